Context: an optimization exercise on an open-source flow, tuned for small area. The choices shown serve that exercise and are no tape-out recipe. At most, simulation tests tie the RTL to the original design; equivalence was not proved. Order is by start time. A run may have started before the one above it ended, and the first run may already hold edits. Some runs may be left out. An edit can pass the tests and still lose a function that they never use. Function not checked in runs 3 to 5: the RTL went through the layout flow alone. In runs 6 to 19 the design's own scripts or RTL, not TritonCTS, make the clock network. No driver is modelled on the clock port, so clock power and skew are understated where the tree is cut down; a real chip needs a root buffer or a tree. No activity file was given, so power comes from the tool's default toggle rates.

==> constraint.sdc <==
create_clock -name core_clock -period 8.0 [get_ports {clk}]
set_input_delay 1.6000 -clock core_clock [delete_from_list [all_inputs] [get_ports {clk}]]
set_output_delay 1.6000 -clock core_clock [all_outputs]
set_load 0.01 [all_outputs]
==> design.v <==
module jtframe_cencross_strobe(
    input      rst,
    input      clk,
    input      cen,
    input      stin,
    output     stout
);
reg last, pending;
assign stout = pending;
always @(posedge clk) begin
    if( rst ) begin
        last    <= 1'b0;
        pending <= 1'b0;
    end else begin
        last <= stin;
        if( stin && !last )
            pending <= 1'b1;
        else if( cen )
            pending <= 1'b0;
    end
end
endmodule
module jtgng_objcnt #(parameter
    [5:0] OBJMAX_LINE = 6'd24
) (
    input               rst,
    input               clk,
    input               draw_cen  ,
    input               rom_ok,
    input               HINIT,
    output              HINIT_draw,
    output              rom_wait,
    output reg          draw_over,
    output reg [4:0]    objcnt,
    output reg [3:0]    pxlcnt
);
jtframe_cencross_strobe u_hinit(
    .rst    ( rst         ),
    .clk    ( clk         ),
    .cen    ( draw_cen    ),
    .stin   ( HINIT       ),
    .stout  ( HINIT_draw  )
);
reg  over;
reg  wait_latch;
wire wait_cond = !rom_ok  ;  
assign rom_wait = wait_cond | wait_latch;
always @(posedge clk) if( rst ) begin
    { over, objcnt, pxlcnt } <= 10'd0;
    draw_over  <= 1'b1;
    wait_latch <= 1'b0;
end else if(draw_cen) begin
    if( HINIT_draw ) begin
        { over, objcnt, pxlcnt } <= { 6'd32-OBJMAX_LINE,4'd0};
        draw_over  <= 1'b0;
        wait_latch <= 1'b0;
    end else begin
        if( over && pxlcnt[2:0] == 3'd6 ) draw_over <= 1'b1;
        if( draw_over ) { objcnt, pxlcnt } <= { 5'd0, 4'd0 };
        if( !draw_over && !rom_wait )
            { over, objcnt, pxlcnt } <=  { over, objcnt, pxlcnt } + 1'd1;
        wait_latch <= wait_cond;
    end
end
endmodule
module jtgng_objdraw #(parameter
    DW               = 8,    
    ROM_AW           = 16,
    LAYOUT           = 0,    
    PALW             = 2,    
    PALETTE          = 0,    
    PALETTE1_SIMFILE = "",  
    PALETTE0_SIMFILE = "",  
    parameter [8:0] XOUT = 9'h1F0  
) (
    (* direct_enable *) input cen,
    input              rst,
    input              clk,
    input       [7:0]  VF,
    input       [3:0]  pxlcnt,
    output reg  [8:0]  posx,
    input              flip,
    input       [4:0]  objcnt,
    input    [DW-1:0]  objbuf_data,
    output  reg [ROM_AW-1:0] obj_addr,
    input       [15:0] obj_data,
    input              rom_wait,
    input              draw_over,
    input              OBJON,
    input       [7:0]  prog_addr,
    input              prom_hi_we,
    input              prom_lo_we,
    input       [3:0]  prog_din,
    output reg  [PALW-1:0]       pospal,
    output reg  [(PALETTE?7:3):0]  new_pxl   
);
localparam IDW = LAYOUT==3 ? 12 : (ROM_AW-6);
localparam IDWDIRECT = IDW<DW ? IDW : DW;
localparam PW = LAYOUT==11 ? 5 : PALW;  
reg  [ IDW-1:0] id;
reg  [ IDW-1:0] idalt;
reg  [  PW-1:0] objpal, objpal1;
reg  [     8:0] objx;
reg             obj_vflip, obj_hflip, hover;
wire            posvflip;
reg             poshflip;
reg             vinzone;
reg             resize, repeated;
reg             poshflip2;
reg  [     7:0] Vsum;
always @(*) begin
    Vsum = (~VF + { {7{~flip}}, 1'b1})+objbuf_data[7:0];  
end
always @(*) begin
    idalt = resize ? (id+{(~obj_vflip)^Vsum[4],4'd0}) : id;
    if( resize ) begin
        if( !obj_hflip ) begin
            if(repeated) idalt = idalt + 1'd1;
        end else begin
            if(!repeated) idalt = idalt + 1'd1;
        end
    end
    if(idalt[4]!=idalt[3]) begin
        idalt[4:3] = ~idalt[4:3];  
    end
end
reg [3:0] Vobj;
always @(posedge clk) begin
if( rst ) begin
    id        <= {IDW{1'b0}};
    objpal    <= {PW{1'b0}};
    obj_vflip <= 1'b0;
    obj_hflip <= 1'b0;
    hover     <= 1'b0;
    resize    <= 1'b0;
    repeated  <= 1'b0;
    Vobj      <= 4'd0;
    vinzone   <= 1'b0;
    objx      <= 9'd0;
end else if(cen) begin
    if(!rom_wait) case( pxlcnt[3:0] )
        4'd0: id[IDWDIRECT-1:0] <= objbuf_data[ IDWDIRECT-1: 0 ];
        4'd1: case( LAYOUT )
            0,7: begin  
                id[9:8]     <= objbuf_data[7:6];
                objpal[1:0] <= objbuf_data[5:4];
                obj_vflip   <= objbuf_data[3];
                obj_hflip   <= objbuf_data[2];
                hover       <= objbuf_data[0];
            end
            1: begin  
                id[10:8]  <= objbuf_data[7:5];
                objpal    <= objbuf_data[3:0];
                obj_vflip <= 1'b0;
                obj_hflip <= 1'b0;
                hover     <= objbuf_data[4];
            end
            2: begin  
                id[9:8]   <= objbuf_data[7:6];
                objpal    <= objbuf_data[3:0];
                obj_vflip <= objbuf_data[4];
                obj_hflip <= 1'b0;
                hover     <= objbuf_data[5];
            end
            3: begin  
                obj_vflip <= objbuf_data[0];
                obj_hflip <= objbuf_data[1];
                objpal    <= objbuf_data[5:2];
            end
            4: begin  
                id[10:8]  <= objbuf_data[7:5];
                hover     <= objbuf_data[4];
                obj_hflip <= objbuf_data[3];
                obj_vflip <= 1'b0;
                objpal    <= objbuf_data[2:0];
            end
            5: begin  
                id[9:8]   <= objbuf_data[7:6];
                hover     <= objbuf_data[0];
                obj_hflip <= objbuf_data[1];
                obj_vflip <= objbuf_data[2];
                objpal    <= objbuf_data[5:3];
            end
            6: begin  
                id[10:8]  <= { objbuf_data[7], objbuf_data[5], objbuf_data[6] };
                hover     <= objbuf_data[0];
                obj_hflip <= objbuf_data[4];
                obj_vflip <= 1;
                objpal    <= objbuf_data[3:1];
            end
            8: begin  
                id[10:8]  <= objbuf_data[7:5];
                hover     <= objbuf_data[4];
                obj_hflip <= 0;
                obj_vflip <= 0;
                objpal    <= objbuf_data[3:0];
            end
            9: begin  
                obj_vflip <= objbuf_data[9];
                obj_hflip <= objbuf_data[8];
                objpal    <= objbuf_data[3:0];
                resize    <= objbuf_data[10];
                repeated  <= objbuf_data[15];
            end
            10: begin  
                id[10:8]  <= objbuf_data[7:5];
                obj_vflip <= objbuf_data[1];
                obj_hflip <= 0;
                objpal    <= objbuf_data[4:2];
                hover     <= objbuf_data[0];
            end
            11: begin  
                objpal      <= { objbuf_data[6], objbuf_data[3:0] };  
                obj_hflip   <= objbuf_data[4];
                obj_vflip   <= objbuf_data[5];
                hover       <= objbuf_data[7];
            end
        endcase
        4'd2: begin  
            if( LAYOUT == 9 ) begin  
                Vobj    <= Vsum[3:0];
                vinzone <= resize ? &Vsum[7:5] : &Vsum[7:4];
                id      <= idalt;
            end else begin
                Vobj    <=  Vsum[3:0];
                vinzone <= &Vsum[7:4];
            end
        end
        4'd3: begin
            objx <= vinzone ?
                { (LAYOUT==3 || LAYOUT==9) ? objbuf_data[8] : hover, objbuf_data[7:0] }  
                : XOUT;
        end
        default:;
    endcase
end
end
always @(posedge clk) begin
    if( rst ) begin
        obj_addr <= {ROM_AW{1'b0}};
    end else if(cen) begin
        if( pxlcnt[1:0]==2'd3 && !rom_wait ) begin
            obj_addr <= !vinzone ? {ROM_AW{1'b0}} :
                { id, Vobj^{4{~obj_vflip}}, pxlcnt[3:2]^{2{obj_hflip}} };
        end
    end
end
reg [ 3:0] z,y,x,w;
reg [8:0] posx1;
always @(posedge clk) if( rst ) begin
    posx1     <= XOUT;
    {z,y,x,w} <= 16'hFFFF;
    objpal1   <= {PW{1'b0}};
    poshflip2 <= 1'b0;
end else if(cen) begin
    if( draw_over ) begin
        posx1 <= XOUT;
        {z,y,x,w} <= 16'hFFFF;
    end else begin
        if( !rom_wait ) begin
            if( pxlcnt[3:0]==4'h7 ) begin
                objpal1   <= objpal;
                poshflip2 <= obj_hflip;
                posx1     <= objx;
            end else begin
                posx1     <= posx1 + 9'b1;
            end
            case( pxlcnt[1:0] )
                2'd3:  begin  
                        {z,y,x,w} <= obj_data;
                    end
                default:
                    if( poshflip2 ) begin
                        z <= z >> 1;
                        y <= y >> 1;
                        x <= x >> 1;
                        w <= w >> 1;
                    end else begin
                        z <= z << 1;
                        y <= y << 1;
                        x <= x << 1;
                        w <= w << 1;
                    end
            endcase
        end
    end
end
generate
    if( PALETTE == 1 ) begin
        wire [7:0] prom_dout;
        wire [3:0] new_col = poshflip2 ? {w[0],x[0],y[0],z[0]} : {w[3],x[3],y[3],z[3]};
        wire [7:0] pal_addr = { objpal1[3:0], new_col };
        jtframe_prom #(.aw(8),.dw(4), .simfile(PALETTE1_SIMFILE) ) u_prom_msb(
            .clk    ( clk            ),
            .cen    ( cen            ),
            .data   ( prog_din       ),
            .rd_addr( pal_addr       ),
            .wr_addr( prog_addr      ),
            .we     ( prom_hi_we     ),
            .q      ( prom_dout[7:4] )
        );
        jtframe_prom #(.aw(8),.dw(4), .simfile(PALETTE0_SIMFILE) ) u_prom_lsb(
            .clk    ( clk            ),
            .cen    ( cen            ),
            .data   ( prog_din       ),
            .rd_addr( pal_addr       ),
            .wr_addr( prog_addr      ),
            .we     ( prom_lo_we     ),
            .q      ( prom_dout[3:0] )
        );
        reg  [8:0] posx2;
        always @(posedge clk ) if (cen) begin  
            pospal <= objpal1;
            posx2  <= posx1;  
            if( OBJON ) begin
                new_pxl <= prom_dout;
                if( LAYOUT==11 )
                    new_pxl[7] <= objpal1[4];
                posx    <= posx2;
            end else begin
                new_pxl <= 8'hf;
                posx    <= XOUT;
            end
        end
    end else begin
        always @(posedge clk) if( rst ) begin
            new_pxl <= 4'hf;
            posx    <= XOUT;
            pospal  <= {PALW{1'b0}};
        end else if(cen && !rom_wait) begin
            new_pxl <= poshflip2 ? {w[0],x[0],y[0],z[0]} : {w[3],x[3],y[3],z[3]};
            posx    <= posx1;
            pospal  <= objpal1;
        end
    end
endgenerate
endmodule  
module jtsf_objdraw(
    input              rst,
    input              clk,
    input              draw_cen,
    input              HINIT,
    input       [ 7:0] VF,
    input              flip,
    output      [ 4:0] objcnt,
    output      [ 3:0] pxlcnt,
    input       [15:0] objbuf_data,
    output      [16:0] obj_addr,
    input       [15:0] obj_data,
    input              rom_ok,
    output             HINIT_draw,
    output             rom_wait,
    output             draw_over,
    output      [ 8:0] posx,
    output      [ 3:0] pospal,
    output      [ 3:0] new_pxl
);
jtgng_objcnt #(.OBJMAX_LINE(6'd32)) u_cnt(
    .rst        ( rst         ),
    .clk        ( clk         ),
    .draw_cen   ( draw_cen    ),
    .rom_ok     ( rom_ok      ),
    .rom_wait   ( rom_wait    ),
    .draw_over  ( draw_over   ),
    .HINIT      ( HINIT       ),
    .HINIT_draw ( HINIT_draw  ),
    .objcnt     ( objcnt      ),
    .pxlcnt     ( pxlcnt      )
);
jtgng_objdraw #(
    .DW               ( 16            ),
    .ROM_AW           ( 17            ),
    .LAYOUT           ( 9             ),
    .PALW             ( 4             ),
    .PALETTE          ( 0             ))
u_draw(
    .rst            ( rst           ),
    .clk            ( clk           ),
    .cen            ( draw_cen      ),
    .OBJON          ( 1'b1          ),
    .VF             ( VF            ),
    .pxlcnt         ( pxlcnt        ),
    .flip           ( flip          ),
    .objcnt         ( objcnt        ),
    .objbuf_data    ( objbuf_data   ),
    .obj_addr       ( obj_addr      ),
    .obj_data       ( obj_data      ),
    .rom_wait       ( rom_wait      ),
    .draw_over      ( draw_over     ),
    .prog_addr      ( 8'd0          ),
    .prom_hi_we     ( 1'b0          ),
    .prom_lo_we     ( 1'b0          ),
    .prog_din       ( 4'd0          ),
    .posx           ( posx          ),
    .pospal         ( pospal        ),
    .new_pxl        ( new_pxl       )
);
endmodule
==> config.mk <==
export PLATFORM = sky130hd
export DESIGN_NAME = jtsf_objdraw
export DESIGN_NICKNAME = jtsf_objdraw
export VERILOG_FILES = /design/flow/design.v
export SDC_FILE = /design/flow/constraint.sdc
export NUM_CORES = 4
export LEC_CHECK = 0
export CAP_MARGIN = 20
export CORE_MARGIN = 2
export CORE_UTILIZATION = 40
export PLACE_DENSITY = 0.6
export SLEW_MARGIN = 20
==> run.sh <==
#!/bin/bash
# synth_recipe.tcl (not shown) runs the flow's synth.tcl, then flattens the netlist and writes it again
# the make line also repeats each setting of config.mk as NAME=value (left out here)
make -C /OpenROAD-flow-scripts/flow DESIGN_CONFIG=/design/flow/config.mk WORK_HOME=/design/flow/orfs CLKGATE_MAP_FILE= SYNTH_SCRIPT=/design/flow/synth_recipe.tcl finish
==> results of run 1 <==
power groups by stage:
stage / logic, W / clock network (W) / registers, W
2_1_floorplan: 0.0000989 / 0 / 0.000584
3_3_place_gp: 0.000155 / 0 / 0.000587
3_5_place_dp: 0.000157 / 0 / 0.000587
4_1_cts: 0.000158 / 0.000532 / 0.000574
5_1_grt: 0.000175 / 0.000548 / 0.000576
6_report: 0.000156 / 0.000518 / 0.000574
layer usage:
layer | vias up | part of all wire [%]
li1 | 2606 | -
met2 | 117 | 49
met3 | 24 | 4.3
met4 | 0 | 2.3
met5 | - | 0
met1 | 2442 | 45
worst min path at each step:
stage | startpoint | to | cells past startpoint
floorplan | u_draw.objpal1[0] | u_draw.pospal[0] | 2
global placement | u_draw.objpal1[2] | u_draw.pospal[2] | 2
detailed placement | u_draw.obj_addr[9] | u_draw.obj_addr[9] | 2
CTS | u_draw.posx[3] | u_draw.posx[3] | 2
global route | u_draw.pospal[2] | u_draw.pospal[2] | 2
finish | u_draw.obj_addr[15] | u_draw.obj_addr[15] | 2
cell families after synthesis:
logic type / Yosys count / synth area share (%)
buf+inv: 81 / 6.05
simple gates: 272 / 22.9
compound gates: 180 / 19.0
flops: 111 / 37.9
fa+ha+maj: 22 / 5.60
mux: 24 / 4.47
xor+xnor: 27 / 4.04
cell type report:
| class | count | area share (%) |
|---|---|---|
| Clock buffer | 11 | 3.43 |
| Clock inverter | 5 | 1.47 |
| Inverter | 32 | 1.69 |
| Tap cell | 184 | 3.25 |
| Timing Repair Buffer | 90 | 12.5 |
| Sequential cell | 111 | 31.4 |
| Multi-Input combinational cell | 525 | 46.3 |
flip-flops by register name (all words and copies together) (netlist names), 5 cells and up:
register         flops
u_cnt.objcnt         5
u_draw.id           11
u_draw.obj_addr     17
u_draw.objx          9
u_draw.posx          9
u_draw.posx1         9
cell usage after synthesis, types with 13 or more instances:
| library cell | number |
|---|---|
| nand2_1 | 85 |
| dfxtp_1 | 111 |
| inv_1 | 32 |
| clkbuf_1 | 24 |
| xnor2_1 | 15 |
| a211o_1 | 13 |
| nor2_1 | 72 |
| o22ai_1 | 13 |
| nand3_1 | 35 |
| ha_1 | 15 |
| a21oi_1 | 90 |
| buf_2 | 16 |
| mux2_2 | 17 |
| nand2b_1 | 14 |
| o21ai_0 | 19 |
worst max-delay path, stage by stage:
cell and delay (ps):
clkdlybuf4s50_1 670, fa_1 710, inv_1 60, ha_1 280, a211oi_1 280, nor2_1 100
xor2_1 230, xnor2_1 190, ha_1 240, ha_1 300, xor2_1 170, nand4_1 170
or3_1 400, a31oi_1 240, a211oi_1 100
metrics by stage:
step	hold slack (ps)	worst slack (ps)	area, sq um
after floorplan	428	3300	5860
after global placement	444	2090	6740
after detailed placement	448	2100	6740
after CTS	460	2450	7090
after global routing	477	2090	7090
final	454	2460	7090
==> impl_metrics.toml, run 1 <==
[clock_network]
post_cts_buffers = 0
clock-sinks = 111
numCtsBuffers = 9
ctsHtreeMaxLevel = 3
clk-insertion-delay-late_ps = 360
clockBufferDepth = 2
cts_tree = "done"
cts_root_buf = "clkbuf_16"
cts-resized-gates = 0
holdBufCountCts = 0
cts.clk_slew.worst_paths_ps = 70

[placed_design]
place.port_buffers = 87
dp.cells = 942
gp_congestion = 0.882
hpwl_mm = 10.8

[detailed_routing]
drt_wl_total_mm = 15.2
drt_pass1_iterations = 5
vias = 5189
viasPerCell = 5.42
wl_per_cell_um = 15.9
drt_iter0_drc = 322
ant_nets = 0
drc = 0

[yosys]
synth-edff-count = 0
synthTopCellsByArea = "dfxtp_1, a21oi_1, nand2_1"
synth_largest_area_cell = "dfxtp_1"
yosysSeqAreaShare_pct = 37.9
synth_ff_type = "dfxtp_1"
yosys_register_bits = 111
synth.yosys.warnings = 3
synth_nets = 785
ys_types = 64
async_flop_share_pct = 0
syn_inst = 717
avgSynthCellArea_sq_um = 8.17
syn_area_sq_um = 5860
synth_top_area_share_pct = 37.9

[timing]
hold_viol = 0
rsz0062_at_grt = "false"
max_freq_mhz = 180
slew_violations = 0
finalSetupViolations = 0
worst_pin_slew_ps = 1060
fin_skew_ps = 9.55
period_share_pct = 69.3
timing.final.crit_period_ps = 5540
slew_headroom_pct = 29.2
fin_tns_setup_ps = 0

[setup_path]
rrSetupSlack_ps = 5510
path_max_fanout = 7
reg2reg_to = "u_draw.id[7]"
r2r_start = "u_draw.obj_vflip"
cp-end-kind = "register"
critPathRequiredTime_ps = 8220
worstPathArrival_ps = 5760
crit_end = "u_draw.id[7]"
crit_type = "input pin to register"
worstSetupStartpointType = "input pin"
startpoint = "flip"
r2r_cells = 8

[min_path]
hp-class = "register to register"

[layout]
finalNonFillerCells = 958
seq_area_sq_um = 2220
final_common_cell = "dfxtp_1"
syn2layout_area_growth_pct = 21.0
layout-drive-gt1-share_pct = 6.59
mostFrequentLayoutCells = "dfxtp_1, a21oi_1, clkdlybuf4s50_1"
num_antenna_cells = 0
final_util_pct = 49.1
multiInputGateArea_sq_um = 3280
nFillCells = 1418
nNetsFinal = 837

[global_route]
grt_max_degree = 64
use_met2_pct = 33.6
track_usage_pct = 19.9
use_met3_pct = 4.49
grt_use_met1_pct = 25.1
grt_pass1_wl_mm = 25.6
grt_pass1_vias = 5141
grt-busiest-layer = "met2"
overflow = 0
antenna_found_initial = 0

[floorplan]
io_pins = 92
start_util_pct = 40.6
dieWidth_um = 125
core_sq_um = 14400
die_h_um = 125
die-area_sq_um = 15600
rows = 44

[pwr]
p_sw_w = 0.000297
p_leak_nw = 2.56
clockPowerShare_pct = 41.5
p_sw_share_pct = 23.8
seqPwrFrac_pct = 46.0
powerDensity_nw_per_um2 = 176
p_int_w = 0.000951
irDropWorstVdd_uv = 129
combPwrFrac_pct = 12.5
finalPower_w = 0.00125

[outcome]
status = "timing/DRC/antenna clean"

[job]
drv_cap = 0
==> run 2: changes to the inputs <==
==> design.v (replaced) <==
module jtsf_objdraw(
    input              rst,
    input              clk,
    input              draw_cen,
    input              HINIT,
    input       [ 7:0] VF,
    input              flip,
    output reg  [ 4:0] objcnt,
    output reg  [ 3:0] pxlcnt,
    input       [15:0] objbuf_data,
    output reg  [16:0] obj_addr,
    input       [15:0] obj_data,
    input              rom_ok,
    output             HINIT_draw,
    output             rom_wait,
    output reg         draw_over,
    output reg  [ 8:0] posx,
    output reg  [ 3:0] pospal,
    output reg  [ 3:0] new_pxl
);
localparam [8:0] XOUT = 9'h1F0;
reg last, pending, over, wait_latch;
assign HINIT_draw = pending;
assign rom_wait   = !rom_ok | wait_latch;
always @(posedge clk) begin
    if( rst ) begin
        last    <= 1'b0;
        pending <= 1'b0;
    end else begin
        last <= HINIT;
        if( HINIT && !last )
            pending <= 1'b1;
        else if( draw_cen )
            pending <= 1'b0;
    end
end
always @(posedge clk) if( rst ) begin
    { over, objcnt, pxlcnt } <= 10'd0;
    draw_over  <= 1'b1;
    wait_latch <= 1'b0;
end else if(draw_cen) begin
    if( pending ) begin
        { over, objcnt, pxlcnt } <= 10'd0;
        draw_over  <= 1'b0;
        wait_latch <= 1'b0;
    end else begin
        if( over && pxlcnt[2:0] == 3'd6 ) draw_over <= 1'b1;
        if( draw_over ) { objcnt, pxlcnt } <= 9'd0;
        else if( !rom_wait )
            { over, objcnt, pxlcnt } <= { over, objcnt, pxlcnt } + 1'd1;
        wait_latch <= !rom_ok;
    end
end
wire adv = draw_cen & !rom_wait;
reg  [10:0] sr;      
reg  [ 3:0] vr;      
reg         vinzone, hflip, hflip2, jmp, xo;
reg  [ 3:0] objpal;
reg  [15:0] planes;
wire [ 7:0] Vsum = (~VF + { {7{~flip}}, 1'b1}) + objbuf_data[7:0];
wire        addv = vr[2] & (~vr[3] ^ Vsum[4]);
wire [10:0] idsum = sr + { 6'd0, addv, 3'd0, vr[1] };
wire [10:0] idalt = { idsum[10:5], idsum[3], idsum[4], idsum[2:0] };
always @(posedge clk) if( adv ) begin
    case( pxlcnt )
        4'd0: sr <= objbuf_data[10:0];
        4'd1: begin
            vr[3:1] <= { objbuf_data[9], objbuf_data[10],
                         objbuf_data[10] & (objbuf_data[8] ^ objbuf_data[15]) };
            hflip   <= objbuf_data[8];
            objpal  <= objbuf_data[3:0];
        end
        4'd2: begin
            sr      <= idalt;
            vr      <= Vsum[3:0] ^ {4{~vr[3]}};
            vinzone <= vr[2] ? &Vsum[7:5] : &Vsum[7:4];
        end
        4'd3: sr[8:0] <= objbuf_data[8:0];
        default:;
    endcase
end
always @(posedge clk) begin
    if( rst ) begin
        obj_addr <= 17'd0;
    end else if( adv && pxlcnt[1:0]==2'd3 ) begin
        if( pxlcnt[3:2]==2'd0 )
            obj_addr[16:2] <= vinzone ? { sr, vr } : 15'd0;
        obj_addr[1:0] <= vinzone ? pxlcnt[3:2] ^ {2{hflip}} : 2'd0;
    end
end
wire       load7 = pxlcnt==4'd7;
wire       hnew  = load7 ? hflip : hflip2;
wire [8:0] posx1 = xo ? XOUT : jmp ? (vinzone ? sr[8:0] : XOUT) : posx + 9'd1;
always @(posedge clk) if( rst ) begin
    planes  <= 16'hFFFF;
    new_pxl <= 4'hF;
    posx    <= XOUT;
    pospal  <= 4'd0;
    hflip2  <= 1'b0;
    jmp     <= 1'b0;
    xo      <= 1'b1;
end else if( draw_cen ) begin
    if( !rom_wait ) begin
        new_pxl <= { planes[3], planes[7], planes[11], planes[15] };
        posx    <= posx1;
        if( jmp ) pospal <= objpal;
        jmp     <= !draw_over && load7;
    end
    if( draw_over ) begin
        planes <= 16'hFFFF;
        xo     <= 1'b1;
    end else if( !rom_wait ) begin
        xo <= 1'b0;
        if( load7 ) hflip2 <= hflip;
        if( pxlcnt[1:0]==2'd3 )
            planes <= hnew ?
                { obj_data[12], obj_data[13], obj_data[14], obj_data[15],
                  obj_data[ 8], obj_data[ 9], obj_data[10], obj_data[11],
                  obj_data[ 4], obj_data[ 5], obj_data[ 6], obj_data[ 7],
                  obj_data[ 0], obj_data[ 1], obj_data[ 2], obj_data[ 3] }
                : obj_data;
        else
            planes <= { planes[14:12], 1'b0, planes[10:8], 1'b0,
                        planes[ 6: 4], 1'b0, planes[ 2:0], 1'b0 };
    end
end
endmodule
==> impl_metrics.toml, run 2 <==
[layout]
largest_reg_flops = 17
mostFrequentLayoutCells = "clkdlybuf4s50_1, dfxtp_1, nand2_1"
final_util_pct = 50.7
num_antenna_cells = 0
regMostFlops = "obj_addr"
finalNonFillerCells = 752
nFillCells = 1145
syn2layout_area_growth_pct = 25.3
layout-drive-gt1-share_pct = 6.12
reg.largest.list = "obj_addr: 17 flops, planes: 16 flops, sr: 11 flops"
final_common_cell = "clkdlybuf4s50_1"
nNetsFinal = 668

[timing]
slew_headroom_pct = 45.7
rsz0062_at_grt = "false"
timing.final.crit_period_ps = 5210
fin_tns_setup_ps = 0
worst_pin_slew_ps = 797
slew_violations = 0
max_freq_mhz = 192
fin_skew_ps = 4.67
hold_viol = 0
layout_setup_ws_ps = 2790
finalSetupViolations = 0
period_share_pct = 65.1

[setup_path]
startpoint = "flip"
cp-end-kind = "register"
path_max_fanout = 7
crit_type = "input pin to register"
cp_cell_sequence = "clkdlybuf4s50_1, fa_1, inv_1, ha_1, a211oi_1, or2_2, xnor3_1, nor2b_1, ha_1, and3_1, a31oi_1, or3_1, a41oi_1"
worstPathArrival_ps = 5260
crit_end = "sr[9]"
reg2reg_to = "sr[9]"
worstSetupStartpointType = "input pin"
critPathRequiredTime_ps = 8050
cp_slowest_stage_delay_ps = 610
r2r_start = "vr[3]"
r2r_cells = 7
rrSetupSlack_ps = 5420
crit_slowest_cell = "clkdlybuf4s50_1"
crit_top_cell = "ha_1"

[placed_design]
place_ws_ps = 2430
place.port_buffers = 87
dp.cells = 736
hpwl_mm = 8.57
gp_congestion = 0.805

[yosys]
async_flop_share_pct = 0
synth-compound-area-share_pct = 17.1
synth.yosys.warnings = 1
synth_top_area_share_pct = 27.8
yosys_register_bits = 88
synthSimpleGateAreaFrac_pct = 19.3
synth_ff_type = "dfxtp_1"
yosysSeqAreaShare_pct = 40.9
synthXorXnorAreaFrac_pct = 4.83
syn_area_sq_um = 4820
synth_top_family_by_area = "simple AND/OR/NAND/NOR gates"
synth_largest_area_cell = "dfxtp_1"
ys_types = 63
synth_adder_area_share_pct = 6.80
avgSynthCellArea_sq_um = 9.01
synthTopCellsByArea = "dfxtp_1, edfxtp_1, nand2_1"
muxShareOfSynthArea_pct = 4.67
synth-edff-count = 21
synth_nets = 603
synth_commonest_cells = "dfxtp_1, nand2_1, inv_1"
syn_inst = 535
yosysMostFrequentCell = "dfxtp_1"

[detailed_routing]
wl_per_cell_um = 15.9
drt_iter0_drc = 230
drt_pass1_iterations = 5
vias = 4135
drc = 0
drt_wl_total_mm = 11.9
viasPerCell = 5.50
ant_nets = 0

[floorplan]
start_util_pct = 40.5
core_sq_um = 11900
die_h_um = 114
rows = 40
io_pins = 92
dieWidth_um = 114
die-area_sq_um = 12900

[clock_network]
cts_root_buf = "clkbuf_16"
numCtsBuffers = 9
clk-insertion-delay-late_ps = 340
cts_tree = "done"
holdBufCountCts = 0
clockBufferDepth = 2
cts.clk_slew.worst_paths_ps = 60
clock-sinks = 88
post_cts_buffers = 0
cts-resized-gates = 0
ctsHtreeMaxLevel = 3

[pwr]
irDropWorstVdd_uv = 98.4
p_leak_nw = 2.45
powerDensity_nw_per_um2 = 174

[global_route]
grt_pass1_wl_mm = 19.4
grt_pass1_vias = 3853
overflow = 0
track_usage_pct = 18.8
antenna_found_initial = 0
grt_max_degree = 54

[outcome]
status = "timing/DRC/antenna clean"

[job]
drv_cap = 0

[min_path]
hp-class = "register to register"
## run 2: cell families after synthesis
family / count (synthesis)
flops: 88
mux: 21
fa+ha+maj: 22
compound gates: 120
buf+inv: 75
xor+xnor: 25
simple gates: 184
## run 2: power breakdown
group | switching, W | internal (W) | total (W)
sequential | 0.00000822 | 0.000463 | 0.000471
clock | 0.000172 | 0.000259 | 0.000432
combinational | 0.0000773 | 0.0000723 | 0.000150
## run 2: layout make-up
class | count | area, sq um | area share, %
multi-input cells | 372 | 2540 | 42.0
flip-flops and latches | 88 | 1970 | 32.6
repair buffers | 91 | 896 | 14.8
clock buffers | 11 | 254 | 4.20
well taps | 147 | 184 | 3.04
inverters | 38 | 143 | 2.36
clock inverters | 5 | 53.8 | 0.891
## run 2: metrics by stage
step / instance area, sq um / hold WS, ps / total power, W
finish: 6040 / 455 / 0.00105
global route: 6040 / 472 / 0.00110
CTS: 6040 / 457 / 0.00106
detailed placement: 5730 / 448 / 0.000630
global placement: 5730 / 444 / 0.000627
floorplan: 4820 / 442 / 0.000575
## run 2: worst max-delay path, delay by kind of cell
kind / cells / cell delay [ps]
AND/OR/NAND/NOR: 4 / 730
XOR/XNOR: 1 / 240
AO/OA/AOI/OAI: 3 / 860
adder cells (fa/ha/maj): 3 / 1140
buffers and inverters: 2 / 680
## run 2: worst min path at each step
stage                             end  slack, ps  cells past startpoint   startpoint
after detailed placement    pospal[1]        450                      2    pospal[1]
final                     obj_addr[4]        450                      2  obj_addr[4]
after CTS                   pospal[1]        460                      2    pospal[1]
after floorplan            new_pxl[1]        440                      2   planes[11]
after global placement    obj_addr[4]        440                      2  obj_addr[4]
after global routing       planes[14]        470                      2   planes[13]
## run 2: per-layer routing
metal / vias to the layer above / wire length, um / global-route usage [%]
li1: 2044 / - / -
met1: 1986 / 5720 / 25.5
met2: 99 / 5600 / 31.0
met3: 6 / 476 / 3.45
met4: 0 / 117 / 4.88
met5: - / 0 / 0
==> run 3: changes to the inputs <==
--- a/design.v
+++ b/design.v
@@ -55,14 +55,13 @@
 reg  [10:0] sr;      
 reg  [ 3:0] vr;      
-reg         vinzone, hflip, hflip2, jmp, xo;
+reg         vinzone, hflip, hflip2, jmp, xo, add1, add16;
 reg  [ 3:0] objpal;
 reg  [15:0] planes;
 wire [ 7:0] Vsum = (~VF + { {7{~flip}}, 1'b1}) + objbuf_data[7:0];
-wire        addv = vr[2] & (~vr[3] ^ Vsum[4]);
-wire [10:0] idsum = sr + { 6'd0, addv, 3'd0, vr[1] };
+wire [10:0] idsum = sr + { 6'd0, add16, 3'd0, add1 };
 wire [10:0] idalt = { idsum[10:5], idsum[3], idsum[4], idsum[2:0] };
 always @(posedge clk) if( adv ) begin
     case( pxlcnt )
-        4'd0: sr <= objbuf_data[10:0];
+        4'd0, 4'd3: sr <= objbuf_data[10:0];
         4'd1: begin
             vr[3:1] <= { objbuf_data[9], objbuf_data[10],
@@ -72,9 +71,9 @@
         end
         4'd2: begin
-            sr      <= idalt;
             vr      <= Vsum[3:0] ^ {4{~vr[3]}};
             vinzone <= vr[2] ? &Vsum[7:5] : &Vsum[7:4];
+            add16   <= vr[2] & (~vr[3] ^ Vsum[4]);
+            add1    <= vr[1];
         end
-        4'd3: sr[8:0] <= objbuf_data[8:0];
         default:;
     endcase
@@ -85,5 +84,5 @@
     end else if( adv && pxlcnt[1:0]==2'd3 ) begin
         if( pxlcnt[3:2]==2'd0 )
-            obj_addr[16:2] <= vinzone ? { sr, vr } : 15'd0;
+            obj_addr[16:2] <= vinzone ? { idalt, vr } : 15'd0;
         obj_addr[1:0] <= vinzone ? pxlcnt[3:2] ^ {2{hflip}} : 2'd0;
     end
==> flow/run.sh (new file) <==
#!/bin/bash
# The standard layout (standard.sh, standard synthesis unchanged) with:
#  - port buffers made with the smallest buffer cell (buf_1)
#  - clock tree synthesis without dummy load cells and with small clock buffers
export BUFFER_PORTS_ARGS="-buffer_cell sky130_fd_sc_hd__buf_1"
export CTS_ARGS="-sink_clustering_enable -repair_clock_nets -dont_use_dummy_load -buf_list {sky130_fd_sc_hd__clkbuf_4 sky130_fd_sc_hd__clkbuf_8} -root_buf sky130_fd_sc_hd__clkbuf_8"
bash standard.sh > standard.log 2>&1
==> standard.sh (new file) <==
#!/bin/bash
# synth_recipe.tcl (not shown) runs the flow's synth.tcl, then flattens the netlist and writes it again
# the make line also repeats each setting of config.mk as NAME=value (left out here)
make -C /OpenROAD-flow-scripts/flow DESIGN_CONFIG=/design/flow/config.mk WORK_HOME=/design/flow/orfs CLKGATE_MAP_FILE= SYNTH_SCRIPT=/design/flow/synth_recipe.tcl "${@:-finish}"
removed: run.sh
==> impl_metrics.toml, run 3 <==
[layout]
num_antenna_cells = 0
largest_reg_flops = 17
final_util_pct = 45.2
syn2layout_area_growth_pct = 10.6
nNetsFinal = 641
layout-drive-gt1-share_pct = 5.43
mostFrequentLayoutCells = "buf_1, dfxtp_1, nor2_1"
final_common_cell = "buf_1"
reg.largest.list = "obj_addr: 17 flops, planes: 16 flops, sr: 11 flops"
regMostFlops = "obj_addr"

[floorplan]
die-area_sq_um = 12500
rows = 39
die_h_um = 112
start_util_pct = 40.8
core_sq_um = 11400
dieWidth_um = 112
io_pins = 92

[yosys]
synth.yosys.warnings = 1
synth_top_area_share_pct = 28.9
synth_nets = 571
synth_commonest_cells = "dfxtp_1, nor2_1, nand2_1"
synth_top_family_by_area = "simple AND/OR/NAND/NOR gates"
synth-edff-count = 23
syn_inst = 503
synth-compound-area-share_pct = 15.6
synth_ff_type = "dfxtp_1"
syn_area_sq_um = 4640
synthXorXnorAreaFrac_pct = 5.47
avgSynthCellArea_sq_um = 9.23
synth_largest_area_cell = "dfxtp_1"
async_flop_share_pct = 0
synth_adder_area_share_pct = 7.06
muxShareOfSynthArea_pct = 4.04
ys_types = 54
yosys_register_bits = 90
yosysMostFrequentCell = "dfxtp_1"
synthSimpleGateAreaFrac_pct = 17.7
synthTopCellsByArea = "dfxtp_1, edfxtp_1, a21oi_1"
yosysSeqAreaShare_pct = 43.8

[pwr]
p_sw_share_pct = 25.3
seqPwrFrac_pct = 57.9
p_sw_w = 0.000210
irDropWorstVdd_uv = 62.8
combPwrFrac_pct = 13.1
powerDensity_nw_per_um2 = 162
p_int_w = 0.000620
clockPowerShare_pct = 29.0
p_leak_nw = 2.04

[min_path]
hp-class = "register to register"

[placed_design]
hpwl_mm = 7.75
gp_congestion = 0.799
place.port_buffers = 87

[timing]
hold_viol = 0
timing.final.crit_period_ps = 4000
slew_violations = 0
holdWs_ps = 451
max_freq_mhz = 250
finalSetupViolations = 0
period_share_pct = 50.0
rsz0062_at_grt = "false"
slew_headroom_pct = 35.6
fin_skew_ps = 19.2
fin_tns_setup_ps = 0
worst_pin_slew_ps = 966

[setup_path]
crit_type = "input pin to output pin"
cp-end-kind = "output pin"
crit_slowest_cell = "nor2b_1"
worstSetupStartpointType = "input pin"
worstPathArrival_ps = 2400
crit_top_cell = "buf_1"
cp_slowest_stage_delay_ps = 390
path_max_fanout = 5
cp_cell_sequence = "buf_1, nor2b_1, inv_1, buf_1"
critPathRequiredTime_ps = 6400

[detailed_routing]
drt_wl_total_mm = 10.6
drc = 0
drt_pass1_iterations = 4
wl_per_cell_um = 14.9
ant_nets = 0
drt_iter0_drc = 154
viasPerCell = 5.28
vias = 3773

[global_route]
grt_pass1_wl_mm = 17.9
grt_pass1_vias = 3691
overflow = 0
grt_max_degree = 46
antenna_found_initial = 0
track_usage_pct = 17.5

[job]
drv_cap = 0

[outcome]
status = "timing/DRC/antenna clean"

[clock_network]
holdBufCountCts = 0
clockBufferDepth = 2
clock-sinks = 90
ctsHtreeMaxLevel = 3
post_cts_buffers = 0
numCtsBuffers = 9
cts_tree = "done"
cts_root_buf = "clkbuf_8"
cts-resized-gates = 0
clk-insertion-delay-late_ps = 360
cts.clk_slew.worst_paths_ps = 60
## run 3: power groups by stage
stage / Sequential, W / Clock, W / Combinational [W]
final: 0.000480 / 0.000240 / 0.000109
after global routing: 0.000481 / 0.000266 / 0.000126
after CTS: 0.000480 / 0.000249 / 0.000110
after detailed placement: 0.000491 / 0 / 0.000110
after global placement: 0.000491 / 0 / 0.000107
after floorplan: 0.000490 / 0 / 0.0000806
## run 3: path summary, 6_finish.rpt
kind	cells after the start	slack [ps]	startpoint	endpoint
setup / recovery	4	4000	rom_ok	rom_wait
hold reg to reg	2	450	obj_addr[7]	obj_addr[7]
setup reg to reg	6	5240	pxlcnt[0]	planes[12]
hold / removal	2	450	obj_addr[7]	obj_addr[7]
## run 3: cells by family (layout without fill, tap and decap cells)
kind of cell / after synthesis / count (layout)
and+or+nand+nor: 174 / 174
AOI/OAI and AO/OA: 104 / 104
DFF: 90 / 90
buffers and inverters: 67 / 135
xor gates and xnor gates: 29 / 29
adders and majority gates: 22 / 22
muxes: 17 / 17
## run 3: metal layers
metal	share of wire [%]	vias to the layer above	global-route usage, %
met5	0	-	0
met4	1.4	0	5.60
met3	4.9	11	3.43
met2	46	92	27.7
met1	48	1778	24.4
li1	-	1892	-
## run 3: final cells by class
cell class / count / area [sq um]
clock buffer: 9 / 124
inverter: 39 / 146
timing repair buffer: 87 / 328
fill: 1148 / 6240
multi-input combinational: 346 / 2320
tap: 143 / 179
sequential: 90 / 2030
## run 3: worst max-delay path: cells and delay by family
family	cells	cell delay, ps
buffers and inverters	3	420
and+or+nand+nor	1	390
## run 3: through the flow
step                      instances  setup slack [ps]  power (W)  instance area [sq um]
after floorplan                 503              4400   0.000570                   4640
after global placement          705              3570   0.000598                   5000
after detailed placement        705              3430   0.000601                   5000
after CTS                       714              3810   0.000840                   5130
after global routing            714              3840   0.000874                   5130
final                           714              4000   0.000830                   5130
==> run 4: changes to the inputs <==
==> flow/run.sh (replaced) <==
#!/bin/bash
export BUFFER_PORTS_ARGS="-buffer_cell sky130_fd_sc_hd__buf_1"
export CTS_ARGS="-sink_clustering_enable -repair_clock_nets -dont_use_dummy_load -buf_list {sky130_fd_sc_hd__clkbuf_16} -root_buf sky130_fd_sc_hd__clkbuf_16 -sink_clustering_size 100 -sink_clustering_max_diameter 500"
bash standard.sh > standard.log 2>&1
==> impl_metrics.toml, run 4 <==
[layout]
nFillCells = 1132
seq_area_sq_um = 2030
multiInputGateArea_sq_um = 2320
final_common_cell = "buf_1"
final_util_pct = 46.0
regMostFlops = "obj_addr"
largest_reg_flops = 17
num_antenna_cells = 0
nNetsFinal = 641
reg.largest.list = "obj_addr: 17 flops, planes: 16 flops, sr: 11 flops"
layout-drive-gt1-share_pct = 5.43
mostFrequentLayoutCells = "buf_1, dfxtp_1, nor2_1"
syn2layout_area_growth_pct = 12.7

[setup_path]
cp_slowest_stage_delay_ps = 390
crit_family = "buffers and inverters"
path_buf_inv = 3
crit_type = "input pin to output pin"
worstSetupStartpointType = "input pin"
cp-end-kind = "output pin"
critPathRequiredTime_ps = 6400
cp_cell_sequence = "buf_1, nor2b_1, inv_1, buf_1"
crit_top_cell = "buf_1"
crit_slowest_cell = "nor2b_1"
path_max_fanout = 5
worstPathArrival_ps = 2400

[detailed_routing]
vias = 3775
wl_met2_mm = 4.84
drt_wl_total_mm = 10.7
drc = 0
drt_pass1_iterations = 4
met3WireLength_um = 546
wl_per_cell_um = 14.9
drt_iter0_drc = 155
wl_met1_mm = 5.10
ant_nets = 0
viasPerCell = 5.29
highest_layer = "met4"

[placed_design]
hpwl_mm = 7.75
place.port_buffers = 87
place_ws_ps = 3430
gp_congestion = 0.799

[yosys]
synth_top_area_share_pct = 28.9
avgSynthCellArea_sq_um = 9.23
yosysMostFrequentCell = "dfxtp_1"
synth_commonest_cells = "dfxtp_1, nor2_1, nand2_1"
yosys_register_bits = 90
synth.yosys.warnings = 1
syn_inst = 503
syn_area_sq_um = 4640
async_flop_share_pct = 0
synthTopCellsByArea = "dfxtp_1, edfxtp_1, a21oi_1"
yosysSeqAreaShare_pct = 43.8
synth_nets = 571
synth_largest_area_cell = "dfxtp_1"
ys_types = 54
synth-edff-count = 23
synth_ff_type = "dfxtp_1"

[global_route]
track_usage_pct = 17.7
grt_max_degree = 46
grt_pass1_vias = 3679
overflow = 0
grt_pass1_wl_mm = 18.0
antenna_found_initial = 0

[clock_network]
cts_root_buf = "clkbuf_16"
clockBufferDepth = 2
cts.clk_slew.worst_paths_ps = 50
clock-sinks = 90
clk-insertion-delay-late_ps = 340
ctsHtreeMaxLevel = 3
holdBufCountCts = 0
post_cts_buffers = 0
cts-resized-gates = 0
cts_tree = "done"
numCtsBuffers = 9

[timing]
worst_pin_slew_ps = 983
fin_tns_setup_ps = 0
fin_skew_ps = 10.6
slew_violations = 0
max_freq_mhz = 250
layout_setup_ws_ps = 4000
slew_headroom_pct = 34.5
finalSetupViolations = 0
timing.final.crit_period_ps = 4000
hold_viol = 0
period_share_pct = 50.0
rsz0062_at_grt = "false"

[floorplan]
dieWidth_um = 112
start_util_pct = 40.8
die-area_sq_um = 12500
io_pins = 92
core_sq_um = 11400
rows = 39
die_h_um = 112

[job]
drv_cap = 0

[pwr]
p_leak_nw = 2.09
irDropWorstVdd_uv = 82.2
finalPower_w = 0.000942
powerDensity_nw_per_um2 = 180

[outcome]
status = "timing/DRC/antenna clean"

[min_path]
hp-class = "register to register"
## run 4: cell counts after synthesis
Identical to the previous run, type by type.
## run 4: cells by family (layout without fill, tap and decap cells)
kind of cell               after synthesis  in the layout  synth area share (%)
muxes                                   17             17                  4.04
buffers and inverters                   67            135                  6.41
xor gates and xnor gates                29             29                  5.47
DFF                                     90             90                  43.8
AOI/OAI and AO/OA                      104            104                  15.6
and+or+nand+nor                        174            174                  17.7
adders and majority gates               22             22                  7.06
## run 4: routing by layer
layer | up-vias | GRT usage [%]
met4 | 0 | 6.42
met5 | - | 0
li1 | 1899 | -
met2 | 102 | 27.7
met3 | 11 | 3.59
met1 | 1763 | 24.5
## run 4: power by group
group | switching (W) | total [W] | leakage [nW] | internal (W)
sequential | 0.00000692 | 0.000481 | 0.753 | 0.000474
clock | 0.000154 | 0.000351 | 0.111 | 0.000198
combinational | 0.0000636 | 0.000109 | 1.22 | 0.0000452
total | 0.000224 | 0.000942 | 2.09 | 0.000717
## run 4: cell type report
type | count | share of cell area [%]
clock buffer | 9 | 4.30
inverter | 39 | 2.80
tap | 143 | 3.42
sequential | 90 | 38.8
timing repair buffer | 87 | 6.26
multi-input combinational | 346 | 44.4
## run 4: final timing paths
kind | to | startpoint | cells after the start | slack (ps)
worst max-delay path | rom_wait | rom_ok | 4 | 4000
worst min-delay path | obj_addr[7] | obj_addr[7] | 2 | 450
worst max register to register | planes[4] | pxlcnt[0] | 6 | 5240
worst min register to register | obj_addr[7] | obj_addr[7] | 2 | 450
## run 4: worst min-delay path, stage by stage, from the launching register on
cell and delay (ps):
dfxtp_1 300, nand2_1 50, a21oi_1 50
## run 4: per-stage QoR
stage          std cells  area [sq um]  hold slack, ps
5_1_grt              714          5240             458
3_3_place_gp         705          5000             438
3_5_place_dp         705          5000             436
2_1_floorplan        503          4640             427
4_1_cts              714          5230             451
6_report             714          5240             448
==> run 5: changes to the inputs <==
==> flow/run.sh (replaced) <==
#!/bin/bash
# Standard layout (standard.sh: standard synthesis, floorplan, placement,
# routing, finish) with two changes:
#  - port buffers use the smallest buffer cell (buf_1)
#  - the clock tree is a single clock buffer placed at the centre of the
#    registers (cts_hook.tcl replaces the clock_tree_synthesis call of the
#    standard CTS step; the rest of that step, timing repair and legalisation,
#    runs unchanged)
HERE=$(cd "$(dirname "$0")" && pwd)
export BUFFER_PORTS_ARGS="-buffer_cell sky130_fd_sc_hd__buf_1"
export PRE_CTS_TCL="$HERE/cts_hook.tcl"
export CTS_ROOT_BUF="${CTS_ROOT_BUF:-sky130_fd_sc_hd__clkbuf_16}"
bash standard.sh > standard.log 2>&1
==> flow/cts_hook.tcl (new file) <==
# Replaces clock_tree_synthesis for this design: one clock buffer drives every
# register clock pin. It sits at the centre of the registers.
proc clock_tree_synthesis { args } {
  set block [ord::get_db_block]
  set dbu [$block getDbUnitsPerMicron]
  set sx 0.0
  set sy 0.0
  set n 0
  foreach inst [$block getInsts] {
    if { [[$inst getMaster] isSequential] } {
      set bb [$inst getBBox]
      set sx [expr { $sx + ([$bb xMin] + [$bb xMax]) / 2.0 }]
      set sy [expr { $sy + ([$bb yMin] + [$bb yMax]) / 2.0 }]
      incr n
    }
  }
  set cx [expr { $sx / $n / $dbu }]
  set cy [expr { $sy / $n / $dbu }]
  puts "clock buffer $::env(CTS_ROOT_BUF) for $n registers at ($cx, $cy)"
  insert_buffer -buffer_cell $::env(CTS_ROOT_BUF) -net clk \
    -location [list $cx $cy] -buffer_name clkbuf_root -net_name clknet_root
  set net [$block findNet clknet_root]
  $net setSigType CLOCK
  set_propagated_clock [all_clocks]
}
==> impl_metrics.toml, run 5 <==
[outcome]
status = "stopped before the end"
haltStage = "clock tree synthesis (4_1_cts)"
tool.error = "Error: cts.tcl, 36 invalid command name \"NULL\""

[yosys]
synth_largest_area_cell = "dfxtp_1"
synth-edff-count = 23
synthTopCellsByArea = "dfxtp_1, edfxtp_1, a21oi_1"
synth_ff_type = "dfxtp_1"
yosysMostFrequentCell = "dfxtp_1"
synth_top_area_share_pct = 28.9
synth_commonest_cells = "dfxtp_1, nor2_1, nand2_1"
synthSimpleGateAreaFrac_pct = 17.7
synth_top_family_by_area = "simple AND/OR/NAND/NOR gates"
ys_types = 54
synth.yosys.warnings = 1
synth_nets = 571
syn_area_sq_um = 4640
async_flop_share_pct = 0
synthXorXnorAreaFrac_pct = 5.47
syn_inst = 503
avgSynthCellArea_sq_um = 9.23
yosys_register_bits = 90
muxShareOfSynthArea_pct = 4.04
synth-compound-area-share_pct = 15.6
synth_adder_area_share_pct = 7.06
yosysSeqAreaShare_pct = 43.8

[floorplan]
rows = 39
dieWidth_um = 112
io_pins = 92
die_h_um = 112
start_util_pct = 40.8

[placed_design]
hpwl_mm = 7.75
gp_congestion = 0.799
place_ws_ps = 3430
place.port_buffers = 87
## run 5: kinds of logic after synthesis
group / after synthesis
AND/OR/NAND/NOR: 174
AO/OA/AOI/OAI: 104
flip-flops: 90
buffers and inverters: 67
XOR/XNOR: 29
adder cells (fa/ha/maj): 22
multiplexers: 17
## run 5: worst max-delay path by stage
stage / to / depth (start not counted) / slack (ps)
global placement: planes[3] / 5 / 3570
detailed placement: planes[2] / 5 / 3430
floorplan: rom_wait / 2 / 4400
## run 5: power groups by stage
| stage | Sequential [W] | Clock (W) | Combinational (W) |
|---|---|---|---|
| after floorplan | 0.000490 | 0 | 0.0000806 |
| after global placement | 0.000491 | 0 | 0.000107 |
| after detailed placement | 0.000491 | 0 | 0.000110 |
## run 5: metrics by stage
step	hold slack (ps)	util [%]	total power (W)	instances	area, sq um
detailed placement	436	44.0	0.000601	705	5000
global placement	438	44.0	0.000598	705	5000
floorplan	427	-	0.000570	503	4640
==> run 6: changes to the inputs <==
--- a/design.v
+++ b/design.v
@@ -58,5 +58,5 @@
 reg  [ 3:0] objpal;
 reg  [15:0] planes;
-wire [ 7:0] Vsum = (~VF + { {7{~flip}}, 1'b1}) + objbuf_data[7:0];
+wire [ 7:0] Vsum = ~(VF + ~objbuf_data[7:0] + { 6'd0, ~flip, 1'b0 });
 wire [10:0] idsum = sr + { 6'd0, add16, 3'd0, add1 };
 wire [10:0] idalt = { idsum[10:5], idsum[3], idsum[4], idsum[2:0] };
==> flow/run.sh (replaced) <==
#!/bin/bash
# Standard layout (standard.sh: standard synthesis, floorplan, placement,
# routing, finish) with two changes:
#  - port buffers use the smallest buffer cell (buf_1)
#  - the clock tree is built by cts_multi.tcl: the clock port drives four clock
#    buffers, each for one group of nearby registers (balanced k-means on the
#    placed register positions), placed at the centre of its group. It replaces
#    the clock_tree_synthesis call of the standard CTS step; the rest of that
#    step (timing repair, legalisation) runs unchanged.
# All tool output goes to standard.log here and to the ORFS logs under orfs/logs.
HERE=$(cd "$(dirname "$0")" && pwd)
export BUFFER_PORTS_ARGS="-buffer_cell sky130_fd_sc_hd__buf_1"
export PRE_CTS_TCL="$HERE/cts_multi.tcl"
export CTS_LEAVES=4
export CTS_SLACK_N=0
export CTS_LEAF_BUF=sky130_fd_sc_hd__buf_12
export CTS_ROOT_BUF=
bash standard.sh > standard.log 2>&1
==> flow/cts_multi.tcl (new file) <==
proc clock_tree_synthesis { args } {
  set block [ord::get_db_block]
  set dbu [$block getDbUnitsPerMicron]
  set k $::env(CTS_LEAVES)
  set pts {}
  foreach pin [get_pins -hierarchical */CLK] {
    set inst [[sta::sta_to_db_pin $pin] getInst]
    set bb [$inst getBBox]
    lappend pts [list $pin [expr { ([$bb xMin] + [$bb xMax]) / 2.0 / $dbu }] \
                           [expr { ([$bb yMin] + [$bb yMax]) / 2.0 / $dbu }]]
  }
  set n [llength $pts]
  # initial centres: spread along the sorted x+y order
  set sorted [lsort -real -index 1 $pts]
  set cen {}
  for { set c 0 } { $c < $k } { incr c } {
    set p [lindex $sorted [expr { int(($c + 0.5) * $n / $k) }]]
    lappend cen [list [lindex $p 1] [lindex $p 2]]
  }
  set cap [expr { int(ceil(double($n) / $k)) + ($::env(CTS_SLACK_N)) }]
  for { set it 0 } { $it < 50 } { incr it } {
    # balanced assignment: each point to nearest centre with room left
    set cnt {}
    for { set c 0 } { $c < $k } { incr c } { lappend cnt 0 }
    set order {}
    foreach p $pts {
      set best 1e18
      foreach cc $cen {
        set d [expr { abs([lindex $p 1] - [lindex $cc 0]) + abs([lindex $p 2] - [lindex $cc 1]) }]
        if { $d < $best } { set best $d }
      }
      lappend order [list $p $best]
    }
    set asg {}
    foreach e [lsort -real -decreasing -index 1 $order] {
      set p [lindex $e 0]
      set best 1e18
      set bc 0
      for { set c 0 } { $c < $k } { incr c } {
        if { [lindex $cnt $c] >= $cap } { continue }
        set cc [lindex $cen $c]
        set d [expr { abs([lindex $p 1] - [lindex $cc 0]) + abs([lindex $p 2] - [lindex $cc 1]) }]
        if { $d < $best } { set best $d; set bc $c }
      }
      lset cnt $bc [expr { [lindex $cnt $bc] + 1 }]
      lappend asg [list $p $bc]
    }
    set ncen {}
    for { set c 0 } { $c < $k } { incr c } {
      set sx 0.0; set sy 0.0; set m 0
      foreach a $asg {
        if { [lindex $a 1] == $c } {
          set sx [expr { $sx + [lindex $a 0 1] }]
          set sy [expr { $sy + [lindex $a 0 2] }]
          incr m
        }
      }
      if { $m > 0 } { lappend ncen [list [expr { $sx / $m }] [expr { $sy / $m }]] } else { lappend ncen [lindex $cen $c] }
    }
    set cen $ncen
  }
  for { set c 0 } { $c < $k } { incr c } {
    set pins {}
    foreach a $asg { if { [lindex $a 1] == $c } { lappend pins [lindex $a 0 0] } }
    if { [llength $pins] == 0 } { continue }
    set cc [lindex $cen $c]
    puts "clock buffer $c: $::env(CTS_LEAF_BUF), [llength $pins] registers, at ($cc)"
    insert_buffer -buffer_cell $::env(CTS_LEAF_BUF) -net clk -load_pins $pins \
      -location $cc -buffer_name clkleaf_$c
  }
  if { [info exists ::env(CTS_ROOT_BUF)] && $::env(CTS_ROOT_BUF) ne "" } {
    # one root buffer between the clock port and the group buffers
    set sx 0.0; set sy 0.0
    foreach cc $cen { set sx [expr { $sx + [lindex $cc 0] }]; set sy [expr { $sy + [lindex $cc 1] }] }
    set rc [list [expr { $sx / $k }] [expr { $sy / $k }]]
    puts "clock root buffer: $::env(CTS_ROOT_BUF) at ($rc)"
    insert_buffer -buffer_cell $::env(CTS_ROOT_BUF) -net clk -location $rc -buffer_name clkroot
    foreach it [[$block findNet clk] getITerms] {
      foreach ot [[$it getInst] getITerms] {
        if { [$ot isOutputSignal] && [$ot getNet] ne "NULL" } { [$ot getNet] setSigType CLOCK }
      }
    }
  }
  foreach it [[$block findNet clk] getITerms] {
    foreach ot [[$it getInst] getITerms] {
      if { [$ot isOutputSignal] && [$ot getNet] ne "NULL" } { [$ot getNet] setSigType CLOCK }
    }
  }
  set_propagated_clock [all_clocks]
}
--- a/config.mk
+++ b/config.mk
@@ -8,5 +8,5 @@
 export CAP_MARGIN = 20
 export CORE_MARGIN = 2
-export CORE_UTILIZATION = 40
-export PLACE_DENSITY = 0.6
+export CORE_UTILIZATION = 65
+export PLACE_DENSITY = 0.85
 export SLEW_MARGIN = 20
removed: flow/cts_hook.tcl
==> impl_metrics.toml, run 6 <==
[clock_network]
post_cts_buffers = 0
cts-resized-gates = 0
cts.clk_slew.worst_paths_ps = 90
clk-insertion-delay-late_ps = 130
holdBufCountCts = 0

[outcome]
status = "timing/DRC/antenna clean"

[yosys]
synth_nets = 556
synth-edff-count = 23
synth_commonest_cells = "nand2_1, dfxtp_1, nand3_1"
syn_inst = 488
syn_area_sq_um = 4530
async_flop_share_pct = 0
synth_adder_area_share_pct = 6.41
synth_ff_type = "dfxtp_1"
avgSynthCellArea_sq_um = 9.28
synth_top_family_by_area = "simple AND/OR/NAND/NOR gates"
yosysMostFrequentCell = "nand2_1"
synthTopCellsByArea = "dfxtp_1, edfxtp_1, nand2_1"
yosys_register_bits = 90
synth_top_area_share_pct = 29.6
synth.yosys.warnings = 1
yosysSeqAreaShare_pct = 44.9
synthXorXnorAreaFrac_pct = 5.22
synthSimpleGateAreaFrac_pct = 20.3
synth-compound-area-share_pct = 16.6
muxShareOfSynthArea_pct = 2.29
synth_largest_area_cell = "dfxtp_1"
ys_types = 60

[detailed_routing]
drt_wl_total_mm = 10.4
vias = 3941
wl_per_cell_um = 16.4
drc = 0
drt_iter0_drc = 314
viasPerCell = 6.25
ant_nets = 0
drt_pass1_iterations = 5

[global_route]
track_usage_pct = 26.3
grt_pass1_wl_mm = 16.6
grt_pass1_vias = 3498
antenna_found_initial = 0
overflow = 0
grt_max_degree = 49

[floorplan]
rows = 30
io_pins = 92
core_sq_um = 6760
start_util_pct = 67.0
die-area_sq_um = 7650
dieWidth_um = 87.5
die_h_um = 87.5

[setup_path]
crit_slowest_cell = "nor2b_1"
r2r_start = "pxlcnt[1]"
crit_type = "input pin to output pin"
startpoint = "rom_ok"
cp-end-kind = "output pin"
worstPathArrival_ps = 2600
path_max_fanout = 10
crit_top_cell = "buf_1"
cp_cell_sequence = "buf_1, nor2b_1, inv_1, buf_1"
critPathRequiredTime_ps = 6400
cp_slowest_stage_delay_ps = 560
worstSetupStartpointType = "input pin"

[timing]
finalSetupViolations = 0
max_freq_mhz = 238
worst_pin_slew_ps = 1000
fin_tns_setup_ps = 0
hold_viol = 0
timing.final.crit_period_ps = 4200
fin_skew_ps = 4.88
slew_headroom_pct = 33.3
period_share_pct = 52.5
rsz0062_at_grt = "false"
slew_violations = 0

[layout]
multiInputGateArea_sq_um = 2300
nNetsFinal = 621
regMostFlops = "obj_addr"
layout-drive-gt1-share_pct = 2.36
syn2layout_area_growth_pct = 8.45
nFillCells = 527
reg.largest.list = "obj_addr: 17 flops, planes: 16 flops, sr: 11 flops"
finalNonFillerCells = 631
stdcell_area_sq_um = 4910
final_common_cell = "buf_1"
largest_reg_flops = 17
mostFrequentLayoutCells = "buf_1, nand2_1, dfxtp_1"
num_antenna_cells = 0
seq_area_sq_um = 2030

[pwr]
powerDensity_nw_per_um2 = 156
p_leak_nw = 1.79
irDropWorstVdd_uv = 163

[job]
drv_cap = 0

[min_path]
min-delay-start = "obj_addr[5]"
hp-class = "register to register"

[placed_design]
place.port_buffers = 87
hpwl_mm = 7.43
dp.cells = 627
gp_congestion = 0.841
dpl_cell_area_sq_um = 4830
[run 6: report_power, final]
group          leakage, nW  internal, W  switching (W)
sequential           0.754     0.000474     0.00000726
combinational         1.00    0.0000360      0.0000570
clock               0.0376    0.0000814       0.000113
[run 6: worst max-delay path, delay by kind of cell]
| family | cells | cell delay, ps |
|---|---|---|
| buffers and inverters | 3 | 440 |
| AND/OR/NAND/NOR | 1 | 560 |
[run 6: routing by layer]
layer  part of all wire, %  wire length [um]  vias up  track usage, %
li1                      -                 -     1908               -
met1                    43              4480     1865            37.3
met2                    49              5110      153            45.1
met3                   6.2               639       15            2.27
met4                   1.3               134        0            3.50
met5                     0                 0        -               0
[run 6: cell families after synthesis]
logic type,after synthesis
XOR/XNOR,27
buffers and inverters,47
AND/OR/NAND/NOR,183
multiplexers,9
adder cells (fa/ha/maj),22
AO/OA/AOI/OAI,110
flip-flops,90
[run 6: path summary, 6_finish.rpt]
path	slack, ps	cells past startpoint	endpoint
worst min-delay path	460	2	obj_addr[5]
worst max register to register	5590	5	planes[0]
worst min register to register	460	2	obj_addr[5]
worst max-delay path	3800	4	rom_wait
[run 6: through the flow]
| step | worst slack [ps] | hold WS, ps | utilization [%] | power, W |
|---|---|---|---|---|
| final | 3800 | 463 | 72.7 | 0.000768 |
| after global routing | 3670 | 474 | 72.7 | 0.000797 |
| after CTS | 3790 | 463 | 72.7 | 0.000770 |
| after detailed placement | 3700 | 442 | 71.5 | 0.000583 |
| after global placement | 3820 | 438 | 71.5 | 0.000578 |
| after floorplan | 4200 | 427 | - | 0.000556 |
[run 6: final cells by class, clock buffers not listed]
type | count | share of cell area (%)
repair buffers | 87 | 6.67
inverters | 19 | 1.45
multi-input cells | 351 | 46.8
well taps | 80 | 2.04
flip-flops and latches | 90 | 41.4
==> run 7: changes to the inputs <==
==> design.v (replaced) <==
module jtsf_objdraw(
    input              rst,
    input              clk,
    input              draw_cen,
    input              HINIT,
    input       [ 7:0] VF,
    input              flip,
    output reg  [ 4:0] objcnt,
    output reg  [ 3:0] pxlcnt,
    input       [15:0] objbuf_data,
    output reg  [16:0] obj_addr,
    input       [15:0] obj_data,
    input              rom_ok,
    output             HINIT_draw,
    output             rom_wait,
    output reg         draw_over,
    output reg  [ 8:0] posx,
    output reg  [ 3:0] pospal,
    output reg  [ 3:0] new_pxl
);
localparam [8:0] XOUT = 9'h1F0;
reg last, pending, over, wait_latch;
assign HINIT_draw = pending;
assign rom_wait   = !rom_ok | wait_latch;
wire [ 9:0] cnt_cur = { over, objcnt, pxlcnt };
wire [10:0] cnt_cy;
wire [ 9:0] cnt_inc;
assign cnt_cy[0] = 1'b1;
genvar gi;
generate for( gi=0; gi<10; gi=gi+1 ) begin : g_cnt
    assign cnt_inc[gi]  = cnt_cur[gi] ^ cnt_cy[gi];
    assign cnt_cy[gi+1] = cnt_cur[gi] & cnt_cy[gi];
end endgenerate
wire c_run = draw_cen & !pending & !rst;      
wire c_inc = c_run & !draw_over & !rom_wait;  
wire c_hld = (!rst & !draw_cen) | (c_run & !draw_over & rom_wait);
wire o_hld = (!rst & !draw_cen) | (c_run & (draw_over | rom_wait));
always @(posedge clk) begin
    last       <= !rst & HINIT;
    pending    <= !rst & ((HINIT & !last) | (!draw_cen & pending));
    { objcnt, pxlcnt } <= ({9{c_inc}} & cnt_inc[8:0]) | ({9{c_hld}} & { objcnt, pxlcnt });
    over       <= (c_inc & cnt_inc[9]) | (o_hld & over);
    draw_over  <= rst | (c_run & over & (pxlcnt[2:0]==3'd6)) |
                  (!rst & !(draw_cen & pending) & draw_over);
    wait_latch <= (c_run & !rom_ok) | (!rst & !draw_cen & wait_latch);
end
wire adv = draw_cen & !rom_wait;
reg  [10:0] sr;      
reg  [ 3:0] vr;      
reg         vinzone, hflip, hflip2, jmp, xo, add1, add16;
reg  [ 3:0] objpal;
reg  [15:0] planes;
wire [ 7:0] vfm;
wire [ 7:1] vfm_cy;
assign vfm_cy[1] = ~flip;
assign vfm[0]    = VF[0];
generate for( gi=1; gi<8; gi=gi+1 ) begin : g_vfm
    assign vfm[gi] = VF[gi] ^ vfm_cy[gi];
    if( gi<7 ) begin : g_c
        assign vfm_cy[gi+1] = VF[gi] & vfm_cy[gi];
    end
end endgenerate
wire [ 7:0] nvfm = ~vfm;
wire [ 7:0] ydat = objbuf_data[7:0];
wire [ 8:0] vs_cy;
wire [ 7:0] Vsum;
assign vs_cy[0] = 1'b1;
generate for( gi=0; gi<8; gi=gi+1 ) begin : g_vsum
    assign Vsum[gi]    = ydat[gi] ^ nvfm[gi] ^ vs_cy[gi];
    assign vs_cy[gi+1] = (ydat[gi] & nvfm[gi]) | (vs_cy[gi] & (ydat[gi] ^ nvfm[gi]));
end endgenerate
wire [11:0] id_cy;
wire [10:0] idsum;
assign id_cy[0] = add1;
generate for( gi=0; gi<11; gi=gi+1 ) begin : g_id
    if( gi==4 ) begin : g_fa
        assign idsum[gi]   = sr[gi] ^ add16 ^ id_cy[gi];
        assign id_cy[gi+1] = (sr[gi] & add16) | (id_cy[gi] & (sr[gi] ^ add16));
    end else begin : g_ha
        assign idsum[gi]   = sr[gi] ^ id_cy[gi];
        assign id_cy[gi+1] = sr[gi] & id_cy[gi];
    end
end endgenerate
wire [10:0] idalt = { idsum[10:5], idsum[3], idsum[4], idsum[2:0] };
always @(posedge clk) if( adv ) begin
    case( pxlcnt )
        4'd0, 4'd3: sr <= objbuf_data[10:0];
        4'd1: begin
            vr[3:1] <= { objbuf_data[9], objbuf_data[10],
                         objbuf_data[10] & (objbuf_data[8] ^ objbuf_data[15]) };
            hflip   <= objbuf_data[8];
            objpal  <= objbuf_data[3:0];
        end
        4'd2: begin
            vr      <= Vsum[3:0] ^ {4{~vr[3]}};
            vinzone <= vr[2] ? &Vsum[7:5] : &Vsum[7:4];
            add16   <= vr[2] & (~vr[3] ^ Vsum[4]);
            add1    <= vr[1];
        end
        default:;
    endcase
end
wire [ 9:0] px_cy;
wire [ 8:0] posx_inc;
assign px_cy[0] = 1'b1;
generate for( gi=0; gi<9; gi=gi+1 ) begin : g_px
    assign posx_inc[gi] = posx[gi] ^ px_cy[gi];
    assign px_cy[gi+1]  = posx[gi] & px_cy[gi];
end endgenerate
wire       load7 = pxlcnt==4'd7;
wire        oa_ld  = adv & (pxlcnt==4'd3);
wire        oa_new = oa_ld & vinzone & !rst;
wire        oa_hld = !oa_ld & !rst;
wire        ob_ld  = adv & (pxlcnt[1:0]==2'd3);
wire        ob_new = ob_ld & vinzone & !rst;
wire        ob_hld = !ob_ld & !rst;
always @(posedge clk) begin
    obj_addr[16:2] <= ({15{oa_new}} & { idalt, vr }) | ({15{oa_hld}} & obj_addr[16:2]);
    obj_addr[ 1:0] <= ({ 2{ob_new}} & (pxlcnt[3:2] ^ {2{hflip}})) | ({2{ob_hld}} & obj_addr[1:0]);
end
wire        px_out = rst | (adv & (xo | (jmp & !vinzone)));
wire        px_obj = adv & !rst & !xo & jmp & vinzone;
wire        px_inc = adv & !rst & !xo & !jmp;
wire        px_hld = !adv & !rst;
wire [ 8:0] posx_nx = ({9{px_out}} & XOUT) | ({9{px_obj}} & sr[8:0]) |
                      ({9{px_inc}} & posx_inc) | ({9{px_hld}} & posx);
wire        pp_new = adv & jmp & !rst;
wire        pp_hld = !(adv & jmp) & !rst;
wire [ 3:0] pospal_nx = ({4{pp_new}} & objpal) | ({4{pp_hld}} & pospal);
wire        pl_set = rst | (draw_cen & draw_over);
wire        pl_adv = adv & !draw_over;
wire        pl_ld  = pl_adv & (pxlcnt[1:0]==2'd3);
wire        pl_sh  = pl_adv & (pxlcnt[1:0]!=2'd3);
wire        pl_shr = pl_sh & hflip2;
wire        pl_shl = pl_sh & !hflip2;
wire        pl_hld = !pl_adv;
wire [15:0] pl_left  = { planes[14:12], 1'b0, planes[10:8], 1'b0,
                         planes[ 6: 4], 1'b0, planes[ 2:0], 1'b0 };
wire [15:0] pl_right = { 1'b0, planes[15:13], 1'b0, planes[11:9],
                         1'b0, planes[ 7: 5], 1'b0, planes[ 3:1] };
wire [15:0] planes_nx = {16{pl_set}} | ({16{pl_ld}} & obj_data) |
                        ({16{pl_shl}} & pl_left) | ({16{pl_shr}} & pl_right) |
                        ({16{pl_hld}} & planes);
wire [ 3:0] pxl_out = hflip2 ? { planes[0], planes[4], planes[ 8], planes[12] }
                             : { planes[3], planes[7], planes[11], planes[15] };
wire [ 3:0] newpxl_nx = {4{rst}} | ({4{adv}} & pxl_out) | ({4{!adv}} & new_pxl);
always @(posedge clk) begin
    posx    <= posx_nx;
    pospal  <= pospal_nx;
    planes  <= planes_nx;
    new_pxl <= newpxl_nx;
end
always @(posedge clk) if( rst ) begin
    hflip2  <= 1'b0;
    jmp     <= 1'b0;
    xo      <= 1'b1;
end else if( draw_cen ) begin
    if( !rom_wait )
        jmp     <= !draw_over && load7;
    if( draw_over ) begin
        xo     <= 1'b1;
    end else if( !rom_wait ) begin
        xo <= 1'b0;
        if( load7 ) hflip2 <= hflip;
    end
end
endmodule
==> impl_metrics.toml, run 7 <==
[outcome]
status = "timing/DRC/antenna clean"

[yosys]
synth_adder_area_share_pct = 13.4
synthTopCellsByArea = "dfxtp_1, edfxtp_1, ha_1"
syn_inst = 392
synth_top_family_by_area = "simple AND/OR/NAND/NOR gates"
async_flop_share_pct = 0
avgSynthCellArea_sq_um = 10.7
yosysMostFrequentCell = "dfxtp_1"
synth_nets = 479
synth_top_area_share_pct = 31.8
syn_area_sq_um = 4210
muxShareOfSynthArea_pct = 1.69
synthXorXnorAreaFrac_pct = 2.50
synth_commonest_cells = "dfxtp_1, nand2_1, ha_1, nand3_1"
synth-compound-area-share_pct = 14.6
synth-edff-count = 23
synth.yosys.warnings = 1
synth_ff_type = "dfxtp_1"
synthSimpleGateAreaFrac_pct = 14.8
ys_types = 46
yosysSeqAreaShare_pct = 48.2
synth_largest_area_cell = "dfxtp_1"
yosys_register_bits = 90

[setup_path]
crit_top_cell = "fa_1"
cp_slowest_stage_delay_ps = 430
cp-end-kind = "register"
reg2reg_to = "obj_addr[16]"
r2r_start = "sr[0]"
worstPathArrival_ps = 4780
worstSetupStartpointType = "input pin"
cp_cell_sequence = "buf_1, inv_1, ha_1, inv_1, fa_1, inv_1, fa_1, inv_1, fa_1, inv_1, fa_1, fa_1, fa_1, xnor2_1, xnor2_1, a2111oi_0"
crit_type = "input pin to register"
rrSetupSlack_ps = 5000
crit_slowest_cell = "fa_1"
r2r_cells = 12
path_max_fanout = 3
critPathRequiredTime_ps = 7910

[timing]
slew_headroom_pct = 31.0
fin_skew_ps = 8.99
max_freq_mhz = 205
hold_viol = 0
rsz0062_at_grt = "false"
period_share_pct = 60.9
worst_pin_slew_ps = 1030
slew_violations = 0
timing.final.crit_period_ps = 4870
fin_tns_setup_ps = 0
finalSetupViolations = 0

[placed_design]
gp_congestion = 0.818
hpwl_mm = 6.27
dp.cells = 534
place.port_buffers = 87

[global_route]
grt_pass1_vias = 3025
antenna_found_initial = 0
track_usage_pct = 23.7
grt_max_degree = 29
grt_pass1_wl_mm = 14.4
overflow = 0

[pwr]
combPwrFrac_pct = 9.3
p_int_w = 0.000586
irDropWorstVdd_uv = 158
seqPwrFrac_pct = 64.3
p_sw_share_pct = 22.1
clockPowerShare_pct = 26.4
p_leak_nw = 1.80
p_sw_w = 0.000166
powerDensity_nw_per_um2 = 163

[job]
drv_cap = 0

[clock_network]
clk-insertion-delay-late_ps = 130
holdBufCountCts = 0
cts.clk_slew.worst_paths_ps = 100
post_cts_buffers = 0
cts-resized-gates = 0

[detailed_routing]
drc = 0
viasPerCell = 5.92
ant_nets = 0
drt_pass1_iterations = 4
drt_iter0_drc = 199
vias = 3187
drt_wl_total_mm = 8.69
wl_per_cell_um = 16.2

[floorplan]
start_util_pct = 66.7
dieWidth_um = 84.5
die-area_sq_um = 7140
die_h_um = 84.5
rows = 29
io_pins = 92
core_sq_um = 6310

[layout]
syn2layout_area_growth_pct = 9.30
mostFrequentLayoutCells = "buf_1, dfxtp_1, nand2_1"
reg.largest.list = "obj_addr: 17 flops, planes: 16 flops, sr: 11 flops"
largest_reg_flops = 17
finalNonFillerCells = 538
layout-drive-gt1-share_pct = 3.69
final_common_cell = "buf_1"
num_antenna_cells = 0
nNetsFinal = 550
regMostFlops = "obj_addr"

[min_path]
hp-class = "register to register"
hold_path_end = "new_pxl[0]"
whs_path_depth = 1
min-delay-start = "new_pxl[0]"
[run 7: critical path: cells and delay by family]
kind	cells	cell delay, ps
AOI/OAI and AO/OA	1	310
adders and majority gates	7	2130
xor gates and xnor gates	2	270
buffers and inverters	6	460
[run 7: through the flow]
step                power, W  worst slack [ps]  hold slack, ps  instance area (sq um)  utilization, %
CTS                 0.000748              3080             474                   4600            72.8
global route        0.000774              2830             503                   4600            72.9
global placement    0.000560              3060             435                   4520            71.6
finish              0.000752              3130             477                   4600            72.9
detailed placement  0.000564              2940             457                   4520            71.6
floorplan           0.000541              3300             427                   4210               -
[run 7: worst max path at each step]
stage                              start  endpoint  cells after the start
after CTS                 objbuf_data[0]   vinzone                     16
after detailed placement  objbuf_data[0]   vinzone                     16
after floorplan                     flip   vinzone                     15
after global placement    objbuf_data[0]   vinzone                     16
after global routing      objbuf_data[0]   vinzone                     16
final                     objbuf_data[0]   vinzone                     16
[run 7: cell type report, clock buffers not listed]
type,count,area (sq um)
sequential,90,2030
multi-input combinational,259,1980
fill,480,1710
timing repair buffer,89,342
tap,77,96.3
inverter,19,71.3
[run 7: per-layer routing]
layer / wire [um] / up-vias / share of wire (%) / GRT usage (%)
met4: 80 / 0 / 0.92 / 2.60
met3: 457 / 8 / 5.3 / 1.77
met5: 0 / - / 0 / 0
met2: 4170 / 98 / 48 / 39.8
met1: 3980 / 1527 / 46 / 35.1
li1: - / 1554 / - / -
[run 7: logic make-up (layout without fill, tap and decap cells)]
| logic type | Yosys count | count (layout) |
|---|---|---|
| AOI/OAI and AO/OA | 84 | 84 |
| xor gates and xnor gates | 12 | 12 |
| adders and majority gates | 41 | 41 |
| buffers and inverters | 43 | 112 |
| DFF | 90 | 90 |
| muxes | 7 | 7 |
| and+or+nand+nor | 115 | 115 |
[run 7: power by group through the flow]
stage | clock network [W] | logic, W | registers [W]
finish | 0.000199 | 0.0000696 | 0.000484
global route | 0.000210 | 0.0000792 | 0.000485
CTS | 0.000194 | 0.0000700 | 0.000484
detailed placement | 0 | 0.0000698 | 0.000494
global placement | 0 | 0.0000663 | 0.000494
floorplan | 0 | 0.0000479 | 0.000493
==> run 8: changes to the inputs <==
--- a/config.mk
+++ b/config.mk
@@ -8,5 +8,5 @@
 export CAP_MARGIN = 20
 export CORE_MARGIN = 2
-export CORE_UTILIZATION = 65
-export PLACE_DENSITY = 0.85
+export CORE_UTILIZATION = 75
+export PLACE_DENSITY = 0.95
 export SLEW_MARGIN = 20
==> impl_metrics.toml, run 8 <==
[min_path]
hp-class = "register to register"
hold_path_end = "obj_addr[2]"
min-delay-start = "vr[0]"
whs_path_depth = 1

[timing]
layout_setup_ws_ps = 3170
max_freq_mhz = 207
timing.final.crit_period_ps = 4830
slew_violations = 0
fin_tns_setup_ps = 0
fin_skew_ps = 16.5
rsz0062_at_grt = "false"
finalSetupViolations = 0
holdWs_ps = 482
worst_pin_slew_ps = 993
slew_headroom_pct = 33.8
hold_viol = 0
period_share_pct = 60.4

[layout]
finalNonFillerCells = 533
multiInputGateArea_sq_um = 1980
nNetsFinal = 550
seq_area_sq_um = 2030
reg.largest.list = "obj_addr: 17 flops, planes: 16 flops, sr: 11 flops"
layout-drive-gt1-share_pct = 3.69
syn2layout_area_growth_pct = 9.15
num_antenna_cells = 0
mostFrequentLayoutCells = "buf_1, dfxtp_1, nand2_1"
stdcell_area_sq_um = 4600
largest_reg_flops = 17
nFillCells = 321
regMostFlops = "obj_addr"
final_common_cell = "buf_1"

[yosys]
synth_largest_area_cell = "dfxtp_1"
yosysSeqAreaShare_pct = 48.2
synth_nets = 479
syn_inst = 392
synthTopCellsByArea = "dfxtp_1, edfxtp_1, ha_1"
synth-edff-count = 23
synth-compound-area-share_pct = 14.6
synth_top_family_by_area = "simple AND/OR/NAND/NOR gates"
async_flop_share_pct = 0
synthSimpleGateAreaFrac_pct = 14.8
ys_types = 46
synth_ff_type = "dfxtp_1"
avgSynthCellArea_sq_um = 10.7
synthXorXnorAreaFrac_pct = 2.50
yosysMostFrequentCell = "dfxtp_1"
synth_top_area_share_pct = 31.8
syn_area_sq_um = 4210
synth_adder_area_share_pct = 13.4
synth_commonest_cells = "dfxtp_1, nand2_1, ha_1, nand3_1"
synth.yosys.warnings = 1
yosys_register_bits = 90
muxShareOfSynthArea_pct = 1.69

[global_route]
grt_pass1_wl_mm = 15.1
overflow = 0
grt_pass1_vias = 3164
antenna_found_initial = 0
track_usage_pct = 30.2
grt_max_degree = 29

[detailed_routing]
drt_pass1_iterations = 5
vias = 3427
drt_wl_total_mm = 9.62
drt_iter0_drc = 403
drc = 0
viasPerCell = 6.43
wl_per_cell_um = 18.0
ant_nets = 0

[placed_design]
gp_congestion = 0.822
dp.cells = 529
hpwl_mm = 6.93
dpl_cell_area_sq_um = 4510
place_ws_ps = 2990
place.port_buffers = 87

[setup_path]
rrSetupSlack_ps = 4930
reg2reg_to = "obj_addr[16]"
worstPathArrival_ps = 4760
cp-end-kind = "register"
r2r_start = "sr[0]"
path_max_fanout = 3
crit_type = "input pin to register"
r2r_cells = 12
critPathRequiredTime_ps = 7920
worstSetupStartpointType = "input pin"

[pwr]
irDropWorstVdd_uv = 145
p_leak_nw = 1.80
powerDensity_nw_per_um2 = 164
combPwrFrac_pct = 9.8
seqPwrFrac_pct = 64.3
p_sw_w = 0.000167
p_int_w = 0.000587
clockPowerShare_pct = 25.9
p_sw_share_pct = 22.1

[floorplan]
die-area_sq_um = 6230
core_sq_um = 5470
io_pins = 92
rows = 27
die_h_um = 78.9
dieWidth_um = 78.9
start_util_pct = 77.0

[clock_network]
holdBufCountCts = 0
clk-insertion-delay-late_ps = 140
cts-resized-gates = 0
post_cts_buffers = 0
cts.clk_slew.worst_paths_ps = 90

[outcome]
status = "timing/DRC/antenna clean"

[job]
drv_cap = 0
run 8: area by class of cell, clock buffers not listed:
cell class	count	share of cell area [%]
inverters	19	1.55
flip-flops and latches	90	44.2
well taps	72	1.96
multi-input cells	259	43.1
repair buffers	89	7.43
run 8: how the worst max path moves through the flow:
| stage | start | end |
|---|---|---|
| floorplan | flip | vinzone |
| global placement | objbuf_data[0] | vinzone |
| detailed placement | objbuf_data[0] | vinzone |
| CTS | objbuf_data[0] | vinzone |
| global route | objbuf_data[0] | vinzone |
| finish | objbuf_data[0] | vinzone |
run 8: kinds of logic after synthesis:
logic type	after synthesis
and+or+nand+nor	115
DFF	90
AOI/OAI and AO/OA	84
buffers and inverters	43
adders and majority gates	41
xor gates and xnor gates	12
muxes	7
run 8: power by group through the flow:
stage | Combinational, W | Sequential (W) | Clock, W
floorplan | 0.0000479 | 0.000493 | 0
CTS | 0.0000731 | 0.000484 | 0.000192
finish | 0.0000738 | 0.000485 | 0.000195
detailed placement | 0.0000724 | 0.000494 | 0
global route | 0.0000824 | 0.000485 | 0.000207
global placement | 0.0000657 | 0.000494 | 0
run 8: critical path, stage by stage:
cell and delay (ps):
buf_1 140, inv_1 60, ha_1 180, inv_1 70
fa_1 160, inv_1 50, fa_1 380, inv_1 80
fa_1 170, inv_1 50, fa_1 410, fa_1 430
fa_1 410, xnor2_1 180, xnor2_1 110, a2111oi_0 260
run 8: routing by layer:
metal / track usage, % / vias up / share of wire (%)
li1: - / 1556 / -
met5: 0 / - / 0
met4: 10.3 / 0 / 3.4
met2: 53.6 / 181 / 51
met3: 1.48 / 37 / 6.6
met1: 40.0 / 1653 / 39
run 8: per-stage QoR:
step | util, % | total power [W]
after floorplan | - | 0.000541
after global placement | 82.5 | 0.000559
after detailed placement | 82.5 | 0.000567
after CTS | 83.9 | 0.000750
after global routing | 84.0 | 0.000774
final | 84.0 | 0.000754
==> run 9: changes to the inputs <==
--- a/flow/run.sh
+++ b/flow/run.sh
@@ -16,3 +16,4 @@
 export CTS_LEAF_BUF=sky130_fd_sc_hd__buf_12
 export CTS_ROOT_BUF=
+export RECOVER_POWER=100
 bash standard.sh > standard.log 2>&1
--- a/config.mk
+++ b/config.mk
@@ -8,5 +8,5 @@
 export CAP_MARGIN = 20
 export CORE_MARGIN = 2
-export CORE_UTILIZATION = 75
-export PLACE_DENSITY = 0.95
+export CORE_UTILIZATION = 65
+export PLACE_DENSITY = 0.85
 export SLEW_MARGIN = 20
==> impl_metrics.toml, run 9 <==
[layout]
reg.largest.list = "obj_addr: 17 flops, planes: 16 flops, sr: 11 flops"
syn2layout_area_growth_pct = 7.96
multiInputGateArea_sq_um = 1930
layout-drive-gt1-share_pct = 1.95
final_common_cell = "buf_1"
final_util_pct = 72.0
stdcell_area_sq_um = 4550
mostFrequentLayoutCells = "buf_1, dfxtp_1, nand2_1"
seq_area_sq_um = 2030
largest_reg_flops = 17
nNetsFinal = 550
num_antenna_cells = 0
nFillCells = 492
regMostFlops = "obj_addr"

[yosys]
synth_top_family_by_area = "simple AND/OR/NAND/NOR gates"
synth_nets = 479
synth_largest_area_cell = "dfxtp_1"
yosysSeqAreaShare_pct = 48.2
synth-edff-count = 23
synthTopCellsByArea = "dfxtp_1, edfxtp_1, ha_1"
yosys_register_bits = 90
muxShareOfSynthArea_pct = 1.69
synth_commonest_cells = "dfxtp_1, nand2_1, ha_1, nand3_1"
synth-compound-area-share_pct = 14.6
synth_top_area_share_pct = 31.8
yosysMostFrequentCell = "dfxtp_1"
syn_area_sq_um = 4210
synthXorXnorAreaFrac_pct = 2.50
synthSimpleGateAreaFrac_pct = 14.8
syn_inst = 392
ys_types = 46
async_flop_share_pct = 0
synth.yosys.warnings = 1
synth_ff_type = "dfxtp_1"
avgSynthCellArea_sq_um = 10.7
synth_adder_area_share_pct = 13.4

[floorplan]
start_util_pct = 66.7
io_pins = 92
rows = 29
die_h_um = 84.5
core_sq_um = 6310
dieWidth_um = 84.5
die-area_sq_um = 7140

[setup_path]
cp-end-kind = "register"
critPathRequiredTime_ps = 7910
crit_type = "input pin to register"
worstPathArrival_ps = 4780
path_max_fanout = 3
worstSetupStartpointType = "input pin"

[clock_network]
cts-resized-gates = 0
holdBufCountCts = 0
clk-insertion-delay-late_ps = 130
post_cts_buffers = 0
cts.clk_slew.worst_paths_ps = 100

[timing]
period_share_pct = 60.8
fin_tns_setup_ps = 0
max_freq_mhz = 205
finalSetupViolations = 0
timing.final.crit_period_ps = 4870
slew_headroom_pct = -23.5
fin_skew_ps = 9.38
hold_viol = 0
worst_pin_slew_ps = 1830
layout_setup_ws_ps = 3130
rsz0062_at_grt = "false"
slew_violations = 13
holdWs_ps = 470

[detailed_routing]
wl_per_cell_um = 16.0
drt_wl_total_mm = 8.63
drt_iter0_drc = 194
drc = 0
viasPerCell = 5.93
ant_nets = 0
drt_pass1_iterations = 5
vias = 3191

[pwr]
powerDensity_nw_per_um2 = 164
p_leak_nw = 1.77
irDropWorstVdd_uv = 155

[placed_design]
gp_congestion = 0.818
dpl_cell_area_sq_um = 4520
place.port_buffers = 87
place_ws_ps = 2940
hpwl_mm = 6.27

[min_path]
hp-class = "register to register"

[global_route]
overflow = 0
track_usage_pct = 23.7
grt_pass1_vias = 3025
grt_max_degree = 29
grt_pass1_wl_mm = 14.4
antenna_found_initial = 0

[outcome]
violations = "capacitance limit, slew limit"
status = "failed layout checks"

[job]
drv_cap = 1
==> run 9: cell count changes in the layout (fill, tap and decap cells not counted), sizes merged <==
cell,before,now
buf,93,90
clkbuf,0,3
==> run 9: area by class of cell, clock buffers not listed <==
type | instances | share of cell area [%]
flip-flops and latches | 90 | 44.7
multi-input cells | 259 | 42.5
well taps | 77 | 2.12
inverters | 19 | 1.57
repair buffers | 89 | 7.35
==> run 9: cell families after synthesis <==
family	after synthesis
buf+inv	43
compound gates	84
simple gates	115
xor+xnor	12
mux	7
fa+ha+maj	41
flops	90
==> run 9: where the power goes <==
part	leakage, nW	internal (W)	total (W)	switching [W]
sequential	0.755	0.000476	0.000483	0.00000774
combinational	0.977	0.0000280	0.0000680	0.0000400
clock	0.0376	0.0000814	0.000196	0.000114
==> run 9: routing by layer <==
layer	vias to the layer above	wire length [um]	GRT usage, %	share of wire (%)
met5	-	0	0	0
met3	10	438	1.77	5.1
li1	1556	-	-	-
met4	0	93	2.60	1.1
met1	1537	3900	35.1	45
met2	88	4200	39.8	49
==> run 9: worst max-delay path, cell delays in order <==
cell       delay (ps)
buf_1             140
inv_1              60
ha_1              180
inv_1              70
fa_1              170
inv_1              50
fa_1              370
inv_1              80
fa_1              160
inv_1              50
fa_1              410
fa_1              430
fa_1              410
xnor2_1           140
xnor2_1           130
a2111oi_0         320
==> run 9: worst paths after layout <==
path / startpoint / slack (ps) / cells after the start / to
hold reg to reg: new_pxl[1] / 470 / 1 / new_pxl[1]
setup / recovery: objbuf_data[0] / 3130 / 16 / vinzone
hold / removal: new_pxl[1] / 470 / 1 / new_pxl[1]
setup reg to reg: wait_latch / 4810 / 3 / planes[14]
==> run 9: metrics by stage <==
step,total power (W),cells
finish,0.000747,538
global route,0.000772,538
CTS,0.000748,538
floorplan,0.000541,392
global placement,0.000560,534
detailed placement,0.000564,534
==> run 10: changes to the inputs <==
--- a/design.v
+++ b/design.v
@@ -151,17 +151,9 @@
     new_pxl <= newpxl_nx;
 end
-always @(posedge clk) if( rst ) begin
-    hflip2  <= 1'b0;
-    jmp     <= 1'b0;
-    xo      <= 1'b1;
-end else if( draw_cen ) begin
-    if( !rom_wait )
-        jmp     <= !draw_over && load7;
-    if( draw_over ) begin
-        xo     <= 1'b1;
-    end else if( !rom_wait ) begin
-        xo <= 1'b0;
-        if( load7 ) hflip2 <= hflip;
-    end
+wire        h2_ld = pl_adv & load7;
+always @(posedge clk) begin
+    hflip2 <= !rst & ((h2_ld & hflip) | (!h2_ld & hflip2));
+    jmp    <= !rst & ((adv & !draw_over & load7) | (!adv & jmp));
+    xo     <= rst | (draw_cen & draw_over) | (!adv & xo);
 end
 endmodule
--- a/flow/run.sh
+++ b/flow/run.sh
@@ -16,4 +16,3 @@
 export CTS_LEAF_BUF=sky130_fd_sc_hd__buf_12
 export CTS_ROOT_BUF=
-export RECOVER_POWER=100
 bash standard.sh > standard.log 2>&1
==> impl_metrics.toml, run 10 <==
[layout]
regMostFlops = "obj_addr"
stdcell_area_sq_um = 4580
num_antenna_cells = 0
final_common_cell = "buf_1"
nNetsFinal = 553
syn2layout_area_growth_pct = 10.4
nFillCells = 476
finalNonFillerCells = 541
largest_reg_flops = 17
mostFrequentLayoutCells = "buf_1, dfxtp_1, nand3_1"
final_util_pct = 73.0
layout-drive-gt1-share_pct = 3.45
reg.largest.list = "obj_addr: 17 flops, planes: 16 flops, sr: 11 flops"

[yosys]
synth-compound-area-share_pct = 13.5
syn_inst = 391
avgSynthCellArea_sq_um = 10.6
synth_top_area_share_pct = 32.3
synthXorXnorAreaFrac_pct = 2.53
synth_nets = 478
synth_top_family_by_area = "simple AND/OR/NAND/NOR gates"
synthTopCellsByArea = "dfxtp_1, edfxtp_1, ha_1"
ys_types = 49
synthSimpleGateAreaFrac_pct = 15.3
synth_largest_area_cell = "dfxtp_1"
muxShareOfSynthArea_pct = 1.72
syn_area_sq_um = 4150
yosys_register_bits = 90
yosysSeqAreaShare_pct = 49.0
synth.yosys.warnings = 1
synth_adder_area_share_pct = 13.6
synth_commonest_cells = "dfxtp_1, nand3_1, nand2_1"
synth-edff-count = 23
async_flop_share_pct = 0
yosysMostFrequentCell = "dfxtp_1"
synth_ff_type = "dfxtp_1"

[detailed_routing]
ant_nets = 0
viasPerCell = 5.99
drt_wl_total_mm = 8.80
vias = 3238
drt_pass1_iterations = 5
drc = 0
drt_iter0_drc = 188
wl_per_cell_um = 16.3

[floorplan]
rows = 29
die-area_sq_um = 7040
dieWidth_um = 83.9
start_util_pct = 66.1
die_h_um = 83.9
core_sq_um = 6280
io_pins = 92

[timing]
max_freq_mhz = 202
fin_tns_setup_ps = 0
timing.final.crit_period_ps = 4960
rsz0062_at_grt = "false"
fin_skew_ps = 10.4
worst_pin_slew_ps = 1080
period_share_pct = 62.0
slew_violations = 0
slew_headroom_pct = 27.8
hold_viol = 0
finalSetupViolations = 0

[placed_design]
hpwl_mm = 6.56
dpl_cell_area_sq_um = 4500
dp.cells = 537
place.port_buffers = 87
gp_congestion = 0.873

[clock_network]
cts-resized-gates = 0
holdBufCountCts = 0
cts.clk_slew.worst_paths_ps = 90
post_cts_buffers = 0
clk-insertion-delay-late_ps = 130

[global_route]
overflow = 0
grt_pass1_wl_mm = 14.4
track_usage_pct = 24.3
antenna_found_initial = 0
grt_max_degree = 33
grt_pass1_vias = 3092

[setup_path]
cp_cell_sequence = "buf_1, inv_1, ha_1, inv_1, fa_1, inv_1, fa_1, inv_1, fa_1, inv_1, fa_1, fa_1, fa_1, xnor2_1, xnor2_1, a2111oi_0"
worstPathArrival_ps = 4860
path_max_fanout = 1
cp_slowest_stage_delay_ps = 440
cp-end-kind = "register"
critPathRequiredTime_ps = 7900
crit_slowest_cell = "fa_1"
worstSetupStartpointType = "input pin"
crit_top_cell = "fa_1"
r2r_cells = 10
crit_type = "input pin to register"

[pwr]
finalPower_w = 0.000746
p_leak_nw = 1.88
powerDensity_nw_per_um2 = 163
irDropWorstVdd_uv = 164

[min_path]
whs_path_depth = 0
hp-class = "register to register"

[job]
drv_cap = 0

[outcome]
status = "timing/DRC/antenna clean"
-- run 10: cell types whose count changed after synthesis, sizes merged, moves of 2 or more --
cell    previous run  this run
buf               15        13
a221o              9         1
nand2             43        38
a22oi              5         0
nor4               4         2
nand3             34        42
nor2              12        17
or2                2         0
nand2b             5         3
a31oi              0         6
o21ai             20         7
a21oi             15        19
a221oi             0         8
-- run 10: final timing paths --
| path | start | end | slack (ps) |
|---|---|---|---|
| setup / recovery | flip | vinzone | 3040 |
| hold / removal | vr[1] | add1 | 470 |
| hold reg to reg | vr[1] | add1 | 470 |
| setup reg to reg | pxlcnt[1] | over | 4980 |
-- run 10: cell type report, clock buffers not listed --
class / count / area [sq um] / area share (%)
sequential: 90 / 2030 / 44.3
tap: 77 / 96.3 / 2.10
multi-input combinational: 260 / 1950 / 42.5
timing repair buffer: 91 / 357 / 7.78
inverter: 19 / 71.3 / 1.56
-- run 10: where the power goes --
part	total [W]	internal, W	switching, W
Sequential	0.000481	0.000474	0.00000650
Combinational	0.0000694	0.0000286	0.0000408
Clock	0.000196	0.0000814	0.000114
-- run 10: cells by family after synthesis --
| kind of cell | count (synthesis) |
|---|---|
| AND/OR/NAND/NOR | 123 |
| flip-flops | 90 |
| AO/OA/AOI/OAI | 77 |
| buffers and inverters | 41 |
| adder cells (fa/ha/maj) | 41 |
| XOR/XNOR | 12 |
| multiplexers | 7 |
-- run 10: routing by layer --
layer	GRT usage (%)	part of all wire [%]
met3	2.47	5.8
met5	0	0
met4	4.84	1.5
met1	34.1	44
met2	41.5	49
-- run 10: worst max-delay path, delay by kind of cell --
family	cells	cell delay, ps
XOR/XNOR	2	260
adder cells (fa/ha/maj)	7	2290
buffers and inverters	6	380
AO/OA/AOI/OAI	1	330
-- run 10: through the flow --
step | hold WS [ps] | setup slack, ps
finish | 469 | 3040
global route | 487 | 2780
CTS | 474 | 3040
detailed placement | 451 | 2900
global placement | 436 | 3000
floorplan | 427 | 3300
==> run 11: changes to the inputs <==
--- a/flow/run.sh
+++ b/flow/run.sh
@@ -12,4 +12,5 @@
 export BUFFER_PORTS_ARGS="-buffer_cell sky130_fd_sc_hd__buf_1"
 export PRE_CTS_TCL="$HERE/cts_multi.tcl"
+export PRE_GLOBAL_ROUTE_TCL="$HERE/pre_grt.tcl"
 export CTS_LEAVES=4
 export CTS_SLACK_N=0
==> flow/pre_grt.tcl (new file) <==
# Before global routing: downsize gates that synthesis sized up but that have
# timing slack to spare (OpenROAD's power recovery). The global-route step
# that follows repairs slew, capacitance and timing as usual.
if { [env_var_exists_and_non_empty DONT_USE_CELLS] } {
  set_dont_use $::env(DONT_USE_CELLS)
}
estimate_parasitics -placement
repair_timing -recover_power 100 -verbose
==> impl_metrics.toml, run 11 <==
[outcome]
status = "timing/DRC/antenna clean"

[global_route]
grt-busiest-layer = "met2"
grt_use_met1_pct = 33.8
use_met3_pct = 2.47
grt_pass1_vias = 3099
track_usage_pct = 24.3
use_met2_pct = 41.6
overflow = 0
grt_max_degree = 33
antenna_found_initial = 0
grt_pass1_wl_mm = 14.4

[yosys]
synthTopCellsByArea = "dfxtp_1, edfxtp_1, ha_1"
synth_largest_area_cell = "dfxtp_1"
synth_commonest_cells = "dfxtp_1, nand3_1, nand2_1"
synth_nets = 478
synth-edff-count = 23
async_flop_share_pct = 0
synthXorXnorAreaFrac_pct = 2.53
synth-compound-area-share_pct = 13.5
synthSimpleGateAreaFrac_pct = 15.3
synth_top_area_share_pct = 32.3
syn_inst = 391
yosysSeqAreaShare_pct = 49.0
ys_types = 49
synth_ff_type = "dfxtp_1"
yosysMostFrequentCell = "dfxtp_1"
muxShareOfSynthArea_pct = 1.72
synth_top_family_by_area = "simple AND/OR/NAND/NOR gates"
synth.yosys.warnings = 1
yosys_register_bits = 90
avgSynthCellArea_sq_um = 10.6
synth_adder_area_share_pct = 13.6
syn_area_sq_um = 4150

[detailed_routing]
viasPerCell = 6.02
drt_iter0_drc = 240
wl_per_cell_um = 16.3
drc = 0
drt_wl_total_mm = 8.83
ant_nets = 0
drt_pass1_iterations = 4
vias = 3271

[layout]
nNetsFinal = 555
reg.largest.list = "obj_addr: 17 flops, planes: 16 flops, sr: 11 flops"
nFillCells = 479
seq_area_sq_um = 2030
final_common_cell = "buf_1"
multiInputGateArea_sq_um = 1930
num_antenna_cells = 0
stdcell_area_sq_um = 4570
regMostFlops = "obj_addr"
layout-drive-gt1-share_pct = 3.00
largest_reg_flops = 17
syn2layout_area_growth_pct = 10.2
mostFrequentLayoutCells = "buf_1, dfxtp_1, nand3_1"

[placed_design]
place_ws_ps = 2900
gp_congestion = 0.873
dpl_cell_area_sq_um = 4500
hpwl_mm = 6.56
place.port_buffers = 87

[floorplan]
die-area_sq_um = 7040
start_util_pct = 66.1
io_pins = 92
die_h_um = 83.9
rows = 29
dieWidth_um = 83.9
core_sq_um = 6280

[clock_network]
cts.clk_slew.worst_paths_ps = 90
post_cts_buffers = 0
holdBufCountCts = 0
cts-resized-gates = 0
clk-insertion-delay-late_ps = 130

[pwr]
irDropWorstVdd_uv = 164
p_leak_nw = 1.87
powerDensity_nw_per_um2 = 163
finalPower_w = 0.000745

[setup_path]
cp_cell_sequence = "buf_1, inv_1, ha_1, inv_1, fa_1, inv_1, fa_1, inv_1, fa_1, inv_1, fa_1, fa_1, fa_1, xnor2_1, xnor2_1, a2111oi_0"
rrSetupSlack_ps = 4970
crit_type = "input pin to register"
path_max_fanout = 1
critPathRequiredTime_ps = 7900
crit_slowest_cell = "fa_1"
worstSetupStartpointType = "input pin"
worstPathArrival_ps = 4860
cp_slowest_stage_delay_ps = 440
crit_top_cell = "fa_1"
cp-end-kind = "register"

[min_path]
hp-class = "register to register"

[timing]
slew_violations = 0
worst_pin_slew_ps = 980
finalSetupViolations = 0
layout_setup_ws_ps = 3040
rsz0062_at_grt = "false"
period_share_pct = 62.0
fin_tns_setup_ps = 0
slew_headroom_pct = 34.4
hold_viol = 0
timing.final.crit_period_ps = 4960
fin_skew_ps = 11.5
max_freq_mhz = 202

[job]
drv_cap = 0
[run 11: cell counts after synthesis]
Identical to the previous run, type by type.
[run 11: cells by family (layout without fill, tap and decap cells)]
| group | count (synthesis) | in the layout |
|---|---|---|
| and+or+nand+nor | 123 | 123 |
| adders and majority gates | 41 | 41 |
| muxes | 7 | 7 |
| xor gates and xnor gates | 12 | 12 |
| DFF | 90 | 90 |
| buffers and inverters | 41 | 116 |
| AOI/OAI and AO/OA | 77 | 77 |
[run 11: final cells by class, clock buffers not listed]
class,count,share of cell area [%]
flip-flops and latches,90,44.4
multi-input cells,260,42.2
repair buffers,93,7.99
well taps,77,2.11
inverters,19,1.56
[run 11: worst paths after layout]
path | start | endpoint | depth (start not counted)
worst max-delay path | flip | vinzone | 16
worst max register to register | pxlcnt[1] | over | 10
worst min-delay path | vr[1] | add1 | 0
worst min register to register | vr[1] | add1 | 0
[run 11: through the flow]
stage	instances	util (%)	hold WS (ps)
finish	543	72.9	470
detailed placement	537	71.7	451
CTS	541	73.0	474
global route	543	72.9	487
global placement	537	71.7	436
floorplan	391	-	427
[run 11: power breakdown]
part	total, W	switching, W	internal, W	leakage, nW
Sequential	0.000480	0.00000636	0.000474	0.754
Combinational	0.0000688	0.0000407	0.0000281	1.08
Clock	0.000196	0.000114	0.0000814	0.0376
Total	0.000745	0.000161	0.000584	1.87
[run 11: routing by layer]
layer	wire length [um]	up-vias
li1	-	1572
met1	3860	1577
met2	4350	110
met3	503	12
met4	119	0
met5	0	-
[run 11: worst max-delay path, delay by kind of cell]
| family | cells | cell delay (ps) |
|---|---|---|
| AO/OA/AOI/OAI | 1 | 330 |
| adder cells (fa/ha/maj) | 7 | 2290 |
| XOR/XNOR | 2 | 260 |
| buffers and inverters | 6 | 380 |
==> run 12: changes to the inputs <==
--- a/config.mk
+++ b/config.mk
@@ -9,4 +9,5 @@
 export CORE_MARGIN = 2
 export CORE_UTILIZATION = 65
+export GPL_TIMING_DRIVEN = 0
 export PLACE_DENSITY = 0.85
 export SLEW_MARGIN = 20
==> impl_metrics.toml, run 12 <==
[setup_path]
cp-end-kind = "register"
worstSetupStartpointType = "input pin"
startpoint = "objbuf_data[0]"
r2r_cells = 12
worstPathArrival_ps = 4840
r2r_start = "sr[0]"
cp_cell_sequence = "buf_1, inv_1, ha_1, inv_1, fa_1, inv_1, fa_1, inv_1, fa_1, inv_1, fa_1, fa_1, fa_1, xnor2_1, xnor2_1, a2111oi_0"
crit_slowest_cell = "fa_1"
crit_type = "input pin to register"
cp_slowest_stage_delay_ps = 430
crit_top_cell = "fa_1"
critPathRequiredTime_ps = 7910
path_max_fanout = 3

[global_route]
track_usage_pct = 24.1
antenna_found_initial = 0
grt_pass1_vias = 2986
grt_max_degree = 24
grt_pass1_wl_mm = 14.2
overflow = 0

[pwr]
powerDensity_nw_per_um2 = 161
p_int_w = 0.000584
clockPowerShare_pct = 25.8
irDropWorstVdd_uv = 153
seqPwrFrac_pct = 64.8
combPwrFrac_pct = 9.4
p_leak_nw = 1.89
p_sw_share_pct = 21.3
p_sw_w = 0.000158

[yosys]
synth_adder_area_share_pct = 13.6
ys_types = 49
synth_top_family_by_area = "simple AND/OR/NAND/NOR gates"
avgSynthCellArea_sq_um = 10.6
muxShareOfSynthArea_pct = 1.72
async_flop_share_pct = 0
synth-edff-count = 23
synth-compound-area-share_pct = 13.5
yosysSeqAreaShare_pct = 49.0
synth.yosys.warnings = 1
synth_largest_area_cell = "dfxtp_1"
synth_ff_type = "dfxtp_1"
synthTopCellsByArea = "dfxtp_1, edfxtp_1, ha_1"
syn_area_sq_um = 4150
synthXorXnorAreaFrac_pct = 2.53
synth_top_area_share_pct = 32.3
synthSimpleGateAreaFrac_pct = 15.3
synth_commonest_cells = "dfxtp_1, nand3_1, nand2_1"
syn_inst = 391
yosys_register_bits = 90
synth_nets = 478
yosysMostFrequentCell = "dfxtp_1"

[clock_network]
clk-insertion-delay-late_ps = 120
cts.clk_slew.worst_paths_ps = 90
post_cts_buffers = 0
holdBufCountCts = 0
cts-resized-gates = 0

[floorplan]
rows = 29
die_h_um = 83.9
dieWidth_um = 83.9
start_util_pct = 66.1
core_sq_um = 6280
die-area_sq_um = 7040
io_pins = 92

[min_path]
min-delay-start = "obj_addr[1]"
whs_path_depth = 2
hp-class = "register to register"

[layout]
mostFrequentLayoutCells = "buf_1, dfxtp_1, nand3_1"
multiInputGateArea_sq_um = 1910
nFillCells = 514
nNetsFinal = 571
num_antenna_cells = 0
seq_area_sq_um = 2030
regMostFlops = "obj_addr"
final_util_pct = 73.3
largest_reg_flops = 17
syn2layout_area_growth_pct = 10.9
reg.largest.list = "obj_addr: 17 flops, planes: 16 flops, sr: 11 flops"
final_common_cell = "buf_1"
layout-drive-gt1-share_pct = 1.87

[detailed_routing]
drt_iter0_drc = 249
viasPerCell = 6.04
drt_pass1_iterations = 6
vias = 3377
wl_per_cell_um = 15.7
drc = 0
drt_wl_total_mm = 8.80
ant_nets = 0

[timing]
fin_tns_setup_ps = 0
max_freq_mhz = 203
hold_viol = 0
period_share_pct = 61.6
rsz0062_at_grt = "false"
slew_violations = 0
slew_headroom_pct = 38.2
timing.final.crit_period_ps = 4930
fin_skew_ps = 4.86
finalSetupViolations = 0
holdWs_ps = 461
worst_pin_slew_ps = 924

[placed_design]
hpwl_mm = 6.75
place.port_buffers = 87
gp_congestion = 0.844

[outcome]
status = "timing/DRC/antenna clean"

[job]
drv_cap = 0
## run 12: final timing paths
check	to	slack (ps)
max	vinzone	3070
min	obj_addr[1]	460
max reg2reg	obj_addr[16]	5060
min reg2reg	obj_addr[1]	460
## run 12: layer usage
layer | vias up | wire length [um] | GRT usage (%)
li1 | 1601 | - | -
met5 | - | 0 | 0
met2 | 132 | 4160 | 39.3
met1 | 1630 | 3950 | 35.6
met4 | 0 | 117 | 3.08
met3 | 14 | 577 | 3.07
## run 12: logic make-up (layout without fill, tap and decap cells)
logic type,after synthesis,in the layout
xor gates and xnor gates,12,12
DFF,90,90
and+or+nand+nor,123,123
muxes,7,7
buffers and inverters,41,132
AOI/OAI and AO/OA,77,77
adders and majority gates,41,41
## run 12: critical path, delay by kind of cell
kind	cells	cell delay [ps]
XOR/XNOR	2	260
AO/OA/AOI/OAI	1	300
adder cells (fa/ha/maj)	7	2160
buffers and inverters	6	490
## run 12: power by group through the flow
stage          sequential (W)  clock, W  combinational (W)
6_report             0.000480  0.000191          0.0000700
4_1_cts              0.000480  0.000192          0.0000716
2_1_floorplan        0.000490         0          0.0000453
3_3_place_gp         0.000490         0          0.0000671
3_5_place_dp         0.000491         0          0.0000712
5_1_grt              0.000481  0.000205          0.0000793
## run 12: layout make-up, clock buffers not listed
type,instances,share of cell area [%]
buffer,22,1.88
timing repair buffer,87,7.09
sequential,90,44.1
multi-input combinational,260,41.5
tap,77,2.09
inverter,19,1.55
## run 12: through the flow
stage,worst slack [ps],total power (W),std cells,area (sq um)
global route,2850,0.000765,559,4600
detailed placement,2870,0.000562,555,4570
floorplan,3300,0.000535,391,4150
finish,3070,0.000742,559,4600
CTS,3000,0.000744,559,4650
global placement,2840,0.000557,555,4570
==> run 13: changes to the inputs <==
--- a/config.mk
+++ b/config.mk
@@ -6,8 +6,8 @@
 export NUM_CORES = 4
 export LEC_CHECK = 0
-export CAP_MARGIN = 20
+export CAP_MARGIN = 0
 export CORE_MARGIN = 2
 export CORE_UTILIZATION = 65
 export GPL_TIMING_DRIVEN = 0
 export PLACE_DENSITY = 0.85
-export SLEW_MARGIN = 20
+export SLEW_MARGIN = 0
==> impl_metrics.toml, run 13 <==
[yosys]
yosys_register_bits = 90
ys_types = 49
async_flop_share_pct = 0
syn_inst = 391
synth_nets = 478
synthTopCellsByArea = "dfxtp_1, edfxtp_1, ha_1"
synth.yosys.warnings = 1
synth_largest_area_cell = "dfxtp_1"
synth-edff-count = 23
synth_ff_type = "dfxtp_1"
avgSynthCellArea_sq_um = 10.6
syn_area_sq_um = 4150
yosysMostFrequentCell = "dfxtp_1"
synth_commonest_cells = "dfxtp_1, nand3_1, nand2_1"
yosysSeqAreaShare_pct = 49.0
synth_top_area_share_pct = 32.3

[detailed_routing]
wl_per_cell_um = 15.7
drc = 0
viasPerCell = 6.04
drt_wl_total_mm = 8.80
ant_nets = 0
drt_pass1_iterations = 6
vias = 3377
drt_iter0_drc = 249

[global_route]
antenna_found_initial = 0
grt_pass1_vias = 2986
overflow = 0
grt_pass1_wl_mm = 14.2
track_usage_pct = 24.1
grt_max_degree = 24

[layout]
layout-drive-gt1-share_pct = 1.87
num_antenna_cells = 0
final_util_pct = 73.3
stdcell_area_sq_um = 4600
nFillCells = 514
mostFrequentLayoutCells = "buf_1, dfxtp_1, nand3_1"
regMostFlops = "obj_addr"
final_common_cell = "buf_1"
largest_reg_flops = 17
reg.largest.list = "obj_addr: 17 flops, planes: 16 flops, sr: 11 flops"
syn2layout_area_growth_pct = 10.9
nNetsFinal = 571

[placed_design]
hpwl_mm = 6.75
gp_congestion = 0.844
place.port_buffers = 87
dpl_cell_area_sq_um = 4570

[floorplan]
rows = 29
start_util_pct = 66.1
core_sq_um = 6280
die-area_sq_um = 7040
die_h_um = 83.9
io_pins = 92
dieWidth_um = 83.9

[outcome]
status = "timing/DRC/antenna clean"

[clock_network]
holdBufCountCts = 0
cts-resized-gates = 0
cts.clk_slew.worst_paths_ps = 90
post_cts_buffers = 0
clk-insertion-delay-late_ps = 120

[pwr]
finalPower_w = 0.000742
powerDensity_nw_per_um2 = 161
irDropWorstVdd_uv = 153
p_leak_nw = 1.89

[min_path]
hp-class = "register to register"

[setup_path]
cp-end-kind = "register"
worstPathArrival_ps = 4840
crit_type = "input pin to register"
worstSetupStartpointType = "input pin"
path_max_fanout = 3
critPathRequiredTime_ps = 7910

[timing]
timing.final.crit_period_ps = 4930
fin_tns_setup_ps = 0
rsz0062_at_grt = "false"
period_share_pct = 61.6
worst_pin_slew_ps = 924
slew_violations = 0
max_freq_mhz = 203
fin_skew_ps = 4.86
hold_viol = 0
slew_headroom_pct = 38.2
holdWs_ps = 461
finalSetupViolations = 0

[job]
drv_cap = 0
## run 13: cell counts in the layout (fill, tap and decap cells not counted)
No cell type changed its count.
## run 13: final timing paths
check / depth (start not counted) / from / to / slack, ps
max: 16 / objbuf_data[0] / vinzone / 3070
min: 2 / obj_addr[1] / obj_addr[1] / 460
max reg2reg: 12 / sr[0] / obj_addr[16] / 5060
min reg2reg: 2 / obj_addr[1] / obj_addr[1] / 460
## run 13: cell type report, clock buffers not listed
cell class,count,area (sq um),share of cell area (%)
flip-flops and latches,90,2030,44.1
multi-input cells,260,1910,41.5
repair buffers,87,327,7.09
well taps,77,96.3,2.09
plain buffers,22,86.3,1.88
inverters,19,71.3,1.55
## run 13: worst max-delay path, stage by stage
cell and delay (ps):
buf_1 150, inv_1 70, ha_1 190, inv_1 80, fa_1 160, inv_1 60, fa_1 380, inv_1 80
fa_1 160, inv_1 50, fa_1 430, fa_1 430, fa_1 410, xnor2_1 140, xnor2_1 120, a2111oi_0 300
## run 13: power breakdown
part	internal [W]	switching [W]	total, W
registers	0.000474	0.00000623	0.000480
clock network	0.0000814	0.000110	0.000191
logic	0.0000284	0.0000416	0.0000700
## run 13: logic make-up (layout without fill, tap and decap cells)
logic type | Yosys count | count (layout) | share of synthesized area (%)
AND/OR/NAND/NOR | 123 | 123 | 15.3
XOR/XNOR | 12 | 12 | 2.53
flip-flops | 90 | 90 | 49.0
multiplexers | 7 | 7 | 1.72
adder cells (fa/ha/maj) | 41 | 41 | 13.6
AO/OA/AOI/OAI | 77 | 77 | 13.5
buffers and inverters | 41 | 132 | 4.28
## run 13: per-layer routing
layer,global-route usage (%),up-vias,share of wire [%]
met5,0,-,0
met4,3.08,0,1.3
met3,3.07,14,6.6
met1,35.6,1630,45
li1,-,1601,-
met2,39.3,132,47
## run 13: per-stage QoR
stage               worst slack, ps  instances
finish                         3070        559
global route                   2850        559
CTS                            3000        559
detailed placement             2870        555
global placement               2840        555
floorplan                      3300        391
==> run 14: changes to the inputs <==
--- a/flow/run.sh
+++ b/flow/run.sh
@@ -13,4 +13,5 @@
 export PRE_CTS_TCL="$HERE/cts_multi.tcl"
 export PRE_GLOBAL_ROUTE_TCL="$HERE/pre_grt.tcl"
+export PRE_GLOBAL_PLACE_TCL="$HERE/pre_gpl.tcl"
 export CTS_LEAVES=4
 export CTS_SLACK_N=0
==> flow/pre_gpl.tcl (new file) <==
# Before global placement: remove the buffers synthesis inserted (the
# standard flow does this only for timing-driven placement, which is off
# here); the resizer step after placement repairs slew and capacitance.
remove_buffers
--- a/config.mk
+++ b/config.mk
@@ -6,8 +6,8 @@
 export NUM_CORES = 4
 export LEC_CHECK = 0
-export CAP_MARGIN = 0
+export CAP_MARGIN = 20
 export CORE_MARGIN = 2
 export CORE_UTILIZATION = 65
 export GPL_TIMING_DRIVEN = 0
 export PLACE_DENSITY = 0.85
-export SLEW_MARGIN = 0
+export SLEW_MARGIN = 20
==> impl_metrics.toml, run 14 <==
[detailed_routing]
vias = 3250
drc = 0
drt_pass1_iterations = 5
drt_wl_total_mm = 8.58
wl_per_cell_um = 15.9
ant_nets = 0
drt_iter0_drc = 243
viasPerCell = 6.01

[global_route]
grt_pass1_vias = 2998
use_met3_pct = 1.78
use_met2_pct = 40.0
antenna_found_initial = 0
track_usage_pct = 23.7
grt_max_degree = 33
grt_pass1_wl_mm = 14.1
grt_use_met1_pct = 34.7
grt-busiest-layer = "met2"
overflow = 0

[timing]
slew_headroom_pct = 37.1
finalSetupViolations = 0
max_freq_mhz = 202
rsz0062_at_grt = "false"
slew_violations = 0
worst_pin_slew_ps = 943
timing.final.crit_period_ps = 4960
hold_viol = 0
fin_skew_ps = 11.8
fin_tns_setup_ps = 0
period_share_pct = 61.9

[yosys]
yosysSeqAreaShare_pct = 49.0
synth.yosys.warnings = 1
syn_inst = 391
async_flop_share_pct = 0
synth-edff-count = 23
synth_commonest_cells = "dfxtp_1, nand3_1, nand2_1"
synth_top_area_share_pct = 32.3
yosysMostFrequentCell = "dfxtp_1"
ys_types = 49
synth_ff_type = "dfxtp_1"
synth_nets = 478
synth_largest_area_cell = "dfxtp_1"
yosys_register_bits = 90
syn_area_sq_um = 4150
synthTopCellsByArea = "dfxtp_1, edfxtp_1, ha_1"
avgSynthCellArea_sq_um = 10.6

[pwr]
powerDensity_nw_per_um2 = 164
p_leak_nw = 1.87
irDropWorstVdd_uv = 191

[job]
drv_cap = 0

[placed_design]
place.port_buffers = 87
hpwl_mm = 6.41
dpl_cell_area_sq_um = 4510
dp.cells = 535
gp_congestion = 0.895

[layout]
finalNonFillerCells = 541
multiInputGateArea_sq_um = 1940
syn2layout_area_growth_pct = 10.2
seq_area_sq_um = 2030
largest_reg_flops = 17
stdcell_area_sq_um = 4570
final_common_cell = "buf_1"
nFillCells = 460
final_util_pct = 72.8
num_antenna_cells = 0
reg.largest.list = "obj_addr: 17 flops, planes: 16 flops, sr: 11 flops"
nNetsFinal = 553
mostFrequentLayoutCells = "buf_1, dfxtp_1, nand3_1"
regMostFlops = "obj_addr"
layout-drive-gt1-share_pct = 3.23

[floorplan]
dieWidth_um = 83.9
core_sq_um = 6280
die_h_um = 83.9
start_util_pct = 66.1
die-area_sq_um = 7040
io_pins = 92
rows = 29

[setup_path]
worstSetupStartpointType = "input pin"
path_max_fanout = 3
cp-end-kind = "register"
crit_type = "input pin to register"
worstPathArrival_ps = 4840
critPathRequiredTime_ps = 7890

[clock_network]
cts.clk_slew.worst_paths_ps = 90
cts-resized-gates = 0
holdBufCountCts = 0
clk-insertion-delay-late_ps = 130
post_cts_buffers = 0

[outcome]
status = "timing/DRC/antenna clean"

[min_path]
hp-class = "register to register"
==> run 14: cell counts after synthesis <==
Identical to the previous run, type by type.
==> run 14: power breakdown <==
group | leakage, nW | total (W) | internal (W) | switching (W)
combinational | 1.08 | 0.0000680 | 0.0000276 | 0.0000404
clock | 0.0376 | 0.000200 | 0.0000815 | 0.000118
sequential | 0.754 | 0.000480 | 0.000474 | 0.00000623
total | 1.87 | 0.000748 | 0.000583 | 0.000165
==> run 14: metrics by stage <==
step | hold WS (ps) | worst slack, ps | total power (W)
final | 460 | 3040 | 0.000748
after global placement | 436 | 2850 | 0.000555
after detailed placement | 447 | 2810 | 0.000560
after floorplan | 427 | 3300 | 0.000535
after CTS | 463 | 2930 | 0.000750
after global routing | 476 | 2770 | 0.000773
==> run 14: kinds of logic after synthesis <==
family,Yosys count,share of synthesized area [%]
AND/OR/NAND/NOR,123,15.3
flip-flops,90,49.0
XOR/XNOR,12,2.53
buffers and inverters,41,4.28
AO/OA/AOI/OAI,77,13.5
multiplexers,7,1.72
adder cells (fa/ha/maj),41,13.6
==> run 14: routing by layer <==
layer  up-vias  share of wire, %
li1       1573                 -
met5         -                 0
met1      1551                45
met4         0               1.2
met2       116                48
met3        10               5.8
==> run 14: worst paths after layout <==
path	from	to	slack, ps	cells after the start
worst max register to register	pxlcnt[1]	over	4960	10
worst min register to register	vr[1]	add1	460	0
worst min-delay path	vr[1]	add1	460	0
worst max-delay path	objbuf_data[0]	vinzone	3040	16
==> run 14: cell type report, clock buffers not listed <==
type | count | area share, %
timing repair buffer | 91 | 7.69
sequential | 90 | 44.4
tap | 77 | 2.11
inverter | 19 | 1.56
multi-input combinational | 260 | 42.4
==> run 14: worst max-delay path, cell delays in order <==
cell,delay (ps)
buf_1,160
inv_1,70
ha_1,170
inv_1,70
fa_1,170
inv_1,60
fa_1,380
inv_1,80
fa_1,160
inv_1,50
fa_1,420
fa_1,430
fa_1,420
xnor2_1,150
xnor2_1,120
a2111oi_0,330
==> run 15: changes to the inputs <==
--- a/flow/run.sh
+++ b/flow/run.sh
@@ -13,8 +13,6 @@
 export PRE_CTS_TCL="$HERE/cts_multi.tcl"
 export PRE_GLOBAL_ROUTE_TCL="$HERE/pre_grt.tcl"
-export PRE_GLOBAL_PLACE_TCL="$HERE/pre_gpl.tcl"
-export CTS_LEAVES=4
-export CTS_SLACK_N=0
-export CTS_LEAF_BUF=sky130_fd_sc_hd__buf_12
+export CTS_LEAF_BUFS="sky130_fd_sc_hd__buf_12 sky130_fd_sc_hd__buf_12 sky130_fd_sc_hd__buf_8 sky130_fd_sc_hd__buf_8"
+export CTS_LEAF_WEIGHTS="0.096 0.096 0.069 0.069"
 export CTS_ROOT_BUF=
 bash standard.sh > standard.log 2>&1
--- a/flow/cts_multi.tcl
+++ b/flow/cts_multi.tcl
@@ -2,5 +2,7 @@
   set block [ord::get_db_block]
   set dbu [$block getDbUnitsPerMicron]
-  set k $::env(CTS_LEAVES)
+  set bufs $::env(CTS_LEAF_BUFS)
+  set wts $::env(CTS_LEAF_WEIGHTS)
+  set k [llength $bufs]
   set pts {}
   foreach pin [get_pins -hierarchical */CLK] {
@@ -18,5 +20,8 @@
     lappend cen [list [lindex $p 1] [lindex $p 2]]
   }
-  set cap [expr { int(ceil(double($n) / $k)) + ($::env(CTS_SLACK_N)) }]
+  set wsum 0.0
+  foreach w $wts { set wsum [expr { $wsum + $w }] }
+  set caps {}
+  foreach w $wts { lappend caps [expr { int(ceil($n * $w / $wsum)) }] }
   for { set it 0 } { $it < 50 } { incr it } {
     # balanced assignment: each point to nearest centre with room left
@@ -38,5 +43,5 @@
       set bc 0
       for { set c 0 } { $c < $k } { incr c } {
-        if { [lindex $cnt $c] >= $cap } { continue }
+        if { [lindex $cnt $c] >= [lindex $caps $c] } { continue }
         set cc [lindex $cen $c]
         set d [expr { abs([lindex $p 1] - [lindex $cc 0]) + abs([lindex $p 2] - [lindex $cc 1]) }]
@@ -65,6 +70,6 @@
     if { [llength $pins] == 0 } { continue }
     set cc [lindex $cen $c]
-    puts "clock buffer $c: $::env(CTS_LEAF_BUF), [llength $pins] registers, at ($cc)"
-    insert_buffer -buffer_cell $::env(CTS_LEAF_BUF) -net clk -load_pins $pins \
+    puts "clock buffer $c: [lindex $bufs $c], [llength $pins] registers, at ($cc)"
+    insert_buffer -buffer_cell [lindex $bufs $c] -net clk -load_pins $pins \
       -location $cc -buffer_name clkleaf_$c
   }
--- a/config.mk
+++ b/config.mk
@@ -9,5 +9,4 @@
 export CORE_MARGIN = 2
 export CORE_UTILIZATION = 65
-export GPL_TIMING_DRIVEN = 0
 export PLACE_DENSITY = 0.85
 export SLEW_MARGIN = 20
removed: flow/pre_gpl.tcl
==> impl_metrics.toml, run 15 <==
[setup_path]
reg2reg_to = "over"
r2r_start = "pxlcnt[1]"
path_max_fanout = 1
crit_top_cell = "fa_1"
r2r_cells = 10
worstSetupStartpointType = "input pin"
cp-end-kind = "register"
cp_slowest_stage_delay_ps = 440
rrSetupSlack_ps = 4990
crit_slowest_cell = "fa_1"
critPathRequiredTime_ps = 7910
worstPathArrival_ps = 4860
crit_type = "input pin to register"
cp_cell_sequence = "buf_1, inv_1, ha_1, inv_1, fa_1, inv_1, fa_1, inv_1, fa_1, inv_1, fa_1, fa_1, fa_1, xnor2_1, xnor2_1, a2111oi_0"

[layout]
nNetsFinal = 555
final_common_cell = "buf_1"
reg.largest.list = "obj_addr: 17 flops, planes: 16 flops, sr: 11 flops"
layout-drive-gt1-share_pct = 3.00
finalNonFillerCells = 543
num_antenna_cells = 0
regMostFlops = "obj_addr"
nFillCells = 486
largest_reg_flops = 17
mostFrequentLayoutCells = "buf_1, dfxtp_1, nand3_1"
syn2layout_area_growth_pct = 9.95
final_util_pct = 72.7

[yosys]
yosysMostFrequentCell = "dfxtp_1"
syn_area_sq_um = 4150
synth.yosys.warnings = 1
synth-edff-count = 23
async_flop_share_pct = 0
yosysSeqAreaShare_pct = 49.0
synthTopCellsByArea = "dfxtp_1, edfxtp_1, ha_1"
synth_ff_type = "dfxtp_1"
avgSynthCellArea_sq_um = 10.6
synth_largest_area_cell = "dfxtp_1"
syn_inst = 391
synth_nets = 478
synth_commonest_cells = "dfxtp_1, nand3_1, nand2_1"
synth_top_area_share_pct = 32.3
yosys_register_bits = 90
ys_types = 49

[pwr]
p_leak_nw = 1.87
clockPowerShare_pct = 25.4
powerDensity_nw_per_um2 = 161
p_int_w = 0.000572
p_sw_share_pct = 22.3
irDropWorstVdd_uv = 171
combPwrFrac_pct = 9.3
p_sw_w = 0.000164
seqPwrFrac_pct = 65.3

[timing]
hold_viol = 0
timing.final.crit_period_ps = 4950
max_freq_mhz = 202
finalSetupViolations = 0
slew_headroom_pct = 34.6
fin_skew_ps = 15.5
fin_tns_setup_ps = 0
slew_violations = 0
rsz0062_at_grt = "false"
period_share_pct = 61.9
worst_pin_slew_ps = 977

[clock_network]
cts-resized-gates = 0
clk-insertion-delay-late_ps = 140
post_cts_buffers = 0
cts.clk_slew.worst_paths_ps = 110
holdBufCountCts = 0

[detailed_routing]
drc = 0
drt_wl_total_mm = 8.87
highest_layer = "met4"
drt_iter0_drc = 169
wl_met1_mm = 3.80
drt_pass1_iterations = 5
viasPerCell = 5.95
ant_nets = 0
wl_met2_mm = 4.38
wl_per_cell_um = 16.3
vias = 3232
met3WireLength_um = 578

[placed_design]
dp.cells = 537
place.port_buffers = 87
hpwl_mm = 6.56
gp_congestion = 0.873

[outcome]
status = "timing/DRC/antenna clean"

[job]
drv_cap = 0

[global_route]
overflow = 0
grt_max_degree = 33
grt_pass1_vias = 3111
antenna_found_initial = 0
track_usage_pct = 24.7
grt_pass1_wl_mm = 14.6

[floorplan]
die_h_um = 83.9
die-area_sq_um = 7040
start_util_pct = 66.1
dieWidth_um = 83.9
io_pins = 92
rows = 29
core_sq_um = 6280

[min_path]
hold_path_end = "add1"
whs_path_depth = 0
hp-class = "register to register"
min-delay-start = "vr[1]"
[run 15: worst max path at each step]
| stage | start | endpoint |
|---|---|---|
| finish | flip | vinzone |
| global route | flip | vinzone |
| CTS | flip | vinzone |
| detailed placement | flip | vinzone |
| global placement | objbuf_data[0] | vinzone |
| floorplan | flip | vinzone |
[run 15: kinds of logic after synthesis]
family | Yosys count | synth area share, %
xor+xnor | 12 | 2.53
mux | 7 | 1.72
flops | 90 | 49.0
buf+inv | 41 | 4.28
compound gates | 77 | 13.5
fa+ha+maj | 41 | 13.6
simple gates | 123 | 15.3
[run 15: area by class of cell, clock buffers not listed]
type | count | area [sq um] | area share, %
Inverter | 19 | 71.3 | 1.56
Multi-Input combinational cell | 260 | 1930 | 42.3
Sequential cell | 90 | 2030 | 44.5
Tap cell | 77 | 96.3 | 2.11
Timing Repair Buffer | 93 | 365 | 8.01
[run 15: metal layers]
metal / track usage [%] / up-vias
met2: 42.1 / 120
li1: - / 1569
met1: 34.7 / 1533
met4: 4.69 / 0
met5: 0 / -
met3: 2.37 / 10
[run 15: power groups by stage]
stage          sequential [W]  combinational, W  clock, W
2_1_floorplan        0.000490         0.0000453         0
3_3_place_gp         0.000490         0.0000653         0
3_5_place_dp         0.000491         0.0000694         0
4_1_cts              0.000480         0.0000698  0.000189
5_1_grt              0.000481         0.0000774  0.000203
6_report             0.000480         0.0000686  0.000187
[run 15: stage by stage]
step / setup WS (ps) / power, W / area, sq um / hold WS [ps]
2_1_floorplan: 3300 / 0.000535 / 4150 / 427
3_3_place_gp: 3000 / 0.000556 / 4500 / 436
3_5_place_dp: 2900 / 0.000560 / 4500 / 451
4_1_cts: 3050 / 0.000740 / 4570 / 470
5_1_grt: 2790 / 0.000762 / 4560 / 490
6_report: 3050 / 0.000736 / 4560 / 461
[run 15: worst max-delay path, delay by kind of cell]
kind                       cells  cell delay [ps]
AOI/OAI and AO/OA              1              330
xor gates and xnor gates       2              260
adders and majority gates      7             2290
buffers and inverters          6              380
==> run 16: changes to the inputs <==
--- a/flow/run.sh
+++ b/flow/run.sh
@@ -13,4 +13,5 @@
 export PRE_CTS_TCL="$HERE/cts_multi.tcl"
 export PRE_GLOBAL_ROUTE_TCL="$HERE/pre_grt.tcl"
+export PRE_GLOBAL_PLACE_TCL="$HERE/pre_gpl.tcl"
 export CTS_LEAF_BUFS="sky130_fd_sc_hd__buf_12 sky130_fd_sc_hd__buf_12 sky130_fd_sc_hd__buf_8 sky130_fd_sc_hd__buf_8"
 export CTS_LEAF_WEIGHTS="0.096 0.096 0.069 0.069"
==> flow/pre_gpl.tcl (new file) <==
# Before global placement: remove the buffers synthesis inserted (the
# standard flow does this only for timing-driven placement, which is off
# here); the resizer step after placement repairs slew and capacitance.
remove_buffers
--- a/config.mk
+++ b/config.mk
@@ -6,7 +6,8 @@
 export NUM_CORES = 4
 export LEC_CHECK = 0
-export CAP_MARGIN = 20
+export CAP_MARGIN = 10
 export CORE_MARGIN = 2
 export CORE_UTILIZATION = 65
+export GPL_TIMING_DRIVEN = 0
 export PLACE_DENSITY = 0.85
-export SLEW_MARGIN = 20
+export SLEW_MARGIN = 10
==> impl_metrics.toml, run 16 <==
[outcome]
status = "timing/DRC/antenna clean"

[detailed_routing]
wl_per_cell_um = 15.6
drc = 0
drt_iter0_drc = 201
viasPerCell = 6.02
ant_nets = 0
vias = 3249
drt_pass1_iterations = 6
drt_wl_total_mm = 8.44

[timing]
period_share_pct = 61.8
hold_viol = 0
finalSetupViolations = 0
worst_pin_slew_ps = 970
timing.final.crit_period_ps = 4940
fin_tns_setup_ps = 0
rsz0062_at_grt = "false"
fin_skew_ps = 9.15
max_freq_mhz = 202
slew_headroom_pct = 35.3
slew_violations = 0

[setup_path]
cp-end-kind = "register"
critPathRequiredTime_ps = 7900
crit_type = "input pin to register"
path_max_fanout = 3
worstSetupStartpointType = "input pin"
worstPathArrival_ps = 4850

[clock_network]
clk-insertion-delay-late_ps = 140
cts.clk_slew.worst_paths_ps = 100
post_cts_buffers = 0
cts-resized-gates = 0
holdBufCountCts = 0

[pwr]
powerDensity_nw_per_um2 = 160
p_leak_nw = 1.86
irDropWorstVdd_uv = 138

[floorplan]
start_util_pct = 66.1
dieWidth_um = 83.9
core_sq_um = 6280
io_pins = 92
die_h_um = 83.9
rows = 29
die-area_sq_um = 7040

[yosys]
synth_nets = 478
syn_inst = 391
synthTopCellsByArea = "dfxtp_1, edfxtp_1, ha_1"
synth_largest_area_cell = "dfxtp_1"
yosysMostFrequentCell = "dfxtp_1"
yosysSeqAreaShare_pct = 49.0
yosys_register_bits = 90
synth-edff-count = 23
synth_ff_type = "dfxtp_1"
avgSynthCellArea_sq_um = 10.6
ys_types = 49
synth.yosys.warnings = 1
async_flop_share_pct = 0
synth_top_area_share_pct = 32.3
synth_commonest_cells = "dfxtp_1, nand3_1, nand2_1"
syn_area_sq_um = 4150

[global_route]
grt_pass1_wl_mm = 13.8
track_usage_pct = 23.0
antenna_found_initial = 0
overflow = 0
grt_max_degree = 33
grt_pass1_vias = 2977

[layout]
layout-drive-gt1-share_pct = 3.02
final_util_pct = 72.6
nNetsFinal = 552
finalNonFillerCells = 540
regMostFlops = "obj_addr"
num_antenna_cells = 0
final_common_cell = "buf_1"
largest_reg_flops = 17
reg.largest.list = "obj_addr: 17 flops, planes: 16 flops, sr: 11 flops"
mostFrequentLayoutCells = "buf_1, dfxtp_1, nand3_1"
syn2layout_area_growth_pct = 9.74

[placed_design]
gp_congestion = 0.895
place.port_buffers = 87
dp.cells = 535
hpwl_mm = 6.40

[job]
drv_cap = 0

[min_path]
hp-class = "register to register"
run 16: cell counts after synthesis:
Identical to the previous run, type by type.
run 16: through the flow:
step / setup WS, ps / cell area, sq um / hold WS (ps) / power (W)
global placement: 2850 / 4470 / 436 / 0.000555
CTS: 2950 / 4580 / 470 / 0.000733
detailed placement: 2810 / 4510 / 447 / 0.000560
floorplan: 3300 / 4150 / 427 / 0.000535
finish: 3060 / 4550 / 471 / 0.000729
global route: 2790 / 4550 / 485 / 0.000753
run 16: kinds of logic after synthesis:
group / Yosys count / share of synthesized area (%)
adder cells (fa/ha/maj): 41 / 13.6
multiplexers: 7 / 1.72
buffers and inverters: 41 / 4.28
XOR/XNOR: 12 / 2.53
flip-flops: 90 / 49.0
AND/OR/NAND/NOR: 123 / 15.3
AO/OA/AOI/OAI: 77 / 13.5
run 16: power by group:
group / switching, W / internal, W
Combinational: 0.0000403 / 0.0000276
Clock: 0.000111 / 0.0000695
Sequential: 0.00000620 / 0.000474
Total: 0.000158 / 0.000571
run 16: worst max-delay path, stage by stage:
cell	delay (ps)
buf_1	160
inv_1	70
ha_1	170
inv_1	70
fa_1	170
inv_1	60
fa_1	380
inv_1	80
fa_1	160
inv_1	50
fa_1	420
fa_1	430
fa_1	420
xnor2_1	150
xnor2_1	120
a2111oi_0	340
run 16: routing by layer:
layer / wire [um] / GRT usage (%)
met4: 117 / 3.37
met3: 486 / 1.68
met2: 3970 / 37.7
met5: 0 / 0
met1: 3870 / 34.5
run 16: path summary, 6_finish.rpt:
path | slack (ps) | from | endpoint | cells past startpoint
setup / recovery | 3060 | objbuf_data[0] | vinzone | 16
hold reg to reg | 470 | vr[1] | add1 | 0
setup reg to reg | 4950 | pxlcnt[1] | over | 10
hold / removal | 470 | vr[1] | add1 | 0
run 16: area by class of cell, clock buffers not listed:
class | count | area, sq um
multi-input cells | 260 | 1940
fillers | 476 | 1720
inverters | 19 | 71.3
well taps | 77 | 96.3
repair buffers | 90 | 344
flip-flops and latches | 90 | 2030
==> run 17: changes to the inputs <==
--- a/config.mk
+++ b/config.mk
@@ -6,8 +6,8 @@
 export NUM_CORES = 4
 export LEC_CHECK = 0
-export CAP_MARGIN = 10
+export CAP_MARGIN = 0
 export CORE_MARGIN = 2
 export CORE_UTILIZATION = 65
 export GPL_TIMING_DRIVEN = 0
 export PLACE_DENSITY = 0.85
-export SLEW_MARGIN = 10
+export SLEW_MARGIN = 0
==> impl_metrics.toml, run 17 <==
[clock_network]
cts-resized-gates = 0
cts.clk_slew.worst_paths_ps = 100
post_cts_buffers = 0
holdBufCountCts = 0
clk-insertion-delay-late_ps = 140

[timing]
layout_setup_ws_ps = 3050
worst_pin_slew_ps = 1280
period_share_pct = 61.8
fin_skew_ps = 11.6
timing.final.crit_period_ps = 4950
fin_tns_setup_ps = 0
slew_violations = 0
finalSetupViolations = 0
max_freq_mhz = 202
holdWs_ps = 470
rsz0062_at_grt = "false"
hold_viol = 0
slew_headroom_pct = 14.2

[floorplan]
io_pins = 92
core_sq_um = 6280
start_util_pct = 66.1
rows = 29
die-area_sq_um = 7040
die_h_um = 83.9
dieWidth_um = 83.9

[pwr]
combPwrFrac_pct = 9.3
p_int_w = 0.000571
irDropWorstVdd_uv = 141
powerDensity_nw_per_um2 = 161
p_leak_nw = 1.85
seqPwrFrac_pct = 65.9
clockPowerShare_pct = 24.8
p_sw_w = 0.000158
p_sw_share_pct = 21.7

[yosys]
ys_types = 49
synth_largest_area_cell = "dfxtp_1"
synth_adder_area_share_pct = 13.6
synthTopCellsByArea = "dfxtp_1, edfxtp_1, ha_1"
synth_top_area_share_pct = 32.3
yosysMostFrequentCell = "dfxtp_1"
yosys_register_bits = 90
synth_ff_type = "dfxtp_1"
synth_commonest_cells = "dfxtp_1, nand3_1, nand2_1"
synth_top_family_by_area = "simple AND/OR/NAND/NOR gates"
yosysSeqAreaShare_pct = 49.0
syn_inst = 391
avgSynthCellArea_sq_um = 10.6
synth-edff-count = 23
synth-compound-area-share_pct = 13.5
muxShareOfSynthArea_pct = 1.72
synth.yosys.warnings = 1
synthSimpleGateAreaFrac_pct = 15.3
async_flop_share_pct = 0
syn_area_sq_um = 4150
synth_nets = 478
synthXorXnorAreaFrac_pct = 2.53

[layout]
nNetsFinal = 549
num_antenna_cells = 0
final_util_pct = 72.3
layout-drive-gt1-share_pct = 2.39
largest_reg_flops = 17
mostFrequentLayoutCells = "buf_1, dfxtp_1, nand3_1"
syn2layout_area_growth_pct = 9.41
final_common_cell = "buf_1"
regMostFlops = "obj_addr"
reg.largest.list = "obj_addr: 17 flops, planes: 16 flops, sr: 11 flops"

[global_route]
track_usage_pct = 23.1
grt_pass1_vias = 2956
overflow = 0
antenna_found_initial = 0
grt_pass1_wl_mm = 13.8
grt_max_degree = 33

[setup_path]
crit_type = "input pin to register"
cp-end-kind = "register"
worstSetupStartpointType = "input pin"
worstPathArrival_ps = 4850
path_max_fanout = 3
critPathRequiredTime_ps = 7900
rrSetupSlack_ps = 4960

[detailed_routing]
drt_pass1_iterations = 5
drt_wl_total_mm = 8.57
viasPerCell = 6.03
wl_per_cell_um = 16.0
ant_nets = 0
vias = 3239
drt_iter0_drc = 218
drc = 0

[min_path]
hp-class = "register to register"

[placed_design]
gp_congestion = 0.895
place.port_buffers = 87
hpwl_mm = 6.35
place_ws_ps = 2800

[outcome]
status = "timing/DRC/antenna clean"

[job]
drv_cap = 0
==> run 17: cell counts after synthesis <==
No cell type changed its count.
==> run 17: power by group through the flow <==
stage	clock, W	combinational [W]	sequential (W)
after floorplan	0	0.0000453	0.000490
after global placement	0	0.0000644	0.000490
after detailed placement	0	0.0000685	0.000491
after CTS	0.000183	0.0000686	0.000480
after global routing	0.000195	0.0000766	0.000481
final	0.000181	0.0000679	0.000481
==> run 17: final cells by class, clock buffers not listed <==
cell class	count	area [sq um]
Timing Repair Buffer	87	328
Multi-Input combinational cell	260	1940
Fill cell	485	1740
Tap cell	77	96.3
Inverter	19	71.3
Sequential cell	90	2030
==> run 17: through the flow <==
stage	cells	total power, W	instance area (sq um)
floorplan	391	0.000535	4150
global placement	533	0.000555	4470
detailed placement	533	0.000559	4490
CTS	537	0.000732	4560
global route	537	0.000753	4540
finish	537	0.000729	4540
==> run 17: critical path: stages <==
cell,delay [ps]
buf_1,160
inv_1,70
ha_1,170
inv_1,70
fa_1,170
inv_1,60
fa_1,380
inv_1,80
fa_1,170
inv_1,50
fa_1,410
fa_1,430
fa_1,410
xnor2_1,180
xnor2_1,90
a2111oi_0,340
==> run 17: final timing paths <==
kind | end | startpoint | depth (start not counted)
max | vinzone | objbuf_data[0] | 16
min | add1 | vr[1] | 0
max reg2reg | over | pxlcnt[1] | 10
min reg2reg | add1 | vr[1] | 0
==> run 17: cells by family after synthesis <==
logic type               count (synthesis)
AND/OR/NAND/NOR                        123
flip-flops                              90
multiplexers                             7
XOR/XNOR                                12
buffers and inverters                   41
AO/OA/AOI/OAI                           77
adder cells (fa/ha/maj)                 41
==> run 17: per-layer routing <==
layer | GRT usage (%) | up-vias | share of wire (%)
met5 | 0 | - | 0
met2 | 37.8 | 129 | 48
met1 | 34.7 | 1540 | 44
met3 | 1.78 | 14 | 7.0
li1 | - | 1556 | -
met4 | 3.52 | 0 | 1.1
==> run 18: changes to the inputs <==
==> flow/run.sh (replaced) <==
#!/bin/bash
# Layout flow: standard.sh (standard synthesis unchanged, then the
# standard ORFS floorplan, placement, CTS step, routing and finish), with
# these changes, all made through ORFS variables and step hooks:
#  - port buffers use the smallest buffer cell (buf_1); every port still
#    gets its buffer
#  - cts_multi.tcl replaces the clock_tree_synthesis call of the standard CTS
#    step: the clock port drives four clock buffers (two buf_12, two buf_8),
#    each driving the clock pins of one group of nearby registers (k-means on
#    the placed register positions, group sizes in proportion to the buffer
#    strengths) from the centre of its group. The rest of the CTS step (timing
#    repair, legalisation) runs unchanged.
#  - pre_grt.tcl: before global routing, gates with timing slack are sized
#    down (OpenROAD power recovery); the global-route step then repairs
#    slew, capacitance and timing as usual
# make's output goes to standard.log here; each ORFS step writes its own log
# under orfs/logs.
HERE=$(cd "$(dirname "$0")" && pwd)
export BUFFER_PORTS_ARGS="-buffer_cell sky130_fd_sc_hd__buf_1"
export PRE_GLOBAL_PLACE_TCL="$HERE/pre_gpl.tcl"
export PRE_CTS_TCL="$HERE/cts_multi.tcl"
export PRE_GLOBAL_ROUTE_TCL="$HERE/pre_grt.tcl"
export CTS_LEAF_BUFS="sky130_fd_sc_hd__buf_12 sky130_fd_sc_hd__buf_12 sky130_fd_sc_hd__buf_8 sky130_fd_sc_hd__buf_8"
export CTS_LEAF_WEIGHTS="0.096 0.096 0.069 0.069"
export CTS_ROOT_BUF=
bash standard.sh > standard.log 2>&1
--- a/flow/cts_multi.tcl
+++ b/flow/cts_multi.tcl
@@ -13,5 +13,5 @@
   }
   set n [llength $pts]
-  # initial centres: spread along the sorted x+y order
+  # initial centres: spread along the registers sorted by x
   set sorted [lsort -real -index 1 $pts]
   set cen {}
==> flow/pre_grt.tcl (replaced) <==
# Before global routing: size combinational gates down to their smallest
# drive strength where synthesis chose a larger one, then let OpenROAD's
# power recovery size down gates with timing slack to spare. The
# global-route step that follows repairs slew, capacitance and timing as
# usual (upsizing or buffering where a smaller gate is too weak).
if { [env_var_exists_and_non_empty DONT_USE_CELLS] } {
  set_dont_use $::env(DONT_USE_CELLS)
}
foreach inst [[ord::get_db_block] getInsts] {
  set master [$inst getMaster]
  if { [$master isSequential] } { continue }
  set m [$master getName]
  if { [regexp {^(sky130_fd_sc_hd__[a-z0-9]+)_([0-9]+)$} $m -> base drv] && $drv > 1 } {
    if { [string match "*buf*" $base] } { continue }
    set cell [get_lib_cells -quiet ${base}_1]
    if { $cell eq "" } { continue }
    puts "size down [$inst getName]: $m -> ${base}_1"
    replace_cell [get_cells [$inst getName]] $cell
  }
}
estimate_parasitics -placement
repair_timing -recover_power 100 -verbose
==> impl_metrics.toml, run 18 <==
[outcome]
status = "timing/DRC/antenna clean"

[layout]
nFillCells = 485
num_antenna_cells = 0
regMostFlops = "obj_addr"
nNetsFinal = 549
reg.largest.list = "obj_addr: 17 flops, planes: 16 flops, sr: 11 flops"
mostFrequentLayoutCells = "buf_1, dfxtp_1, nand3_1"
syn2layout_area_growth_pct = 9.41
layout-drive-gt1-share_pct = 2.17
multiInputGateArea_sq_um = 1940
largest_reg_flops = 17
finalNonFillerCells = 537
final_common_cell = "buf_1"
seq_area_sq_um = 2030

[yosys]
synth-compound-area-share_pct = 13.5
synthSimpleGateAreaFrac_pct = 15.3
ys_types = 49
avgSynthCellArea_sq_um = 10.6
synth-edff-count = 23
synth_nets = 478
syn_inst = 391
async_flop_share_pct = 0
yosysMostFrequentCell = "dfxtp_1"
synth_ff_type = "dfxtp_1"
yosysSeqAreaShare_pct = 49.0
synth.yosys.warnings = 1
yosys_register_bits = 90
synth_top_family_by_area = "simple AND/OR/NAND/NOR gates"
muxShareOfSynthArea_pct = 1.72
synth_commonest_cells = "dfxtp_1, nand3_1, nand2_1"
synth_largest_area_cell = "dfxtp_1"
synthXorXnorAreaFrac_pct = 2.53
synth_adder_area_share_pct = 13.6
synthTopCellsByArea = "dfxtp_1, edfxtp_1, ha_1"
synth_top_area_share_pct = 32.3
syn_area_sq_um = 4150

[pwr]
irDropWorstVdd_uv = 140
p_leak_nw = 1.85
powerDensity_nw_per_um2 = 160
finalPower_w = 0.000728

[timing]
max_freq_mhz = 202
finalSetupViolations = 0
fin_tns_setup_ps = 0
slew_headroom_pct = 14.8
holdWs_ps = 470
rsz0062_at_grt = "false"
period_share_pct = 61.9
hold_viol = 0
slew_violations = 0
fin_skew_ps = 11.6
timing.final.crit_period_ps = 4950
worst_pin_slew_ps = 1270

[floorplan]
die_h_um = 83.9
start_util_pct = 66.1
io_pins = 92
core_sq_um = 6280
dieWidth_um = 83.9
rows = 29
die-area_sq_um = 7040

[setup_path]
worstPathArrival_ps = 4850
path_max_fanout = 3
worstSetupStartpointType = "input pin"
cp-end-kind = "register"
critPathRequiredTime_ps = 7900
crit_type = "input pin to register"

[job]
drv_cap = 0

[detailed_routing]
viasPerCell = 6.06
wl_per_cell_um = 15.8
ant_nets = 0
drc = 0
drt_iter0_drc = 231
drt_pass1_iterations = 5
vias = 3252
drt_wl_total_mm = 8.48

[clock_network]
clk-insertion-delay-late_ps = 140
post_cts_buffers = 0
cts-resized-gates = 0
holdBufCountCts = 0
cts.clk_slew.worst_paths_ps = 100

[global_route]
grt_max_degree = 33
overflow = 0
antenna_found_initial = 0
grt_pass1_vias = 2963
track_usage_pct = 23.1
grt_pass1_wl_mm = 13.8

[min_path]
hp-class = "register to register"

[placed_design]
place.port_buffers = 87
hpwl_mm = 6.35
dp.cells = 533
gp_congestion = 0.895
run 18: power by group:
| part | switching [W] | total (W) | internal, W | leakage [nW] |
|---|---|---|---|---|
| combinational | 0.0000400 | 0.0000677 | 0.0000277 | 1.07 |
| sequential | 0.00000661 | 0.000480 | 0.000474 | 0.754 |
| clock | 0.000110 | 0.000180 | 0.0000695 | 0.0336 |
| total | 0.000157 | 0.000728 | 0.000571 | 1.85 |
run 18: path summary, 6_finish.rpt:
check | startpoint | endpoint | slack, ps | depth (start not counted)
min reg2reg | vr[1] | add1 | 470 | 0
min | vr[1] | add1 | 470 | 0
max reg2reg | pxlcnt[1] | over | 4970 | 10
max | objbuf_data[0] | vinzone | 3050 | 16
run 18: routing by layer:
layer	routed length, um	GRT usage (%)	up-vias	share of wire (%)
li1	-	-	1561	-
met1	3760	34.6	1551	44
met2	4040	37.9	127	48
met3	582	1.78	13	6.9
met4	95	3.67	0	1.1
met5	0	0	-	0
run 18: worst max-delay path, stage by stage:
cell	delay [ps]
buf_1	160
inv_1	70
ha_1	170
inv_1	70
fa_1	170
inv_1	60
fa_1	380
inv_1	80
fa_1	170
inv_1	50
fa_1	410
fa_1	430
fa_1	410
xnor2_1	180
xnor2_1	90
a2111oi_0	350
run 18: cell type report, clock buffers not listed:
class / count / share of cell area, %
Timing Repair Buffer: 87 / 7.22
Tap cell: 77 / 2.12
Inverter: 19 / 1.57
Multi-Input combinational cell: 260 / 42.8
Sequential cell: 90 / 44.8
run 18: cells by family (layout without fill, tap and decap cells):
logic type               Yosys count  after routing
XOR/XNOR                          12             12
multiplexers                       7              7
buffers and inverters             41            110
AO/OA/AOI/OAI                     77             77
adder cells (fa/ha/maj)           41             41
AND/OR/NAND/NOR                  123            123
flip-flops                        90             90
run 18: metrics by stage:
stage	area (sq um)	setup slack (ps)	utilization, %
floorplan	4150	3300	-
global placement	4470	2850	71.2
detailed placement	4490	2800	71.5
CTS	4560	2950	72.6
global route	4540	2770	72.3
finish	4540	3050	72.3
==> run 19: changes to the inputs <==
==> flow/pre_grt.tcl (replaced) <==
# Before global routing: downsize gates that synthesis sized up but that have
# timing slack to spare (OpenROAD's power recovery). The global-route step
# that follows repairs slew, capacitance and timing as usual.
if { [env_var_exists_and_non_empty DONT_USE_CELLS] } {
  set_dont_use $::env(DONT_USE_CELLS)
}
estimate_parasitics -placement
repair_timing -recover_power 100 -verbose
==> impl_metrics.toml, run 19 <==
[pwr]
irDropWorstVdd_uv = 141
powerDensity_nw_per_um2 = 161
p_leak_nw = 1.85

[yosys]
async_flop_share_pct = 0
yosys_register_bits = 90
synth_nets = 478
syn_inst = 391
synth_commonest_cells = "dfxtp_1, nand3_1, nand2_1"
synth_ff_type = "dfxtp_1"
syn_area_sq_um = 4150
synth-edff-count = 23
synth_largest_area_cell = "dfxtp_1"
ys_types = 49
synth_top_area_share_pct = 32.3
yosysMostFrequentCell = "dfxtp_1"
yosysSeqAreaShare_pct = 49.0
avgSynthCellArea_sq_um = 10.6
synth.yosys.warnings = 1
synthTopCellsByArea = "dfxtp_1, edfxtp_1, ha_1"

[timing]
rsz0062_at_grt = "false"
holdWs_ps = 470
worst_pin_slew_ps = 1280
period_share_pct = 61.8
timing.final.crit_period_ps = 4950
slew_violations = 0
finalSetupViolations = 0
fin_tns_setup_ps = 0
max_freq_mhz = 202
slew_headroom_pct = 14.2
hold_viol = 0
fin_skew_ps = 11.6

[detailed_routing]
drt_wl_total_mm = 8.57
viasPerCell = 6.03
ant_nets = 0
drt_iter0_drc = 218
drc = 0
vias = 3239
drt_pass1_iterations = 5
wl_per_cell_um = 16.0

[setup_path]
cp-end-kind = "register"
rrSetupSlack_ps = 4960
cp.depth = 16
crit_top_cell = "fa_1"
r2r_cells = 10
critPathRequiredTime_ps = 7900
cp_cell_sequence = "buf_1, inv_1, ha_1, inv_1, fa_1, inv_1, fa_1, inv_1, fa_1, inv_1, fa_1, fa_1, fa_1, xnor2_1, xnor2_1, a2111oi_0"
worstPathArrival_ps = 4850
r2r_start = "pxlcnt[1]"
path_buf_inv = 6
path_max_fanout = 3
cp_slowest_stage_delay_ps = 430
worstSetupStartpointType = "input pin"
crit_family = "adder cells"
crit_type = "input pin to register"
crit_slowest_cell = "fa_1"
reg2reg_to = "over"

[placed_design]
gp_congestion = 0.895
hpwl_mm = 6.35
place.port_buffers = 87

[outcome]
status = "timing/DRC/antenna clean"

[layout]
nFillCells = 485
largest_reg_flops = 17
final_common_cell = "buf_1"
num_antenna_cells = 0
syn2layout_area_growth_pct = 9.41
nNetsFinal = 549
reg.largest.list = "obj_addr: 17 flops, planes: 16 flops, sr: 11 flops"
layout-drive-gt1-share_pct = 2.39
regMostFlops = "obj_addr"
mostFrequentLayoutCells = "buf_1, dfxtp_1, nand3_1"

[global_route]
use_met3_pct = 1.78
grt_use_met1_pct = 34.7
grt_max_degree = 33
grt_pass1_wl_mm = 13.8
track_usage_pct = 23.1
grt_pass1_vias = 2956
antenna_found_initial = 0
grt-busiest-layer = "met2"
use_met2_pct = 37.8
overflow = 0

[min_path]
hold_path_end = "add1"
hp-class = "register to register"
min-delay-start = "vr[1]"
whs_path_depth = 0

[floorplan]
start_util_pct = 66.1
rows = 29
io_pins = 92
die_h_um = 83.9
core_sq_um = 6280
die-area_sq_um = 7040
dieWidth_um = 83.9

[clock_network]
clk-insertion-delay-late_ps = 140
cts.clk_slew.worst_paths_ps = 100
cts-resized-gates = 0
holdBufCountCts = 0
post_cts_buffers = 0

[job]
drv_cap = 0
[run 19: cell count changes in the layout (fill, tap and decap cells not counted)]
cell / delta
mux2_1: -1
mux2_2: +1
[run 19: worst max path at each step]
stage / start / to
after floorplan: flip / vinzone
after global placement: objbuf_data[0] / vinzone
after detailed placement: objbuf_data[0] / vinzone
after CTS: objbuf_data[0] / vinzone
after global routing: objbuf_data[0] / vinzone
final: objbuf_data[0] / vinzone
[run 19: area by class of cell, clock buffers not listed]
type | count | area [sq um] | area share (%)
Sequential cell | 90 | 2030 | 44.8
Timing Repair Buffer | 87 | 328 | 7.22
Tap cell | 77 | 96.3 | 2.12
Multi-Input combinational cell | 260 | 1940 | 42.8
Inverter | 19 | 71.3 | 1.57
[run 19: per-layer routing]
layer,share of wire [%],wire [um]
met1,44,3800
met2,48,4080
met3,7.0,596
met4,1.1,95
met5,0,0
[run 19: cells by family after synthesis]
family | Yosys count | share of synthesized area (%)
simple gates | 123 | 15.3
flops | 90 | 49.0
compound gates | 77 | 13.5
buf+inv | 41 | 4.28
fa+ha+maj | 41 | 13.6
xor+xnor | 12 | 2.53
mux | 7 | 1.72
[run 19: through the flow]
| stage | area, sq um | worst slack [ps] | instances | power, W | utilization, % |
|---|---|---|---|---|---|
| floorplan | 4150 | 3300 | 391 | 0.000535 | - |
| global placement | 4470 | 2850 | 533 | 0.000555 | 71.2 |
| detailed placement | 4490 | 2800 | 533 | 0.000559 | 71.5 |
| CTS | 4560 | 2950 | 537 | 0.000732 | 72.6 |
| global route | 4540 | 2770 | 537 | 0.000753 | 72.3 |
| finish | 4540 | 3050 | 537 | 0.000729 | 72.3 |
[run 19: power by group]
group / total (W) / switching, W / leakage [nW] / internal (W)
logic: 0.0000679 / 0.0000401 / 1.07 / 0.0000277
registers: 0.000481 / 0.00000670 / 0.754 / 0.000474
clock network: 0.000181 / 0.000111 / 0.0336 / 0.0000695
total: 0.000729 / 0.000158 / 1.85 / 0.000571

separate check: timing with driven ports:
How much do the figures lean on ideal ports? The routed layouts below were timed once more, with nothing changed but the port constraints. Step 1 (the two cells are an assumption about what drives the block):
set clk [get_ports {clk}]
set_driving_cell -lib_cell sky130_fd_sc_hd__clkbuf_16 $clk
set_driving_cell -lib_cell sky130_fd_sc_hd__buf_2 [delete_from_list [all_inputs] $clk]
Step 2, shift: input delay + t, output delay - t, t = (earliest + latest rising clock arrival at the registers) / 2. This alone moves slack from input paths to output paths. Three values: no drivers, after step 1, after step 2; two values: the first two.
run	shift t [ns]	slack for setup (ns)	worst register clock-pin slew, ns	worst data-port slew with drivers (ns)
run 1	0.393	2.457 / 2.473 / 2.081	0.07 / 0.07	0.03
run 2	0.373	2.792 / 2.807 / 2.434	0.06 / 0.06	0.04
run 3	0.379	3.996 / 3.961 / 3.760	0.09 / 0.09	0.04
run 4	0.371	4.000 / 3.966 / 3.733	0.06 / 0.06	0.04
run 6	0.212	3.801 / 3.771 / 3.673	0.09 / 0.09	0.05
run 7	0.210	3.126 / 3.181 / 2.971	0.10 / 0.10	0.04
run 8	0.213	3.165 / 3.227 / 3.014	0.10 / 0.10	0.04
run 9	0.209	3.133 / 3.187 / 2.978	0.10 / 0.10	0.04
run 10	0.205	3.038 / 3.095 / 2.890	0.09 / 0.09	0.04
run 11	0.207	3.038 / 3.096 / 2.889	0.09 / 0.09	0.04
run 12	0.206	3.069 / 3.130 / 2.924	0.09 / 0.09	0.04
run 13	0.206	3.069 / 3.130 / 2.924	0.09 / 0.09	0.04
run 14	0.203	3.045 / 3.098 / 2.895	0.10 / 0.10	0.04
run 15	0.213	3.050 / 3.104 / 2.891	0.11 / 0.11	0.04
run 16	0.206	3.056 / 3.106 / 2.900	0.11 / 0.11	0.04
run 17	0.204	3.054 / 3.103 / 2.899	0.10 / 0.10	0.04
run 18	0.205	3.051 / 3.100 / 2.895	0.10 / 0.10	0.04
run 19	0.204	3.054 / 3.103 / 2.899	0.10 / 0.10	0.04
For run 1, which loses most, drivers alone change the setup slack by +0.016 ns; drivers and shift together by -0.376 ns.
